Source: an optimization exercise on an open RTL-to-GDS flow (aim: small area, a short achievable clock period and few clock cycles). Production flows keep margins and buffers that such runs may drop. RTL that was checked went through simulation tests only; none was proved equivalent to the original. Order is by start time. A run may have started before the one above it ended, and the first run may already hold edits. Some runs may be left out. An edit can pass the tests and still lose a function that they never use. Function not checked in runs 5 to 10, 22, 31 and 32: the RTL went through the layout flow alone.

### design/flow/design.v
`timescale 1ns / 1ps
module pcounter(
    input clk,           
    input cp,            
    input clr,           
    output [3:0] pc      
    );
    reg [3:0] count;
    always @(posedge clk)
        if (clr)
            count <= 0;
        else if (cp)
            count <= pc + 1;
    assign pc = count;
endmodule
`timescale 1ns / 1ps
module ram(
    input            clk,
    input            we,
    input      [3:0] wa,
    input      [7:0] wd,
    input      [3:0] a,
    output     [7:0] d
    );
    reg [7:0] mem [0:15];
    always @(posedge clk)
        if (we)
            mem[wa] <= wd;
    assign d = mem[a];
endmodule
`timescale 1ns / 1ps
module controller(
    input            clk,      
    input            clr,      
    input [3:0]      inst,     
    output reg [6:1] t,        
    output           mar_sel,  
    output           lm,       
    output           cp,       
    output           li,       
    output           a_sel,    
    output           la,       
    output           lb,       
    output           su,       
    output           lo,       
    output reg       hlt       
    );
    wire         lda, add, sub, out, halt;
    always @(posedge clk)
        if (clr)
            t <= 6'b000000;
        else if (!hlt) begin
            if (t == 0)
                t <= 6'b000001;
            else begin
                t[6:2] <= t[5:1];
                t[1] <= t[6];
            end
        end
    assign lm = t[1] ||
                (t[4] && (lda || add || sub));
    assign la = (t[5] && lda) ||
                (t[6] && (add || sub));
    assign a_sel = t[6] && (add || sub);
    assign lb = t[5] && (add || sub);
    assign lo = t[4] && out;
    assign lda = (inst == 4'b0000);
    assign add = (inst == 4'b0001);
    assign sub = (inst == 4'b0010);
    assign out = (inst == 4'b1110);
    assign halt = (inst == 4'b1111);
    always @(posedge clk)
        if (clr)
            hlt <= 1'b0;
        else if (t[4] && halt)
            hlt <= 1'b1;
    assign cp = t[2];
    assign li = t[3];
    assign mar_sel = t[4];
    assign su = sub;
endmodule
`timescale 1ns / 1ps
module sap1(
    input        clk,       
    input        clr,       
    input        prog_we,   
    input  [3:0] prog_addr, 
    input  [7:0] prog_data, 
    output [7:0] OUT,       
    output       out_valid, 
    output       halted,    
    output [7:0] ACC        
    );
    reg [3:0]    mar;       
    reg [7:0]    ir;        
    reg [7:0]    a_reg;     
    reg [7:0]    b_reg;     
    reg [7:0]    out_reg;   
    wire         lm;        
    wire         cp;        
    wire         li;        
    wire         su;        
    wire         lo;        
    wire         la;        
    wire         lb;        
    reg          out_strobe;  
    wire [7:0]   alu_out;   
    wire [6:1]   t;         
    wire [3:0]   pc;        
    wire [7:0]   ram_data;  
    wire [3:0]   mar_mux;   
    wire         mar_sel;   
    wire [7:0]   a_mux;     
    wire         a_sel;     
    pcounter program_counter (
        .clk(clk),
        .clr(clr),
        .cp(cp),
        .pc(pc)
    );
    assign mar_mux = (mar_sel) ? ir[3:0] : pc;
    always @(posedge clk)
        if (clr)
            mar <= 0;
        else if (lm)
            mar <= mar_mux;
    ram ram (
        .clk(clk),
        .we(prog_we),
        .wa(prog_addr),
        .wd(prog_data),
        .a(mar),
        .d(ram_data)
    );
    always @(posedge clk)
        if (clr)
            ir[7:4] <= 4'b0000;
        else if (li)
            ir <= ram_data;
    controller controller (
        .clk(clk),
        .clr(clr),
        .inst(ir[7:4]),
        .t(t),
        .mar_sel(mar_sel),
        .lm(lm),
        .cp(cp),
        .li(li),
        .a_sel(a_sel),
        .la(la),
        .lb(lb),
        .su(su),
        .lo(lo),
        .hlt(halted)
    );
    assign a_mux = (a_sel) ? alu_out : ram_data;
    always @(posedge clk)
        if (clr)
            a_reg <= 0;
        else if (la)
            a_reg <= a_mux;
    assign alu_out = (su) ?
                     a_reg - b_reg    
                   : a_reg + b_reg;   
    always @(posedge clk)
        if (clr)
            b_reg <= 0;
        else if (lb)
            b_reg <= ram_data;
    always @(posedge clk)
        if (clr)
            out_reg <= 0;
        else if (lo)
            out_reg <= a_reg;
    always @(posedge clk)
        if (clr)
            out_strobe <= 1'b0;
        else
            out_strobe <= lo;
    assign OUT = out_reg;
    assign out_valid = out_strobe;
    assign ACC = a_reg;
endmodule
### design/flow/run.sh
#!/bin/bash
# synth_recipe.tcl (not shown) runs the flow's synth.tcl, then flattens the netlist and writes it again
# the make line also repeats each setting of config.mk as NAME=value (left out here)
make -C /OpenROAD-flow-scripts/flow DESIGN_CONFIG=/design/flow/config.mk WORK_HOME=/design/flow/orfs CLKGATE_MAP_FILE= SYNTH_SCRIPT=/design/flow/synth_recipe.tcl finish
### design/flow/config.mk
export PLATFORM = sky130hd
export DESIGN_NAME = sap1
export DESIGN_NICKNAME = sap1
export VERILOG_FILES = /design/flow/design.v
export SDC_FILE = /design/flow/constraint.sdc
export NUM_CORES = 4
export LEC_CHECK = 0
export CAP_MARGIN = 20
export CORE_MARGIN = 2
export CORE_UTILIZATION = 40
export SLEW_MARGIN = 20
### design/flow/constraint.sdc
create_clock -name core_clock -period 4.0 [get_ports {clk}]
set_input_delay 0.8000 -clock core_clock [delete_from_list [all_inputs] [get_ports {clk}]]
set_output_delay 0.8000 -clock core_clock [all_outputs]
set_load 0.01 [all_outputs]
==> impl_metrics.yaml, run 1 <==
clock_network:
  cts_buffers: 17
  clockBufferDepth: 2
  clk_pin_slew_ns: 0.07
  htreeDepth: 4
  clock_sink_count: 180
  cts_tree: "yes"
  cts-resized-gates: 0
  clkLatencyLatePin_ns: 0.44
  hold_buffers: 0
  cts-root-buf: "clkbuf_16"
  cts_setup_buffers: 0
synth:
  synth_edf_count: 132
  ys_seq_elements: 180
  synth_common_cells: "edfxtp_1, nor2_1, dfxtp_1"
  yosysSeqAreaShare_pct: 68.2
  synth.avg_cell_area_um2: 16.7
  synth-main-ff-cell: "edfxtp_1"
  synth_warnings: 4
  netlist.area_leader.share_pct: 54.9
  synth_area_um2: 7220
  async_reset_ff_share_pct: 0
  synthTopCellsByArea: "edfxtp_1, dfxtp_1, mux4_2, mux2i_1, nor2_1"
  yosysMostFrequentCell: "edfxtp_1"
  ys_types: 42
  syn_inst: 432
  synth_area_leader_cell: "edfxtp_1"
timing:
  relSlewSlack_pct: 30.6
  tns_ns: 0
  fmax_mhz: 329
  fin_worst_skew_ns: 0.0132
  period_minus_slack_ns: 3.04
  finalHoldViolCount: 0
  drv_slew: 0
  worst_slew_pin_slew_ns: 1.04
  final-setup-viol-count: 0
  period_share_pct: 76.1
  rsz0062_at_grt: "no"
route:
  remaining_drc_errors: 0
  vias: 3823
  postRouteWirelength_mm: 14.0
  drt_iter0_markers: 377
  wl_per_cell_um: 19.7
  first_pass_iters: 5
  drtAntennaViolNets: 0
  viasPerCell: 5.35
worst_setup_path:
  cp-start-kind: "register"
  arrival_ns: 3.36
  slowest_delay_ns: 0.63
  r2r_end: "a_reg[7]$_SDFFE_PP0P_"
  worstRegToRegCells: 9
  cp_slowest_cell: "nor4b_2"
  path_cells: "nor4b_2, mux2i_1, ha_1, nor2b_1, o21a_1, a311o_1, o31ai_1, xnor2_1, o22ai_1"
  r2r-start: "ir[4]$_SDFFE_PP0P_"
  crit_path_end: "a_reg[7]$_SDFFE_PP0P_"
  crit_path_end_kind: "register"
  startpoint: "ir[4]$_SDFFE_PP0P_"
  cp_max_fo: 8
  cp.buffers_inverters: 0
  rrSetupSlack_ns: 0.96
  crit_cells: 9
  crit_family: "compound AO/OA/AOI/OAI gates"
  critPathRequiredTime_ns: 4.31
  criticalPathCategory: "register to register"
die:
  die_area_um2: 19100
  start_util_pct: 40.5
  core_area_um2: 17800
  pin_count: 33
  die_w_um: 138
  fp.dieH_um: 138
  rows: 49
grt:
  globalRouteOverflowTotal: 0
  antenna_found_initial: 0
  grt_pass1_vias: 3879
  grt_max_degree: 35
  grt_pass1_wl_mm: 22.1
  grt.total_usage_pct: 15.4
cells_and_area:
  register_area_um2: 4930
  max_flop_register: "ram.mem"
  fillers: 1501
  multi_input_area_um2: 2170
  diodes: 0
  syn2layout_area_growth_pct: 15.6
  drive_above_1_share_pct: 16.1
  fin_nets: 497
  largest_reg_flops: 128
placed_design:
  dp_hpwl_mm: 9.25
  place.gp.congestion: 0.785
  io_buffer_count: 32
min_path:
  hp-class: "register to register"
status:
  outcome: "no timing/DRC/antenna violations"
job:
  maxCapViolCount: 0
worst min path at each step:
stage	from	end	slack [ns]	cells after the start
floorplan	mar[0]$_SDFFE_PP0N_	register	0.46	2
global placement	out_reg[7]$_SDFFE_PP0P_	out_reg[7]$_SDFFE_PP0P_	0.47	2
detailed placement	mar[2]$_SDFFE_PP0N_	register	0.49	2
CTS	out_reg[7]$_SDFFE_PP0P_	out_reg[7]$_SDFFE_PP0P_	0.50	2
global route	out_reg[7]$_SDFFE_PP0P_	out_reg[7]$_SDFFE_PP0P_	0.52	2
finish	out_reg[7]$_SDFFE_PP0P_	out_reg[7]$_SDFFE_PP0P_	0.50	2
stage by stage:
step           utilization (%)  setup WS (ns)  std cells  instance area [µm²]  hold slack [ns]
2_1_floorplan                -           1.21        432                 7220            0.459
3_3_place_gp              43.6           1.02        682                 7780            0.471
3_5_place_dp              43.6          0.944        682                 7780            0.486
4_1_cts                   46.8          0.930        714                 8350            0.505
5_1_grt                   46.8          0.736        714                 8350            0.523
6_report                  46.8          0.957        714                 8350            0.500
tightest hold or removal path: cells and delay by family, from the launching register on:
kind | cells | cell delay [ns]
muxes | 1 | 0.06
and+or+nand+nor | 1 | 0.08
DFF | 1 | 0.33
area by class of cell:
cell class / instances / share of cell area, %
inverters: 5 / 0.225
repair buffers: 40 / 4.56
flip-flops and latches: 180 / 59.0
multi-input cells: 228 / 26.0
clock buffers: 17 / 5.10
clock inverters: 15 / 1.65
well taps: 229 / 3.43
layer usage:
| metal | up-vias | global-route usage, % | share of wire, % | wire length, µm |
|---|---|---|---|---|
| li1 | 1767 | - | - | - |
| met5 | - | 0 | 0 | 0 |
| met4 | 0 | 5.59 | 1.4 | 197 |
| met3 | 16 | 3.57 | 4.3 | 600 |
| met1 | 1951 | 20.7 | 44 | 6190 |
| met2 | 89 | 24.9 | 50 | 7040 |
cell families (layout without fill, tap and decap cells):
family                     Yosys count  after routing  synth area share (%)
xor gates and xnor gates            17             17                  2.06
AOI/OAI and AO/OA                   44             44                  4.16
and+or+nand+nor                     93             93                  5.86
buffers and inverters               24             77                  1.72
muxes                               64             64                  16.2
adders and majority gates           10             10                  1.84
DFF                                180            180                  68.2
layout by cell type (no fill, tap or decap), types with 3 or more instances in the layout:
cell / netlist / routed
a22o_1: 7 / 7
ha_1: 9 / 9
xnor2_1: 12 / 12
nor2_1: 55 / 55
mux2i_1: 24 / 24
a31oi_1: 3 / 3
nor3_1: 9 / 9
inv_1: 5 / 5
a22oi_1: 7 / 7
buf_4: 2 / 8
nand2_1: 10 / 10
inv_6: 0 / 3
clkbuf_16: 0 / 17
mux4_2: 33 / 33
nor2b_1: 3 / 3
a21oi_1: 18 / 18
dfxtp_1: 48 / 47
mux4_1: 7 / 7
xor2_1: 5 / 5
clkinv_4: 0 / 3
nand2b_1: 4 / 4
clkdlybuf4s50_1: 0 / 32
edfxtp_1: 132 / 132
inv_8: 0 / 4
Testbench counts, summed over its fixed seeds: cycles 21,192.
Power of run 1 is not shown: the default activity estimate is doubtful for this run.
==> run 2: changes to the inputs <==
==> design/flow/design.v (replaced) <==
module pcounter(
    input            clk,
    input            clr,
    input            cp,
    output reg [3:0] pc
    );
    always @(posedge clk)
        if (clr)
            pc <= 4'd1;
        else if (cp)
            pc <= pc + 4'd1;
endmodule
module ram(
    input            clk,
    input            we,
    input      [3:0] wa,
    input      [7:0] wd,
    input      [3:0] ia,
    output     [7:0] id,
    input      [3:0] oa,
    output     [7:0] od,
    output     [7:0] d0
    );
    reg [7:0] mem [0:15];
    always @(posedge clk)
        if (we)
            mem[wa] <= wd;
    assign id = mem[ia];
    assign od = mem[oa];
    assign d0 = mem[0];
endmodule
module controller(
    input  [3:0] op,        
    input  [3:0] nop,       
    output       lda,
    output       add,
    output       sub,
    output       out,
    output       hlt,       
    output       hlt_next   
    );
    assign lda = (op == 4'h0);
    assign add = (op == 4'h1);
    assign sub = (op == 4'h2);
    assign out = (op == 4'he);
    assign hlt = (op == 4'hf);
    assign hlt_next = hlt || ((nop == 4'hf) && !out);
endmodule
module sap1(
    input        clk,
    input        clr,
    input        prog_we,
    input  [3:0] prog_addr,
    input  [7:0] prog_data,
    output [7:0] OUT,
    output       out_valid,
    output       halted,
    output [7:0] ACC
    );
    reg  [7:0] ir;
    reg  [7:0] a_reg;
    reg        hlt_r;
    reg        ov_r;
    wire [3:0] pc;
    wire [7:0] inst_data;
    wire [7:0] opnd;
    wire       lda, add, sub, out, hlt, hlt_next;
    wire [7:0] mem0;
    ram ram (
        .clk(clk),
        .we(prog_we),
        .wa(prog_addr),
        .wd(prog_data),
        .ia(pc),
        .id(inst_data),
        .oa(ir[3:0]),
        .od(opnd),
        .d0(mem0)
    );
    controller controller (
        .op(ir[7:4]),
        .nop(inst_data[7:4]),
        .lda(lda),
        .add(add),
        .sub(sub),
        .out(out),
        .hlt(hlt),
        .hlt_next(hlt_next)
    );
    wire run = !hlt_r;
    pcounter program_counter (
        .clk(clk),
        .clr(clr),
        .cp(run),
        .pc(pc)
    );
    wire wr0 = prog_we && (prog_addr == 4'd0);
    always @(posedge clk)
        if (clr)
            ir <= wr0 ? prog_data : mem0;
        else if (run)
            ir <= inst_data;
    wire [7:0] a_in  = lda ? 8'd0 : a_reg;
    wire [7:0] b_in  = sub ? ~opnd : opnd;
    wire [7:0] a_sum = a_in + b_in + {7'd0, sub};
    always @(posedge clk)
        if (clr)
            a_reg <= 8'd0;
        else if (run && (lda || add || sub))
            a_reg <= a_sum;
    always @(posedge clk)
        if (clr)
            hlt_r <= 1'b0;
        else if (run && hlt_next)
            hlt_r <= 1'b1;
    always @(posedge clk)
        if (clr)
            ov_r <= 1'b0;
        else
            ov_r <= run && out;
    assign OUT = a_reg;
    assign ACC = a_reg;
    assign out_valid = ov_r;
    assign halted = hlt_r;
endmodule
==> run 2 against run 1 <==
  * Synthesized cell count down 0.23%
  * Critical path depth is 3 higher
  * Die area grew 3.4%
  * Non-clock buffer count increased by 15
  * Still clean on timing, DRC and antenna
  * Area after synthesis grew 3.5%
  * Via count increased by 9.8%
  * Hold slack worse by 0.027 ns
  * Count of clock-buffer cells in the layout did not move
  * Flip-flop and latch count fell by 22
  * Sequential share of layout area decreased by 6.8 points
  * Maximum frequency down 12%
==> impl_metrics.yaml, run 2 <==
worst_setup_path:
  arrival_ns: 3.84
  critPathRequiredTime_ns: 4.36
  path_cells: "buf_4, mux4_2, mux4_2, xnor2_1, ha_1, nor2b_1, o21ai_0, a21boi_0, o21a_1, o21ai_0, nand3b_1, a21oi_1"
  cp-start-kind: "register"
  criticalPathCategory: "register to register"
  slowest_delay_ns: 0.52
  cp_max_fo: 10
  cp_slowest_cell: "dfxtp_2"
  rrSetupSlack_ns: 0.52
  r2r_end: "a_reg[6]$_SDFFE_PP0P_"
  crit_path_end_kind: "register"
  worstRegToRegCells: 12
grt:
  antenna_found_initial: 0
  globalRouteOverflowTotal: 0
  grt.total_usage_pct: 18.1
  grt_pass1_vias: 4387
  grt_max_degree: 33
  grt_pass1_wl_mm: 26.5
clock_network:
  cts_buffers: 17
  clockBufferDepth: 2
  clock_sink_count: 158
  cts_tree: "yes"
  cts-resized-gates: 0
  clk_pin_slew_ns: 0.06
  cts-root-buf: "clkbuf_16"
  hold_buffers: 0
  clkLatencyLatePin_ns: 0.43
  htreeDepth: 4
  cts_setup_buffers: 0
synth:
  syn_inst: 431
  synth_area_leader_cell: "edfxtp_1"
  async_reset_ff_share_pct: 0
  yosysMostFrequentCell: "edfxtp_1"
  netlist.area_leader.share_pct: 54.6
  yosysSeqAreaShare_pct: 60.5
  synth_area_um2: 7470
  synth.avg_cell_area_um2: 17.3
  synthTopCellsByArea: "edfxtp_1, mux4_2, dfxtp_1, nor2_1, nand2_1"
  synth_warnings: 3
  synth_common_cells: "edfxtp_1, mux4_2, nor2_1"
  ys_seq_elements: 158
  synth_edf_count: 136
  ys_types: 43
  synth-main-ff-cell: "edfxtp_1"
route:
  wl_per_cell_um: 23.3
  drt_iter0_markers: 404
  vias: 4199
  first_pass_iters: 4
  postRouteWirelength_mm: 16.7
  viasPerCell: 5.86
  remaining_drc_errors: 0
  drtAntennaViolNets: 0
cells_and_area:
  final_cell_mix: "edfxtp_1, mux4_2, clkdlybuf4s50_1"
  largest_reg_flops: 128
  fin_nets: 497
  syn2layout_area_growth_pct: 16.0
  multi_input_area_um2: 2770
  diodes: 0
  final_common_cell: "edfxtp_1"
  register_area_um2: 4530
  drive_above_1_share_pct: 29.0
  fillers: 1514
die:
  start_util_pct: 41.2
  pin_count: 33
  fp.dieH_um: 141
  die_area_um2: 19800
  core_area_um2: 18100
  rows: 49
  die_w_um: 141
min_path:
  hp-class: "register to register"
  hp-start: "ir[0]$_DFFE_PN_"
  hold_depth: 1
timing:
  worst_slew_pin_slew_ns: 1.09
  drv_slew: 0
  hold_slack_ns: 0.473
  finalHoldViolCount: 0
  relSlewSlack_pct: 27.4
  tns_ns: 0
  fmax_mhz: 288
  period_minus_slack_ns: 3.48
  period_share_pct: 86.9
  rsz0062_at_grt: "no"
  final-setup-viol-count: 0
  fin_worst_skew_ns: 0.0166
placed_design:
  dp_hpwl_mm: 11.5
  io_buffer_count: 32
  place.gp.congestion: 0.838
status:
  outcome: "no timing/DRC/antenna violations"
job:
  maxCapViolCount: 0
## run 2: cell types whose count changed after synthesis, moves of 6 or more
cell / before / now
a21oi_1: 18 / 10
a22o_1: 7 / 0
a22oi_1: 7 / 1
buf_4: 2 / 8
clkbuf_1: 8 / 14
dfxtp_1: 48 / 22
mux2i_1: 24 / 4
mux4_1: 7 / 1
mux4_2: 33 / 78
nand2_1: 10 / 28
nor2_1: 55 / 29
nor2b_1: 3 / 10
## run 2: logic make-up after synthesis
kind of cell / count (synthesis) / synth area share [%]
xor gates and xnor gates: 12 / 1.41
and+or+nand+nor: 96 / 6.09
muxes: 88 / 25.2
DFF: 158 / 60.5
buffers and inverters: 36 / 2.39
adders and majority gates: 8 / 1.44
AOI/OAI and AO/OA: 33 / 2.93
## run 2: routing by layer
layer | track usage [%] | vias to the layer above | wire length, µm
met5 | 0 | - | 0
met3 | 4.82 | 17 | 1090
met2 | 28.4 | 169 | 8080
met1 | 25.0 | 2178 | 7290
met4 | 5.53 | 0 | 205
li1 | - | 1835 | -
## run 2: layout make-up
type                       count  share of cell area, %
sequential                   158                   52.2
clock buffer                  17                   4.91
timing repair buffer          55                   5.83
tap                          229                   3.30
inverter                       5                  0.216
clock inverter                15                   1.59
multi-input combinational    237                   32.0
## run 2: per-stage QoR
step / std cells / setup WS [ns] / utilization (%) / area (µm²)
detailed placement: 684 / 0.510 / 44.7 / 8110
global route: 716 / 0.232 / 47.8 / 8670
CTS: 716 / 0.484 / 47.8 / 8670
finish: 716 / 0.524 / 47.8 / 8670
global placement: 684 / 0.532 / 44.7 / 8110
floorplan: 431 / 0.208 / - / 7470
## run 2: worst max-delay path, delay by kind of cell, from the launching register on
family          cells  cell delay [ns]
compound gates      5             0.85
xor+xnor            1             0.15
fa+ha+maj           1             0.36
buf+inv             1             0.27
flops               1             0.52
mux                 2             1.03
simple gates        2             0.23
## run 2: worst max-delay path by stage
stage | start | endpoint | slack [ns]
floorplan | register | a_reg[6]$_SDFFE_PP0P_ | 0.21
global placement | register | a_reg[6]$_SDFFE_PP0P_ | 0.53
detailed placement | register | a_reg[6]$_SDFFE_PP0P_ | 0.51
CTS | register | a_reg[6]$_SDFFE_PP0P_ | 0.48
global route | register | a_reg[6]$_SDFFE_PP0P_ | 0.23
finish | register | a_reg[6]$_SDFFE_PP0P_ | 0.52
Testbench counts for the RTL of run 2, summed over its fixed seeds: cycles 7,603.
Power of run 2 is not shown: the default activity estimate is doubtful for this run.
==> run 3: changes to the inputs <==
--- a/design/flow/design.v
+++ b/design/flow/design.v
@@ -31,12 +31,10 @@
 endmodule
 module controller(
-    input  [3:0] op,        
-    input  [3:0] nop,       
+    input  [3:0] op,
     output       lda,
     output       add,
     output       sub,
     output       out,
-    output       hlt,       
-    output       hlt_next   
+    output       hlt
     );
     assign lda = (op == 4'h0);
@@ -45,5 +43,4 @@
     assign out = (op == 4'he);
     assign hlt = (op == 4'hf);
-    assign hlt_next = hlt || ((nop == 4'hf) && !out);
 endmodule
 module sap1(
@@ -58,5 +55,8 @@
     output [7:0] ACC
     );
-    reg  [7:0] ir;
+    reg  [7:0] f_ir;      
+    reg        e_valid;   
+    reg        e_lda, e_add, e_sub, e_out, e_hlt;
+    reg  [7:0] opnd;      
     reg  [7:0] a_reg;
     reg        hlt_r;
@@ -64,7 +64,7 @@
     wire [3:0] pc;
     wire [7:0] inst_data;
-    wire [7:0] opnd;
-    wire       lda, add, sub, out, hlt, hlt_next;
+    wire [7:0] opnd_data;
     wire [7:0] mem0;
+    wire       lda, add, sub, out, hlt;
     ram ram (
         .clk(clk),
@@ -74,17 +74,15 @@
         .ia(pc),
         .id(inst_data),
-        .oa(ir[3:0]),
-        .od(opnd),
+        .oa(f_ir[3:0]),
+        .od(opnd_data),
         .d0(mem0)
     );
     controller controller (
-        .op(ir[7:4]),
-        .nop(inst_data[7:4]),
+        .op(f_ir[7:4]),
         .lda(lda),
         .add(add),
         .sub(sub),
         .out(out),
-        .hlt(hlt),
-        .hlt_next(hlt_next)
+        .hlt(hlt)
     );
     wire run = !hlt_r;
@@ -98,15 +96,31 @@
     always @(posedge clk)
         if (clr)
-            ir <= wr0 ? prog_data : mem0;
+            f_ir <= wr0 ? prog_data : mem0;
         else if (run)
-            ir <= inst_data;
-    wire [7:0] a_in  = lda ? 8'd0 : a_reg;
-    wire [7:0] b_in  = sub ? ~opnd : opnd;
-    wire [7:0] a_sum = a_in + b_in + {7'd0, sub};
+            f_ir <= inst_data;
+    always @(posedge clk)
+        if (clr)
+            e_valid <= 1'b0;
+        else if (run)
+            e_valid <= 1'b1;
+    always @(posedge clk)
+        if (run) begin
+            e_lda <= lda;
+            e_add <= add;
+            e_sub <= sub;
+            e_out <= out;
+            e_hlt <= hlt;
+            opnd  <= opnd_data;
+        end
+    wire [7:0] a_in  = e_lda ? 8'd0 : a_reg;
+    wire [7:0] b_in  = e_sub ? ~opnd : opnd;
+    wire [7:0] a_sum = a_in + b_in + {7'd0, e_sub};
     always @(posedge clk)
         if (clr)
             a_reg <= 8'd0;
-        else if (run && (lda || add || sub))
+        else if (run && e_valid && (e_lda || e_add || e_sub))
             a_reg <= a_sum;
+    wire e_outv = e_valid && e_out;
+    wire hlt_next = (e_valid && e_hlt) || (hlt && !e_outv);
     always @(posedge clk)
         if (clr)
@@ -118,5 +132,5 @@
             ov_r <= 1'b0;
         else
-            ov_r <= run && out;
+            ov_r <= run && e_outv;
     assign OUT = a_reg;
     assign ACC = a_reg;
==> run 3 against run 2 <==
  * Still clean
  * First-iteration DRC count down 18%
  * Synthesized cell count grew 14%
  * Setup slack better by 0.70 ns
  * Non-clock buffer count fell by 7
  * Area after synthesis rose by 6.3%
  * Die area rose by 6.1%
  * Utilization shrank 1.2 points
  * Wire length is 7.8% higher
  * Count of clock-buffer cells in the layout rose by 3
  * Critical endpoint is now f_ir[3]$_DFFE_PP_
==> impl_metrics.yaml, run 3 <==
job:
  maxCapViolCount: 0
timing:
  worst_slew_pin_slew_ns: 1.03
  relSlewSlack_pct: 31.4
  drv_slew: 0
  period_minus_slack_ns: 2.78
  period_share_pct: 69.4
  rsz0062_at_grt: "no"
  fmax_mhz: 360
  finalHoldViolCount: 0
  final-setup-viol-count: 0
  tns_ns: 0
  fin_worst_skew_ns: 0.00603
synth:
  synthMuxAreaShare_pct: 22.0
  async_reset_ff_share_pct: 0
  syn_inst: 490
  synth_edf_count: 149
  netlist.area_leader.share_pct: 56.3
  ys_types: 54
  synthAdderAreaFrac_pct: 1.35
  yosysMostFrequentCell: "edfxtp_1"
  synthTopCellsByArea: "edfxtp_1, mux4_2, dfxtp_1, mux2_2, mux2i_1"
  ys_seq_elements: 168
  yosysSeqAreaShare_pct: 61.1
  synth_warnings: 3
  synth-simple-area-share_pct: 6.27
  synth_area_leader_cell: "edfxtp_1"
  synth-main-ff-cell: "edfxtp_1"
  synth_common_cells: "edfxtp_1, mux4_2, nand2_1"
  synth_compound_area_share_pct: 4.98
  synth.avg_cell_area_um2: 16.2
  synth_top_family_by_area: "multiplexers"
  synth_xor_area_share_pct: 1.43
  synth_area_um2: 7950
clock_network:
  cts_buffers: 17
  htreeDepth: 4
  cts-root-buf: "clkbuf_16"
  clk_pin_slew_ns: 0.06
  cts-resized-gates: 0
  cts_tree: "yes"
  cts_setup_buffers: 0
  clock_sink_count: 168
  clkLatencyLatePin_ns: 0.43
  hold_buffers: 0
  clockBufferDepth: 2
die:
  rows: 51
  core_area_um2: 19500
  die_area_um2: 21000
  start_util_pct: 40.8
  die_w_um: 145
  pin_count: 33
  fp.dieH_um: 145
cells_and_area:
  largest_reg_flops: 128
  max_flop_register: "ram.mem"
  diodes: 0
  final_cell_mix: "edfxtp_1, mux4_2, nand2_1"
  fin_nets: 544
  register_area_um2: 4860
  syn2layout_area_growth_pct: 14.0
  fillers: 1663
  final_common_cell: "edfxtp_1"
  multi_input_area_um2: 2870
  drive_above_1_share_pct: 23.3
grt:
  grt_pass1_vias: 4712
  grt_pass1_wl_mm: 28.0
  grt_max_degree: 39
  antenna_found_initial: 0
  globalRouteOverflowTotal: 0
  grt.total_usage_pct: 18.0
route:
  wl_per_cell_um: 22.5
  remaining_drc_errors: 0
  drtAntennaViolNets: 0
  viasPerCell: 5.68
  vias: 4526
  first_pass_iters: 4
  drt_iter0_markers: 332
  postRouteWirelength_mm: 18.0
worst_setup_path:
  cp_max_fo: 14
  rrSetupSlack_ns: 1.44
  critPathRequiredTime_ns: 4.30
  cp-start-kind: "primary input"
  arrival_ns: 3.07
  crit_path_end_kind: "register"
  criticalPathCategory: "primary input to register"
placed_design:
  dp_hpwl_mm: 12.0
  io_buffer_count: 32
  place.gp.congestion: 0.858
status:
  outcome: "no timing/DRC/antenna violations"
min_path:
  hp-class: "register to register"
-- run 3: changes by cell type in the layout (fill, tap and decap cells not counted), sizes merged, moves of 8 or more --
cell | previous run | this run
edfxtp | 136 | 149
mux2 | 5 | 20
mux2i | 4 | 17
mux4 | 79 | 60
o21ai | 5 | 13
-- run 3: logic make-up after synthesis --
logic type | Yosys count
buf+inv | 44
compound gates | 58
flops | 168
xor+xnor | 13
simple gates | 102
fa+ha+maj | 8
mux | 97
-- run 3: worst paths after layout --
path / end / cells after the start / from
worst max-delay path: f_ir[3]$_DFFE_PP_ / 7 / prog_we
worst min register to register: a_reg[4]$_SDFFE_PP0P_ / 2 / a_reg[4]$_SDFFE_PP0P_
worst max register to register: a_reg[6]$_SDFFE_PP0P_ / 8 / e_sub$_DFFE_PN_
worst min-delay path: a_reg[4]$_SDFFE_PP0P_ / 2 / a_reg[4]$_SDFFE_PP0P_
-- run 3: cell type report --
cell class	count	share of cell area, %
Tap cell	265	3.66
Clock buffer	20	4.82
Timing Repair Buffer	48	5.00
Clock inverter	10	0.912
Sequential cell	168	53.6
Multi-Input combinational cell	278	31.7
Inverter	8	0.331
-- run 3: metrics by stage --
step	hold WS, ns	instances	setup WS [ns]	area, µm²	util [%]
3_3_place_gp	0.467	767	0.871	8530	43.8
6_report	0.489	797	1.22	9060	46.5
5_1_grt	0.531	797	1.07	9060	46.5
4_1_cts	0.495	797	1.23	9050	46.5
2_1_floorplan	0.474	490	1.64	7950	-
3_5_place_dp	0.484	767	0.780	8530	43.8
-- run 3: per-layer routing --
layer	vias up	global-route usage, %	wire, µm
li1	2023	-	-
met1	2357	22.7	7390
met2	123	30.2	9220
met3	23	4.81	1060
met4	0	5.79	287
met5	-	0	0
-- run 3: worst max-delay path, cell delays in order --
cell and delay (ns):
clkdlybuf4s50_1 0.51, or3b_1 0.41, or3_1 0.54, inv_1 0.45
nand2_1 0.11, nand2_1 0.09, a221o_1 0.14
Testbench counts for the RTL of run 3, summed over its fixed seeds: cycles 7,923.
Power of run 3 is not shown: the default activity estimate is doubtful for this run.
==> run 4: changes to the inputs <==
--- a/design/flow/config.mk
+++ b/design/flow/config.mk
@@ -6,4 +6,5 @@
 export NUM_CORES = 4
 export LEC_CHECK = 0
+export ABC_CLOCK_PERIOD_IN_PS = 1000
 export CAP_MARGIN = 20
 export CORE_MARGIN = 2
==> run 4 against run 3 <==
  * Still clean on timing, DRC and antenna
  * Setup slack stayed put
  * Critical path depth stayed put
  * Via count stayed put
  * Maximum frequency stayed put
  * Highest routed layer unchanged
==> impl_metrics.yaml, run 4 <==
worst_setup_path:
  cp_slowest_cell: "or3_1"
  crit_path_end_kind: "register"
  slowest_delay_ns: 0.54
  crit_cells: 7
  rrSetupSlack_ns: 1.44
  worstRegToRegCells: 8
  cp.buffers_inverters: 2
  criticalPathCategory: "primary input to register"
  critPathRequiredTime_ns: 4.30
  path_cells: "clkdlybuf4s50_1, or3b_1, or3_1, inv_1, nand2_1, nand2_1, a221o_1"
  arrival_ns: 3.07
  cp_max_fo: 14
  r2r-start: "e_sub$_DFFE_PN_"
  crit_top_cell: "nand2_1"
  crit_path_end: "f_ir[3]$_DFFE_PP_"
  cp-start-kind: "primary input"
  crit_family: "simple AND/OR/NAND/NOR gates"
  startpoint: "prog_we"
  r2r_end: "a_reg[6]$_SDFFE_PP0P_"
min_path:
  hold_depth: 2
  hp-class: "register to register"
job:
  maxCapViolCount: 0
clock_network:
  cts_setup_buffers: 0
  htreeDepth: 4
  cts-resized-gates: 0
  clk_pin_slew_ns: 0.06
  clkLatencyLatePin_ns: 0.43
  clockBufferDepth: 2
  hold_buffers: 0
  cts-root-buf: "clkbuf_16"
  cts_tree: "yes"
  clock_sink_count: 168
  cts_buffers: 17
route:
  remaining_drc_errors: 0
  postRouteWirelength_mm: 18.0
  first_pass_iters: 4
  drt_iter0_markers: 332
  drtAntennaViolNets: 0
  wl_per_cell_um: 22.5
  vias: 4526
  viasPerCell: 5.68
synth:
  async_reset_ff_share_pct: 0
  synth_area_um2: 7950
  yosysMostFrequentCell: "edfxtp_1"
  netlist.area_leader.share_pct: 56.3
  syn_inst: 490
  yosysSeqAreaShare_pct: 61.1
  ys_seq_elements: 168
  synth.avg_cell_area_um2: 16.2
  synth_area_leader_cell: "edfxtp_1"
  synth_common_cells: "edfxtp_1, mux4_2, nand2_1"
  synth_edf_count: 149
  ys_types: 54
  synthTopCellsByArea: "edfxtp_1, mux4_2, dfxtp_1, mux2_2, mux2i_1"
  synth-main-ff-cell: "edfxtp_1"
  synth_warnings: 3
placed_design:
  dp_hpwl_mm: 12.0
  dp_cells: 767
  placed_area_um2: 8530
  place.gp.congestion: 0.858
  io_buffer_count: 32
cells_and_area:
  final_cell_mix: "edfxtp_1, mux4_2, nand2_1"
  final_area_um2: 9060
  largest_reg_flops: 128
  finalNonFillerCells: 797
  fin_nets: 544
  fillers: 1663
  diodes: 0
  max_flop_register: "ram.mem"
  drive_above_1_share_pct: 23.3
  final_common_cell: "edfxtp_1"
  fin_util_pct: 46.5
  syn2layout_area_growth_pct: 14.0
status:
  outcome: "no timing/DRC/antenna violations"
grt:
  globalRouteOverflowTotal: 0
  antenna_found_initial: 0
  grt.total_usage_pct: 18.0
  grt_max_degree: 39
  grt_pass1_vias: 4712
  grt_pass1_wl_mm: 28.0
timing:
  period_minus_slack_ns: 2.78
  fin_worst_skew_ns: 0.00603
  rsz0062_at_grt: "no"
  worst_slew_pin_slew_ns: 1.03
  relSlewSlack_pct: 31.4
  tns_ns: 0
  final-setup-viol-count: 0
  period_share_pct: 69.4
  fmax_mhz: 360
  drv_slew: 0
  finalHoldViolCount: 0
die:
  die_area_um2: 21000
  start_util_pct: 40.8
  die_w_um: 145
  core_area_um2: 19500
  rows: 51
  pin_count: 33
  fp.dieH_um: 145
run 4: cell counts in the layout (fill, tap and decap cells not counted):
No cell type changed its count.
run 4: tightest hold or removal path: stages, from the launching register on:
cell and delay [ns]:
dfxtp_1 0.33, nand2_1 0.06, a21oi_1 0.05
run 4: layout make-up:
| cell class | instances | area (µm²) | share of cell area (%) |
|---|---|---|---|
| tap | 265 | 332 | 3.66 |
| timing repair buffer | 48 | 453 | 5.00 |
| clock inverter | 10 | 82.6 | 0.912 |
| clock buffer | 20 | 437 | 4.82 |
| inverter | 8 | 30.0 | 0.331 |
| sequential | 168 | 4860 | 53.6 |
| multi-input combinational | 278 | 2870 | 31.7 |
run 4: through the flow:
step	hold slack (ns)	worst slack (ns)
finish	0.489	1.22
CTS	0.495	1.23
global route	0.531	1.07
floorplan	0.474	1.64
detailed placement	0.484	0.780
global placement	0.467	0.871
run 4: kinds of logic after synthesis:
family                   Yosys count  synth area share (%)
AND/OR/NAND/NOR                  102                  6.27
AO/OA/AOI/OAI                     58                  4.98
multiplexers                      97                  22.0
flip-flops                       168                  61.1
buffers and inverters             44                  2.90
XOR/XNOR                          13                  1.43
adder cells (fa/ha/maj)            8                  1.35
run 4: worst min path at each step:
stage | startpoint | endpoint | slack, ns
floorplan | e_hlt$_DFFE_PN_ | hlt_r$_SDFFE_PP0P_ | 0.47
global placement | a_reg[4]$_SDFFE_PP0P_ | a_reg[4]$_SDFFE_PP0P_ | 0.47
detailed placement | a_reg[2]$_SDFFE_PP0P_ | a_reg[2]$_SDFFE_PP0P_ | 0.48
CTS | a_reg[4]$_SDFFE_PP0P_ | a_reg[4]$_SDFFE_PP0P_ | 0.49
global route | a_reg[2]$_SDFFE_PP0P_ | a_reg[2]$_SDFFE_PP0P_ | 0.53
finish | a_reg[4]$_SDFFE_PP0P_ | a_reg[4]$_SDFFE_PP0P_ | 0.49
run 4: metal layers:
metal,vias to the layer above,GRT usage (%),wire (µm)
met1,2357,22.7,7390
met4,0,5.79,287
met3,23,4.81,1060
met5,-,0,0
li1,2023,-,-
met2,123,30.2,9220
Power of run 4 is not shown: the default activity estimate is doubtful for this run.
==> run 5: changes to the inputs <==
--- a/design/flow/design.v
+++ b/design/flow/design.v
@@ -8,5 +8,5 @@
         if (clr)
             pc <= 4'd1;
-        else if (cp)
+        else
             pc <= pc + 4'd1;
 endmodule
@@ -97,13 +97,10 @@
         if (clr)
             f_ir <= wr0 ? prog_data : mem0;
-        else if (run)
+        else
             f_ir <= inst_data;
     always @(posedge clk)
-        if (clr)
-            e_valid <= 1'b0;
-        else if (run)
-            e_valid <= 1'b1;
+        e_valid <= !clr;
     always @(posedge clk)
-        if (run) begin
+        begin
             e_lda <= lda;
             e_add <= add;
--- a/design/flow/config.mk
+++ b/design/flow/config.mk
@@ -6,7 +6,7 @@
 export NUM_CORES = 4
 export LEC_CHECK = 0
-export ABC_CLOCK_PERIOD_IN_PS = 1000
 export CAP_MARGIN = 20
 export CORE_MARGIN = 2
 export CORE_UTILIZATION = 40
+export SETUP_SLACK_MARGIN = 2.0
 export SLEW_MARGIN = 20
==> run 5 against run 4 <==
  * Critical path depth is 2 higher
  * Register-to-register slack better by 0.47 ns
  * Utilization is 2.6 points higher
  * Count of clock-buffer cells in the layout is 2 lower
==> impl_metrics.yaml, run 5 <==
synth:
  synth_xor_area_share_pct: 1.38
  synth-main-ff-cell: "edfxtp_1"
  synth_area_leader_cell: "edfxtp_1"
  synth_compound_area_share_pct: 5.21
  synthAdderAreaFrac_pct: 1.41
  yosysMostFrequentCell: "edfxtp_1"
  synth_edf_count: 128
  synth_top_family_by_area: "multiplexers"
  syn_inst: 479
  synth.avg_cell_area_um2: 15.9
  async_reset_ff_share_pct: 0
  synthMuxAreaShare_pct: 22.8
  yosysSeqAreaShare_pct: 59.8
  synth_common_cells: "edfxtp_1, mux4_2, dfxtp_1"
  synth_area_um2: 7630
  synth-simple-area-share_pct: 6.44
  ys_seq_elements: 164
  ys_types: 54
  synth_warnings: 3
  netlist.area_leader.share_pct: 50.4
  synthTopCellsByArea: "edfxtp_1, mux4_2, dfxtp_1, mux2_2, mux2i_1"
timing:
  finalHoldViolCount: 0
  drv_slew: 0
  period_share_pct: 52.2
  tns_ns: 0
  fin_worst_skew_ns: 0.0110
  relSlewSlack_pct: 51.4
  worst_slew_pin_slew_ns: 0.728
  fmax_mhz: 478
  rsz0062_at_grt: "yes"
  period_minus_slack_ns: 2.09
  final-setup-viol-count: 0
clock_network:
  clkLatencyLatePin_ns: 0.43
  cts_buffers: 17
  clk_pin_slew_ns: 0.07
  clockBufferDepth: 2
  cts_tree: "yes"
  cts-root-buf: "clkbuf_16"
  htreeDepth: 4
  hold_buffers: 0
  clock_sink_count: 164
min_path:
  hp-class: "register to register"
  holdPathEnd: "e_lda$_DFF_P_"
  hp-start: "f_ir[4]$_DFF_P_"
  hold_depth: 1
route:
  viasPerCell: 5.83
  drt_iter0_markers: 274
  drtAntennaViolNets: 0
  postRouteWirelength_mm: 18.0
  first_pass_iters: 5
  wl_per_cell_um: 22.9
  remaining_drc_errors: 0
  vias: 4601
grt:
  grt_pass1_wl_mm: 27.6
  grt_pass1_vias: 4751
  grt_max_degree: 41
  globalRouteOverflowTotal: 0
  grt.total_usage_pct: 18.9
  antenna_found_initial: 0
worst_setup_path:
  r2r_end: "a_reg[7]$_SDFFE_PP0P_"
  worstRegToRegCells: 9
  slowest_delay_ns: 0.38
  r2r-start: "e_lda$_DFF_P_"
  cp-start-kind: "register"
  path_cells: "buf_4, nor2b_2, ha_1, and3_1, o21ai_2, o311ai_4, xnor2_1, o31ai_1, a41o_1"
  criticalPathCategory: "register to register"
  rrSetupSlack_ns: 1.91
  cp_max_fo: 6
  crit_path_end_kind: "register"
  critPathRequiredTime_ns: 4.31
  arrival_ns: 2.40
  cp_slowest_cell: "dfxtp_4"
cells_and_area:
  largest_reg_flops: 128
  fin_util_pct: 49.2
  final_common_cell: "edfxtp_1"
  drive_above_1_share_pct: 37.1
  syn2layout_area_growth_pct: 20.5
  final_cell_mix: "edfxtp_1, mux4_2, buf_4"
  diodes: 0
  max_flop_register: "ram.mem"
  fin_nets: 565
job:
  maxCapViolCount: 0
die:
  rows: 50
  pin_count: 33
  core_area_um2: 18700
  start_util_pct: 40.8
  fp.dieH_um: 142
  die_area_um2: 20200
  die_w_um: 142
placed_design:
  dp_hpwl_mm: 11.5
  io_buffer_count: 32
  place.gp.congestion: 0.796
status:
  outcome: "no timing/DRC/antenna violations"
run 5: routing by layer:
layer	share of wire [%]	vias up	track usage, %
li1	-	2041	-
met1	43	2365	24.9
met2	50	171	31.1
met3	5.0	24	3.67
met4	1.8	0	7.05
met5	0	-	0
run 5: timing repair:
action / 4_1_cts / 5_1_grt
setup endpoints to repair: 108 / 34
pin swaps: 13 / 16
setup buffers: 16 / 12
gates cloned: 2 / 0
gates resized for setup: 67 / 29
run 5: critical path: cells and delay by family, from the launching register on:
family                   cells  cell delay, ns
AO/OA/AOI/OAI                4            0.62
buffers and inverters        1            0.17
XOR/XNOR                     1            0.23
AND/OR/NAND/NOR              2            0.23
adder cells (fa/ha/maj)      1            0.34
flip-flops                   1            0.38
run 5: logic make-up (layout without fill, tap and decap cells):
family	after synthesis	count (layout)
AO/OA/AOI/OAI	57	57
XOR/XNOR	12	12
adder cells (fa/ha/maj)	8	8
buffers and inverters	43	118
flip-flops	164	164
multiplexers	96	96
AND/OR/NAND/NOR	99	100
run 5: worst max-delay path by stage:
stage / start / endpoint / slack [ns]
finish: e_lda$_DFF_P_ / a_reg[7]$_SDFFE_PP0P_ / 1.91
global route: a_reg[5]$_SDFFE_PP0P_ / a_reg[7]$_SDFFE_PP0P_ / 1.82
CTS: e_sub$_DFF_P_ / a_reg[7]$_SDFFE_PP0P_ / 1.84
detailed placement: prog_we / f_ir[7]$_DFF_P_ / 0.97
global placement: prog_we / f_ir[6]$_DFF_P_ / 1.03
floorplan: prog_addr[2] / f_ir[6]$_DFF_P_ / 1.80
run 5: cell type report:
type / instances / area (µm²)
fill: 1582 / 9510
sequential: 164 / 4590
multi-input combinational: 273 / 3050
timing repair buffer: 77 / 654
clock buffer: 18 / 429
tap: 234 / 293
clock inverter: 14 / 143
inverter: 8 / 33.8
timing repair inverter: 1 / 7.51
run 5: metrics by stage:
step	cells	hold slack (ns)	area, µm²	setup slack [ns]
floorplan	479	0.431	7650	1.80
global placement	727	0.463	8180	1.03
detailed placement	727	0.461	8180	0.973
CTS	777	0.473	8980	1.84
global route	789	0.499	9200	1.82
finish	789	0.474	9200	1.91
Power of run 5 is not shown: the default activity estimate is doubtful for this run.
==> run 6: changes to the inputs <==
--- a/design/flow/config.mk
+++ b/design/flow/config.mk
@@ -9,4 +9,4 @@
 export CORE_MARGIN = 2
 export CORE_UTILIZATION = 40
-export SETUP_SLACK_MARGIN = 2.0
+export SETUP_SLACK_MARGIN = 1.2
 export SLEW_MARGIN = 20
==> run 6 against run 5 <==
  * Still clean
  * Hold slack lost 0.011 ns
  * Utilization shrank 2.3 points
  * Count of clock-buffer cells in the layout is the same
  * Non-clock buffer count shrank 28
  * First-iteration DRC count grew 29%
==> impl_metrics.yaml, run 6 <==
route:
  viasPerCell: 5.68
  first_pass_iters: 5
  postRouteWirelength_mm: 16.5
  remaining_drc_errors: 0
  vias: 4294
  maxUsedRoutingLayer: "met4"
  wl_per_cell_um: 21.9
  wl_met1_mm: 6.90
  drtAntennaViolNets: 0
  routed-wl-met3_um: 918
  wl_met2_mm: 8.57
  drt_iter0_markers: 354
clock_network:
  clkLatencyLatePin_ns: 0.42
  cts_buffers: 17
  clockBufferDepth: 2
  cts_tree: "yes"
  clock_sink_count: 164
  cts-root-buf: "clkbuf_16"
  clk_pin_slew_ns: 0.06
  hold_buffers: 0
  htreeDepth: 4
worst_setup_path:
  slowest_delay_ns: 0.58
  startpoint: "prog_we"
  cp_slowest_cell: "or3_1"
  crit_path_end_kind: "register"
  r2r-start: "e_lda$_DFF_P_"
  path_cells: "clkdlybuf4s50_1, or3b_1, or3_1, clkinvlp_4, buf_4"
  cp-start-kind: "primary input"
  critPathRequiredTime_ns: 4.13
  cp.buffers_inverters: 3
  worstRegToRegCells: 9
  crit_cells: 5
  crit_family: "simple AND/OR/NAND/NOR gates"
  criticalPathCategory: "primary input to register"
  cp_max_fo: 12
  arrival_ns: 2.77
status:
  outcome: "no timing/DRC/antenna violations"
timing:
  drv_slew: 0
  finalHoldViolCount: 0
  relSlewSlack_pct: 31.2
  worst_slew_pin_slew_ns: 1.03
  rsz0062_at_grt: "no"
  final-setup-viol-count: 0
  fin_worst_skew_ns: 0.00687
  period_minus_slack_ns: 2.64
  tns_ns: 0
  fmax_mhz: 379
  period_share_pct: 65.9
cells_and_area:
  largest_reg_flops: 128
  drive_above_1_share_pct: 25.1
  fillers: 1570
  max_flop_register: "ram.mem"
  final_common_cell: "edfxtp_1"
  fin_util_pct: 46.9
  fin_nets: 535
  final_cell_mix: "edfxtp_1, mux4_2, dfxtp_1"
  syn2layout_area_growth_pct: 14.9
  diodes: 0
synth:
  async_reset_ff_share_pct: 0
  ys_seq_elements: 164
  synth_warnings: 3
  synth_common_cells: "edfxtp_1, mux4_2, dfxtp_1"
  syn_inst: 479
  yosysSeqAreaShare_pct: 59.8
  synth-main-ff-cell: "edfxtp_1"
  yosysMostFrequentCell: "edfxtp_1"
  synth_area_um2: 7630
  synth.avg_cell_area_um2: 15.9
  synth_edf_count: 128
  synthTopCellsByArea: "edfxtp_1, mux4_2, dfxtp_1, mux2_2, mux2i_1"
  ys_types: 54
  synth_area_leader_cell: "edfxtp_1"
  netlist.area_leader.share_pct: 50.4
grt:
  grt_pass1_vias: 4340
  grt.total_usage_pct: 17.3
  globalRouteOverflowTotal: 0
  grt_max_degree: 41
  antenna_found_initial: 0
  grt_pass1_wl_mm: 25.4
placed_design:
  io_buffer_count: 32
  dp_hpwl_mm: 11.1
  place.gp.congestion: 0.842
die:
  fp.dieH_um: 142
  die_w_um: 142
  rows: 50
  start_util_pct: 40.8
  pin_count: 33
  die_area_um2: 20200
  core_area_um2: 18700
min_path:
  hold_depth: 2
  hp-start: "e_out$_DFF_P_"
  hp-class: "register to register"
job:
  maxCapViolCount: 0
==> run 6: metrics by stage <==
| stage | hold WS, ns | worst slack (ns) | instances | cell area, µm² |
|---|---|---|---|---|
| detailed placement | 0.458 | 0.849 | 722 | 8140 |
| finish | 0.463 | 1.36 | 756 | 8770 |
| floorplan | 0.431 | 1.71 | 479 | 7630 |
| CTS | 0.466 | 1.27 | 751 | 8730 |
| global route | 0.497 | 1.26 | 756 | 8770 |
| global placement | 0.446 | 0.936 | 722 | 8140 |
==> run 6: worst register-to-register path: stages (launching register included) <==
cell and delay [ns]:
dfxtp_1 0.60, and3b_1 0.26, nor2_1 0.15, fa_1 0.23
nor2b_1 0.06, o21ai_0 0.24, a21boi_0 0.16, o21a_1 0.20
or4_1 0.46, nand3_1 0.09
==> run 6: what timing repair did <==
| item | 4_1_cts | 5_1_grt |
|---|---|---|
| buffers inserted | 0 | 5 |
| resized for setup | 0 | 1 |
| setup endpoints to repair | 0 | 6 |
==> run 6: kinds of logic (layout without fill, tap and decap cells) <==
logic type	after synthesis	after routing	synth area share (%)
flops	164	164	59.8
simple gates	99	99	6.44
mux	96	96	22.8
compound gates	57	57	5.21
buf+inv	43	86	3.02
xor+xnor	12	12	1.38
fa+ha+maj	8	8	1.41
==> run 6: final timing paths <==
path                            slack (ns)                      end
worst max-delay path                  1.36  ram.mem[0][6]$_DFFE_PN_
worst min-delay path                  0.46          ov_r$_SDFF_PP0_
worst max register to register        1.50    a_reg[6]$_SDFFE_PP0P_
worst min register to register        0.46          ov_r$_SDFF_PP0_
==> run 6: final cells by class <==
type | instances | area [µm²] | share of cell area, %
Tap cell | 234 | 293 | 3.34
Sequential cell | 164 | 4570 | 52.1
Timing Repair Buffer | 49 | 448 | 5.11
Multi-Input combinational cell | 272 | 2840 | 32.4
Clock inverter | 11 | 163 | 1.85
Inverter | 8 | 33.8 | 0.385
Clock buffer | 18 | 429 | 4.89
==> run 6: per-layer routing <==
metal	global-route usage (%)	vias to the layer above
met3	4.14	7
met4	4.63	0
met2	29.5	98
met1	22.2	2225
li1	-	1964
met5	0	-
Power of run 6 is not shown: the default activity estimate is doubtful for this run.
==> run 7: changes to the inputs <==
--- a/design/flow/config.mk
+++ b/design/flow/config.mk
@@ -9,4 +9,4 @@
 export CORE_MARGIN = 2
 export CORE_UTILIZATION = 40
-export SETUP_SLACK_MARGIN = 1.2
+export SETUP_SLACK_MARGIN = 2.6
 export SLEW_MARGIN = 20
==> run 7 against run 6 <==
  * Sequential share of layout area shrank 5.2 points
  * Critical endpoint is now a_reg[7]$_SDFFE_PP0P_
  * Utilization is 5.6 points higher
  * Clock skew fell by 0.0010 ns
  * Highest routed layer is now met5
  * Flip-flop and latch count unchanged
  * Count of clock-buffer cells in the layout is 1 higher
  * Die area unchanged
==> impl_metrics.yaml, run 7 <==
clock_network:
  clockBufferDepth: 2
  cts_buffers: 17
  clkLatencyLatePin_ns: 0.43
  cts_tree: "yes"
  htreeDepth: 4
  hold_buffers: 0
  clock_sink_count: 164
  cts-root-buf: "clkbuf_16"
  clk_pin_slew_ns: 0.06
die:
  core_area_um2: 18700
  rows: 50
  die_area_um2: 20200
  fp.dieH_um: 142
  pin_count: 33
  start_util_pct: 40.8
  die_w_um: 142
synth:
  synth_area_leader_cell: "edfxtp_1"
  async_reset_ff_share_pct: 0
  yosysMostFrequentCell: "edfxtp_1"
  syn_inst: 479
  synth_common_cells: "edfxtp_1, mux4_2, dfxtp_1"
  synth_area_um2: 7630
  synth_edf_count: 128
  synthTopCellsByArea: "edfxtp_1, mux4_2, dfxtp_1, mux2_2, mux2i_1"
  synth_warnings: 3
  ys_types: 54
  ys_seq_elements: 164
  netlist.area_leader.share_pct: 50.4
  synth.avg_cell_area_um2: 15.9
  synth-main-ff-cell: "edfxtp_1"
  yosysSeqAreaShare_pct: 59.8
status:
  outcome: "no timing/DRC/antenna violations"
route:
  vias: 4680
  drtAntennaViolNets: 0
  wl_met1_mm: 7.73
  first_pass_iters: 5
  remaining_drc_errors: 0
  wl_met2_mm: 9.38
  maxUsedRoutingLayer: "met5"
  viasPerCell: 5.74
  postRouteWirelength_mm: 18.6
  wl_per_cell_um: 22.8
  drt_iter0_markers: 395
  routed-wl-met3_um: 967
placed_design:
  io_buffer_count: 32
  pre_cts_ws_ns: 0.722
  place.gp.congestion: 0.798
  dp_hpwl_mm: 11.4
timing:
  finalHoldViolCount: 0
  final-setup-viol-count: 0
  period_minus_slack_ns: 2.05
  tns_ns: 0
  drv_slew: 0
  period_share_pct: 51.1
  rsz0062_at_grt: "yes"
  relSlewSlack_pct: 56.3
  worst_slack_ns: 1.95
  fmax_mhz: 489
  worst_slew_pin_slew_ns: 0.656
  fin_worst_skew_ns: 0.00586
grt:
  grt.total_usage_pct: 19.3
  grt_pass1_wl_mm: 28.2
  grt_max_degree: 41
  globalRouteOverflowTotal: 0
  grt_pass1_vias: 4874
  antenna_found_initial: 1
cells_and_area:
  syn2layout_area_growth_pct: 28.7
  final_cell_mix: "edfxtp_1, mux4_2, buf_4"
  diodes: 0
  fin_util_pct: 52.5
  drive_above_1_share_pct: 45.6
  final_common_cell: "edfxtp_1"
  fin_nets: 591
  max_flop_register: "ram.mem"
  largest_reg_flops: 128
worst_setup_path:
  slowest_delay_ns: 0.39
  path_cells: "buf_4, nor2b_1, ha_1, nand4_1, o311ai_2, xnor2_1, buf_4, a41o_1"
  cp_max_fo: 6
  crit_family: "compound AO/OA/AOI/OAI gates"
  arrival_ns: 2.36
  critPathRequiredTime_ns: 4.32
  crit_top_cell: "buf_4"
  criticalPathCategory: "register to register"
  cp.buffers_inverters: 2
  crit_path_end_kind: "register"
  r2r-start: "e_lda$_DFF_P_"
  cp_slowest_cell: "dfxtp_4"
  startpoint: "e_lda$_DFF_P_"
  cp-start-kind: "register"
min_path:
  hp-class: "register to register"
  hp-start: "e_out$_DFF_P_"
job:
  maxCapViolCount: 0
==> run 7: final timing paths <==
check | slack [ns] | cells past startpoint | endpoint
setup / recovery | 1.95 | 8 | a_reg[7]$_SDFFE_PP0P_
hold / removal | 0.45 | 2 | ov_r$_SDFF_PP0_
setup reg to reg | 1.95 | 8 | a_reg[7]$_SDFFE_PP0P_
hold reg to reg | 0.45 | 2 | ov_r$_SDFF_PP0_
==> run 7: what timing repair did <==
| item | in CTS | in global routing |
|---|---|---|
| pin swaps | 29 | 20 |
| gates resized for setup | 178 | 13 |
| cloned | 3 | 1 |
| setup endpoints to repair | 303 | 100 |
| buffers inserted | 50 | 11 |
==> run 7: through the flow <==
stage	hold WS [ns]	std cells	cell area, µm²
3_3_place_gp	0.444	718	8300
5_1_grt	0.488	815	9820
3_5_place_dp	0.447	718	8300
6_report	0.453	815	9820
2_1_floorplan	0.431	479	7900
4_1_cts	0.456	803	9640
==> run 7: area by class of cell <==
class                   instances  area [µm²]
clock buffers                  19         433
clock inverters                13         160
fillers                      1514        8880
inverters                       8        33.8
multi-input cells             273        3120
flip-flops and latches        164        4600
well taps                     234         293
repair buffers                103        1170
repair inverters                1        7.51
==> run 7: layer usage <==
layer	track usage, %	vias up
met2	32.6	133
li1	-	2095
met5	0	-
met3	4.51	30
met1	24.2	2420
met4	7.21	2
==> run 7: kinds of logic after synthesis <==
family | count (synthesis) | share of synthesized area (%)
and+or+nand+nor | 99 | 6.44
xor gates and xnor gates | 12 | 1.38
AOI/OAI and AO/OA | 57 | 5.21
muxes | 96 | 22.8
buffers and inverters | 43 | 3.02
DFF | 164 | 59.8
adders and majority gates | 8 | 1.41
==> run 7: worst reg2reg max path: cells and delay by family (launching register included) <==
kind                     cells  cell delay (ns)
AO/OA/AOI/OAI                2             0.55
XOR/XNOR                     1             0.14
adder cells (fa/ha/maj)      1             0.36
buffers and inverters        2             0.29
flip-flops                   1             0.39
AND/OR/NAND/NOR              2             0.20
Power of run 7 is not shown: the default activity estimate is doubtful for this run.
==> run 8: changes to the inputs <==
--- a/design/flow/design.v
+++ b/design/flow/design.v
@@ -2,10 +2,10 @@
     input            clk,
     input            clr,
-    input            cp,
+    input            ok,      
     output reg [3:0] pc
     );
     always @(posedge clk)
         if (clr)
-            pc <= 4'd1;
+            pc <= ok ? 4'd2 : 4'd1;
         else
             pc <= pc + 4'd1;
@@ -56,5 +56,4 @@
     );
     reg  [7:0] f_ir;      
-    reg        e_valid;   
     reg        e_lda, e_add, e_sub, e_out, e_hlt;
     reg  [7:0] opnd;      
@@ -62,4 +61,7 @@
     reg        hlt_r;
     reg        ov_r;
+    reg        clr_q;     
+    reg        pf_ok;     
+    reg        pf_sel;    
     wire [3:0] pc;
     wire [7:0] inst_data;
@@ -67,4 +69,5 @@
     wire [7:0] mem0;
     wire       lda, add, sub, out, hlt;
+    wire [7:0] e_src = pf_sel ? mem0 : f_ir;
     ram ram (
         .clk(clk),
@@ -74,10 +77,10 @@
         .ia(pc),
         .id(inst_data),
-        .oa(f_ir[3:0]),
+        .oa(e_src[3:0]),
         .od(opnd_data),
         .d0(mem0)
     );
     controller controller (
-        .op(f_ir[7:4]),
+        .op(e_src[7:4]),
         .lda(lda),
         .add(add),
@@ -87,20 +90,15 @@
     );
     wire run = !hlt_r;
+    wire conflict = prog_we && ((prog_addr[3:1] == 3'd0) || (prog_addr == mem0[3:0]));
+    wire ok_clr = clr_q && (pf_sel || pf_ok) && !conflict;
     pcounter program_counter (
         .clk(clk),
         .clr(clr),
-        .cp(run),
+        .ok(ok_clr),
         .pc(pc)
     );
-    wire wr0 = prog_we && (prog_addr == 4'd0);
     always @(posedge clk)
-        if (clr)
-            f_ir <= wr0 ? prog_data : mem0;
-        else
-            f_ir <= inst_data;
-    always @(posedge clk)
-        e_valid <= !clr;
-    always @(posedge clk)
-        begin
+        if (!clr || pf_sel) begin
+            f_ir  <= inst_data;
             e_lda <= lda;
             e_add <= add;
@@ -110,18 +108,29 @@
             opnd  <= opnd_data;
         end
+    always @(posedge clk) begin
+        clr_q <= clr;
+        if (clr) begin
+            pf_ok  <= ok_clr;
+            pf_sel <= !ok_clr;
+        end else begin
+            pf_ok  <= 1'b1;
+            pf_sel <= 1'b0;
+        end
+    end
     wire [7:0] a_in  = e_lda ? 8'd0 : a_reg;
     wire [7:0] b_in  = e_sub ? ~opnd : opnd;
     wire [7:0] a_sum = a_in + b_in + {7'd0, e_sub};
+    wire exec = run && pf_ok;
     always @(posedge clk)
         if (clr)
             a_reg <= 8'd0;
-        else if (run && e_valid && (e_lda || e_add || e_sub))
+        else if (exec && (e_lda || e_add || e_sub))
             a_reg <= a_sum;
-    wire e_outv = e_valid && e_out;
-    wire hlt_next = (e_valid && e_hlt) || (hlt && !e_outv);
+    wire f_hlt = (f_ir[7:4] == 4'hf);
+    wire hlt_next = e_hlt || (f_hlt && !e_out);
     always @(posedge clk)
         if (clr)
             hlt_r <= 1'b0;
-        else if (run && hlt_next)
+        else if (exec && hlt_next)
             hlt_r <= 1'b1;
     always @(posedge clk)
@@ -129,5 +138,5 @@
             ov_r <= 1'b0;
         else
-            ov_r <= run && e_outv;
+            ov_r <= exec && e_out;
     assign OUT = a_reg;
     assign ACC = a_reg;
--- a/design/flow/config.mk
+++ b/design/flow/config.mk
@@ -9,4 +9,4 @@
 export CORE_MARGIN = 2
 export CORE_UTILIZATION = 40
-export SETUP_SLACK_MARGIN = 2.6
+export SETUP_SLACK_MARGIN = 2.0
 export SLEW_MARGIN = 20
==> run 8 against run 7 <==
  * Final cell count increased by 4.3%
  * Count of clock-buffer cells in the layout fell by 2
  * Highest routed layer is now met4
  * Synthesized cell count rose by 1.0%
  * Largest cell class unchanged
  * Hold slack improved by 0.024 ns
  * Critical endpoint is now a_reg[6]$_SDFFE_PP0P_
  * Still clean
  * Non-clock buffer count fell by 1
==> impl_metrics.yaml, run 8 <==
timing:
  tns_ns: 0
  period_share_pct: 55.5
  final-setup-viol-count: 0
  rsz0062_at_grt: "yes"
  worst_slack_ns: 1.78
  fmax_mhz: 450
  finalHoldViolCount: 0
  period_minus_slack_ns: 2.22
  relSlewSlack_pct: 41.4
  fin_worst_skew_ns: 0.0147
  worst_slew_pin_slew_ns: 0.878
  drv_slew: 0
worst_setup_path:
  arrival_ns: 2.60
  crit_cells: 8
  criticalPathCategory: "register to register"
  crit_family: "simple AND/OR/NAND/NOR gates"
  r2r-start: "e_sub$_DFFE_PP_"
  rrSetupSlack_ns: 1.78
  cp-start-kind: "register"
  cp_slowest_cell: "edfxtp_1"
  cp.buffers_inverters: 0
  crit_path_end_kind: "register"
  cp_max_fo: 7
  worstRegToRegCells: 8
  path_cells: "xor2_1, ha_1, nor2b_4, o21ai_2, a21boi_2, o21a_1, or4_4, nand3_2"
  critPathRequiredTime_ns: 4.38
  startpoint: "e_sub$_DFFE_PP_"
  r2r_end: "a_reg[6]$_SDFFE_PP0P_"
  slowest_delay_ns: 0.55
min_path:
  hp-class: "register to register"
  holdPathEnd: "a_reg[5]$_SDFFE_PP0P_"
  hold_depth: 2
  hp-start: "a_reg[5]$_SDFFE_PP0P_"
clock_network:
  clk_pin_slew_ns: 0.07
  cts_tree: "yes"
  htreeDepth: 4
  cts_buffers: 17
  clkLatencyLatePin_ns: 0.43
  cts-root-buf: "clkbuf_16"
  clock_sink_count: 166
  clockBufferDepth: 2
grt:
  globalRouteOverflowTotal: 0
  grt_max_degree: 22
  use_met2_pct: 31.7
  top_usage_layer: "met2"
  grt_util_met1_pct: 26.5
  grt.total_usage_pct: 19.7
  antenna_found_initial: 0
  grt_pass1_vias: 4999
  grtUsageMet3_pct: 3.59
  grt_pass1_wl_mm: 29.7
cells_and_area:
  final_cell_mix: "edfxtp_1, mux4_2, buf_4"
  syn2layout_area_growth_pct: 24.8
  max_flop_register: "ram.mem"
  drive_above_1_share_pct: 39.8
  diodes: 0
  fin_nets: 595
  largest_reg_flops: 128
  final_common_cell: "edfxtp_1"
die:
  pin_count: 33
  rows: 51
  die_area_um2: 21000
  die_w_um: 145
  core_area_um2: 19500
  fp.dieH_um: 145
  start_util_pct: 40.8
placed_design:
  io_buffer_count: 32
  dp_hpwl_mm: 12.7
  pre_cts_ws_ns: 0.922
  place.gp.congestion: 0.817
synth:
  yosysSeqAreaShare_pct: 60.7
  ys_seq_elements: 166
  synth_area_um2: 7930
  synth-main-ff-cell: "edfxtp_1"
  synth_warnings: 3
  async_reset_ff_share_pct: 0
  ys_types: 55
  synthTopCellsByArea: "edfxtp_1, mux4_2, dfxtp_1, nor2_1, nand2_1"
  synth_area_leader_cell: "edfxtp_1"
  synth_edf_count: 149
  synth_common_cells: "edfxtp_1, mux4_2, nor2_1"
  yosysMostFrequentCell: "edfxtp_1"
  netlist.area_leader.share_pct: 56.4
  synth.avg_cell_area_um2: 16.4
  syn_inst: 484
route:
  drt_iter0_markers: 445
  viasPerCell: 5.82
  first_pass_iters: 5
  remaining_drc_errors: 0
  vias: 4950
  drtAntennaViolNets: 0
  wl_per_cell_um: 22.8
  postRouteWirelength_mm: 19.4
job:
  maxCapViolCount: 0
status:
  outcome: "no timing/DRC/antenna violations"
==> run 8: changes by cell type after synthesis, sizes merged, moves of 9 or more <==
cell / previous run / this run
a31oi: 0 / 11
and2: 0 / 9
dfxtp: 36 / 17
edfxtp: 128 / 149
mux2: 20 / 1
mux2i: 16 / 7
mux4: 60 / 70
nor2: 22 / 31
==> run 8: cells by family (layout without fill, tap and decap cells) <==
group                      count (synthesis)  count (layout)  synth area share [%]
muxes                                     78              78                  21.2
adders and majority gates                  8               8                  1.36
buffers and inverters                     46             147                  3.06
DFF                                      166             166                  60.7
and+or+nand+nor                          109             109                  6.77
AOI/OAI and AO/OA                         61              61                  5.21
xor gates and xnor gates                  16              16                  1.77
==> run 8: per-stage QoR <==
stage	hold WS [ns]	std cells	area, µm²	utilization [%]
finish	0.477	850	9900	50.9
global placement	0.465	769	8580	44.1
floorplan	0.486	484	7970	-
CTS	0.479	847	9820	50.4
detailed placement	0.470	769	8580	44.1
global route	0.508	850	9900	50.9
==> run 8: repair_timing <==
action	CTS	global route
hold buffers	0	0
setup endpoints to repair	142	13
cloned	1	0
setup buffers	45	3
resized for setup	91	13
pin swaps	26	10
==> run 8: worst min-delay path, cell delays in order (launching register included) <==
cell and delay, ns:
dfxtp_1 0.33, nand2_1 0.06, a21oi_1 0.05
==> run 8: metal layers <==
metal / vias to the layer above / wire length (µm)
li1: 2116 / -
met1: 2584 / 8160
met2: 215 / 9430
met3: 35 / 1130
met4: 0 / 641
met5: - / 0
==> run 8: layout make-up <==
class | count | area [µm²]
fill | 1564 | 9560
sequential | 166 | 4830
multi-input combinational | 272 | 3140
timing repair buffer | 102 | 932
clock buffer | 17 | 425
tap | 265 | 332
clock inverter | 15 | 190
inverter | 13 | 48.8
==> run 8: worst max-delay path by stage <==
stage	to	slack (ns)
2_1_floorplan	ram.mem[2][0]$_DFFE_PP_	1.95
3_3_place_gp	ram.mem[6][4]$_DFFE_PP_	0.86
3_5_place_dp	ram.mem[6][5]$_DFFE_PP_	0.92
4_1_cts	a_reg[6]$_SDFFE_PP0P_	1.80
5_1_grt	a_reg[7]$_SDFFE_PP0P_	1.66
6_report	a_reg[6]$_SDFFE_PP0P_	1.78
Power of run 8 is not shown: the default activity estimate is doubtful for this run.
==> run 9: changes to the inputs <==
==> design/flow/design.v (replaced) <==
module pcounter(
    input            clk,
    input            clr,
    input            cp,
    output reg [3:0] pc
    );
    always @(posedge clk)
        if (clr)
            pc <= 4'd1;
        else
            pc <= pc + 4'd1;
endmodule
module ram(
    input            clk,
    input            we,
    input      [3:0] wa,
    input      [7:0] wd,
    input      [3:0] ia,
    output     [7:0] id,
    input      [3:0] oa,
    output     [7:0] od,
    output     [7:0] d0
    );
    reg [7:0] mem [0:15];
    always @(posedge clk)
        if (we)
            mem[wa] <= wd;
    assign id = mem[ia];
    assign od = mem[oa];
    assign d0 = mem[0];
endmodule
module controller(
    input  [3:0] op,
    output       lda,
    output       add,
    output       sub,
    output       out,
    output       hlt
    );
    assign lda = (op == 4'h0);
    assign add = (op == 4'h1);
    assign sub = (op == 4'h2);
    assign out = (op == 4'he);
    assign hlt = (op == 4'hf);
endmodule
module sap1(
    input        clk,
    input        clr,
    input        prog_we,
    input  [3:0] prog_addr,
    input  [7:0] prog_data,
    output [7:0] OUT,
    output       out_valid,
    output       halted,
    output [7:0] ACC
    );
    reg  [7:0] f_ir;      
    reg        e_valid;   
    reg        e_lda, e_add, e_sub, e_out, e_hlt;
    reg  [7:0] opnd;      
    reg  [7:0] a_reg;
    reg        hlt_r;
    reg        ov_r;
    wire [3:0] pc;
    wire [7:0] inst_data;
    wire [7:0] opnd_data;
    wire [7:0] mem0;
    wire       lda, add, sub, out, hlt;
    ram ram (
        .clk(clk),
        .we(prog_we),
        .wa(prog_addr),
        .wd(prog_data),
        .ia(pc),
        .id(inst_data),
        .oa(f_ir[3:0]),
        .od(opnd_data),
        .d0(mem0)
    );
    controller controller (
        .op(f_ir[7:4]),
        .lda(lda),
        .add(add),
        .sub(sub),
        .out(out),
        .hlt(hlt)
    );
    wire run = !hlt_r;
    pcounter program_counter (
        .clk(clk),
        .clr(clr),
        .cp(run),
        .pc(pc)
    );
    wire wr0 = prog_we && (prog_addr == 4'd0);
    always @(posedge clk)
        if (clr)
            f_ir <= wr0 ? prog_data : mem0;
        else
            f_ir <= inst_data;
    always @(posedge clk)
        e_valid <= !clr;
    always @(posedge clk)
        begin
            e_lda <= lda;
            e_add <= add;
            e_sub <= sub;
            e_out <= out;
            e_hlt <= hlt;
            opnd  <= opnd_data;
        end
    wire [7:0] b_in  = e_sub ? ~opnd : opnd;
    wire [7:0] a_sum = e_lda ? opnd : a_reg + b_in + {7'd0, e_sub};
    always @(posedge clk)
        if (clr)
            a_reg <= 8'd0;
        else if (run && e_valid && (e_lda || e_add || e_sub))
            a_reg <= a_sum;
    wire e_outv = e_valid && e_out;
    wire hlt_next = (e_valid && e_hlt) || (hlt && !e_outv);
    always @(posedge clk)
        if (clr)
            hlt_r <= 1'b0;
        else if (run && hlt_next)
            hlt_r <= 1'b1;
    always @(posedge clk)
        if (clr)
            ov_r <= 1'b0;
        else
            ov_r <= run && e_outv;
    assign OUT = a_reg;
    assign ACC = a_reg;
    assign out_valid = ov_r;
    assign halted = hlt_r;
endmodule
--- a/design/flow/config.mk
+++ b/design/flow/config.mk
@@ -8,5 +8,7 @@
 export CAP_MARGIN = 20
 export CORE_MARGIN = 2
-export CORE_UTILIZATION = 40
+export CORE_UTILIZATION = 60
+export CTS_BUF_LIST = sky130_fd_sc_hd__clkbuf_8
+export CTS_CLUSTER_SIZE = 40
 export SETUP_SLACK_MARGIN = 2.0
 export SLEW_MARGIN = 20
==> run 9 against run 8 <==
  * Synthesized cell count down 13%
  * Highest routed layer unchanged
  * Global-route usage is 6.9 points higher
  * Wire length down 15%
  * Still clean on timing, DRC and antenna
  * Flip-flop and latch count fell by 2
  * Largest cell class unchanged
  * Critical path depth fell by 1
  * Area after synthesis decreased by 5.4%
  * Maximum frequency shrank 0.46%
  * Sequential share of layout area increased by 4.6 points
==> impl_metrics.yaml, run 9 <==
route:
  postRouteWirelength_mm: 16.5
  first_pass_iters: 5
  viasPerCell: 6.58
  remaining_drc_errors: 0
  drt_iter0_markers: 458
  vias: 4287
  drtAntennaViolNets: 0
  wl_per_cell_um: 25.4
die:
  fp.dieH_um: 116
  core_area_um2: 12100
  start_util_pct: 61.9
  rows: 40
  pin_count: 33
  die_w_um: 116
  die_area_um2: 13400
synth:
  synth_common_cells: "edfxtp_1, mux4_2, dfxtp_1"
  yosysMostFrequentCell: "edfxtp_1"
  synth_xor_area_share_pct: 1.98
  synth_area_um2: 7500
  ys_seq_elements: 164
  async_reset_ff_share_pct: 0
  synth-main-ff-cell: "edfxtp_1"
  synthMuxAreaShare_pct: 24.8
  synthTopCellsByArea: "edfxtp_1, mux4_2, dfxtp_1, mux2_4, mux2i_1"
  synth_top_family_by_area: "multiplexers"
  synth-simple-area-share_pct: 4.29
  synthAdderAreaFrac_pct: 1.60
  netlist.area_leader.share_pct: 51.2
  synth_warnings: 3
  synth_area_leader_cell: "edfxtp_1"
  synth.avg_cell_area_um2: 17.8
  ys_types: 44
  synth_compound_area_share_pct: 3.74
  syn_inst: 422
  yosysSeqAreaShare_pct: 60.8
  synth_edf_count: 128
timing:
  period_share_pct: 55.8
  period_minus_slack_ns: 2.23
  rsz0062_at_grt: "yes"
  worst_slew_pin_slew_ns: 0.944
  fin_worst_skew_ns: 0.00915
  relSlewSlack_pct: 37.0
  drv_slew: 0
  worst_slack_ns: 1.77
  final-setup-viol-count: 0
  finalHoldViolCount: 0
  fmax_mhz: 448
  tns_ns: 0
worst_setup_path:
  cp.buffers_inverters: 2
  critPathRequiredTime_ns: 4.33
  cp-start-kind: "primary input"
  path_cells: "buf_8, or3b_4, buf_4, or3_4, mux2_4, a222oi_1, o21ai_1"
  cp_slowest_cell: "or3b_4"
  crit_family: "simple AND/OR/NAND/NOR gates"
  crit_path_end_kind: "register"
  criticalPathCategory: "primary input to register"
  cp_max_fo: 5
  slowest_delay_ns: 0.42
  arrival_ns: 2.56
cells_and_area:
  syn2layout_area_growth_pct: 14.3
  final_cell_mix: "edfxtp_1, mux4_2, dfxtp_1"
  largest_reg_flops: 128
  drive_above_1_share_pct: 36.4
  max_flop_register: "ram.mem"
  diodes: 0
  final_common_cell: "edfxtp_1"
  fin_nets: 495
placed_design:
  dp_hpwl_mm: 11.1
  pre_cts_ws_ns: 0.713
  place.gp.congestion: 0.834
  io_buffer_count: 32
clock_network:
  hold_buffers: 0
  clock_sink_count: 164
  clockBufferDepth: 2
  cts_buffers: 17
  clk_pin_slew_ns: 0.08
  htreeDepth: 4
  clkLatencyLatePin_ns: 0.45
  cts-root-buf: "clkbuf_8"
  cts_tree: "yes"
status:
  outcome: "no timing/DRC/antenna violations"
min_path:
  hp-class: "register to register"
job:
  maxCapViolCount: 0
grt:
  grt_pass1_wl_mm: 24.5
  globalRouteOverflowTotal: 0
  grt_pass1_vias: 4171
  grt_max_degree: 36
  antenna_found_initial: 0
  grt.total_usage_pct: 26.5
==> run 9: changes by cell type in the layout (fill, tap and decap cells not counted), moves of 12 or more <==
cell and change:
dfxtp_1 +17, clkbuf_8 +18, edfxtp_1 -21, buf_4 -29, clkbuf_16 -17, nor2_1 -12
==> run 9: final timing paths <==
path | startpoint | endpoint | slack (ns) | depth (start not counted)
worst max register to register | e_sub$_DFF_P_ | a_reg[7]$_SDFFE_PP0P_ | 1.88 | 7
worst min register to register | f_ir[5]$_DFF_P_ | e_add$_DFF_P_ | 0.49 | 1
worst max-delay path | prog_addr[3] | f_ir[1]$_DFF_P_ | 1.77 | 7
worst min-delay path | f_ir[5]$_DFF_P_ | e_add$_DFF_P_ | 0.49 | 1
==> run 9: per-stage QoR <==
stage / instance area [µm²] / hold slack (ns) / cells / util (%)
4_1_cts: 8430 / 0.490 / 647 / 69.6
6_report: 8580 / 0.491 / 652 / 70.8
5_1_grt: 8580 / 0.528 / 652 / 70.8
2_1_floorplan: 7520 / 0.445 / 422 / -
3_3_place_gp: 8030 / 0.471 / 612 / 66.3
3_5_place_dp: 8030 / 0.477 / 612 / 66.3
==> run 9: final cells by class <==
| class | instances | area, µm² |
|---|---|---|
| clock buffers | 18 | 248 |
| clock inverters | 14 | 113 |
| fillers | 812 | 3530 |
| inverters | 5 | 18.8 |
| multi-input cells | 222 | 2880 |
| flip-flops and latches | 164 | 4580 |
| well taps | 168 | 210 |
| repair buffers | 61 | 532 |
==> run 9: what timing repair did <==
item | 4_1_cts | 5_1_grt
resized for setup | 50 | 27
buffers inserted | 2 | 5
setup endpoints to repair | 115 | 51
pin swaps | 5 | 12
gates cloned | 1 | 0
==> run 9: metal layers <==
layer,share of wire (%),track usage (%)
met1,39,36.4
met2,51,42.3
met3,7.2,5.81
met4,2.5,10.5
met5,0,0
==> run 9: worst reg2reg max path, delay by kind of cell (launching register included) <==
kind,cells,cell delay (ns)
simple gates,2,0.45
xor+xnor,2,0.36
compound gates,2,0.44
flops,1,0.39
fa+ha+maj,1,0.38
==> run 9: cell families (layout without fill, tap and decap cells) <==
logic type | Yosys count | count (layout)
buffers and inverters | 37 | 98
AO/OA/AOI/OAI | 42 | 42
multiplexers | 91 | 91
AND/OR/NAND/NOR | 62 | 63
flip-flops | 164 | 164
XOR/XNOR | 17 | 17
adder cells (fa/ha/maj) | 9 | 9
Power of run 9 is not shown: the default activity estimate is doubtful for this run.
==> run 10: changes to the inputs <==
--- a/design/flow/config.mk
+++ b/design/flow/config.mk
@@ -8,7 +8,5 @@
 export CAP_MARGIN = 20
 export CORE_MARGIN = 2
-export CORE_UTILIZATION = 60
-export CTS_BUF_LIST = sky130_fd_sc_hd__clkbuf_8
-export CTS_CLUSTER_SIZE = 40
+export CORE_UTILIZATION = 40
 export SETUP_SLACK_MARGIN = 2.0
 export SLEW_MARGIN = 20
==> run 10 against run 9 <==
  * Area after synthesis unchanged
  * Flip-flop and latch count unchanged
  * Non-clock buffer count up 5
  * Critical path depth down 1
  * Sequential share of layout area down 2.2 points
  * Still clean
==> impl_metrics.yaml, run 10 <==
status:
  outcome: "no timing/DRC/antenna violations"
placed_design:
  io_buffer_count: 32
  place.gp.congestion: 0.810
  placed_area_um2: 8110
  pre_cts_ws_ns: 0.736
  dp_hpwl_mm: 11.3
worst_setup_path:
  r2r_end: "a_reg[7]$_SDFFE_PP0P_"
  crit_path_end_kind: "register"
  cp-start-kind: "primary input"
  cp_max_fo: 5
  cp_slowest_cell: "or3_4"
  slowest_delay_ns: 0.43
  critPathRequiredTime_ns: 4.30
  r2r-start: "e_sub$_DFF_P_"
  crit_family: "simple AND/OR/NAND/NOR gates"
  criticalPathCategory: "primary input to register"
  cp.buffers_inverters: 1
  arrival_ns: 2.47
  worstRegToRegCells: 7
  path_cells: "buf_6, or3b_4, or3_4, mux2_4, a222oi_1, o21ai_1"
  crit_cells: 6
  rrSetupSlack_ns: 1.83
grt:
  globalRouteOverflowTotal: 0
  grt_pass1_wl_mm: 26.2
  antenna_found_initial: 1
  grt.total_usage_pct: 18.4
  grt_max_degree: 35
  grt_pass1_vias: 4289
route:
  first_pass_iters: 5
  drtAntennaViolNets: 0
  wl_met1_mm: 7.57
  wl_met2_mm: 8.63
  maxUsedRoutingLayer: "met5"
  remaining_drc_errors: 0
  vias: 4169
  routed-wl-met3_um: 872
  postRouteWirelength_mm: 17.3
  drt_iter0_markers: 361
  wl_per_cell_um: 24.0
  viasPerCell: 5.77
min_path:
  holdPathEnd: "e_sub$_DFF_P_"
  hp-class: "register to register"
  hp-start: "f_ir[4]$_DFF_P_"
  hold_depth: 1
synth:
  async_reset_ff_share_pct: 0
  yosysMostFrequentCell: "edfxtp_1"
  synth.avg_cell_area_um2: 17.8
  synthTopCellsByArea: "edfxtp_1, mux4_2, dfxtp_1, mux2_4, mux2i_1"
  ys_types: 44
  synth_warnings: 3
  synth_area_leader_cell: "edfxtp_1"
  synth_area_um2: 7500
  yosysSeqAreaShare_pct: 60.8
  synth-main-ff-cell: "edfxtp_1"
  synth_edf_count: 128
  netlist.area_leader.share_pct: 51.2
  synth_common_cells: "edfxtp_1, mux4_2, dfxtp_1"
  syn_inst: 422
  ys_seq_elements: 164
clock_network:
  cts-root-buf: "clkbuf_16"
  cts_tree: "yes"
  clkLatencyLatePin_ns: 0.43
  clockBufferDepth: 2
  clock_sink_count: 164
  clk_pin_slew_ns: 0.06
  hold_buffers: 0
  cts_buffers: 17
  htreeDepth: 4
die:
  rows: 50
  die_w_um: 141
  core_area_um2: 18600
  die_area_um2: 19900
  pin_count: 33
  fp.dieH_um: 141
  start_util_pct: 40.4
timing:
  relSlewSlack_pct: 42.7
  final-setup-viol-count: 0
  rsz0062_at_grt: "yes"
  fmax_mhz: 461
  period_minus_slack_ns: 2.17
  fin_worst_skew_ns: 0.00704
  worst_slew_pin_slew_ns: 0.858
  period_share_pct: 54.3
  finalHoldViolCount: 0
  tns_ns: 0
  worst_slack_ns: 1.83
  drv_slew: 0
cells_and_area:
  final_common_cell: "edfxtp_1"
  final_area_um2: 8950
  drive_above_1_share_pct: 37.2
  diodes: 0
  fin_nets: 500
  largest_reg_flops: 128
  max_flop_register: "ram.mem"
  final_cell_mix: "edfxtp_1, mux4_2, buf_4"
  syn2layout_area_growth_pct: 19.4
job:
  maxCapViolCount: 0
-- run 10: final cells by class --
class	count	area, µm²
sequential	164	4580
inverter	5	18.8
fill	1562	9630
tap	234	293
clock inverter	13	153
timing repair buffer	66	563
clock buffer	19	433
multi-input combinational	222	2910
-- run 10: how the worst max path moves through the flow --
stage,start,to,slack [ns]
after floorplan,prog_addr[3],f_ir[0]$_DFF_P_,1.55
after global placement,prog_we,f_ir[0]$_DFF_P_,0.79
after detailed placement,prog_we,f_ir[1]$_DFF_P_,0.74
after CTS,e_sub$_DFF_P_,a_reg[7]$_SDFFE_PP0P_,1.79
after global routing,e_sub$_DFF_P_,a_reg[7]$_SDFFE_PP0P_,1.68
final,prog_addr[2],f_ir[4]$_DFF_P_,1.83
-- run 10: what timing repair did --
| item | 4_1_cts | 5_1_grt |
|---|---|---|
| pin swaps | 5 | 16 |
| resized for setup | 52 | 25 |
| endpoints found under the setup margin | 83 | 23 |
| hold endpoints to repair | 0 | 0 |
| cloned | 1 | 0 |
| buffers inserted | 7 | 5 |
-- run 10: through the flow --
stage	instances	util (%)	hold slack, ns
after floorplan	422	-	0.445
after global placement	678	43.7	0.474
after detailed placement	678	43.7	0.490
after CTS	718	47.3	0.487
after global routing	723	48.2	0.529
final	723	48.2	0.489
-- run 10: layer usage --
layer	up-vias	global-route usage (%)
met4	2	5.00
met5	-	0
met1	2188	25.4
met3	23	5.23
li1	1842	-
met2	114	28.8
-- run 10: kinds of logic after synthesis --
logic type,share of synthesized area [%]
flip-flops,60.8
AND/OR/NAND/NOR,4.29
AO/OA/AOI/OAI,3.74
multiplexers,24.8
buffers and inverters,2.77
adder cells (fa/ha/maj),1.60
XOR/XNOR,1.98
Power of run 10 is not shown: the default activity estimate is doubtful for this run.
==> run 11: changes to the inputs <==
--- a/design/flow/design.v
+++ b/design/flow/design.v
@@ -89,16 +89,19 @@
     pcounter program_counter (
         .clk(clk),
-        .clr(clr),
+        .clr(load0),
         .cp(run),
         .pc(pc)
     );
-    wire wr0 = prog_we && (prog_addr == 4'd0);
+    reg stale0;
     always @(posedge clk)
-        if (clr)
-            f_ir <= wr0 ? prog_data : mem0;
+        stale0 <= clr && prog_we && (prog_addr == 4'd0);
+    wire load0 = clr || stale0;
+    always @(posedge clk)
+        if (load0)
+            f_ir <= mem0;
         else
             f_ir <= inst_data;
     always @(posedge clk)
-        e_valid <= !clr;
+        e_valid <= !load0;
     always @(posedge clk)
         begin
@@ -108,8 +111,7 @@
             e_out <= out;
             e_hlt <= hlt;
-            opnd  <= opnd_data;
+            opnd  <= sub ? ~opnd_data : opnd_data;
         end
-    wire [7:0] b_in  = e_sub ? ~opnd : opnd;
-    wire [7:0] a_sum = e_lda ? opnd : a_reg + b_in + {7'd0, e_sub};
+    wire [7:0] a_sum = e_lda ? opnd : a_reg + opnd + {7'd0, e_sub};
     always @(posedge clk)
         if (clr)
@@ -118,5 +120,5 @@
             a_reg <= a_sum;
     wire e_outv = e_valid && e_out;
-    wire hlt_next = (e_valid && e_hlt) || (hlt && !e_outv);
+    wire hlt_next = (e_valid && e_hlt) || (hlt && !e_outv && !stale0);
     always @(posedge clk)
         if (clr)
--- a/design/flow/config.mk
+++ b/design/flow/config.mk
@@ -8,5 +8,7 @@
 export CAP_MARGIN = 20
 export CORE_MARGIN = 2
-export CORE_UTILIZATION = 40
+export CORE_UTILIZATION = 60
+export CTS_BUF_LIST = sky130_fd_sc_hd__clkbuf_8
+export CTS_CLUSTER_SIZE = 40
 export SETUP_SLACK_MARGIN = 2.0
 export SLEW_MARGIN = 20
==> run 11 against run 10 <==
  * Critical endpoint is now ram.mem[2][3]$_DFFE_PP_
  * Synthesized cell count up 11%
  * Wire length down 3.5%
  * Critical path type unchanged
  * Die area down 31%
  * Non-clock buffer count down 2
  * Largest cell class unchanged
==> impl_metrics.yaml, run 11 <==
status:
  outcome: "no timing/DRC/antenna violations"
route:
  vias: 4437
  drtAntennaViolNets: 0
  wl_per_cell_um: 24.0
  first_pass_iters: 5
  postRouteWirelength_mm: 16.7
  drt_iter0_markers: 459
  viasPerCell: 6.38
  remaining_drc_errors: 0
worst_setup_path:
  critPathRequiredTime_ns: 4.09
  cp-start-kind: "primary input"
  worstRegToRegCells: 8
  arrival_ns: 2.22
  cp_max_fo: 8
  crit_path_end_kind: "register"
  criticalPathCategory: "primary input to register"
grt:
  grt_pass1_wl_mm: 25.3
  grt.total_usage_pct: 25.1
  grtUsageMet3_pct: 5.35
  grt_util_met1_pct: 34.3
  globalRouteOverflowTotal: 0
  antenna_found_initial: 0
  grt_max_degree: 35
  use_met2_pct: 40.3
  top_usage_layer: "met2"
  grt_pass1_vias: 4373
timing:
  fmax_mhz: 470
  tns_ns: 0
  drv_slew: 0
  worst_slew_pin_slew_ns: 0.935
  finalHoldViolCount: 0
  final-setup-viol-count: 0
  period_minus_slack_ns: 2.13
  relSlewSlack_pct: 37.6
  worst_slack_ns: 1.87
  fin_worst_skew_ns: 0.00866
  period_share_pct: 53.2
  hold_slack_ns: 0.501
  rsz0062_at_grt: "yes"
synth:
  synthAdderAreaFrac_pct: 1.66
  synth-simple-area-share_pct: 6.43
  ys_seq_elements: 165
  syn_inst: 468
  ys_types: 48
  yosysSeqAreaShare_pct: 59.5
  yosysMostFrequentCell: "edfxtp_1"
  async_reset_ff_share_pct: 0
  synth_common_cells: "edfxtp_1, mux4_2, dfxtp_1"
  synthTopCellsByArea: "edfxtp_1, mux4_2, dfxtp_1, mux2i_1, mux4_1"
  synth-main-ff-cell: "edfxtp_1"
  synth_top_family_by_area: "multiplexers"
  synth.avg_cell_area_um2: 16.5
  synthMuxAreaShare_pct: 23.0
  synth_edf_count: 128
  synth_compound_area_share_pct: 5.02
  synth_xor_area_share_pct: 1.14
  netlist.area_leader.share_pct: 49.9
  synth_area_um2: 7710
  synth_area_leader_cell: "edfxtp_1"
  synth_warnings: 3
placed_design:
  place.gp.congestion: 0.823
  pre_cts_ws_ns: 1.12
  dp_hpwl_mm: 11.1
  io_buffer_count: 32
cells_and_area:
  fillers: 790
  final_cell_mix: "edfxtp_1, mux4_2, dfxtp_1"
  syn2layout_area_growth_pct: 15.9
  max_flop_register: "ram.mem"
  drive_above_1_share_pct: 32.3
  largest_reg_flops: 128
  diodes: 0
  fin_nets: 535
  final_common_cell: "edfxtp_1"
clock_network:
  clk_pin_slew_ns: 0.08
  clock_sink_count: 165
  cts_buffers: 17
  htreeDepth: 4
  clockBufferDepth: 2
  cts_tree: "yes"
  cts-root-buf: "clkbuf_8"
  clkLatencyLatePin_ns: 0.45
job:
  maxCapViolCount: 0
min_path:
  hold_depth: 1
  hp-class: "register to register"
die:
  fp.dieH_um: 117
  start_util_pct: 61.3
  die_w_um: 117
  pin_count: 33
  core_area_um2: 12600
  rows: 41
  die_area_um2: 13800
run 11: changes by cell type in the layout (fill, tap and decap cells not counted), moves of 9 or more:
cell       previous run  this run
mux4_2               69        56
a211oi_2              0         9
mux2i_1              10        20
a21oi_1               6        16
nor3_1                5        14
clkbuf_16            17         0
clkbuf_8              0        19
buf_4                32        23
run 11: stage by stage:
stage / cells / utilization [%] / cell area, µm²
after floorplan: 468 / - / 7710
after global placement: 644 / 64.5 / 8110
after detailed placement: 644 / 64.5 / 8110
after CTS: 688 / 69.7 / 8760
after global routing: 696 / 71.1 / 8930
final: 696 / 71.1 / 8930
run 11: cell type report:
| type | count | area, µm² | area share, % |
|---|---|---|---|
| clock buffers | 19 | 262 | 2.93 |
| clock inverters | 13 | 168 | 1.88 |
| inverters | 5 | 18.8 | 0.210 |
| multi-input cells | 258 | 3040 | 34.0 |
| flip-flops and latches | 165 | 4610 | 51.6 |
| well taps | 172 | 215 | 2.41 |
| repair buffers | 64 | 623 | 6.98 |
run 11: metal layers:
layer	part of all wire (%)	wire [µm]
met5	0	0
met4	2.8	461
met3	7.0	1170
met2	49	8270
met1	41	6830
run 11: critical path, stage by stage:
cell and delay (ns):
clkdlybuf4s50_1 0.51, or3b_4 0.44, nor2_2 0.47
run 11: timing repair:
| action | CTS | global route |
|---|---|---|
| hold buffers | 0 | 0 |
| endpoints found under the hold margin | 0 | 0 |
| pin swaps | 3 | 14 |
| buffers inserted | 12 | 8 |
| setup endpoints to repair | 139 | 111 |
| gates resized for setup | 61 | 26 |
run 11: worst paths after layout:
check        slack (ns)                   from                 endpoint
min                0.50        f_ir[5]$_DFF_P_            e_add$_DFF_P_
max                1.87                prog_we  ram.mem[2][3]$_DFFE_PP_
min reg2reg        0.50        f_ir[5]$_DFF_P_            e_add$_DFF_P_
max reg2reg        2.00  a_reg[0]$_SDFFE_PP0P_    a_reg[6]$_SDFFE_PP0P_
run 11: logic make-up (layout without fill, tap and decap cells):
group                      after synthesis  count (layout)
adders and majority gates                9               9
AOI/OAI and AO/OA                       54              54
and+or+nand+nor                         92              92
muxes                                   93              93
DFF                                    165             165
xor gates and xnor gates                10              10
buffers and inverters                   45             101
Testbench counts for the RTL of run 11, summed over its fixed seeds: cycles 7,923.
Power of run 11 is not shown: the default activity estimate is doubtful for this run.
==> run 12: changes to the inputs <==
--- a/design/flow/config.mk
+++ b/design/flow/config.mk
@@ -11,4 +11,4 @@
 export CTS_BUF_LIST = sky130_fd_sc_hd__clkbuf_8
 export CTS_CLUSTER_SIZE = 40
-export SETUP_SLACK_MARGIN = 2.0
+export SETUP_SLACK_MARGIN = 2.4
 export SLEW_MARGIN = 20
==> run 12 against run 11 <==
  * Register-to-register slack about the same
  * Hold slack lost 0.013 ns
  * Global-route usage grew 2.2 points
  * Count of clock-buffer cells in the layout decreased by 2
  * Synthesized cell count unchanged
  * Utilization rose by 7.8 points
  * Final cell count rose by 7.3%
  * First-iteration DRC count grew 1.7%
  * Non-clock buffer count grew 51
  * Critical path type is now register to register
  * Largest cell class unchanged
  * Highest routed layer unchanged
==> impl_metrics.yaml, run 12 <==
cells_and_area:
  largest_reg_flops: 128
  final_common_cell: "edfxtp_1"
  syn2layout_area_growth_pct: 28.6
  final_cell_mix: "edfxtp_1, mux4_2, buf_4"
  drive_above_1_share_pct: 49.2
  diodes: 0
  max_flop_register: "ram.mem"
  fin_nets: 586
worst_setup_path:
  path_cells: "buf_12, buf_4, mux4_2, a211oi_2, a21oi_1, xor2_1"
  cp_max_fo: 7
  cp.buffers_inverters: 2
  criticalPathCategory: "register to register"
  arrival_ns: 2.33
  crit_path_end_kind: "register"
  crit_family: "multiplexers"
  worstRegToRegCells: 6
  critPathRequiredTime_ns: 4.32
  cp-start-kind: "register"
  slowest_delay_ns: 0.55
  r2r-start: "f_ir[0]$_DFF_P_"
  cp_slowest_cell: "mux4_2"
  rrSetupSlack_ns: 2.00
  r2r_end: "opnd[4]$_DFF_P_"
timing:
  finalHoldViolCount: 0
  period_share_pct: 50.1
  fin_worst_skew_ns: 0.0115
  tns_ns: 0
  fmax_mhz: 499
  relSlewSlack_pct: 21.4
  worst_slew_pin_slew_ns: 1.18
  period_minus_slack_ns: 2.00
  final-setup-viol-count: 0
  rsz0062_at_grt: "yes"
  drv_slew: 0
route:
  drt_iter0_markers: 467
  first_pass_iters: 5
  wl_per_cell_um: 25.1
  viasPerCell: 6.40
  drtAntennaViolNets: 0
  postRouteWirelength_mm: 18.7
  remaining_drc_errors: 0
  vias: 4782
grt:
  globalRouteOverflowTotal: 0
  grt_pass1_vias: 4736
  grt_max_degree: 35
  grt.total_usage_pct: 27.3
  grt_pass1_wl_mm: 27.4
  antenna_found_initial: 0
synth:
  async_reset_ff_share_pct: 0
  synth.avg_cell_area_um2: 16.5
  synth_warnings: 3
  syn_inst: 468
  ys_types: 48
  synth_area_um2: 7710
  synth_common_cells: "edfxtp_1, mux4_2, dfxtp_1"
  ys_seq_elements: 165
  yosysSeqAreaShare_pct: 59.5
  synth-main-ff-cell: "edfxtp_1"
  yosysMostFrequentCell: "edfxtp_1"
  synthTopCellsByArea: "edfxtp_1, mux4_2, dfxtp_1, mux2i_1, mux4_1"
  synth_area_leader_cell: "edfxtp_1"
  netlist.area_leader.share_pct: 49.9
  synth_edf_count: 128
job:
  maxCapViolCount: 0
die:
  die_area_um2: 13800
  start_util_pct: 61.3
  pin_count: 33
  rows: 41
  fp.dieH_um: 117
  die_w_um: 117
  core_area_um2: 12600
min_path:
  hold_depth: 1
  holdPathEnd: "ov_r$_SDFF_PP0_"
  hp-start: "e_out$_DFF_P_"
  hp-class: "register to register"
clock_network:
  clk_pin_slew_ns: 0.09
  clock_sink_count: 165
  clockBufferDepth: 2
  cts-root-buf: "clkbuf_8"
  hold_buffers: 0
  htreeDepth: 4
  cts_tree: "yes"
  cts_buffers: 17
  clkLatencyLatePin_ns: 0.46
placed_design:
  dp_hpwl_mm: 11.1
  io_buffer_count: 32
  place.gp.congestion: 0.813
status:
  outcome: "no timing/DRC/antenna violations"
[run 12: final cells by class]
class	instances	area [µm²]
clock buffer	17	234
clock inverter	15	211
fill	668	2660
inverter	5	21.3
multi-input combinational	258	3250
sequential	165	4620
tap	172	215
timing repair buffer	115	1360
[run 12: worst max path at each step]
stage / slack [ns] / cells after the start / end / start
floorplan: 2.06 / 2 / ram.mem[0][0]$_DFFE_PP_ / prog_addr[3]
global placement: 1.25 / 3 / ram.mem[3][0]$_DFFE_PP_ / prog_addr[0]
detailed placement: 1.20 / 3 / ram.mem[3][7]$_DFFE_PP_ / prog_addr[0]
CTS: 2.01 / 7 / opnd[3]$_DFF_P_ / f_ir[0]$_DFF_P_
global route: 1.95 / 8 / a_reg[6]$_SDFFE_PP0P_ / opnd[0]$_DFF_P_
finish: 2.00 / 6 / opnd[4]$_DFF_P_ / f_ir[0]$_DFF_P_
[run 12: metal layers]
metal  global-route usage, %  share of wire [%]  routed length [µm]
met1                    34.4                 38                7080
met2                    46.6                 54               10000
met3                    6.27                6.7                1260
met4                    10.5                2.0                 369
met5                       0                  0                   0
[run 12: kinds of logic (layout without fill, tap and decap cells)]
family	count (synthesis)	in the layout	synth area share [%]
AO/OA/AOI/OAI	54	54	5.02
XOR/XNOR	10	10	1.14
adder cells (fa/ha/maj)	9	9	1.66
buffers and inverters	45	152	3.30
flip-flops	165	165	59.5
multiplexers	93	93	23.0
AND/OR/NAND/NOR	92	92	6.43
[run 12: what timing repair did]
item	4_1_cts	5_1_grt
pin swaps	27	21
buffers inserted	48	24
endpoints found under the hold margin	0	0
cloned	2	1
resized for setup	174	51
setup endpoints to repair	176	147
[run 12: metrics by stage]
stage          hold WS, ns  setup WS [ns]  cell area [µm²]  util, %  instances
2_1_floorplan        0.445           2.06             7950        -        468
4_1_cts              0.487           2.01             9500     75.6        722
3_3_place_gp         0.475           1.25             8240     65.6        640
5_1_grt              0.497           1.95             9910     78.9        747
3_5_place_dp         0.474           1.20             8240     65.6        640
6_report             0.487           2.00             9910     78.9        747
Power of run 12 is not shown: the default activity estimate is doubtful for this run.
==> run 13: changes to the inputs <==
==> design/flow/flow/run.sh (new file) <==
#!/bin/bash
# Standard layout, with the port buffers made of plain buffers and cell
# sizing free to change a cell's footprint.
set -euo pipefail
bash standard.sh MATCH_CELL_FOOTPRINT=0 \
    "BUFFER_PORTS_ARGS=-buffer_cell sky130_fd_sc_hd__buf_2" \
    finish > standard.log 2>&1
==> design/flow/standard.sh (new file) <==
#!/bin/bash
# synth_recipe.tcl (not shown) runs the flow's synth.tcl, then flattens the netlist and writes it again
# the make line also repeats each setting of config.mk as NAME=value (left out here)
make -C /OpenROAD-flow-scripts/flow DESIGN_CONFIG=/design/flow/config.mk WORK_HOME=/design/flow/orfs CLKGATE_MAP_FILE= SYNTH_SCRIPT=/design/flow/synth_recipe.tcl "${@:-finish}"
--- a/design/flow/config.mk
+++ b/design/flow/config.mk
@@ -11,4 +11,4 @@
 export CTS_BUF_LIST = sky130_fd_sc_hd__clkbuf_8
 export CTS_CLUSTER_SIZE = 40
-export SETUP_SLACK_MARGIN = 2.4
+export SETUP_SLACK_MARGIN = 2.0
 export SLEW_MARGIN = 20
removed: design/flow/run.sh
==> run 13 against run 12 <==
  * Setup slack gained 0.022 ns
  * Synthesized cell count is the same
  * Flip-flop and latch count unchanged
  * First-iteration DRC count fell by 29%
  * Register-to-register slack gained 0.02 ns
  * Final cell count shrank 8.3%
==> impl_metrics.yaml, run 13 <==
synth:
  synth_common_cells: "edfxtp_1, mux4_2, dfxtp_1"
  netlist.area_leader.share_pct: 49.9
  synth_warnings: 3
  syn_inst: 468
  ys_types: 48
  ys_seq_elements: 165
  synth_area_leader_cell: "edfxtp_1"
  synthTopCellsByArea: "edfxtp_1, mux4_2, dfxtp_1, mux2i_1, mux4_1"
  synth_area_um2: 7710
  yosysMostFrequentCell: "edfxtp_1"
  async_reset_ff_share_pct: 0
  synth_edf_count: 128
  yosysSeqAreaShare_pct: 59.5
  synth-main-ff-cell: "edfxtp_1"
  synth.avg_cell_area_um2: 16.5
worst_setup_path:
  cp_max_fo: 3
  slowest_delay_ns: 0.44
  crit_path_end_kind: "register"
  cp-start-kind: "register"
  critPathRequiredTime_ns: 4.38
  criticalPathCategory: "register to register"
  arrival_ns: 2.36
  path_cells: "fa_2, inv_1, fa_2, nor2b_2, o31a_1, a211oi_1, a21oi_1, a211oi_1"
  cp_slowest_cell: "fa_2"
timing:
  final-setup-viol-count: 0
  worst_slew_pin_slew_ns: 1.03
  fin_worst_skew_ns: 0.00557
  drv_slew: 0
  period_minus_slack_ns: 1.98
  rsz0062_at_grt: "yes"
  finalHoldViolCount: 0
  fmax_mhz: 504
  relSlewSlack_pct: 31.2
  period_share_pct: 49.6
  tns_ns: 0
cells_and_area:
  final_area_um2: 8530
  final_cell_mix: "edfxtp_1, mux4_2, buf_2"
  drive_above_1_share_pct: 32.7
  final_common_cell: "edfxtp_1"
  largest_reg_flops: 128
  fillers: 852
  syn2layout_area_growth_pct: 10.6
  max_flop_register: "ram.mem"
  fin_nets: 524
  diodes: 0
clock_network:
  cts-root-buf: "clkbuf_8"
  clockBufferDepth: 2
  clock_sink_count: 165
  hold_buffers: 0
  clk_pin_slew_ns: 0.08
  clkLatencyLatePin_ns: 0.45
  cts_tree: "yes"
  htreeDepth: 4
  cts_buffers: 17
route:
  drtAntennaViolNets: 0
  first_pass_iters: 4
  remaining_drc_errors: 0
  vias: 4355
  viasPerCell: 6.36
  postRouteWirelength_mm: 16.3
  drt_iter0_markers: 330
  wl_per_cell_um: 23.8
die:
  rows: 41
  core_area_um2: 12600
  start_util_pct: 61.3
  pin_count: 33
  die_area_um2: 13800
  fp.dieH_um: 117
  die_w_um: 117
placed_design:
  io_buffer_count: 32
  dp_hpwl_mm: 10.9
  place.gp.congestion: 0.850
  placed_area_um2: 7970
grt:
  grt_pass1_wl_mm: 25.4
  grt_pass1_vias: 4421
  globalRouteOverflowTotal: 0
  grt.total_usage_pct: 25.2
  antenna_found_initial: 0
  grt_max_degree: 35
min_path:
  hp-class: "register to register"
job:
  maxCapViolCount: 0
status:
  outcome: "no timing/DRC/antenna violations"
run 13: cell counts after synthesis:
Identical to the previous run, type by type.
run 13: kinds of logic (layout without fill, tap and decap cells):
| family | Yosys count | in the layout | synth area share (%) |
|---|---|---|---|
| AO/OA/AOI/OAI | 54 | 54 | 5.02 |
| AND/OR/NAND/NOR | 92 | 92 | 6.43 |
| flip-flops | 165 | 165 | 59.5 |
| buffers and inverters | 45 | 90 | 3.30 |
| multiplexers | 93 | 93 | 23.0 |
| XOR/XNOR | 10 | 10 | 1.14 |
| adder cells (fa/ha/maj) | 9 | 9 | 1.66 |
run 13: path summary, 6_finish.rpt:
kind                         from                    end  slack, ns  depth (start not counted)
setup reg to reg  opnd[0]$_DFF_P_  a_reg[4]$_SDFFE_PP0P_       2.02                          8
setup / recovery  opnd[0]$_DFF_P_  a_reg[4]$_SDFFE_PP0P_       2.02                          8
hold / removal      e_hlt$_DFF_P_     hlt_r$_SDFFE_PP0P_       0.49                          2
hold reg to reg     e_hlt$_DFF_P_     hlt_r$_SDFFE_PP0P_       0.49                          2
run 13: layout make-up:
cell class | count | area (µm²) | share of cell area (%)
clock buffers | 20 | 275 | 3.23
flip-flops and latches | 165 | 4600 | 54.0
well taps | 172 | 215 | 2.52
multi-input cells | 258 | 2920 | 34.3
inverters | 5 | 18.8 | 0.220
clock inverters | 12 | 125 | 1.47
repair buffers | 53 | 367 | 4.30
run 13: routing by layer:
layer	up-vias	GRT usage [%]	wire [µm]
li1	1961	-	-
met1	2241	32.2	6650
met2	133	41.5	8420
met3	20	7.34	956
met4	0	8.96	304
met5	-	0	0
run 13: critical path, delay by kind of cell, from the launching register on:
kind	cells	cell delay, ns
adder cells (fa/ha/maj)	2	0.65
flip-flops	1	0.34
AND/OR/NAND/NOR	1	0.05
AO/OA/AOI/OAI	4	0.78
buffers and inverters	1	0.09
run 13: repair_timing:
item | 4_1_cts | 5_1_grt
pin swaps | 4 | 0
buffers inserted | 8 | 2
resized for setup | 14 | 6
setup endpoints to repair | 32 | 17
run 13: through the flow:
stage / setup slack, ns / hold slack, ns / util, % / std cells
final: 2.02 / 0.493 / 67.8 / 685
after floorplan: 1.92 / 0.445 / - / 468
after detailed placement: 1.46 / 0.480 / 63.4 / 643
after global routing: 1.94 / 0.525 / 67.8 / 685
after CTS: 2.01 / 0.496 / 67.6 / 683
after global placement: 1.47 / 0.476 / 63.4 / 643
Power of run 13 is not shown: the default activity estimate is doubtful for this run.
==> run 14: changes to the inputs <==
--- a/design/flow/config.mk
+++ b/design/flow/config.mk
@@ -11,4 +11,4 @@
 export CTS_BUF_LIST = sky130_fd_sc_hd__clkbuf_8
 export CTS_CLUSTER_SIZE = 40
-export SETUP_SLACK_MARGIN = 2.0
+export SETUP_SLACK_MARGIN = 2.3
 export SLEW_MARGIN = 20
==> run 14 against run 13 <==
  * Area after synthesis unchanged
  * Flip-flop and latch count unchanged
  * Count of clock-buffer cells in the layout decreased by 3
  * Maximum frequency increased by 1.5%
  * First-iteration DRC count increased by 39%
  * Critical endpoint unchanged
  * Largest cell class unchanged
==> impl_metrics.yaml, run 14 <==
clock_network:
  cts_buffers: 17
  clk_pin_slew_ns: 0.09
  clkLatencyLatePin_ns: 0.45
  htreeDepth: 4
  cts-root-buf: "clkbuf_8"
  cts_tree: "yes"
  clockBufferDepth: 2
  clock_sink_count: 165
grt:
  top_usage_layer: "met2"
  grt_max_degree: 35
  grtUsageMet3_pct: 5.79
  antenna_found_initial: 0
  grt_util_met1_pct: 36.4
  grt.total_usage_pct: 27.2
  grt_pass1_vias: 4622
  use_met2_pct: 44.2
  grt_pass1_wl_mm: 27.3
  globalRouteOverflowTotal: 0
placed_design:
  dp_cells: 641
  dp_hpwl_mm: 11.2
  io_buffer_count: 32
  placed_area_um2: 8050
  place.gp.congestion: 0.840
synth:
  ys_types: 48
  synth_edf_count: 128
  async_reset_ff_share_pct: 0
  synth_area_um2: 7710
  netlist.area_leader.share_pct: 49.9
  synth-main-ff-cell: "edfxtp_1"
  synth_common_cells: "edfxtp_1, mux4_2, dfxtp_1"
  synth_warnings: 3
  ys_seq_elements: 165
  yosysMostFrequentCell: "edfxtp_1"
  synthTopCellsByArea: "edfxtp_1, mux4_2, dfxtp_1, mux2i_1, mux4_1"
  yosysSeqAreaShare_pct: 59.5
  synth.avg_cell_area_um2: 16.5
  synth_area_leader_cell: "edfxtp_1"
  syn_inst: 468
worst_setup_path:
  crit_top_cell: "fa_2"
  criticalPathCategory: "register to register"
  worstRegToRegCells: 8
  critPathRequiredTime_ns: 4.36
  r2r-start: "opnd[0]$_DFF_P_"
  rrSetupSlack_ns: 2.05
  cp_max_fo: 3
  arrival_ns: 2.31
  crit_path_end_kind: "register"
  path_cells: "fa_2, inv_1, fa_2, nor2b_2, o31a_1, a211oi_2, a21oi_1, a211oi_1"
  slowest_delay_ns: 0.44
  r2r_end: "a_reg[4]$_SDFFE_PP0P_"
  cp-start-kind: "register"
  cp_slowest_cell: "fa_2"
timing:
  final-setup-viol-count: 0
  relSlewSlack_pct: 40.5
  fin_worst_skew_ns: 0.00799
  fmax_mhz: 512
  worst_slew_pin_slew_ns: 0.891
  period_share_pct: 48.8
  rsz0062_at_grt: "yes"
  tns_ns: 0
  drv_slew: 0
  finalHoldViolCount: 0
  period_minus_slack_ns: 1.95
min_path:
  holdPathEnd: "hlt_r$_SDFFE_PP0P_"
  hp-class: "register to register"
  hold_depth: 2
  hp-start: "e_hlt$_DFF_P_"
route:
  vias: 4681
  drt_iter0_markers: 459
  viasPerCell: 6.57
  drtAntennaViolNets: 0
  remaining_drc_errors: 0
  first_pass_iters: 5
  postRouteWirelength_mm: 18.0
  wl_per_cell_um: 25.3
die:
  pin_count: 33
  core_area_um2: 12600
  fp.dieH_um: 117
  die_w_um: 117
  rows: 41
  start_util_pct: 61.3
  die_area_um2: 13800
cells_and_area:
  diodes: 0
  drive_above_1_share_pct: 46.3
  fin_nets: 551
  finalNonFillerCells: 712
  final_area_um2: 9320
  largest_reg_flops: 128
  syn2layout_area_growth_pct: 20.9
  final_cell_mix: "edfxtp_1, mux4_2, buf_6"
  max_flop_register: "ram.mem"
  final_common_cell: "edfxtp_1"
job:
  maxCapViolCount: 0
status:
  outcome: "no timing/DRC/antenna violations"
run 14: metrics by stage:
| step | hold WS (ns) | setup slack (ns) | util [%] |
|---|---|---|---|
| 2_1_floorplan | 0.445 | 2.06 | - |
| 3_3_place_gp | 0.465 | 1.55 | 64.0 |
| 3_5_place_dp | 0.480 | 1.50 | 64.0 |
| 4_1_cts | 0.491 | 2.06 | 72.8 |
| 5_1_grt | 0.511 | 1.97 | 74.2 |
| 6_report | 0.488 | 2.05 | 74.2 |
run 14: logic make-up after synthesis:
kind of cell | count (synthesis) | synth area share [%]
adders and majority gates | 9 | 1.66
xor gates and xnor gates | 10 | 1.14
and+or+nand+nor | 92 | 6.43
DFF | 165 | 59.5
AOI/OAI and AO/OA | 54 | 5.02
muxes | 93 | 23.0
buffers and inverters | 45 | 3.30
run 14: layout make-up:
class	instances	area, µm²
clock buffers	17	234
clock inverters	15	180
fillers	745	3250
inverters	5	21.3
multi-input cells	258	3200
flip-flops and latches	165	4630
well taps	172	215
repair buffers	80	841
run 14: timing repair:
| item | CTS | global route |
|---|---|---|
| cloned | 5 | 0 |
| hold endpoints to repair | 0 | 0 |
| setup endpoints to repair | 106 | 73 |
| hold buffers | 0 | 0 |
| gates resized for setup | 80 | 25 |
| buffers inserted | 26 | 8 |
| pin swaps | 14 | 13 |
run 14: how the worst max path moves through the flow:
| stage | end | startpoint | cells after the start |
|---|---|---|---|
| 6_report | a_reg[4]$_SDFFE_PP0P_ | opnd[0]$_DFF_P_ | 8 |
| 5_1_grt | a_reg[4]$_SDFFE_PP0P_ | opnd[0]$_DFF_P_ | 8 |
| 4_1_cts | a_reg[7]$_SDFFE_PP0P_ | opnd[0]$_DFF_P_ | 7 |
| 3_5_place_dp | f_ir[1]$_DFF_P_ | program_counter.pc[0]$_SDFF_PN1_ | 4 |
| 3_3_place_gp | f_ir[1]$_DFF_P_ | program_counter.pc[0]$_SDFF_PN1_ | 4 |
| 2_1_floorplan | ram.mem[0][0]$_DFFE_PP_ | prog_addr[3] | 2 |
run 14: metal layers:
metal  part of all wire [%]  vias to the layer above  wire length, µm
li1                       -                     2003                -
met1                     38                     2422             6900
met2                     52                      219             9350
met3                    7.2                       37             1300
met4                    2.6                        0              470
met5                      0                        -                0
run 14: worst max-delay path: cells and delay by family (launching register included):
kind,cells,cell delay (ns)
compound gates,4,0.74
fa+ha+maj,2,0.64
buf+inv,1,0.09
flops,1,0.34
simple gates,1,0.06
Power of run 14 is not shown: the default activity estimate is doubtful for this run.
==> run 15: changes to the inputs <==
--- a/design/flow/config.mk
+++ b/design/flow/config.mk
@@ -11,4 +11,4 @@
 export CTS_BUF_LIST = sky130_fd_sc_hd__clkbuf_8
 export CTS_CLUSTER_SIZE = 40
-export SETUP_SLACK_MARGIN = 2.3
+export SETUP_SLACK_MARGIN = 1.7
 export SLEW_MARGIN = 20
==> run 15 against run 14 <==
  * Wire length is 9.8% lower
  * Global-route usage fell by 2.4 points
  * Still clean on timing, DRC and antenna
  * Critical endpoint is now f_ir[7]$_DFF_P_
  * Non-clock buffer count is 30 lower
==> impl_metrics.yaml, run 15 <==
cells_and_area:
  fin_nets: 521
  diodes: 0
  final_common_cell: "edfxtp_1"
  max_flop_register: "ram.mem"
  drive_above_1_share_pct: 30.8
  largest_reg_flops: 128
  syn2layout_area_growth_pct: 9.64
  final_cell_mix: "edfxtp_1, mux4_2, dfxtp_1"
route:
  vias: 4321
  drt_iter0_markers: 361
  postRouteWirelength_mm: 16.2
  first_pass_iters: 5
  drtAntennaViolNets: 0
  remaining_drc_errors: 0
  wl_per_cell_um: 23.8
  viasPerCell: 6.34
worst_setup_path:
  worstRegToRegCells: 4
  slowest_delay_ns: 0.57
  critPathRequiredTime_ns: 4.35
  path_cells: "buf_4, mux4_1, mux2_2, a221o_1"
  cp-start-kind: "register"
  arrival_ns: 2.52
  cp_max_fo: 17
  cp_slowest_cell: "dfxtp_4"
  crit_path_end_kind: "register"
  criticalPathCategory: "register to register"
grt:
  top_usage_layer: "met2"
  grt_pass1_wl_mm: 25.1
  use_met2_pct: 40.6
  grt.total_usage_pct: 24.9
  grtUsageMet3_pct: 7.20
  grt_pass1_vias: 4352
  grt_util_met1_pct: 32.2
  grt_max_degree: 35
  globalRouteOverflowTotal: 0
  antenna_found_initial: 0
synth:
  netlist.area_leader.share_pct: 49.9
  synth_edf_count: 128
  ys_seq_elements: 165
  yosysMostFrequentCell: "edfxtp_1"
  ys_types: 48
  synth_area_leader_cell: "edfxtp_1"
  synth_xor_area_share_pct: 1.14
  synthMuxAreaShare_pct: 23.0
  synthTopCellsByArea: "edfxtp_1, mux4_2, dfxtp_1, mux2i_1, mux4_1"
  synth-main-ff-cell: "edfxtp_1"
  async_reset_ff_share_pct: 0
  synth_common_cells: "edfxtp_1, mux4_2, dfxtp_1"
  synthAdderAreaFrac_pct: 1.66
  synth_area_um2: 7710
  yosysSeqAreaShare_pct: 59.5
  synth_compound_area_share_pct: 5.02
  synth_top_family_by_area: "multiplexers"
  syn_inst: 468
  synth_warnings: 3
  synth-simple-area-share_pct: 6.43
  synth.avg_cell_area_um2: 16.5
status:
  outcome: "no timing/DRC/antenna violations"
placed_design:
  place.gp.congestion: 0.850
  io_buffer_count: 32
  dp_hpwl_mm: 10.9
job:
  maxCapViolCount: 0
clock_network:
  htreeDepth: 4
  clk_pin_slew_ns: 0.08
  clockBufferDepth: 2
  clkLatencyLatePin_ns: 0.46
  cts-root-buf: "clkbuf_8"
  cts_tree: "yes"
  hold_buffers: 0
  clock_sink_count: 165
  cts_buffers: 17
min_path:
  hp-class: "register to register"
  hold_depth: 1
die:
  core_area_um2: 12600
  fp.dieH_um: 117
  pin_count: 33
  die_w_um: 117
  die_area_um2: 13800
  start_util_pct: 61.3
  rows: 41
timing:
  period_minus_slack_ns: 2.16
  worst_slew_pin_slew_ns: 1.12
  fin_worst_skew_ns: 0.00595
  fmax_mhz: 462
  finalHoldViolCount: 0
  drv_slew: 0
  rsz0062_at_grt: "no"
  tns_ns: 0
  relSlewSlack_pct: 25.1
  period_share_pct: 54.1
  final-setup-viol-count: 0
## run 15: what timing repair did
item / 4_1_cts / 5_1_grt
resized for setup: 3 / 2
setup buffers: 0 / 7
endpoints found under the setup margin: 9 / 6
## run 15: kinds of logic after synthesis
family	count (synthesis)
multiplexers	93
AND/OR/NAND/NOR	92
XOR/XNOR	10
adder cells (fa/ha/maj)	9
buffers and inverters	45
AO/OA/AOI/OAI	54
flip-flops	165
## run 15: cell type report
type                            instances  area [µm²]
Clock buffer                           20         275
Clock inverter                         12         125
Fill cell                             851        4120
Inverter                                5        18.8
Multi-Input combinational cell        258        2900
Sequential cell                       165        4590
Tap cell                              172         215
Timing Repair Buffer                   50         320
## run 15: critical path, delay by kind of cell, from the launching register on
family,cells,cell delay [ns]
buffers and inverters,1,0.25
flip-flops,1,0.57
AO/OA/AOI/OAI,1,0.32
multiplexers,2,0.90
## run 15: worst paths after layout
kind	from	end	slack (ns)
setup / recovery	program_counter.pc[0]$_SDFF_PN1_	f_ir[7]$_DFF_P_	1.84
hold / removal	e_out$_DFF_P_	ov_r$_SDFF_PP0_	0.49
setup reg to reg	program_counter.pc[0]$_SDFF_PN1_	f_ir[7]$_DFF_P_	1.84
hold reg to reg	e_out$_DFF_P_	ov_r$_SDFF_PP0_	0.49
## run 15: metrics by stage
stage          utilization [%]  worst slack [ns]  hold slack (ns)  cell area (µm²)  instances
3_5_place_dp              63.4              1.46            0.480             7970        643
3_3_place_gp              63.4              1.47            0.476             7970        643
6_report                  67.2              1.84            0.493             8450        682
5_1_grt                   67.2              1.71            0.518             8450        682
4_1_cts                   66.7              1.74            0.496             8380        675
2_1_floorplan                -              1.92            0.445             7710        468
## run 15: per-layer routing
| metal | share of wire, % | vias up |
|---|---|---|
| li1 | - | 1948 |
| met1 | 41 | 2205 |
| met2 | 50 | 145 |
| met3 | 6.4 | 23 |
| met4 | 2.0 | 0 |
| met5 | 0 | - |
Power of run 15 is not shown: the default activity estimate is doubtful for this run.
==> run 16: changes to the inputs <==
--- a/design/flow/config.mk
+++ b/design/flow/config.mk
@@ -11,4 +11,4 @@
 export CTS_BUF_LIST = sky130_fd_sc_hd__clkbuf_8
 export CTS_CLUSTER_SIZE = 40
-export SETUP_SLACK_MARGIN = 1.7
+export SETUP_SLACK_MARGIN = 1.9
 export SLEW_MARGIN = 20
==> run 16 against run 15 <==
  * Still clean on timing, DRC and antenna
  * Via count up 1.5%
  * Non-clock buffer count up 1
  * Synthesized cell count unchanged
  * Hold slack better by 0.0012 ns
  * Area after synthesis unchanged
  * Register-to-register slack better by 0.14 ns
  * Clock skew up 0.0013 ns
  * Global-route usage up 0.11 points
  * Wire length up 0.58%
  * Setup slack better by 0.14 ns
  * First-iteration DRC count down 4.4%
==> impl_metrics.yaml, run 16 <==
status:
  outcome: "no timing/DRC/antenna violations"
cells_and_area:
  syn2layout_area_growth_pct: 10.1
  diodes: 0
  max_flop_register: "ram.mem"
  final_cell_mix: "edfxtp_1, mux4_2, buf_2"
  largest_reg_flops: 128
  drive_above_1_share_pct: 32.1
  final_common_cell: "edfxtp_1"
  fin_nets: 522
clock_network:
  clk_pin_slew_ns: 0.08
  cts-root-buf: "clkbuf_8"
  clkLatencyLatePin_ns: 0.45
  cts_tree: "yes"
  clock_sink_count: 165
  cts_buffers: 17
  hold_buffers: 0
  htreeDepth: 4
  clockBufferDepth: 2
synth:
  synth.avg_cell_area_um2: 16.5
  yosysSeqAreaShare_pct: 59.5
  synth_area_leader_cell: "edfxtp_1"
  synth_warnings: 3
  syn_inst: 468
  synth_edf_count: 128
  ys_types: 48
  yosysMostFrequentCell: "edfxtp_1"
  synth-main-ff-cell: "edfxtp_1"
  synth_common_cells: "edfxtp_1, mux4_2, dfxtp_1"
  synthTopCellsByArea: "edfxtp_1, mux4_2, dfxtp_1, mux2i_1, mux4_1"
  ys_seq_elements: 165
  async_reset_ff_share_pct: 0
  netlist.area_leader.share_pct: 49.9
  synth_area_um2: 7710
worst_setup_path:
  cp_slowest_cell: "fa_2"
  critPathRequiredTime_ns: 4.38
  criticalPathCategory: "register to register"
  cp_max_fo: 3
  worstRegToRegCells: 8
  crit_path_end_kind: "register"
  arrival_ns: 2.40
  cp-start-kind: "register"
  crit_top_cell: "a211oi_1"
  slowest_delay_ns: 0.45
  path_cells: "fa_2, inv_1, fa_1, nor2b_2, o31a_1, a211oi_1, a21oi_1, a211oi_1"
timing:
  drv_slew: 0
  finalHoldViolCount: 0
  fmax_mhz: 495
  relSlewSlack_pct: 33.6
  period_minus_slack_ns: 2.02
  worst_slew_pin_slew_ns: 0.992
  final-setup-viol-count: 0
  period_share_pct: 50.5
  rsz0062_at_grt: "no"
  fin_worst_skew_ns: 0.00727
  tns_ns: 0
route:
  first_pass_iters: 5
  wl_per_cell_um: 23.9
  drtAntennaViolNets: 0
  viasPerCell: 6.42
  remaining_drc_errors: 0
  vias: 4384
  postRouteWirelength_mm: 16.3
  drt_iter0_markers: 345
die:
  die_area_um2: 13800
  die_w_um: 117
  start_util_pct: 61.3
  fp.dieH_um: 117
  pin_count: 33
  rows: 41
  core_area_um2: 12600
placed_design:
  dp_hpwl_mm: 10.9
  io_buffer_count: 32
  place.gp.congestion: 0.850
grt:
  grt_pass1_vias: 4343
  globalRouteOverflowTotal: 0
  antenna_found_initial: 0
  grt.total_usage_pct: 25.0
  grt_max_degree: 35
  grt_pass1_wl_mm: 25.2
job:
  maxCapViolCount: 0
min_path:
  hp-class: "register to register"
  hold_depth: 2
run 16: routing by layer:
| layer | wire length [µm] | vias to the layer above | part of all wire (%) | global-route usage (%) |
|---|---|---|---|---|
| li1 | - | 1954 | - | - |
| met1 | 6640 | 2258 | 41 | 32.3 |
| met2 | 8330 | 151 | 51 | 40.8 |
| met3 | 1090 | 21 | 6.7 | 7.34 |
| met4 | 286 | 0 | 1.8 | 8.73 |
| met5 | 0 | - | 0 | 0 |
run 16: cell families after synthesis:
family | share of synthesized area, %
flops | 59.5
fa+ha+maj | 1.66
compound gates | 5.02
buf+inv | 3.30
simple gates | 6.43
xor+xnor | 1.14
mux | 23.0
run 16: final timing paths:
| path | slack (ns) | from | endpoint |
|---|---|---|---|
| worst max register to register | 1.98 | opnd[0]$_DFF_P_ | a_reg[4]$_SDFFE_PP0P_ |
| worst min register to register | 0.49 | e_hlt$_DFF_P_ | hlt_r$_SDFFE_PP0P_ |
| worst min-delay path | 0.49 | e_hlt$_DFF_P_ | hlt_r$_SDFFE_PP0P_ |
| worst max-delay path | 1.98 | opnd[0]$_DFF_P_ | a_reg[4]$_SDFFE_PP0P_ |
run 16: stage by stage:
step                      cell area, µm²  setup slack (ns)  utilization, %  cells  hold slack [ns]
final                               8480              1.98            67.5    683            0.495
after floorplan                     7710              1.92               -    468            0.445
after CTS                           8440              1.92            67.1    679            0.496
after global routing                8480              1.90            67.5    683            0.518
after detailed placement            7970              1.46            63.4    643            0.480
after global placement              7970              1.47            63.4    643            0.476
run 16: final cells by class:
class	count	area, µm²
well taps	172	215
repair buffers	51	332
multi-input cells	258	2920
flip-flops and latches	165	4600
inverters	5	18.8
clock inverters	12	125
fillers	854	4080
clock buffers	20	275
run 16: worst max-delay path, delay by kind of cell, from the launching register on:
kind	cells	cell delay, ns
flops	1	0.34
simple gates	1	0.06
compound gates	4	0.79
buf+inv	1	0.09
fa+ha+maj	2	0.66
run 16: timing repair:
action / 4_1_cts / 5_1_grt
cloned: 0 / 0
setup endpoints to repair: 23 / 17
setup buffers: 4 / 4
gates resized for setup: 9 / 5
pin swaps: 0 / 2
Power of run 16 is not shown: the default activity estimate is doubtful for this run.
==> run 17: changes to the inputs <==
--- a/design/flow/config.mk
+++ b/design/flow/config.mk
@@ -8,7 +8,7 @@
 export CAP_MARGIN = 20
 export CORE_MARGIN = 2
-export CORE_UTILIZATION = 60
+export CORE_UTILIZATION = 75
 export CTS_BUF_LIST = sky130_fd_sc_hd__clkbuf_8
 export CTS_CLUSTER_SIZE = 40
-export SETUP_SLACK_MARGIN = 1.9
+export SETUP_SLACK_MARGIN = 2.0
 export SLEW_MARGIN = 20
==> run 17 against run 16 <==
  * Still clean
  * First-iteration DRC count increased by 53%
  * Sequential share of layout area decreased by 0.13 points
  * Via count increased by 4.5%
  * Global-route usage rose by 6.9 points
  * Utilization rose by 16 points
  * Count of clock-buffer cells in the layout decreased by 2
  * Clock skew grew 0.0075 ns
  * Largest cell class unchanged
==> impl_metrics.yaml, run 17 <==
clock_network:
  cts_tree: "yes"
  cts-root-buf: "clkbuf_8"
  htreeDepth: 4
  cts_buffers: 17
  clockBufferDepth: 2
  clock_sink_count: 165
  hold_buffers: 0
  clkLatencyLatePin_ns: 0.45
  clk_pin_slew_ns: 0.08
cells_and_area:
  largest_reg_flops: 128
  fin_nets: 523
  drive_above_1_share_pct: 32.4
  diodes: 0
  final_cell_mix: "edfxtp_1, mux4_2, buf_2"
  syn2layout_area_growth_pct: 10.3
  final_common_cell: "edfxtp_1"
  max_flop_register: "ram.mem"
worst_setup_path:
  rrSetupSlack_ns: 2.00
  cp-start-kind: "primary input"
  worstRegToRegCells: 8
  crit_path_end_kind: "register"
  r2r_end: "a_reg[6]$_SDFFE_PP0P_"
  arrival_ns: 2.15
  r2r-start: "opnd[0]$_DFF_P_"
  startpoint: "prog_addr[3]"
  criticalPathCategory: "primary input to register"
  critPathRequiredTime_ns: 4.07
  cp_max_fo: 8
die:
  start_util_pct: 76.0
  pin_count: 33
  die_w_um: 105
  core_area_um2: 10100
  die_area_um2: 11100
  fp.dieH_um: 105
  rows: 37
timing:
  tns_ns: 0
  period_minus_slack_ns: 2.09
  worst_slew_pin_slew_ns: 0.987
  finalHoldViolCount: 0
  fin_worst_skew_ns: 0.0147
  relSlewSlack_pct: 33.9
  rsz0062_at_grt: "yes"
  drv_slew: 0
  worst_slack_ns: 1.91
  period_share_pct: 52.2
  fmax_mhz: 479
  final-setup-viol-count: 0
route:
  drt_iter0_markers: 527
  viasPerCell: 7.07
  first_pass_iters: 6
  remaining_drc_errors: 0
  drtAntennaViolNets: 0
  vias: 4580
  postRouteWirelength_mm: 16.2
  wl_per_cell_um: 25.0
synth:
  synth_common_cells: "edfxtp_1, mux4_2, dfxtp_1"
  synth_edf_count: 128
  ys_seq_elements: 165
  yosysMostFrequentCell: "edfxtp_1"
  netlist.area_leader.share_pct: 49.9
  synth_compound_area_share_pct: 5.02
  synth-main-ff-cell: "edfxtp_1"
  synthMuxAreaShare_pct: 23.0
  synthAdderAreaFrac_pct: 1.66
  synth_warnings: 3
  synth_area_leader_cell: "edfxtp_1"
  synth_top_family_by_area: "multiplexers"
  synth.avg_cell_area_um2: 16.5
  yosysSeqAreaShare_pct: 59.5
  synth-simple-area-share_pct: 6.43
  syn_inst: 468
  synthTopCellsByArea: "edfxtp_1, mux4_2, dfxtp_1, mux2i_1, mux4_1"
  async_reset_ff_share_pct: 0
  ys_types: 48
  synth_xor_area_share_pct: 1.14
  synth_area_um2: 7710
placed_design:
  place.gp.congestion: 0.825
  pre_cts_ws_ns: 1.46
  io_buffer_count: 32
  dp_hpwl_mm: 10.5
min_path:
  hp-start: "e_hlt$_DFF_P_"
  holdPathEnd: "hlt_r$_SDFFE_PP0P_"
  hp-class: "register to register"
  hold_depth: 2
grt:
  grt_max_degree: 35
  antenna_found_initial: 0
  grt_pass1_wl_mm: 25.4
  grt_pass1_vias: 4595
  globalRouteOverflowTotal: 0
  grt.total_usage_pct: 31.9
job:
  maxCapViolCount: 0
status:
  outcome: "no timing/DRC/antenna violations"
## run 17: logic make-up (layout without fill, tap and decap cells)
logic type               Yosys count  count (layout)
buffers and inverters             45              89
multiplexers                      93              93
AND/OR/NAND/NOR                   92              92
AO/OA/AOI/OAI                     54              54
XOR/XNOR                          10              10
adder cells (fa/ha/maj)            9               9
flip-flops                       165             165
## run 17: worst max path at each step
stage	to	slack [ns]
after floorplan	ram.mem[1][0]$_DFFE_PP_	1.92
after detailed placement	opnd[2]$_DFF_P_	1.46
final	ram.mem[3][5]$_DFFE_PP_	1.91
after global routing	a_reg[4]$_SDFFE_PP0P_	1.91
after CTS	ram.mem[0][6]$_DFFE_PP_	1.95
after global placement	opnd[2]$_DFF_P_	1.54
## run 17: cell type report
type,instances,area [µm²]
tap,136,170
sequential,165,4600
fill,478,1640
clock inverter,14,160
timing repair buffer,52,384
multi-input combinational,258,2920
inverter,5,18.8
clock buffer,18,248
## run 17: metrics by stage
stage	utilization (%)	hold WS (ns)	std cells	cell area, µm²
finish	83.9	0.493	648	8500
global route	83.9	0.527	648	8500
CTS	83.6	0.499	648	8470
detailed placement	77.9	0.478	605	7890
global placement	77.9	0.469	605	7890
floorplan	-	0.445	468	7710
## run 17: timing repair
item	in CTS	in global routing
pin swaps	2	1
resized for setup	11	10
endpoints found under the setup margin	56	49
setup buffers	11	0
## run 17: critical path, stage by stage
cell and delay (ns):
buf_2 0.12, or3b_2 0.54, nor2_1 0.68
## run 17: metal layers
| metal | wire, µm | track usage (%) | share of wire, % |
|---|---|---|---|
| met3 | 1290 | 7.17 | 7.9 |
| met4 | 520 | 12.9 | 3.2 |
| met2 | 8330 | 52.5 | 51 |
| met5 | 0 | 0 | 0 |
| met1 | 6080 | 42.0 | 37 |
Power of run 17 is not shown: the default activity estimate is doubtful for this run.
==> run 18: changes to the inputs <==
--- a/design/flow/config.mk
+++ b/design/flow/config.mk
@@ -8,7 +8,7 @@
 export CAP_MARGIN = 20
 export CORE_MARGIN = 2
-export CORE_UTILIZATION = 75
+export CORE_UTILIZATION = 60
 export CTS_BUF_LIST = sky130_fd_sc_hd__clkbuf_8
 export CTS_CLUSTER_SIZE = 40
-export SETUP_SLACK_MARGIN = 2.0
+export SETUP_SLACK_MARGIN = 2.1
 export SLEW_MARGIN = 20
==> run 18 against run 17 <==
  * Area after synthesis stayed put
  * Final cell count is 5.2% higher
  * Wire length is 4.3% higher
  * Critical endpoint is now a_reg[7]$_SDFFE_PP0P_
  * Highest routed layer unchanged
==> impl_metrics.yaml, run 18 <==
placed_design:
  io_buffer_count: 32
  place.gp.congestion: 0.837
  pre_cts_ws_ns: 1.53
  dp_hpwl_mm: 10.5
  dp_cells: 639
worst_setup_path:
  crit_path_end_kind: "register"
  path_cells: "fa_2, buf_4, a211oi_4, nor3_2, o31a_1, a211oi_2, o32ai_1"
  cp_slowest_cell: "fa_2"
  cp-start-kind: "register"
  cp_max_fo: 3
  slowest_delay_ns: 0.44
  critPathRequiredTime_ns: 4.34
  arrival_ns: 2.29
  criticalPathCategory: "register to register"
synth:
  synth_top_family_by_area: "multiplexers"
  synth-main-ff-cell: "edfxtp_1"
  netlist.area_leader.share_pct: 49.9
  synth_area_um2: 7710
  yosysSeqAreaShare_pct: 59.5
  synthMuxAreaShare_pct: 23.0
  synthTopCellsByArea: "edfxtp_1, mux4_2, dfxtp_1, mux2i_1, mux4_1"
  synth_area_leader_cell: "edfxtp_1"
  async_reset_ff_share_pct: 0
  synth.avg_cell_area_um2: 16.5
  synth_warnings: 3
  synthAdderAreaFrac_pct: 1.66
  synth_compound_area_share_pct: 5.02
  synth-simple-area-share_pct: 6.43
  yosysMostFrequentCell: "edfxtp_1"
  synth_common_cells: "edfxtp_1, mux4_2, dfxtp_1"
  syn_inst: 468
  ys_seq_elements: 165
  ys_types: 48
  synth_edf_count: 128
  synth_xor_area_share_pct: 1.14
cells_and_area:
  max_flop_register: "ram.mem"
  diodes: 0
  largest_reg_flops: 128
  register_area_um2: 4610
  drive_above_1_share_pct: 39.4
  syn2layout_area_growth_pct: 12.9
  finalNonFillerCells: 682
  multi_input_area_um2: 3020
  final_common_cell: "edfxtp_1"
  fin_util_pct: 69.2
  fillers: 841
  final_cell_mix: "edfxtp_1, mux4_2, buf_2"
  fin_nets: 521
clock_network:
  clk_pin_slew_ns: 0.08
  cts_buffers: 17
  clockBufferDepth: 2
  cts-root-buf: "clkbuf_8"
  clock_sink_count: 165
  cts_tree: "yes"
  htreeDepth: 4
  clkLatencyLatePin_ns: 0.46
timing:
  period_share_pct: 48.8
  worst_slack_ns: 2.05
  worst_slew_pin_slew_ns: 0.972
  final-setup-viol-count: 0
  drv_slew: 0
  fmax_mhz: 512
  rsz0062_at_grt: "yes"
  relSlewSlack_pct: 34.9
  finalHoldViolCount: 0
  fin_worst_skew_ns: 0.0103
  tns_ns: 0
  period_minus_slack_ns: 1.95
route:
  drtAntennaViolNets: 0
  drt_iter0_markers: 410
  postRouteWirelength_mm: 16.9
  wl_per_cell_um: 24.8
  remaining_drc_errors: 0
  viasPerCell: 6.40
  first_pass_iters: 5
  vias: 4367
die:
  pin_count: 33
  start_util_pct: 61.3
  rows: 41
  die_area_um2: 13800
  fp.dieH_um: 117
  core_area_um2: 12600
  die_w_um: 117
grt:
  grt.total_usage_pct: 25.7
  grt_pass1_wl_mm: 25.4
  globalRouteOverflowTotal: 0
  antenna_found_initial: 0
  grt_max_degree: 35
  grt_pass1_vias: 4272
job:
  maxCapViolCount: 0
min_path:
  hp-class: "register to register"
status:
  outcome: "no timing/DRC/antenna violations"
-- run 18: cell counts after synthesis --
No cell type changed its count.
-- run 18: cells by family (layout without fill, tap and decap cells) --
group / Yosys count / count (layout)
DFF: 165 / 165
muxes: 93 / 93
and+or+nand+nor: 92 / 92
AOI/OAI and AO/OA: 54 / 54
buffers and inverters: 45 / 87
xor gates and xnor gates: 10 / 10
adders and majority gates: 9 / 9
-- run 18: through the flow --
stage | hold WS (ns) | instance area, µm²
floorplan | 0.445 | 7740
global placement | 0.488 | 7950
detailed placement | 0.479 | 7950
CTS | 0.494 | 8510
global route | 0.508 | 8700
finish | 0.487 | 8700
-- run 18: final cells by class --
class,instances,share of cell area [%]
Tap cell,172,2.47
Multi-Input combinational cell,258,34.8
Clock inverter,12,1.44
Sequential cell,165,53.0
Inverter,5,0.216
Timing Repair Buffer,50,4.98
Clock buffer,20,3.16
-- run 18: what timing repair did --
action | 4_1_cts | 5_1_grt
setup endpoints to repair | 28 | 52
buffers inserted | 3 | 3
cloned | 2 | 3
pin swaps | 2 | 18
hold buffers | 0 | 0
resized for setup | 24 | 42
-- run 18: path summary, 6_finish.rpt --
kind	from	endpoint	slack, ns	depth (start not counted)
setup reg to reg	e_sub$_DFF_P_	a_reg[7]$_SDFFE_PP0P_	2.05	7
hold / removal	e_out$_DFF_P_	ov_r$_SDFF_PP0_	0.49	1
setup / recovery	e_sub$_DFF_P_	a_reg[7]$_SDFFE_PP0P_	2.05	7
hold reg to reg	e_out$_DFF_P_	ov_r$_SDFF_PP0_	0.49	1
-- run 18: routing by layer --
| layer | part of all wire [%] | track usage (%) | wire length (µm) | vias up |
|---|---|---|---|---|
| met5 | 0 | 0 | 0 | - |
| met4 | 1.6 | 8.28 | 274 | 0 |
| met3 | 6.4 | 5.01 | 1090 | 19 |
| met2 | 51 | 42.7 | 8620 | 165 |
| met1 | 41 | 34.6 | 6920 | 2240 |
| li1 | - | - | - | 1943 |
-- run 18: critical path, delay by kind of cell, from the launching register on --
kind            cells  cell delay (ns)
simple gates        1             0.09
buf+inv             1             0.17
fa+ha+maj           1             0.44
compound gates      4             0.79
flops               1             0.34
Power of run 18 is not shown: the default activity estimate is doubtful for this run.
==> run 19: changes to the inputs <==
--- a/design/flow/design.v
+++ b/design/flow/design.v
@@ -56,6 +56,5 @@
     );
     reg  [7:0] f_ir;      
-    reg        e_valid;   
-    reg        e_lda, e_add, e_sub, e_out, e_hlt;
+    reg        e_alu, e_lda, e_sub, e_out, e_hlt;   
     reg  [7:0] opnd;      
     reg  [7:0] a_reg;
@@ -103,12 +102,10 @@
             f_ir <= inst_data;
     always @(posedge clk)
-        e_valid <= !load0;
-    always @(posedge clk)
         begin
+            e_alu <= !load0 && (lda || add || sub);
             e_lda <= lda;
-            e_add <= add;
             e_sub <= sub;
-            e_out <= out;
-            e_hlt <= hlt;
+            e_out <= !load0 && out;
+            e_hlt <= !load0 && hlt;
             opnd  <= sub ? ~opnd_data : opnd_data;
         end
@@ -117,8 +114,7 @@
         if (clr)
             a_reg <= 8'd0;
-        else if (run && e_valid && (e_lda || e_add || e_sub))
+        else if (run && e_alu)
             a_reg <= a_sum;
-    wire e_outv = e_valid && e_out;
-    wire hlt_next = (e_valid && e_hlt) || (hlt && !e_outv && !stale0);
+    wire hlt_next = e_hlt || (hlt && !e_out && !stale0);
     always @(posedge clk)
         if (clr)
@@ -130,5 +126,5 @@
             ov_r <= 1'b0;
         else
-            ov_r <= run && e_outv;
+            ov_r <= run && e_out;
     assign OUT = a_reg;
     assign ACC = a_reg;
==> run 19 against run 18 <==
  * Still clean
  * Synthesized cell count shrank 2.1%
  * Area after synthesis shrank 1.1%
  * Utilization grew 0.57 points
  * Setup slack lost 0.052 ns
  * First-iteration DRC count shrank 12%
  * Via count shrank 0.32%
  * Critical endpoint unchanged
  * Hold slack lost 0.034 ns
==> impl_metrics.yaml, run 19 <==
clock_network:
  clkLatencyLatePin_ns: 0.45
  clock_sink_count: 164
  htreeDepth: 4
  cts-root-buf: "clkbuf_8"
  clockBufferDepth: 2
  cts_buffers: 17
  cts_tree: "yes"
  hold_buffers: 0
  clk_pin_slew_ns: 0.09
synth:
  synthMuxAreaShare_pct: 23.3
  synth_compound_area_share_pct: 4.71
  synth_area_um2: 7630
  ys_types: 44
  yosysSeqAreaShare_pct: 59.9
  synth_top_family_by_area: "multiplexers"
  synth_edf_count: 128
  yosysMostFrequentCell: "edfxtp_1"
  syn_inst: 458
  synth_xor_area_share_pct: 1.38
  ys_seq_elements: 164
  synth.avg_cell_area_um2: 16.7
  synth-main-ff-cell: "edfxtp_1"
  synth-simple-area-share_pct: 5.84
  synth_common_cells: "edfxtp_1, mux4_2, dfxtp_1"
  synthAdderAreaFrac_pct: 1.67
  synth_area_leader_cell: "edfxtp_1"
  synthTopCellsByArea: "edfxtp_1, mux4_2, dfxtp_1, mux4_1, mux2i_1"
  synth_warnings: 3
  async_reset_ff_share_pct: 0
  netlist.area_leader.share_pct: 50.4
timing:
  rsz0062_at_grt: "yes"
  period_minus_slack_ns: 2.01
  period_share_pct: 50.1
  final-setup-viol-count: 0
  drv_slew: 0
  fmax_mhz: 499
  worst_slew_pin_slew_ns: 0.944
  relSlewSlack_pct: 37.0
  tns_ns: 0
  fin_worst_skew_ns: 0.00703
  finalHoldViolCount: 0
cells_and_area:
  register_area_um2: 4590
  final_cell_mix: "edfxtp_1, mux4_2, buf_2"
  drive_above_1_share_pct: 39.3
  fillers: 870
  multi_input_area_um2: 2940
  max_flop_register: "ram.mem"
  fin_util_pct: 69.8
  fin_nets: 523
  final_common_cell: "edfxtp_1"
  diodes: 0
  syn2layout_area_growth_pct: 14.6
  largest_reg_flops: 128
worst_setup_path:
  r2r-start: "a_reg[0]$_SDFFE_PP0P_"
  cp-start-kind: "register"
  worstRegToRegCells: 7
  r2r_end: "a_reg[7]$_SDFFE_PP0P_"
  rrSetupSlack_ns: 1.99
  critPathRequiredTime_ns: 4.33
  criticalPathCategory: "register to register"
  crit_path_end_kind: "register"
  cp_max_fo: 3
  arrival_ns: 2.34
die:
  die_w_um: 117
  rows: 41
  fp.dieH_um: 117
  core_area_um2: 12500
  die_area_um2: 13600
  start_util_pct: 60.9
  pin_count: 33
min_path:
  hold_depth: 1
  hp-start: "e_out$_DFF_P_"
  hp-class: "register to register"
  holdPathEnd: "hlt_r$_SDFFE_PP0P_"
grt:
  grt_pass1_vias: 4140
  globalRouteOverflowTotal: 0
  grt.total_usage_pct: 27.0
  grt_pass1_wl_mm: 25.4
  grt_max_degree: 35
  antenna_found_initial: 0
route:
  vias: 4353
  drt_iter0_markers: 360
  drtAntennaViolNets: 0
  postRouteWirelength_mm: 17.5
  first_pass_iters: 4
  wl_per_cell_um: 25.6
  viasPerCell: 6.36
  remaining_drc_errors: 0
job:
  maxCapViolCount: 0
status:
  outcome: "no timing/DRC/antenna violations"
placed_design:
  dp_hpwl_mm: 11.1
  io_buffer_count: 32
  place.gp.congestion: 0.873
run 19: changes by cell type after synthesis, sizes merged, moves of 3 or more:
cell	before	now
a21oi	16	12
nand2	6	11
nand2b	7	3
nor2	30	24
o21a	1	4
run 19: kinds of logic after synthesis:
logic type,Yosys count
flops,164
mux,93
simple gates,87
compound gates,49
buf+inv,44
xor+xnor,12
fa+ha+maj,9
run 19: layout make-up:
class,count,share of cell area (%)
well taps,172,2.46
flip-flops and latches,164,52.5
clock buffers,17,2.68
inverters,5,0.215
clock inverters,15,2.35
multi-input cells,250,33.6
repair buffers,61,6.14
run 19: repair_timing:
| item | 4_1_cts | 5_1_grt |
|---|---|---|
| setup endpoints to repair | 19 | 30 |
| pin swaps | 8 | 14 |
| setup buffers | 5 | 11 |
| endpoints found under the hold margin | 0 | 0 |
| cloned | 3 | 2 |
| resized for setup | 35 | 25 |
run 19: stage by stage:
step	setup WS [ns]	cell area [µm²]	std cells	hold slack, ns
6_report	1.99	8740	684	0.453
5_1_grt	1.93	8740	684	0.467
4_1_cts	2.02	8500	671	0.453
3_5_place_dp	1.64	7880	631	0.443
3_3_place_gp	1.66	7880	631	0.434
2_1_floorplan	2.08	7670	458	0.427
run 19: metal layers:
metal  track usage, %  part of all wire [%]
met1             37.6                    40
met2             44.0                    52
met3             4.67                   7.0
met4             9.02                   1.2
met5                0                     0
run 19: critical path, cell delays in order (launching register included):
cell and delay [ns]:
dfxtp_4 0.36, fa_2 0.43, a211oi_4 0.26, o211ai_1 0.14, a21oi_2 0.21, buf_4 0.14, mux2i_2 0.22, a41oi_2 0.12
run 19: worst max path at each step:
stage          depth (start not counted)  slack, ns                   from                      end
2_1_floorplan                          2       2.08           prog_addr[3]  ram.mem[0][0]$_DFFE_PP_
3_3_place_gp                           5       1.66        f_ir[0]$_DFF_P_          opnd[3]$_DFF_P_
3_5_place_dp                           3       1.64           prog_addr[2]  ram.mem[8][1]$_DFFE_PP_
4_1_cts                                8       2.02          e_sub$_DFF_P_    a_reg[4]$_SDFFE_PP0P_
5_1_grt                                8       1.93  a_reg[0]$_SDFFE_PP0P_    a_reg[4]$_SDFFE_PP0P_
6_report                               7       1.99  a_reg[0]$_SDFFE_PP0P_    a_reg[7]$_SDFFE_PP0P_
Testbench counts for the RTL of run 19, summed over its fixed seeds: cycles 7,923.
Power of run 19 is not shown: the default activity estimate is doubtful for this run.
==> run 20: changes to the inputs <==
--- a/design/flow/config.mk
+++ b/design/flow/config.mk
@@ -11,4 +11,4 @@
 export CTS_BUF_LIST = sky130_fd_sc_hd__clkbuf_8
 export CTS_CLUSTER_SIZE = 40
-export SETUP_SLACK_MARGIN = 2.1
+export SETUP_SLACK_MARGIN = 2.0
 export SLEW_MARGIN = 20
==> run 20 against run 19 <==
  * Still clean
  * First-iteration DRC count up 21%
  * Global-route usage down 0.98 points
  * Register-to-register slack about the same
  * Setup slack better by 0.013 ns
  * Utilization down 1.8 points
  * Critical endpoint is now a_reg[4]$_SDFFE_PP0P_
  * Wire length down 5.1%
  * Sequential share of layout area up 1.3 points
==> impl_metrics.yaml, run 20 <==
status:
  outcome: "no timing/DRC/antenna violations"
cells_and_area:
  syn2layout_area_growth_pct: 11.6
  max_flop_register: "ram.mem"
  largest_reg_flops: 128
  drive_above_1_share_pct: 33.3
  fin_nets: 516
  final_cell_mix: "edfxtp_1, mux4_2, buf_2"
  final_common_cell: "edfxtp_1"
  diodes: 0
synth:
  synth_warnings: 3
  synth_common_cells: "edfxtp_1, mux4_2, dfxtp_1"
  synth-main-ff-cell: "edfxtp_1"
  yosysMostFrequentCell: "edfxtp_1"
  synth_area_leader_cell: "edfxtp_1"
  synth.avg_cell_area_um2: 16.7
  async_reset_ff_share_pct: 0
  yosysSeqAreaShare_pct: 59.9
  synth_area_um2: 7630
  synth_edf_count: 128
  ys_types: 44
  netlist.area_leader.share_pct: 50.4
  synthTopCellsByArea: "edfxtp_1, mux4_2, dfxtp_1, mux4_1, mux2i_1"
  ys_seq_elements: 164
  syn_inst: 458
worst_setup_path:
  critPathRequiredTime_ns: 4.37
  criticalPathCategory: "register to register"
  crit_path_end_kind: "register"
  arrival_ns: 2.37
  cp-start-kind: "register"
  cp_max_fo: 4
grt:
  antenna_found_initial: 0
  globalRouteOverflowTotal: 0
  grt_max_degree: 20
  grt.total_usage_pct: 26.0
  grt_pass1_wl_mm: 24.7
  grt_pass1_vias: 4219
route:
  first_pass_iters: 5
  wl_per_cell_um: 24.6
  postRouteWirelength_mm: 16.6
  vias: 4380
  drt_iter0_markers: 437
  drtAntennaViolNets: 0
  remaining_drc_errors: 0
  viasPerCell: 6.47
timing:
  tns_ns: 0
  fin_worst_skew_ns: 0.00794
  drv_slew: 0
  final-setup-viol-count: 0
  relSlewSlack_pct: 30.4
  period_share_pct: 49.8
  worst_slew_pin_slew_ns: 1.04
  rsz0062_at_grt: "yes"
  fmax_mhz: 502
  period_minus_slack_ns: 1.99
  finalHoldViolCount: 0
die:
  pin_count: 33
  start_util_pct: 60.9
  rows: 41
  die_area_um2: 13600
  die_w_um: 117
  fp.dieH_um: 117
  core_area_um2: 12500
placed_design:
  io_buffer_count: 32
  dp_hpwl_mm: 10.7
  place.gp.congestion: 0.820
clock_network:
  clock_sink_count: 164
  clockBufferDepth: 2
  cts_tree: "yes"
  hold_buffers: 0
  clk_pin_slew_ns: 0.08
  cts_buffers: 17
  cts-root-buf: "clkbuf_8"
  htreeDepth: 4
  clkLatencyLatePin_ns: 0.45
job:
  maxCapViolCount: 0
min_path:
  hp-class: "register to register"
[run 20: final cells by class]
| cell class | count | area [µm²] |
|---|---|---|
| clock inverter | 12 | 139 |
| timing repair buffer | 54 | 409 |
| inverter | 5 | 18.8 |
| multi-input combinational | 250 | 2870 |
| fill | 891 | 4010 |
| tap | 172 | 215 |
| clock buffer | 20 | 275 |
| sequential | 164 | 4580 |
[run 20: path summary, 6_finish.rpt]
kind | start | cells past startpoint | to | slack (ns)
min | e_out$_DFF_P_ | 1 | hlt_r$_SDFFE_PP0P_ | 0.48
max | a_reg[0]$_SDFFE_PP0P_ | 8 | a_reg[4]$_SDFFE_PP0P_ | 2.01
max reg2reg | a_reg[0]$_SDFFE_PP0P_ | 8 | a_reg[4]$_SDFFE_PP0P_ | 2.01
min reg2reg | e_out$_DFF_P_ | 1 | hlt_r$_SDFFE_PP0P_ | 0.48
[run 20: cell families after synthesis]
logic type	Yosys count	share of synthesized area [%]
flops	164	59.9
mux	93	23.3
simple gates	87	5.84
compound gates	49	4.71
buf+inv	44	3.25
xor+xnor	12	1.38
fa+ha+maj	9	1.67
[run 20: layer usage]
| metal | GRT usage [%] | vias to the layer above | part of all wire, % | wire length [µm] |
|---|---|---|---|---|
| met5 | 0 | - | 0 | 0 |
| met4 | 9.10 | 0 | 2.3 | 391 |
| met3 | 4.57 | 28 | 5.0 | 824 |
| met2 | 43.5 | 159 | 51 | 8500 |
| met1 | 35.0 | 2275 | 42 | 6930 |
| li1 | - | 1918 | - | - |
[run 20: worst max-delay path, stage by stage (launching register included)]
cell	delay, ns
dfxtp_2	0.35
fa_2	0.43
inv_2	0.07
fa_2	0.19
nor2b_1	0.05
o21a_1	0.21
o21a_1	0.18
o311a_1	0.33
nor3_2	0.10
[run 20: metrics by stage]
step	util, %	hold WS (ns)	worst slack, ns	cells	area, µm²
final	68.0	0.475	2.01	677	8510
after global routing	68.0	0.500	1.91	677	8510
after CTS	67.5	0.482	2.01	674	8450
after detailed placement	63.1	0.472	1.46	636	7890
after global placement	63.1	0.439	1.47	636	7890
after floorplan	-	0.427	1.92	458	7630
[run 20: what timing repair did]
action                                  4_1_cts  5_1_grt
buffers inserted                              5        2
endpoints found under the setup margin       34        9
cloned                                        1        1
resized for setup                            17        6
pin swaps                                     2        2
Power of run 20 is not shown: the default activity estimate is doubtful for this run.
==> run 21: changes to the inputs <==
--- a/design/flow/config.mk
+++ b/design/flow/config.mk
@@ -13,2 +13,3 @@
 export SETUP_SLACK_MARGIN = 2.0
 export SLEW_MARGIN = 20
+export SYNTH_HIERARCHICAL = 1
==> run 21 against run 20 <==
  * Global-route usage is 0.51 points lower
  * Flip-flop and latch count stayed put
  * Count of clock-buffer cells in the layout down 3
  * Largest cell class unchanged
  * Hold slack about the same
  * Setup slack got worse by 0.059 ns
  * Register-to-register slack better by 0.02 ns
  * Non-clock buffer count is 10 lower
  * Synthesized cell count increased by 1.5%
  * Clock skew up 0.0090 ns
  * Still clean on timing, DRC and antenna
==> impl_metrics.yaml, run 21 <==
timing:
  tns_ns: 0
  relSlewSlack_pct: 30.4
  period_minus_slack_ns: 2.05
  final-setup-viol-count: 0
  fin_worst_skew_ns: 0.0170
  period_share_pct: 51.3
  hold_slack_ns: 0.475
  fmax_mhz: 488
  worst_slack_ns: 1.95
  drv_slew: 0
  worst_slew_pin_slew_ns: 1.04
  finalHoldViolCount: 0
  rsz0062_at_grt: "yes"
cells_and_area:
  final_cell_mix: "edfxtp_1, mux4_2, dfxtp_1, buf_2"
  drive_above_1_share_pct: 28.5
  largest_reg_flops: 128
  final_area_um2: 8440
  fillers: 876
  multi_input_area_um2: 2930
  final_common_cell: "edfxtp_1"
  syn2layout_area_growth_pct: 9.20
  max_flop_register: "ram.mem"
  diodes: 0
  register_area_um2: 4580
  fin_nets: 517
synth:
  ys_seq_elements: 164
  synthTopCellsByArea: "edfxtp_1, mux4_2, mux4_1, dfxtp_1, a22oi_1"
  yosysSeqAreaShare_pct: 59.1
  synth-main-ff-cell: "edfxtp_1"
  ys_types: 52
  netlist.area_leader.share_pct: 49.7
  synth_area_leader_cell: "edfxtp_1"
  synth_edf_count: 128
  synth_common_cells: "edfxtp_1, dfxtp_1, mux4_2"
  syn_inst: 465
  synth.avg_cell_area_um2: 16.6
  synth_warnings: 9
  yosysMostFrequentCell: "edfxtp_1"
  synth_area_um2: 7730
  async_reset_ff_share_pct: 0
grt:
  grt.total_usage_pct: 25.5
  grt_util_met1_pct: 34.8
  grtUsageMet3_pct: 6.98
  globalRouteOverflowTotal: 0
  grt_pass1_wl_mm: 25.4
  top_usage_layer: "met2"
  use_met2_pct: 40.2
  grt_max_degree: 35
  antenna_found_initial: 1
  grt_pass1_vias: 4340
die:
  pin_count: 33
  die_area_um2: 13800
  core_area_um2: 12600
  rows: 41
  die_w_um: 117
  start_util_pct: 61.2
  fp.dieH_um: 117
placed_design:
  dp_hpwl_mm: 11.2
  placed_area_um2: 7920
  io_buffer_count: 32
  place.gp.congestion: 0.869
  pre_cts_ws_ns: 1.44
worst_setup_path:
  criticalPathCategory: "primary input to register"
  critPathRequiredTime_ns: 4.08
  crit_path_end_kind: "register"
  cp_max_fo: 8
  r2r-start: "f_ir[1]$_DFF_P_"
  r2r_end: "opnd[1]$_DFF_P_"
  cp-start-kind: "primary input"
  worstRegToRegCells: 5
  rrSetupSlack_ns: 2.03
  cp_slowest_cell: "nor3_2"
  slowest_delay_ns: 0.62
  arrival_ns: 2.13
  path_cells: "buf_2, or3b_2, nor3_2"
job:
  maxCapViolCount: 0
clock_network:
  htreeDepth: 4
  cts_tree: "yes"
  clk_pin_slew_ns: 0.08
  clock_sink_count: 164
  cts-root-buf: "clkbuf_8"
  cts_buffers: 17
  clockBufferDepth: 2
  clkLatencyLatePin_ns: 0.46
min_path:
  holdPathEnd: "hlt_r$_SDFFE_PP0P_"
  hold_depth: 2
  hp-start: "e_hlt$_DFF_P_"
  hp-class: "register to register"
route:
  remaining_drc_errors: 0
  vias: 4421
  drt_iter0_markers: 494
  postRouteWirelength_mm: 16.9
  wl_per_cell_um: 24.9
  viasPerCell: 6.52
  first_pass_iters: 5
  drtAntennaViolNets: 0
status:
  outcome: "no timing/DRC/antenna violations"
run 21: per-layer routing:
metal	share of wire, %	routed length [µm]	up-vias
met5	0.065	11	-
met4	2.6	440	2
met3	6.2	1050	32
met2	49	8330	185
met1	42	7060	2254
li1	-	-	1948
run 21: final cells by class:
class	instances	area share (%)
timing repair buffer	44	3.77
tap	172	2.55
clock buffer	17	2.77
clock inverter	15	1.75
inverter	5	0.222
multi-input combinational	261	34.7
sequential	164	54.2
run 21: kinds of logic (layout without fill, tap and decap cells):
logic type	count (synthesis)	in the layout	share of synthesized area, %
AOI/OAI and AO/OA	61	61	5.65
xor gates and xnor gates	10	10	1.13
adders and majority gates	9	9	1.65
buffers and inverters	40	81	3.64
DFF	164	164	59.1
muxes	77	77	22.0
and+or+nand+nor	104	104	6.88
run 21: Yosys stat by module (local to each module, per instance):
module	copies in the design	flip-flops and latches	cell area, µm²	cells
pcounter	1	4	148	13
sap1	1	32	1510	156
ram	1	128	6020	291
controller	1	0	45.0	5
run 21: timing repair:
action / CTS / global route
buffers inserted: 1 / 1
endpoints found under the setup margin: 49 / 22
gates resized for setup: 13 / 6
gates cloned: 1 / 1
hold buffers: 0 / 0
pin swaps: 1 / 0
run 21: worst max path at each step:
stage	start	endpoint	slack [ns]	cells after the start
after floorplan	prog_addr[3]	ram.mem[1][0]$_DFFE_PP_	1.92	2
after global placement	prog_we	ram.mem[1][7]$_DFFE_PP_	1.47	3
after detailed placement	prog_we	ram.mem[2][7]$_DFFE_PP_	1.44	3
after CTS	prog_we	ram.mem[0][7]$_DFFE_PP_	1.95	3
after global routing	prog_we	ram.mem[0][7]$_DFFE_PP_	1.95	3
final	prog_we	ram.mem[0][7]$_DFFE_PP_	1.95	3
run 21: per-stage QoR:
| step | instances | utilization (%) |
|---|---|---|
| detailed placement | 642 | 62.8 |
| global route | 678 | 66.9 |
| global placement | 642 | 62.7 |
| floorplan | 465 | - |
| finish | 678 | 66.9 |
| CTS | 676 | 66.4 |
run 21: worst max-delay path: cells and delay by family:
family | cells | cell delay, ns
buf+inv | 1 | 0.17
simple gates | 2 | 1.15
Power of run 21 is not shown: the default activity estimate is doubtful for this run.
==> run 22: changes to the inputs <==
--- a/design/flow/design.v
+++ b/design/flow/design.v
@@ -26,7 +26,35 @@
         if (we)
             mem[wa] <= wd;
-    assign id = mem[ia];
-    assign od = mem[oa];
+    wire [127:0] rows;
+    genvar g;
+    generate
+        for (g = 0; g < 16; g = g + 1) begin : row
+            assign rows[8*g +: 8] = mem[g];
+        end
+    endgenerate
+    wire [15:0] isel, osel;
+    dec16 idec (.a(ia), .y(isel));
+    dec16 odec (.a(oa), .y(osel));
+    sel16 iport (.s(isel), .d(rows), .y(id));
+    sel16 oport (.s(osel), .d(rows), .y(od));
     assign d0 = mem[0];
+endmodule
+module dec16(
+    input      [3:0]  a,
+    output     [15:0] y
+    );
+    assign y = 16'd1 << a;
+endmodule
+module sel16(
+    input      [15:0]  s,
+    input      [127:0] d,
+    output reg [7:0]   y
+    );
+    integer i;
+    always @* begin
+        y = 8'd0;
+        for (i = 0; i < 16; i = i + 1)
+            y = y | (d[8*i +: 8] & {8{s[i]}});
+    end
 endmodule
 module controller(
==> run 22 against run 21 <==
  * Die area shrank 1.0%
  * First-iteration DRC count rose by 12%
  * Critical endpoint is now opnd[3]$_DFF_P_
  * Synthesized cell count grew 16%
  * Hold slack worse by 0.020 ns
  * Via count rose by 15%
  * Flip-flop and latch count unchanged
  * Wire length rose by 20%
  * Utilization grew 0.95 points
  * Area after synthesis shrank 1.1%
  * Setup slack better by 0.0099 ns
  * Critical path type is now register to register
  * Critical path depth grew 2
==> impl_metrics.yaml, run 22 <==
clock_network:
  htreeDepth: 4
  cts_buffers: 17
  clockBufferDepth: 2
  clock_sink_count: 164
  clk_pin_slew_ns: 0.09
  clkLatencyLatePin_ns: 0.46
  cts-root-buf: "clkbuf_8"
  cts_tree: "yes"
cells_and_area:
  final_area_um2: 8490
  final_cell_mix: "edfxtp_1, a22o_1, a221oi_2"
  drive_above_1_share_pct: 31.9
  fin_nets: 573
  max_flop_register: "ram.mem"
  diodes: 0
  largest_reg_flops: 128
  final_common_cell: "edfxtp_1"
  syn2layout_area_growth_pct: 11.0
worst_setup_path:
  criticalPathCategory: "register to register"
  critPathRequiredTime_ns: 4.35
  slowest_delay_ns: 0.53
  cp-start-kind: "register"
  r2r_end: "opnd[3]$_DFF_P_"
  worstRegToRegCells: 5
  arrival_ns: 2.40
  cp_slowest_cell: "a221oi_1"
  cp_max_fo: 16
  crit_family: "compound AO/OA/AOI/OAI gates"
  crit_path_end_kind: "register"
  rrSetupSlack_ns: 1.96
  cp.buffers_inverters: 0
  r2r-start: "f_ir[1]$_DFF_P_"
  path_cells: "and4b_1, a22o_1, a221oi_1, nand4_1, xor2_1"
die:
  core_area_um2: 12500
  start_util_pct: 61.1
  fp.dieH_um: 117
  rows: 41
  die_w_um: 117
  pin_count: 33
  die_area_um2: 13700
route:
  postRouteWirelength_mm: 20.2
  drtAntennaViolNets: 0
  first_pass_iters: 7
  drt_iter0_markers: 553
  remaining_drc_errors: 0
  viasPerCell: 6.96
  wl_per_cell_um: 27.5
  vias: 5105
timing:
  finalHoldViolCount: 0
  tns_ns: 0
  fmax_mhz: 490
  fin_worst_skew_ns: 0.00739
  period_minus_slack_ns: 2.04
  period_share_pct: 51.0
  worst_slew_pin_slew_ns: 1.03
  drv_slew: 0
  relSlewSlack_pct: 30.5
  final-setup-viol-count: 0
  hold_slack_ns: 0.454
  rsz0062_at_grt: "yes"
grt:
  grt.total_usage_pct: 31.0
  antenna_found_initial: 0
  grt_pass1_vias: 4777
  grt_pass1_wl_mm: 29.6
  grt_max_degree: 20
  globalRouteOverflowTotal: 0
placed_design:
  place.gp.congestion: 1.02
  dp_hpwl_mm: 14.2
  io_buffer_count: 32
  placed_area_um2: 7660
min_path:
  hp-start: "e_hlt$_DFF_P_"
  holdPathEnd: "hlt_r$_SDFFE_PP0P_"
  hp-class: "register to register"
  hold_depth: 2
job:
  maxCapViolCount: 0
synth:
  syn_inst: 539
  synth_area_um2: 7640
  synth_warnings: 10
  synth.avg_cell_area_um2: 14.2
status:
  outcome: "no timing/DRC/antenna violations"
==> run 22: worst max path at each step <==
stage	startpoint	end	slack, ns	depth (start not counted)
final	f_ir[1]$_DFF_P_	opnd[3]$_DFF_P_	1.96	5
after global routing	f_ir[2]$_DFF_P_	opnd[3]$_DFF_P_	1.98	5
after CTS	f_ir[0]$_DFF_P_	opnd[2]$_DFF_P_	1.97	5
after detailed placement	prog_addr[2]	ram.mem[2][5]$_DFFE_PP_	1.48	3
after global placement	prog_addr[0]	ram.mem[5][4]$_DFFE_PP_	1.24	3
after floorplan	prog_addr[0]	ram.mem[4][0]$_DFFE_PP_	2.01	2
==> run 22: layer usage <==
layer  GRT usage, %  routed length [µm]  part of all wire, %
met5              0                   0                    0
met4           16.5                 883                  4.4
met3           5.72                1490                  7.4
met2           47.6                9510                   47
met1           42.3                8300                   41
==> run 22: what timing repair did <==
action	in CTS	in global routing
endpoints found under the setup margin	34	30
setup buffers	1	10
gates cloned	0	0
pin swaps	4	4
gates resized for setup	34	33
hold buffers	0	0
==> run 22: tightest hold or removal path, stage by stage (launching register included) <==
cell and delay (ns):
dfxtp_1 0.31, a211oi_1 0.04, nor2_1 0.07
==> run 22: cell type report <==
class / instances / area [µm²]
sequential: 164 / 4600
inverter: 5 / 18.8
timing repair buffer: 46 / 265
tap: 172 / 215
multi-input combinational: 315 / 2980
clock inverter: 14 / 178
clock buffer: 17 / 234
fill: 900 / 4030
==> run 22: through the flow <==
stage	setup slack [ns]	cells	util, %
after floorplan	2.01	539	-
after global placement	1.24	690	61.1
after detailed placement	1.48	691	61.2
after CTS	1.97	723	65.7
after global routing	1.98	733	67.8
final	1.96	733	67.8
Power of run 22 is not shown: the default activity estimate is doubtful for this run.
==> run 23: changes to the inputs <==
--- a/design/flow/design.v
+++ b/design/flow/design.v
@@ -26,35 +26,7 @@
         if (we)
             mem[wa] <= wd;
-    wire [127:0] rows;
-    genvar g;
-    generate
-        for (g = 0; g < 16; g = g + 1) begin : row
-            assign rows[8*g +: 8] = mem[g];
-        end
-    endgenerate
-    wire [15:0] isel, osel;
-    dec16 idec (.a(ia), .y(isel));
-    dec16 odec (.a(oa), .y(osel));
-    sel16 iport (.s(isel), .d(rows), .y(id));
-    sel16 oport (.s(osel), .d(rows), .y(od));
+    assign id = mem[ia];
+    assign od = mem[oa];
     assign d0 = mem[0];
-endmodule
-module dec16(
-    input      [3:0]  a,
-    output     [15:0] y
-    );
-    assign y = 16'd1 << a;
-endmodule
-module sel16(
-    input      [15:0]  s,
-    input      [127:0] d,
-    output reg [7:0]   y
-    );
-    integer i;
-    always @* begin
-        y = 8'd0;
-        for (i = 0; i < 16; i = i + 1)
-            y = y | (d[8*i +: 8] & {8{s[i]}});
-    end
 endmodule
 module controller(
==> design/flow/flow/run.sh (replaced) <==
#!/bin/bash
# Standard layout, with the port buffers made of plain buffers, cell sizing
# free to change a cell's footprint, and clock tree synthesis without dummy
# loads.
set -euo pipefail
bash standard.sh MATCH_CELL_FOOTPRINT=0 \
    "BUFFER_PORTS_ARGS=-buffer_cell sky130_fd_sc_hd__buf_2" \
    "CTS_ARGS=-sink_clustering_enable -repair_clock_nets -sink_clustering_size 40 -buf_list sky130_fd_sc_hd__clkbuf_8 -dont_use_dummy_load" \
    finish > standard.log 2>&1
--- a/design/flow/config.mk
+++ b/design/flow/config.mk
@@ -11,5 +11,4 @@
 export CTS_BUF_LIST = sky130_fd_sc_hd__clkbuf_8
 export CTS_CLUSTER_SIZE = 40
-export SETUP_SLACK_MARGIN = 2.0
+export SETUP_SLACK_MARGIN = 2.1
 export SLEW_MARGIN = 20
-export SYNTH_HIERARCHICAL = 1
==> run 23 against run 22 <==
  * Maximum frequency up 2.1%
  * Final cell count down 9.0%
  * Setup slack better by 0.041 ns
  * Non-clock buffer count up 13
  * Critical endpoint is now a_reg[7]$_SDFFE_PP0P_
==> impl_metrics.yaml, run 23 <==
status:
  outcome: "no timing/DRC/antenna violations"
route:
  postRouteWirelength_mm: 17.5
  wl_per_cell_um: 26.2
  viasPerCell: 6.49
  remaining_drc_errors: 0
  vias: 4327
  drtAntennaViolNets: 0
  drt_iter0_markers: 364
  first_pass_iters: 4
synth:
  syn_inst: 458
  synth_common_cells: "edfxtp_1, mux4_2, dfxtp_1"
  netlist.area_leader.share_pct: 50.4
  synth.avg_cell_area_um2: 16.7
  synth_area_leader_cell: "edfxtp_1"
  ys_types: 44
  yosysMostFrequentCell: "edfxtp_1"
  yosysSeqAreaShare_pct: 59.9
  synth-main-ff-cell: "edfxtp_1"
  async_reset_ff_share_pct: 0
  synth_warnings: 3
  ys_seq_elements: 164
  synth_area_um2: 7630
  synthTopCellsByArea: "edfxtp_1, mux4_2, dfxtp_1, mux4_1, mux2i_1"
  synth_edf_count: 128
die:
  start_util_pct: 60.9
  pin_count: 33
  die_w_um: 117
  die_area_um2: 13600
  rows: 41
  core_area_um2: 12500
  fp.dieH_um: 117
timing:
  worst_slew_pin_slew_ns: 0.941
  period_share_pct: 50.0
  fin_worst_skew_ns: 0.0162
  fmax_mhz: 500
  tns_ns: 0
  final-setup-viol-count: 0
  finalHoldViolCount: 0
  rsz0062_at_grt: "yes"
  drv_slew: 0
  relSlewSlack_pct: 37.1
  period_minus_slack_ns: 2.00
clock_network:
  htreeDepth: 4
  clk_pin_slew_ns: 0.08
  cts-root-buf: "clkbuf_8"
  clock_sink_count: 164
  cts_buffers: 17
  clockBufferDepth: 2
  clkLatencyLatePin_ns: 0.46
  cts_tree: "yes"
cells_and_area:
  fin_util_pct: 67.7
  final_cell_mix: "edfxtp_1, mux4_2, buf_2"
  syn2layout_area_growth_pct: 11.1
  drive_above_1_share_pct: 36.8
  fin_nets: 521
  final_common_cell: "edfxtp_1"
  diodes: 0
  largest_reg_flops: 128
  max_flop_register: "ram.mem"
grt:
  grt_pass1_wl_mm: 25.6
  grt_pass1_vias: 4121
  antenna_found_initial: 0
  globalRouteOverflowTotal: 0
  grt.total_usage_pct: 27.2
  grt_max_degree: 35
placed_design:
  io_buffer_count: 32
  place.gp.congestion: 0.873
  dp_hpwl_mm: 11.1
worst_setup_path:
  cp_max_fo: 4
  worstRegToRegCells: 7
  arrival_ns: 2.31
  r2r_end: "a_reg[7]$_SDFFE_PP0P_"
  critPathRequiredTime_ns: 4.31
  cp-start-kind: "register"
  rrSetupSlack_ns: 2.00
  crit_path_end_kind: "register"
  r2r-start: "a_reg[0]$_SDFFE_PP0P_"
  criticalPathCategory: "register to register"
min_path:
  hp-class: "register to register"
  holdPathEnd: "hlt_r$_SDFFE_PP0P_"
  hold_depth: 1
  hp-start: "e_out$_DFF_P_"
job:
  maxCapViolCount: 0
==> run 23: critical path: stages, from the launching register on <==
cell	delay, ns
dfxtp_2	0.34
fa_2	0.44
a211oi_4	0.25
o211ai_1	0.14
a21oi_2	0.21
buf_4	0.14
mux2i_2	0.22
a41oi_2	0.12
==> run 23: metal layers <==
metal	vias to the layer above	global-route usage (%)	part of all wire, %
met4	0	8.55	2.0
met3	30	4.57	5.7
met1	2216	38.2	41
met5	-	0	0
li1	1899	-	-
met2	182	44.4	51
==> run 23: cells by family after synthesis <==
kind of cell / count (synthesis) / synth area share, %
DFF: 164 / 59.9
muxes: 93 / 23.3
and+or+nand+nor: 87 / 5.84
AOI/OAI and AO/OA: 49 / 4.71
buffers and inverters: 44 / 3.25
xor gates and xnor gates: 12 / 1.38
adders and majority gates: 9 / 1.67
==> run 23: final cells by class <==
| class | instances | area, µm² |
|---|---|---|
| tap | 172 | 215 |
| inverter | 5 | 18.8 |
| clock buffer | 17 | 234 |
| timing repair buffer | 59 | 493 |
| sequential | 164 | 4580 |
| multi-input combinational | 250 | 2930 |
| fill | 894 | 4040 |
==> run 23: stage by stage <==
step,std cells,area (µm²),setup WS (ns),hold WS (ns)
after floorplan,458,7670,2.08,0.427
after global placement,631,7880,1.66,0.434
after detailed placement,631,7880,1.64,0.443
after CTS,658,8310,2.02,0.452
after global routing,667,8480,1.93,0.466
final,667,8480,2.00,0.452
==> run 23: worst max path at each step <==
| stage | to | cells after the start | startpoint | slack [ns] |
|---|---|---|---|---|
| floorplan | ram.mem[0][0]$_DFFE_PP_ | 2 | prog_addr[3] | 2.08 |
| global placement | opnd[3]$_DFF_P_ | 5 | f_ir[0]$_DFF_P_ | 1.66 |
| detailed placement | ram.mem[8][1]$_DFFE_PP_ | 3 | prog_addr[2] | 1.64 |
| CTS | a_reg[4]$_SDFFE_PP0P_ | 8 | e_sub$_DFF_P_ | 2.02 |
| global route | a_reg[7]$_SDFFE_PP0P_ | 7 | a_reg[0]$_SDFFE_PP0P_ | 1.93 |
| finish | a_reg[7]$_SDFFE_PP0P_ | 7 | a_reg[0]$_SDFFE_PP0P_ | 2.00 |
==> run 23: repair_timing <==
action	CTS	global route
buffers inserted	6	7
pin swaps	8	13
hold buffers	0	0
gates resized for setup	31	25
gates cloned	4	2
setup endpoints to repair	19	33
Testbench counts for the RTL of run 23, summed over its fixed seeds: cycles 7,923.
Power of run 23 is not shown: the default activity estimate is doubtful for this run.
==> run 24: changes to the inputs <==
--- a/design/flow/config.mk
+++ b/design/flow/config.mk
@@ -11,4 +11,4 @@
 export CTS_BUF_LIST = sky130_fd_sc_hd__clkbuf_8
 export CTS_CLUSTER_SIZE = 40
-export SETUP_SLACK_MARGIN = 2.1
+export SETUP_SLACK_MARGIN = 2.0
 export SLEW_MARGIN = 20
==> run 24 against run 23 <==
  * Still clean
  * Die area unchanged
  * Count of clock-buffer cells in the layout unchanged
  * First-iteration DRC count shrank 1.4%
  * Via count down 2.3%
  * Critical endpoint is now a_reg[4]$_SDFFE_PP0P_
  * Largest cell class unchanged
==> impl_metrics.yaml, run 24 <==
cells_and_area:
  drive_above_1_share_pct: 31.8
  syn2layout_area_growth_pct: 9.22
  final_common_cell: "edfxtp_1"
  fin_nets: 516
  largest_reg_flops: 128
  fin_util_pct: 66.5
  final_cell_mix: "edfxtp_1, mux4_2, buf_2"
  finalNonFillerCells: 662
  max_flop_register: "ram.mem"
  diodes: 0
die:
  fp.dieH_um: 117
  die_w_um: 117
  core_area_um2: 12500
  pin_count: 33
  rows: 41
  die_area_um2: 13600
  start_util_pct: 60.9
clock_network:
  hold_buffers: 0
  htreeDepth: 4
  clkLatencyLatePin_ns: 0.44
  clock_sink_count: 164
  cts_buffers: 17
  clockBufferDepth: 2
  cts-root-buf: "clkbuf_8"
  cts_tree: "yes"
  clk_pin_slew_ns: 0.08
route:
  postRouteWirelength_mm: 16.3
  drt_iter0_markers: 359
  drtAntennaViolNets: 0
  remaining_drc_errors: 0
  viasPerCell: 6.39
  wl_per_cell_um: 24.6
  vias: 4227
  first_pass_iters: 4
synth:
  synth_area_um2: 7630
  synth_area_leader_cell: "edfxtp_1"
  synth-main-ff-cell: "edfxtp_1"
  yosysSeqAreaShare_pct: 59.9
  synth_common_cells: "edfxtp_1, mux4_2, dfxtp_1"
  ys_types: 44
  synthTopCellsByArea: "edfxtp_1, mux4_2, dfxtp_1, mux4_1, mux2i_1"
  async_reset_ff_share_pct: 0
  syn_inst: 458
  synth.avg_cell_area_um2: 16.7
  ys_seq_elements: 164
  netlist.area_leader.share_pct: 50.4
  yosysMostFrequentCell: "edfxtp_1"
  synth_edf_count: 128
  synth_warnings: 3
timing:
  rsz0062_at_grt: "yes"
  period_minus_slack_ns: 1.99
  relSlewSlack_pct: 31.6
  fmax_mhz: 503
  fin_worst_skew_ns: 0.0163
  period_share_pct: 49.7
  drv_slew: 0
  worst_slew_pin_slew_ns: 1.02
  tns_ns: 0
  final-setup-viol-count: 0
  finalHoldViolCount: 0
grt:
  grt_pass1_wl_mm: 24.4
  globalRouteOverflowTotal: 0
  grt.total_usage_pct: 25.7
  grt_pass1_vias: 4168
  antenna_found_initial: 0
  grt_max_degree: 20
worst_setup_path:
  cp-start-kind: "register"
  crit_path_end_kind: "register"
  r2r_end: "a_reg[4]$_SDFFE_PP0P_"
  criticalPathCategory: "register to register"
  r2r-start: "a_reg[0]$_SDFFE_PP0P_"
  crit_path_end: "a_reg[4]$_SDFFE_PP0P_"
  arrival_ns: 2.35
  critPathRequiredTime_ns: 4.36
  startpoint: "a_reg[0]$_SDFFE_PP0P_"
  worstRegToRegCells: 8
  rrSetupSlack_ns: 2.01
  cp_max_fo: 4
placed_design:
  dp_hpwl_mm: 10.7
  dp_cells: 636
  place.gp.congestion: 0.820
  io_buffer_count: 32
min_path:
  hp-class: "register to register"
status:
  outcome: "no timing/DRC/antenna violations"
job:
  maxCapViolCount: 0
[run 24: cell counts after synthesis]
Identical to the previous run, type by type.
[run 24: layout make-up]
| cell class | instances | area, µm² |
|---|---|---|
| Timing Repair Buffer | 54 | 409 |
| Sequential cell | 164 | 4580 |
| Clock buffer | 17 | 234 |
| Tap cell | 172 | 215 |
| Fill cell | 907 | 4190 |
| Inverter | 5 | 18.8 |
| Multi-Input combinational cell | 250 | 2870 |
[run 24: metal layers]
| metal | share of wire, % | wire length [µm] | up-vias | GRT usage, % |
|---|---|---|---|---|
| met3 | 4.3 | 703 | 21 | 4.72 |
| met2 | 52 | 8390 | 125 | 43.0 |
| met1 | 42 | 6850 | 2179 | 34.5 |
| met4 | 2.0 | 329 | 0 | 8.63 |
| li1 | - | - | 1902 | - |
| met5 | 0 | 0 | - | 0 |
[run 24: per-stage QoR]
stage / setup WS [ns] / cell area, µm² / hold slack [ns]
after floorplan: 1.92 / 7630 / 0.427
after global placement: 1.47 / 7890 / 0.439
after detailed placement: 1.46 / 7890 / 0.472
after CTS: 2.00 / 8270 / 0.474
after global routing: 1.91 / 8330 / 0.498
final: 2.01 / 8330 / 0.468
[run 24: how the worst min path moves through the flow]
| stage | startpoint | to | slack (ns) | cells past startpoint |
|---|---|---|---|---|
| floorplan | e_out$_DFF_P_ | hlt_r$_SDFFE_PP0P_ | 0.43 | 1 |
| global placement | e_out$_DFF_P_ | hlt_r$_SDFFE_PP0P_ | 0.44 | 1 |
| detailed placement | e_out$_DFF_P_ | hlt_r$_SDFFE_PP0P_ | 0.47 | 1 |
| CTS | e_out$_DFF_P_ | hlt_r$_SDFFE_PP0P_ | 0.47 | 1 |
| global route | e_out$_DFF_P_ | ov_r$_SDFF_PP0_ | 0.50 | 1 |
| finish | e_out$_DFF_P_ | hlt_r$_SDFFE_PP0P_ | 0.47 | 1 |
[run 24: critical path: stages, from the launching register on]
cell     delay (ns)
dfxtp_2        0.34
fa_2           0.43
inv_2          0.07
fa_2           0.19
nor2b_1        0.05
o21a_1         0.21
o21a_1         0.18
o311a_1        0.33
nor3_2         0.10
[run 24: logic make-up after synthesis]
group / after synthesis / share of synthesized area [%]
AOI/OAI and AO/OA: 49 / 4.71
xor gates and xnor gates: 12 / 1.38
adders and majority gates: 9 / 1.67
buffers and inverters: 44 / 3.25
DFF: 164 / 59.9
muxes: 93 / 23.3
and+or+nand+nor: 87 / 5.84
[run 24: timing repair]
| action | CTS | global route |
|---|---|---|
| gates resized for setup | 18 | 5 |
| setup endpoints to repair | 35 | 14 |
| setup buffers | 5 | 2 |
| pin swaps | 2 | 2 |
| gates cloned | 1 | 1 |
Power of run 24 is not shown: the default activity estimate is doubtful for this run.
==> run 25: changes to the inputs <==
--- a/design/flow/flow/run.sh
+++ b/design/flow/flow/run.sh
@@ -7,3 +7,4 @@
     "BUFFER_PORTS_ARGS=-buffer_cell sky130_fd_sc_hd__buf_2" \
     "CTS_ARGS=-sink_clustering_enable -repair_clock_nets -sink_clustering_size 40 -buf_list sky130_fd_sc_hd__clkbuf_8 -dont_use_dummy_load" \
+    SKIP_GATE_CLONING=1 \
     finish > standard.log 2>&1
==> run 25 against run 24 <==
  * Synthesized cell count stayed put
  * Wire length rose by 3.3%
  * Design area up 2.0%
  * Critical path type unchanged
  * Hold slack about the same
  * Via count increased by 2.3%
  * Highest routed layer unchanged
  * Area after synthesis unchanged
  * Still clean
  * Setup slack got worse by 0.032 ns
==> impl_metrics.yaml, run 25 <==
min_path:
  hp-start: "e_out$_DFF_P_"
  hold_depth: 1
  holdPathEnd: "hlt_r$_SDFFE_PP0P_"
  hp-class: "register to register"
synth:
  synth-simple-area-share_pct: 5.84
  synth_warnings: 3
  synth_area_um2: 7630
  syn_inst: 458
  yosysSeqAreaShare_pct: 59.9
  synth-main-ff-cell: "edfxtp_1"
  synthMuxAreaShare_pct: 23.3
  synth_top_family_by_area: "multiplexers"
  ys_types: 44
  synth_xor_area_share_pct: 1.38
  netlist.area_leader.share_pct: 50.4
  ys_seq_elements: 164
  synthTopCellsByArea: "edfxtp_1, mux4_2, dfxtp_1, mux4_1, mux2i_1"
  yosysMostFrequentCell: "edfxtp_1"
  synth_compound_area_share_pct: 4.71
  synth_area_leader_cell: "edfxtp_1"
  synth_common_cells: "edfxtp_1, mux4_2, dfxtp_1"
  async_reset_ff_share_pct: 0
  synthAdderAreaFrac_pct: 1.67
  synth_edf_count: 128
  synth.avg_cell_area_um2: 16.7
cells_and_area:
  fin_nets: 524
  final_cell_mix: "edfxtp_1, mux4_2, buf_2"
  syn2layout_area_growth_pct: 11.4
  max_flop_register: "ram.mem"
  drive_above_1_share_pct: 35.7
  diodes: 0
  largest_reg_flops: 128
  fin_util_pct: 67.8
  final_common_cell: "edfxtp_1"
worst_setup_path:
  path_cells: "fa_2, inv_2, fa_2, nor2b_2, o21a_1, o21a_1, o311a_1, nor3_2"
  arrival_ns: 2.38
  cp.buffers_inverters: 1
  slowest_delay_ns: 0.43
  rrSetupSlack_ns: 1.98
  crit_family: "compound AO/OA/AOI/OAI gates"
  r2r_end: "a_reg[4]$_SDFFE_PP0P_"
  worstRegToRegCells: 8
  cp-start-kind: "register"
  critPathRequiredTime_ns: 4.36
  cp_slowest_cell: "fa_2"
  crit_path_end_kind: "register"
  cp_max_fo: 4
  criticalPathCategory: "register to register"
  r2r-start: "a_reg[0]$_SDFFE_PP0P_"
timing:
  worst_slew_pin_slew_ns: 1.05
  drv_slew: 0
  relSlewSlack_pct: 29.8
  tns_ns: 0
  finalHoldViolCount: 0
  fmax_mhz: 494
  fin_worst_skew_ns: 0.0168
  period_share_pct: 50.6
  period_minus_slack_ns: 2.02
  rsz0062_at_grt: "yes"
  final-setup-viol-count: 0
clock_network:
  clkLatencyLatePin_ns: 0.45
  clockBufferDepth: 2
  clk_pin_slew_ns: 0.08
  htreeDepth: 4
  cts-root-buf: "clkbuf_8"
  clock_sink_count: 164
  cts_tree: "yes"
  hold_buffers: 0
  cts_buffers: 17
die:
  core_area_um2: 12500
  die_w_um: 117
  rows: 41
  die_area_um2: 13600
  pin_count: 33
  start_util_pct: 60.9
  fp.dieH_um: 117
route:
  first_pass_iters: 5
  vias: 4326
  postRouteWirelength_mm: 16.8
  remaining_drc_errors: 0
  drtAntennaViolNets: 0
  viasPerCell: 6.46
  drt_iter0_markers: 403
  wl_per_cell_um: 25.1
grt:
  grt_pass1_vias: 4186
  grt_pass1_wl_mm: 24.6
  antenna_found_initial: 0
  globalRouteOverflowTotal: 0
  grt_max_degree: 20
  grt.total_usage_pct: 26.0
placed_design:
  dp_hpwl_mm: 10.7
  place.gp.congestion: 0.820
  io_buffer_count: 32
job:
  maxCapViolCount: 0
status:
  outcome: "no timing/DRC/antenna violations"
==> run 25: cell types whose count changed in the layout (fill, tap and decap cells not counted), moves of 4 or more <==
cell | before | now
a211oi_1 | 11 | 5
a211oi_2 | 2 | 7
a21oi_1 | 11 | 7
a21oi_2 | 1 | 5
buf_4 | 16 | 22
==> run 25: how the worst max path moves through the flow <==
stage                                from                 endpoint  slack [ns]  depth (start not counted)
CTS                       opnd[0]$_DFF_P_    a_reg[4]$_SDFFE_PP0P_        2.00                          8
detailed placement           prog_addr[3]  ram.mem[0][0]$_DFFE_PP_        1.46                          3
global route        a_reg[0]$_SDFFE_PP0P_    a_reg[4]$_SDFFE_PP0P_        1.90                          8
global placement             prog_addr[3]  ram.mem[0][0]$_DFFE_PP_        1.47                          3
finish              a_reg[0]$_SDFFE_PP0P_    a_reg[4]$_SDFFE_PP0P_        1.98                          8
floorplan                    prog_addr[3]  ram.mem[1][0]$_DFFE_PP_        1.92                          2
==> run 25: per-layer routing <==
layer  vias up  share of wire, %  track usage [%]
met5         -                 0                0
met4         0               1.7             7.92
met3        26               4.2             4.72
met2       109                52             43.4
met1      2270                42             35.5
li1       1921                 -                -
==> run 25: layout make-up <==
type                       instances  area (µm²)
multi-input combinational        250        2940
sequential                       164        4580
timing repair buffer              62         508
inverter                           5        18.8
clock buffer                      17         234
tap                              172         215
fill                             886        4030
==> run 25: what timing repair did <==
item	CTS	global route
buffers inserted	9	8
setup endpoints to repair	35	18
pin swaps	2	7
resized for setup	18	23
hold endpoints to repair	0	0
==> run 25: through the flow <==
stage	instances	instance area [µm²]	setup slack [ns]	hold WS [ns]
2_1_floorplan	458	7630	1.92	0.427
3_3_place_gp	636	7890	1.47	0.439
3_5_place_dp	636	7890	1.46	0.472
4_1_cts	662	8310	2.00	0.474
5_1_grt	670	8490	1.90	0.498
6_report	670	8490	1.98	0.468
==> run 25: cells by family (layout without fill, tap and decap cells) <==
group	Yosys count	after routing
buffers and inverters	44	84
adders and majority gates	9	9
xor gates and xnor gates	12	12
DFF	164	164
and+or+nand+nor	87	87
AOI/OAI and AO/OA	49	49
muxes	93	93
Power of run 25 is not shown: the default activity estimate is doubtful for this run.
==> run 26: changes to the inputs <==
--- a/design/flow/flow/run.sh
+++ b/design/flow/flow/run.sh
@@ -7,4 +7,4 @@
     "BUFFER_PORTS_ARGS=-buffer_cell sky130_fd_sc_hd__buf_2" \
     "CTS_ARGS=-sink_clustering_enable -repair_clock_nets -sink_clustering_size 40 -buf_list sky130_fd_sc_hd__clkbuf_8 -dont_use_dummy_load" \
-    SKIP_GATE_CLONING=1 \
+    REMOVE_ABC_BUFFERS=1 \
     finish > standard.log 2>&1
==> run 26 against run 25 <==
  * Register-to-register slack improved by 0.03 ns
  * Die area did not move
  * Clock skew barely moved
  * Largest cell class unchanged
==> impl_metrics.yaml, run 26 <==
placed_design:
  place.gp.congestion: 0.915
  dp_hpwl_mm: 10.7
  io_buffer_count: 32
timing:
  hold_slack_ns: 0.469
  fin_worst_skew_ns: 0.0166
  worst_slew_pin_slew_ns: 1.02
  fmax_mhz: 502
  finalHoldViolCount: 0
  relSlewSlack_pct: 31.9
  drv_slew: 0
  period_minus_slack_ns: 1.99
  final-setup-viol-count: 0
  period_share_pct: 49.8
  tns_ns: 0
  rsz0062_at_grt: "yes"
min_path:
  hp-class: "register to register"
  hold_depth: 1
  hp-start: "e_out$_DFF_P_"
  holdPathEnd: "hlt_r$_SDFFE_PP0P_"
worst_setup_path:
  criticalPathCategory: "register to register"
  r2r-start: "a_reg[0]$_SDFFE_PP0P_"
  arrival_ns: 2.37
  worstRegToRegCells: 8
  critPathRequiredTime_ns: 4.38
  r2r_end: "a_reg[4]$_SDFFE_PP0P_"
  cp-start-kind: "register"
  crit_path_end_kind: "register"
  cp_max_fo: 4
  rrSetupSlack_ns: 2.01
clock_network:
  clockBufferDepth: 2
  hold_buffers: 0
  clock_sink_count: 164
  htreeDepth: 4
  cts-root-buf: "clkbuf_8"
  cts_buffers: 17
  clkLatencyLatePin_ns: 0.46
  cts_tree: "yes"
  clk_pin_slew_ns: 0.07
cells_and_area:
  fin_nets: 514
  multi_input_area_um2: 2860
  max_flop_register: "ram.mem"
  final_common_cell: "edfxtp_1"
  final_cell_mix: "edfxtp_1, mux4_2, buf_2"
  diodes: 0
  register_area_um2: 4580
  fillers: 898
  largest_reg_flops: 128
  syn2layout_area_growth_pct: 8.58
  drive_above_1_share_pct: 31.8
synth:
  syn_inst: 458
  yosysSeqAreaShare_pct: 59.9
  ys_seq_elements: 164
  synth_area_leader_cell: "edfxtp_1"
  netlist.area_leader.share_pct: 50.4
  synth-main-ff-cell: "edfxtp_1"
  ys_types: 44
  synthTopCellsByArea: "edfxtp_1, mux4_2, dfxtp_1, mux4_1, mux2i_1"
  synth_warnings: 3
  synth.avg_cell_area_um2: 16.7
  yosysMostFrequentCell: "edfxtp_1"
  async_reset_ff_share_pct: 0
  synth_area_um2: 7630
  synth_common_cells: "edfxtp_1, mux4_2, dfxtp_1"
  synth_edf_count: 128
die:
  die_w_um: 117
  core_area_um2: 12500
  rows: 41
  fp.dieH_um: 117
  die_area_um2: 13600
  start_util_pct: 60.9
  pin_count: 33
grt:
  globalRouteOverflowTotal: 0
  grt.total_usage_pct: 25.4
  antenna_found_initial: 0
  grt_pass1_vias: 4261
  grt_pass1_wl_mm: 24.3
  grt_max_degree: 35
status:
  outcome: "no timing/DRC/antenna violations"
route:
  drtAntennaViolNets: 0
  wl_per_cell_um: 23.9
  remaining_drc_errors: 0
  postRouteWirelength_mm: 15.8
  vias: 4268
  viasPerCell: 6.47
  drt_iter0_markers: 294
  first_pass_iters: 4
job:
  maxCapViolCount: 0
==> run 26: worst max-delay path by stage <==
stage                           from               endpoint  slack [ns]  cells after the start
3_5_place_dp         f_ir[0]$_DFF_P_        opnd[0]$_DFF_P_        1.50                      6
2_1_floorplan        f_ir[0]$_DFF_P_        opnd[0]$_DFF_P_        1.16                      5
6_report       a_reg[0]$_SDFFE_PP0P_  a_reg[4]$_SDFFE_PP0P_        2.01                      8
5_1_grt        a_reg[0]$_SDFFE_PP0P_  a_reg[4]$_SDFFE_PP0P_        1.92                      8
3_3_place_gp         f_ir[0]$_DFF_P_        opnd[2]$_DFF_P_        1.56                      5
4_1_cts              f_ir[1]$_DFF_P_        opnd[4]$_DFF_P_        2.01                      6
==> run 26: metal layers <==
layer  vias up  track usage (%)  share of wire [%]
met3        39             5.24                5.2
li1       1895                -                  -
met1      2178             34.8                 42
met4         0             11.8                3.2
met2       156             39.8                 49
met5         -                0                  0
==> run 26: per-stage QoR <==
| stage | util [%] | worst slack (ns) | cell area (µm²) | instances |
|---|---|---|---|---|
| floorplan | - | 1.16 | 7400 | 419 |
| CTS | 65.8 | 2.01 | 8240 | 659 |
| detailed placement | 62.8 | 1.50 | 7860 | 634 |
| global route | 66.2 | 1.92 | 8280 | 660 |
| finish | 66.2 | 2.01 | 8280 | 660 |
| global placement | 62.8 | 1.56 | 7860 | 634 |
==> run 26: critical path: stages (launching register included) <==
cell and delay (ns):
dfxtp_4 0.36, fa_2 0.44, inv_2 0.08, fa_2 0.20
nor2b_2 0.05, o21a_1 0.21, o21a_1 0.18, o311a_1 0.30
nor3_2 0.09
==> run 26: layout make-up <==
type | count | area share, %
Clock buffer | 17 | 2.83
Inverter | 5 | 0.227
Multi-Input combinational cell | 250 | 34.5
Sequential cell | 164 | 55.4
Tap cell | 172 | 2.60
Timing Repair Buffer | 52 | 4.44
==> run 26: cell families after synthesis <==
logic type / Yosys count / share of synthesized area [%]
AO/OA/AOI/OAI: 49 / 4.71
XOR/XNOR: 12 / 1.38
buffers and inverters: 44 / 3.25
flip-flops: 164 / 59.9
adder cells (fa/ha/maj): 9 / 1.67
multiplexers: 93 / 23.3
AND/OR/NAND/NOR: 87 / 5.84
==> run 26: repair_timing <==
item | 4_1_cts | 5_1_grt
setup endpoints to repair | 19 | 33
cloned | 1 | 0
resized for setup | 19 | 12
endpoints found under the hold margin | 0 | 0
pin swaps | 6 | 6
buffers inserted | 7 | 1
Power of run 26 is not shown: the default activity estimate is doubtful for this run.
==> run 27: changes to the inputs <==
--- a/design/flow/config.mk
+++ b/design/flow/config.mk
@@ -11,4 +11,4 @@
 export CTS_BUF_LIST = sky130_fd_sc_hd__clkbuf_8
 export CTS_CLUSTER_SIZE = 40
-export SETUP_SLACK_MARGIN = 2.0
+export SETUP_SLACK_MARGIN = 2.1
 export SLEW_MARGIN = 20
==> run 27 against run 26 <==
  * Still clean on timing, DRC and antenna
  * Setup slack got worse by 0.0049 ns
  * Wire length rose by 1.2%
  * Register-to-register slack barely moved
  * Global-route usage rose by 0.48 points
  * Utilization rose by 0.61 points
  * Maximum frequency fell by 0.25%
==> impl_metrics.yaml, run 27 <==
status:
  outcome: "no timing/DRC/antenna violations"
timing:
  rsz0062_at_grt: "yes"
  tns_ns: 0
  drv_slew: 0
  relSlewSlack_pct: 39.7
  final-setup-viol-count: 0
  hold_slack_ns: 0.469
  fmax_mhz: 501
  period_minus_slack_ns: 2.00
  worst_slew_pin_slew_ns: 0.902
  finalHoldViolCount: 0
  period_share_pct: 49.9
  fin_worst_skew_ns: 0.0144
die:
  pin_count: 33
  start_util_pct: 60.9
  die_w_um: 117
  core_area_um2: 12500
  fp.dieH_um: 117
  die_area_um2: 13600
  rows: 41
worst_setup_path:
  arrival_ns: 2.37
  startpoint: "a_reg[0]$_SDFFE_PP0P_"
  r2r-start: "a_reg[0]$_SDFFE_PP0P_"
  critPathRequiredTime_ns: 4.37
  cp-start-kind: "register"
  cp_max_fo: 4
  rrSetupSlack_ns: 2.00
  criticalPathCategory: "register to register"
  crit_path_end_kind: "register"
cells_and_area:
  drive_above_1_share_pct: 34.8
  multi_input_area_um2: 2880
  final_cell_mix: "edfxtp_1, mux4_2, buf_2"
  syn2layout_area_growth_pct: 9.58
  diodes: 0
  largest_reg_flops: 128
  fin_nets: 514
  fin_util_pct: 66.8
  fillers: 898
  max_flop_register: "ram.mem"
  register_area_um2: 4590
  final_common_cell: "edfxtp_1"
grt:
  grt_max_degree: 35
  globalRouteOverflowTotal: 0
  grt.total_usage_pct: 25.9
  grt_pass1_wl_mm: 24.6
  grt_pass1_vias: 4281
  antenna_found_initial: 0
synth:
  netlist.area_leader.share_pct: 50.4
  synth_area_leader_cell: "edfxtp_1"
  synth_area_um2: 7630
  ys_types: 44
  synth.avg_cell_area_um2: 16.7
  yosysSeqAreaShare_pct: 59.9
  yosysMostFrequentCell: "edfxtp_1"
  synthTopCellsByArea: "edfxtp_1, mux4_2, dfxtp_1, mux4_1, mux2i_1"
  synth_common_cells: "edfxtp_1, mux4_2, dfxtp_1"
  async_reset_ff_share_pct: 0
  syn_inst: 458
  ys_seq_elements: 164
  synth-main-ff-cell: "edfxtp_1"
  synth_warnings: 3
  synth_edf_count: 128
placed_design:
  dp_hpwl_mm: 10.7
  io_buffer_count: 32
  place.gp.congestion: 0.915
route:
  drtAntennaViolNets: 0
  remaining_drc_errors: 0
  wl_per_cell_um: 24.2
  drt_iter0_markers: 320
  vias: 4243
  first_pass_iters: 5
  postRouteWirelength_mm: 15.9
  viasPerCell: 6.43
job:
  maxCapViolCount: 0
clock_network:
  clockBufferDepth: 2
  clkLatencyLatePin_ns: 0.45
  clk_pin_slew_ns: 0.07
  clock_sink_count: 164
  hold_buffers: 0
  htreeDepth: 4
  cts_buffers: 17
  cts-root-buf: "clkbuf_8"
  cts_tree: "yes"
min_path:
  hp-class: "register to register"
  hp-start: "e_out$_DFF_P_"
[run 27: area by class of cell]
| cell class | count | area share [%] |
|---|---|---|
| Inverter | 5 | 0.225 |
| Timing Repair Buffer | 52 | 5.05 |
| Multi-Input combinational cell | 250 | 34.5 |
| Sequential cell | 164 | 54.9 |
| Tap cell | 172 | 2.58 |
| Clock buffer | 17 | 2.80 |
[run 27: metrics by stage]
stage	worst slack (ns)	std cells	area (µm²)
after floorplan	1.16	419	7400
after global placement	1.56	634	7860
after detailed placement	1.50	634	7860
after CTS	2.02	660	8320
after global routing	1.93	660	8360
final	2.00	660	8360
[run 27: worst paths after layout]
kind | cells after the start | to
max reg2reg | 6 | a_reg[7]$_SDFFE_PP0P_
min reg2reg | 1 | hlt_r$_SDFFE_PP0P_
max | 6 | a_reg[7]$_SDFFE_PP0P_
min | 1 | hlt_r$_SDFFE_PP0P_
[run 27: cells by family (layout without fill, tap and decap cells)]
kind of cell    Yosys count  count (layout)  synth area share (%)
xor+xnor                 12              12                  1.38
simple gates             87              87                  5.84
compound gates           49              49                  4.71
mux                      93              93                  23.3
buf+inv                  44              74                  3.25
flops                   164             164                  59.9
fa+ha+maj                 9               9                  1.67
[run 27: routing by layer]
layer	track usage, %	part of all wire (%)	vias to the layer above	wire [µm]
li1	-	-	1892	-
met1	35.7	42	2167	6630
met2	41.0	50	151	7940
met3	5.03	5.9	33	943
met4	10.9	2.7	0	437
met5	0	0	-	0
[run 27: worst max-delay path, stage by stage, from the launching register on]
cell,delay (ns)
dfxtp_4,0.36
fa_2,0.44
a211oi_2,0.28
o211ai_1,0.13
a21oi_2,0.25
mux2_4,0.33
a41oi_2,0.12
[run 27: repair_timing]
action	CTS	global route
buffers inserted	7	0
gates cloned	2	0
endpoints found under the hold margin	0	0
pin swaps	14	8
setup endpoints to repair	66	44
gates resized for setup	44	18
Power of run 27 is not shown: the default activity estimate is doubtful for this run.
==> run 28: changes to the inputs <==
--- a/design/flow/config.mk
+++ b/design/flow/config.mk
@@ -11,4 +11,5 @@
 export CTS_BUF_LIST = sky130_fd_sc_hd__clkbuf_8
 export CTS_CLUSTER_SIZE = 40
-export SETUP_SLACK_MARGIN = 2.1
+export PLACE_DENSITY = 0.7
+export SETUP_SLACK_MARGIN = 2.0
 export SLEW_MARGIN = 20
==> run 28 against run 27 <==
  * Count of clock-buffer cells in the layout is the same
  * Utilization shrank 0.91 points
  * Wire length grew 0.62%
  * Critical path type is now primary input to register
==> impl_metrics.yaml, run 28 <==
grt:
  grt_pass1_wl_mm: 24.4
  grt_pass1_vias: 4233
  grt.total_usage_pct: 25.6
  antenna_found_initial: 0
  grt_max_degree: 35
  globalRouteOverflowTotal: 0
synth:
  synth_area_leader_cell: "edfxtp_1"
  synth-main-ff-cell: "edfxtp_1"
  ys_seq_elements: 164
  yosysMostFrequentCell: "edfxtp_1"
  synth_area_um2: 7630
  syn_inst: 458
  synth_warnings: 3
  synth.avg_cell_area_um2: 16.7
  netlist.area_leader.share_pct: 50.4
  synth_common_cells: "edfxtp_1, mux4_2, dfxtp_1"
  synthTopCellsByArea: "edfxtp_1, mux4_2, dfxtp_1, mux4_1, mux2i_1"
  ys_types: 44
  synth_edf_count: 128
  yosysSeqAreaShare_pct: 59.9
  async_reset_ff_share_pct: 0
worst_setup_path:
  criticalPathCategory: "primary input to register"
  crit_path_end_kind: "register"
  cp-start-kind: "primary input"
  cp_max_fo: 8
  critPathRequiredTime_ns: 4.09
  arrival_ns: 2.05
clock_network:
  clock_sink_count: 164
  htreeDepth: 4
  cts-root-buf: "clkbuf_8"
  cts_tree: "yes"
  clkLatencyLatePin_ns: 0.47
  clk_pin_slew_ns: 0.07
  clockBufferDepth: 2
  cts_buffers: 17
timing:
  tns_ns: 0
  fmax_mhz: 510
  relSlewSlack_pct: 31.1
  period_minus_slack_ns: 1.96
  drv_slew: 0
  finalHoldViolCount: 0
  worst_slew_pin_slew_ns: 1.03
  hold_slack_ns: 0.454
  rsz0062_at_grt: "yes"
  fin_worst_skew_ns: 0.0207
  period_share_pct: 49.0
  final-setup-viol-count: 0
die:
  start_util_pct: 60.9
  pin_count: 33
  die_w_um: 117
  rows: 41
  die_area_um2: 13600
  fp.dieH_um: 117
  core_area_um2: 12500
route:
  drt_iter0_markers: 262
  wl_per_cell_um: 24.4
  drtAntennaViolNets: 0
  postRouteWirelength_mm: 16.0
  vias: 4211
  first_pass_iters: 4
  viasPerCell: 6.40
  remaining_drc_errors: 0
cells_and_area:
  final_cell_mix: "edfxtp_1, mux4_2, buf_2"
  finalNonFillerCells: 658
  drive_above_1_share_pct: 31.1
  fin_util_pct: 65.9
  largest_reg_flops: 128
  final_common_cell: "edfxtp_1"
  max_flop_register: "ram.mem"
  fillers: 905
  multi_input_area_um2: 2850
  diodes: 0
  register_area_um2: 4590
  fin_nets: 512
  syn2layout_area_growth_pct: 8.09
placed_design:
  place.gp.congestion: 0.815
  io_buffer_count: 32
  dp_hpwl_mm: 10.5
  dp_cells: 633
min_path:
  hp-class: "register to register"
job:
  maxCapViolCount: 0
status:
  outcome: "no timing/DRC/antenna violations"
==> run 28: final cells by class <==
cell class / instances / area share (%)
Clock buffer: 17 / 2.84
Inverter: 5 / 0.228
Multi-Input combinational cell: 250 / 34.6
Sequential cell: 164 / 55.7
Tap cell: 172 / 2.61
Timing Repair Buffer: 50 / 4.08
==> run 28: final timing paths <==
kind                        start                 endpoint  slack [ns]  depth (start not counted)
hold / removal      e_out$_DFF_P_       hlt_r$_SDFFE_PP0P_        0.45                          1
hold reg to reg     e_out$_DFF_P_       hlt_r$_SDFFE_PP0P_        0.45                          1
setup / recovery     prog_addr[3]  ram.mem[2][2]$_DFFE_PP_        2.04                          3
setup reg to reg  opnd[0]$_DFF_P_    a_reg[4]$_SDFFE_PP0P_        2.05                          8
==> run 28: metrics by stage <==
step / worst slack [ns] / cell area (µm²)
2_1_floorplan: 1.16 / 7400
3_3_place_gp: 1.62 / 7860
3_5_place_dp: 1.56 / 7860
4_1_cts: 2.01 / 8190
5_1_grt: 1.97 / 8240
6_report: 2.04 / 8240
==> run 28: critical path, cell delays in order <==
cell and delay (ns):
buf_2 0.11, or3b_2 0.54, nor2_1 0.60
==> run 28: cells by family after synthesis <==
group,after synthesis,share of synthesized area [%]
AO/OA/AOI/OAI,49,4.71
buffers and inverters,44,3.25
adder cells (fa/ha/maj),9,1.67
multiplexers,93,23.3
flip-flops,164,59.9
AND/OR/NAND/NOR,87,5.84
XOR/XNOR,12,1.38
==> run 28: repair_timing <==
item | 4_1_cts | 5_1_grt
cloned | 1 | 0
pin swaps | 3 | 6
hold buffers | 0 | 0
gates resized for setup | 15 | 12
endpoints found under the setup margin | 19 | 20
buffers inserted | 3 | 4
hold endpoints to repair | 0 | 0
==> run 28: layer usage <==
layer | track usage, % | vias up | wire length [µm]
li1 | - | 1894 | -
met1 | 34.1 | 2164 | 6610
met2 | 42.0 | 129 | 8230
met3 | 5.50 | 24 | 911
met4 | 9.65 | 0 | 293
met5 | 0 | - | 0
Power of run 28 is not shown: the default activity estimate is doubtful for this run.
==> run 29: changes to the inputs <==
--- a/design/flow/config.mk
+++ b/design/flow/config.mk
@@ -8,8 +8,7 @@
 export CAP_MARGIN = 20
 export CORE_MARGIN = 2
-export CORE_UTILIZATION = 60
+export CORE_UTILIZATION = 50
 export CTS_BUF_LIST = sky130_fd_sc_hd__clkbuf_8
 export CTS_CLUSTER_SIZE = 40
-export PLACE_DENSITY = 0.7
 export SETUP_SLACK_MARGIN = 2.0
 export SLEW_MARGIN = 20
==> run 29 against run 28 <==
  * Highest routed layer unchanged
  * Flip-flop and latch count unchanged
  * Still clean on timing, DRC and antenna
  * Hold slack improved by 0.0064 ns
  * Final cell count increased by 2.6%
==> impl_metrics.yaml, run 29 <==
synth:
  synth_common_cells: "edfxtp_1, mux4_2, dfxtp_1"
  yosysMostFrequentCell: "edfxtp_1"
  async_reset_ff_share_pct: 0
  synth_area_leader_cell: "edfxtp_1"
  synth.avg_cell_area_um2: 16.7
  synth_warnings: 3
  synth_edf_count: 128
  netlist.area_leader.share_pct: 50.4
  syn_inst: 458
  synthTopCellsByArea: "edfxtp_1, mux4_2, dfxtp_1, mux4_1, mux2i_1"
  ys_types: 44
  synth_area_um2: 7630
  synth-main-ff-cell: "edfxtp_1"
  yosysSeqAreaShare_pct: 59.9
  ys_seq_elements: 164
die:
  die_area_um2: 16300
  start_util_pct: 50.7
  die_w_um: 128
  pin_count: 33
  rows: 45
  fp.dieH_um: 128
  core_area_um2: 15000
clock_network:
  clk_pin_slew_ns: 0.07
  clkLatencyLatePin_ns: 0.45
  cts_tree: "yes"
  clockBufferDepth: 2
  htreeDepth: 4
  clock_sink_count: 164
  cts-root-buf: "clkbuf_8"
  cts_buffers: 17
  hold_buffers: 0
cells_and_area:
  fin_nets: 513
  drive_above_1_share_pct: 33.3
  final_common_cell: "edfxtp_1"
  max_flop_register: "ram.mem"
  fillers: 1191
  largest_reg_flops: 128
  syn2layout_area_growth_pct: 8.74
  diodes: 0
  final_cell_mix: "edfxtp_1, mux4_2, buf_2"
status:
  outcome: "no timing/DRC/antenna violations"
timing:
  fin_worst_skew_ns: 0.0234
  relSlewSlack_pct: 31.4
  final-setup-viol-count: 0
  finalHoldViolCount: 0
  rsz0062_at_grt: "yes"
  period_share_pct: 49.8
  tns_ns: 0
  worst_slew_pin_slew_ns: 1.02
  fmax_mhz: 502
  period_minus_slack_ns: 1.99
  drv_slew: 0
worst_setup_path:
  slowest_delay_ns: 0.43
  crit_path_end_kind: "register"
  criticalPathCategory: "register to register"
  cp_max_fo: 4
  critPathRequiredTime_ns: 4.36
  cp_slowest_cell: "fa_2"
  rrSetupSlack_ns: 2.01
  cp-start-kind: "register"
  path_cells: "fa_2, inv_2, fa_2, nor2b_2, o21a_1, o21a_1, o311a_1, nor3_2"
  arrival_ns: 2.36
job:
  maxCapViolCount: 0
route:
  remaining_drc_errors: 0
  viasPerCell: 6.29
  vias: 4247
  drt_iter0_markers: 271
  first_pass_iters: 5
  postRouteWirelength_mm: 16.6
  wl_per_cell_um: 24.7
  drtAntennaViolNets: 0
grt:
  grt_max_degree: 23
  globalRouteOverflowTotal: 0
  grt_pass1_wl_mm: 25.6
  antenna_found_initial: 0
  grt_pass1_vias: 4304
  grt.total_usage_pct: 21.8
placed_design:
  place.gp.congestion: 0.810
  io_buffer_count: 32
  dp_hpwl_mm: 11.2
min_path:
  hp-class: "register to register"
-- run 29: metrics by stage --
stage          setup WS (ns)  instances  hold slack, ns  area (µm²)  utilization (%)
4_1_cts                 1.98        674           0.468        8220             54.7
2_1_floorplan           1.16        419           0.427        7400                -
3_5_place_dp            1.48        652           0.456        7910             52.6
5_1_grt                 1.91        675           0.489        8290             55.2
6_report                2.01        675           0.460        8290             55.2
3_3_place_gp            1.56        652           0.435        7910             52.6
-- run 29: critical path, delay by kind of cell, from the launching register on --
kind / cells / cell delay (ns)
compound gates: 3 / 0.73
fa+ha+maj: 2 / 0.64
buf+inv: 1 / 0.08
flops: 1 / 0.33
simple gates: 2 / 0.15
-- run 29: cell type report --
class / count / area, µm² / area share [%]
Tap cell: 188 / 235 / 2.84
Inverter: 5 / 18.8 / 0.226
Timing Repair Buffer: 51 / 322 / 3.88
Sequential cell: 164 / 4580 / 55.3
Multi-Input combinational cell: 250 / 2900 / 35.0
Clock buffer: 17 / 234 / 2.82
-- run 29: layer usage --
layer	GRT usage, %	up-vias	routed length [µm]
met1	28.5	2175	6920
met4	7.37	0	258
li1	-	1897	-
met2	36.8	157	8500
met3	4.52	18	969
met5	0	-	0
-- run 29: final timing paths --
path	cells after the start	to	start
worst min register to register	1	hlt_r$_SDFFE_PP0P_	e_out$_DFF_P_
worst max-delay path	8	a_reg[4]$_SDFFE_PP0P_	e_sub$_DFF_P_
worst max register to register	8	a_reg[4]$_SDFFE_PP0P_	e_sub$_DFF_P_
worst min-delay path	1	hlt_r$_SDFFE_PP0P_	e_out$_DFF_P_
-- run 29: repair_timing --
item | CTS | global route
buffers inserted | 5 | 1
gates cloned | 0 | 0
pin swaps | 2 | 1
endpoints found under the setup margin | 34 | 38
gates resized for setup | 16 | 19
-- run 29: kinds of logic (layout without fill, tap and decap cells) --
group,count (synthesis),in the layout,synth area share (%)
AO/OA/AOI/OAI,49,49,4.71
XOR/XNOR,12,12,1.38
adder cells (fa/ha/maj),9,9,1.67
buffers and inverters,44,73,3.25
flip-flops,164,164,59.9
multiplexers,93,93,23.3
AND/OR/NAND/NOR,87,87,5.84
Power of run 29 is not shown: the default activity estimate is doubtful for this run.
==> run 30: changes to the inputs <==
--- a/design/flow/flow/run.sh
+++ b/design/flow/flow/run.sh
@@ -5,5 +5,5 @@
 set -euo pipefail
 bash standard.sh MATCH_CELL_FOOTPRINT=0 \
-    "BUFFER_PORTS_ARGS=-buffer_cell sky130_fd_sc_hd__buf_2" \
+    "BUFFER_PORTS_ARGS=-buffer_cell sky130_fd_sc_hd__buf_1" \
     "CTS_ARGS=-sink_clustering_enable -repair_clock_nets -sink_clustering_size 40 -buf_list sky130_fd_sc_hd__clkbuf_8 -dont_use_dummy_load" \
     REMOVE_ABC_BUFFERS=1 \
--- a/design/flow/config.mk
+++ b/design/flow/config.mk
@@ -8,5 +8,5 @@
 export CAP_MARGIN = 20
 export CORE_MARGIN = 2
-export CORE_UTILIZATION = 50
+export CORE_UTILIZATION = 60
 export CTS_BUF_LIST = sky130_fd_sc_hd__clkbuf_8
 export CTS_CLUSTER_SIZE = 40
==> run 30 against run 29 <==
  * Design area shrank 1.3%
  * Utilization is 10 points higher
  * Area after synthesis is the same
  * Still clean on timing, DRC and antenna
  * Largest cell class unchanged
  * Clock skew decreased by 0.0015 ns
  * Highest routed layer unchanged
  * Final cell count fell by 2.8%
==> impl_metrics.yaml, run 30 <==
status:
  outcome: "no timing/DRC/antenna violations"
cells_and_area:
  fin_nets: 510
  max_flop_register: "ram.mem"
  final_area_um2: 8190
  drive_above_1_share_pct: 24.6
  largest_reg_flops: 128
  finalNonFillerCells: 656
  syn2layout_area_growth_pct: 7.38
  fillers: 923
  diodes: 0
  final_common_cell: "edfxtp_1"
  final_cell_mix: "edfxtp_1, mux4_2, buf_1"
synth:
  async_reset_ff_share_pct: 0
  ys_types: 44
  yosysMostFrequentCell: "edfxtp_1"
  synth_area_leader_cell: "edfxtp_1"
  synth_warnings: 3
  synth.avg_cell_area_um2: 16.7
  synthTopCellsByArea: "edfxtp_1, mux4_2, dfxtp_1, mux4_1, mux2i_1"
  ys_seq_elements: 164
  synth_top_family_by_area: "multiplexers"
  synth_area_um2: 7630
  synth-simple-area-share_pct: 5.84
  synth_common_cells: "edfxtp_1, mux4_2, dfxtp_1"
  yosysSeqAreaShare_pct: 59.9
  synth_edf_count: 128
  netlist.area_leader.share_pct: 50.4
  synth_compound_area_share_pct: 4.71
  syn_inst: 458
  synthAdderAreaFrac_pct: 1.67
  synthMuxAreaShare_pct: 23.3
  synth_xor_area_share_pct: 1.38
  synth-main-ff-cell: "edfxtp_1"
worst_setup_path:
  cp_max_fo: 4
  arrival_ns: 2.33
  rrSetupSlack_ns: 2.04
  r2r_end: "a_reg[4]$_SDFFE_PP0P_"
  crit_path_end_kind: "register"
  cp-start-kind: "register"
  worstRegToRegCells: 8
  critPathRequiredTime_ns: 4.37
  r2r-start: "e_sub$_DFF_P_"
  criticalPathCategory: "register to register"
grt:
  grt_pass1_wl_mm: 24.2
  grt_pass1_vias: 4111
  antenna_found_initial: 0
  globalRouteOverflowTotal: 0
  grt_max_degree: 35
  grt.total_usage_pct: 25.5
min_path:
  hp-start: "f_ir[5]$_DFF_P_"
  hold_depth: 1
  hp-class: "register to register"
  holdPathEnd: "e_lda$_DFF_P_"
clock_network:
  clock_sink_count: 164
  cts_buffers: 17
  hold_buffers: 0
  clockBufferDepth: 2
  cts_tree: "yes"
  htreeDepth: 4
  clk_pin_slew_ns: 0.08
  clkLatencyLatePin_ns: 0.44
  cts-root-buf: "clkbuf_8"
timing:
  rsz0062_at_grt: "yes"
  period_minus_slack_ns: 1.96
  worst_slew_pin_slew_ns: 0.941
  relSlewSlack_pct: 36.9
  finalHoldViolCount: 0
  final-setup-viol-count: 0
  fin_worst_skew_ns: 0.0219
  fmax_mhz: 511
  period_share_pct: 48.9
  tns_ns: 0
  worst_slack_ns: 2.04
  drv_slew: 0
die:
  pin_count: 33
  die_area_um2: 13600
  die_w_um: 117
  start_util_pct: 60.9
  fp.dieH_um: 117
  core_area_um2: 12500
  rows: 41
placed_design:
  io_buffer_count: 32
  placed_area_um2: 7830
  place.gp.congestion: 0.802
  dp_hpwl_mm: 10.9
  pre_cts_ws_ns: 1.47
  dp_cells: 634
route:
  wl_per_cell_um: 24.3
  remaining_drc_errors: 0
  drt_iter0_markers: 329
  first_pass_iters: 5
  viasPerCell: 6.43
  drtAntennaViolNets: 0
  vias: 4220
  postRouteWirelength_mm: 15.9
job:
  maxCapViolCount: 0
==> run 30: cell count changes in the layout (fill, tap and decap cells not counted), moves of 2 or more <==
| cell | change |
|---|---|
| buf_1 | +32 |
| buf_12 | +2 |
| buf_2 | -32 |
| buf_4 | -3 |
| buf_6 | -3 |
| mux2i_1 | +5 |
| mux2i_2 | -5 |
| nor3_1 | +2 |
| nor3_2 | -2 |
==> run 30: worst max path at each step <==
stage,from,endpoint,slack (ns),cells after the start
after detailed placement,prog_we,ram.mem[1][1]$_DFFE_PP_,1.47,3
after floorplan,f_ir[0]$_DFF_P_,opnd[0]$_DFF_P_,1.16,5
after CTS,f_ir[2]$_DFF_P_,opnd[3]$_DFF_P_,2.02,6
final,e_sub$_DFF_P_,a_reg[4]$_SDFFE_PP0P_,2.04,8
after global placement,prog_we,ram.mem[1][6]$_DFFE_PP_,1.58,3
after global routing,a_reg[0]$_SDFFE_PP0P_,a_reg[7]$_SDFFE_PP0P_,1.95,6
==> run 30: worst max-delay path, stage by stage, from the launching register on <==
cell     delay, ns
dfxtp_2       0.33
fa_2          0.42
inv_2         0.07
fa_2          0.18
nor2b_1       0.06
o21a_1        0.22
o21a_1        0.19
o311a_1       0.32
nor3_1        0.11
==> run 30: logic make-up after synthesis <==
logic type,after synthesis
fa+ha+maj,9
compound gates,49
mux,93
buf+inv,44
xor+xnor,12
flops,164
simple gates,87
==> run 30: per-stage QoR <==
step	hold slack [ns]	util, %
after floorplan	0.427	-
after global placement	0.443	62.6
after detailed placement	0.458	62.6
after CTS	0.459	65.1
after global routing	0.494	65.4
final	0.454	65.4
==> run 30: final cells by class <==
| cell class | instances | area [µm²] | share of cell area [%] |
|---|---|---|---|
| tap | 172 | 215 | 2.63 |
| inverter | 5 | 18.8 | 0.229 |
| clock buffer | 17 | 234 | 2.86 |
| sequential | 164 | 4580 | 56.0 |
| multi-input combinational | 250 | 2850 | 34.8 |
| timing repair buffer | 48 | 290 | 3.54 |
==> run 30: what timing repair did <==
item	4_1_cts	5_1_grt
buffers inserted	1	3
pin swaps	3	0
cloned	1	0
setup endpoints to repair	27	40
gates resized for setup	17	7
==> run 30: routing by layer <==
metal / share of wire (%) / up-vias / GRT usage (%)
li1: - / 1892 / -
met1: 42 / 2161 / 34.6
met2: 51 / 147 / 41.0
met3: 6.1 / 20 / 6.38
met4: 1.4 / 0 / 8.39
met5: 0 / - / 0
Power of run 30 is not shown: the default activity estimate is doubtful for this run.
==> run 31: changes to the inputs <==
--- a/design/flow/design.v
+++ b/design/flow/design.v
@@ -110,5 +110,6 @@
             opnd  <= sub ? ~opnd_data : opnd_data;
         end
-    wire [7:0] a_sum = e_lda ? opnd : a_reg + opnd + {7'd0, e_sub};
+    wire [7:0] a_in  = e_lda ? 8'd0 : a_reg;
+    wire [7:0] a_sum = a_in + opnd + {7'd0, e_sub};
     always @(posedge clk)
         if (clr)
==> run 31 against run 30 <==
  * Synthesized cell count up 1.1%
  * Final cell count up 2.7%
  * First-iteration DRC count up 28%
==> impl_metrics.yaml, run 31 <==
synth:
  synth_compound_area_share_pct: 4.49
  yosysMostFrequentCell: "edfxtp_1"
  synth_warnings: 3
  synth-simple-area-share_pct: 6.74
  synthTopCellsByArea: "edfxtp_1, mux4_2, dfxtp_1, mux4_1, mux2i_1"
  netlist.area_leader.share_pct: 50.1
  synth_top_family_by_area: "multiplexers"
  synthAdderAreaFrac_pct: 1.67
  ys_types: 47
  synth_edf_count: 128
  async_reset_ff_share_pct: 0
  synth_xor_area_share_pct: 1.14
  yosysSeqAreaShare_pct: 59.5
  synth-main-ff-cell: "edfxtp_1"
  synthMuxAreaShare_pct: 23.0
  synth_area_um2: 7660
  syn_inst: 463
  synth_common_cells: "edfxtp_1, mux4_2, dfxtp_1"
  synth_area_leader_cell: "edfxtp_1"
  ys_seq_elements: 164
  synth.avg_cell_area_um2: 16.6
cells_and_area:
  max_flop_register: "ram.mem"
  syn2layout_area_growth_pct: 9.45
  fin_nets: 528
  multi_input_area_um2: 2920
  register_area_um2: 4580
  final_common_cell: "edfxtp_1"
  fillers: 897
  final_cell_mix: "edfxtp_1, mux4_2, buf_1"
  diodes: 0
  drive_above_1_share_pct: 25.9
  largest_reg_flops: 128
route:
  vias: 4528
  remaining_drc_errors: 0
  drt_iter0_markers: 421
  postRouteWirelength_mm: 17.8
  first_pass_iters: 5
  drtAntennaViolNets: 0
  viasPerCell: 6.72
  wl_per_cell_um: 26.4
die:
  fp.dieH_um: 117
  pin_count: 33
  core_area_um2: 12600
  die_area_um2: 13700
  die_w_um: 117
  start_util_pct: 61.0
  rows: 41
timing:
  rsz0062_at_grt: "yes"
  worst_slew_pin_slew_ns: 0.700
  relSlewSlack_pct: 53.3
  drv_slew: 0
  fin_worst_skew_ns: 0.0146
  final-setup-viol-count: 0
  fmax_mhz: 478
  tns_ns: 0
  period_share_pct: 52.3
  finalHoldViolCount: 0
  period_minus_slack_ns: 2.09
worst_setup_path:
  crit_top_cell: "fa_2"
  slowest_delay_ns: 0.39
  cp_max_fo: 2
  arrival_ns: 2.47
  criticalPathCategory: "register to register"
  path_cells: "nand2b_4, fa_2, fa_2, nor2b_4, o21ai_2, nor3b_1, or3_1, a21oi_2"
  crit_path_end_kind: "register"
  cp-start-kind: "register"
  rrSetupSlack_ns: 1.91
  cp_slowest_cell: "fa_2"
  cp.buffers_inverters: 0
  r2r_end: "a_reg[4]$_SDFFE_PP0P_"
  worstRegToRegCells: 8
  critPathRequiredTime_ns: 4.38
  crit_family: "adder cells"
  r2r-start: "e_lda$_DFF_P_"
placed_design:
  io_buffer_count: 32
  place.gp.congestion: 0.848
  dp_hpwl_mm: 11.1
grt:
  globalRouteOverflowTotal: 0
  grt_pass1_wl_mm: 26.1
  grt_pass1_vias: 4350
  antenna_found_initial: 0
  grt_max_degree: 35
  grt.total_usage_pct: 27.9
clock_network:
  htreeDepth: 4
  cts-root-buf: "clkbuf_8"
  cts_buffers: 17
  clock_sink_count: 164
  hold_buffers: 0
  clockBufferDepth: 2
  clkLatencyLatePin_ns: 0.46
  clk_pin_slew_ns: 0.07
  cts_tree: "yes"
min_path:
  hp-start: "e_hlt$_DFF_P_"
  hold_depth: 2
  hp-class: "register to register"
  holdPathEnd: "hlt_r$_SDFFE_PP0P_"
status:
  outcome: "no timing/DRC/antenna violations"
job:
  maxCapViolCount: 0
-- run 31: cell types whose count changed after synthesis, moves of 2 or more --
| cell | previous run | this run |
|---|---|---|
| mux4_2 | 55 | 47 |
| mux4_1 | 9 | 17 |
| nor2b_1 | 11 | 16 |
| a21oi_1 | 12 | 14 |
| mux2i_1 | 20 | 17 |
| nand2b_1 | 3 | 8 |
| nand3_1 | 4 | 6 |
| nor3_1 | 18 | 20 |
| a211oi_1 | 13 | 10 |
| inv_1 | 5 | 7 |
| nand2_1 | 11 | 7 |
-- run 31: worst min-delay path: stages (launching register included) --
cell and delay (ns):
dfxtp_1 0.32, nor3_1 0.04, nor2_1 0.07
-- run 31: cells by family after synthesis --
kind of cell / after synthesis
and+or+nand+nor: 97
buffers and inverters: 46
DFF: 164
muxes: 89
xor gates and xnor gates: 10
adders and majority gates: 9
AOI/OAI and AO/OA: 48
-- run 31: worst max-delay path by stage --
stage	from	end	slack, ns	cells past startpoint
final	e_lda$_DFF_P_	a_reg[4]$_SDFFE_PP0P_	1.91	8
after global routing	e_lda$_DFF_P_	a_reg[4]$_SDFFE_PP0P_	1.84	8
after CTS	e_lda$_DFF_P_	a_reg[4]$_SDFFE_PP0P_	1.93	8
after detailed placement	prog_we	ram.mem[1][0]$_DFFE_PP_	1.27	3
after global placement	prog_we	ram.mem[2][0]$_DFFE_PP_	1.32	3
after floorplan	f_ir[0]$_DFF_P_	opnd[0]$_DFF_P_	1.18	5
-- run 31: what timing repair did --
item | CTS | global route
cloned | 1 | 1
setup endpoints to repair | 53 | 31
gates resized for setup | 27 | 9
pin swaps | 6 | 3
setup buffers | 6 | 2
-- run 31: per-stage QoR --
stage                     utilization (%)  setup WS, ns  instance area, µm²  instances  hold WS (ns)
after floorplan                         -          1.18                7430        424         0.415
after global placement               63.0          1.32                7910        647         0.435
after detailed placement             63.0          1.27                7920        647         0.451
after CTS                            66.3          1.93                8330        671         0.458
after global routing                 66.7          1.84                8390        674         0.482
final                                66.7          1.91                8390        674         0.451
-- run 31: cell type report --
class	instances	share of cell area [%]
repair buffers	61	4.95
multi-input cells	253	34.8
inverters	7	0.313
flip-flops and latches	164	54.6
clock buffers	17	2.79
well taps	172	2.57
-- run 31: layer usage --
| layer | track usage (%) | up-vias | part of all wire [%] |
|---|---|---|---|
| met4 | 12.5 | 0 | 4.3 |
| met2 | 45.5 | 233 | 49 |
| met3 | 5.30 | 50 | 6.9 |
| met1 | 36.9 | 2312 | 40 |
| li1 | - | 1933 | - |
| met5 | 0 | - | 0 |
Power of run 31 is not shown: the default activity estimate is doubtful for this run.
==> run 32: changes to the inputs <==
--- a/design/flow/design.v
+++ b/design/flow/design.v
@@ -108,8 +108,8 @@
             e_out <= !load0 && out;
             e_hlt <= !load0 && hlt;
-            opnd  <= sub ? ~opnd_data : opnd_data;
+            opnd  <= opnd_data;
         end
-    wire [7:0] a_in  = e_lda ? 8'd0 : a_reg;
-    wire [7:0] a_sum = a_in + opnd + {7'd0, e_sub};
+    wire [7:0] b_in  = e_sub ? ~opnd : opnd;
+    wire [7:0] a_sum = e_lda ? opnd : a_reg + b_in + {7'd0, e_sub};
     always @(posedge clk)
         if (clr)
==> run 32 against run 31 <==
  * Clock skew is 0.0036 ns higher
  * Critical endpoint is now a_reg[7]$_SDFFE_PP0P_
  * Critical path depth is 1 lower
  * Hold slack gained 0.0039 ns
==> impl_metrics.yaml, run 32 <==
cells_and_area:
  drive_above_1_share_pct: 17.8
  largest_reg_flops: 128
  syn2layout_area_growth_pct: 8.25
  final_common_cell: "edfxtp_1"
  diodes: 0
  fin_nets: 549
  max_flop_register: "ram.mem"
  final_cell_mix: "edfxtp_1, mux2i_1, buf_1"
route:
  wl_per_cell_um: 25.5
  vias: 4592
  drtAntennaViolNets: 0
  remaining_drc_errors: 0
  first_pass_iters: 7
  viasPerCell: 6.61
  drt_iter0_markers: 421
  postRouteWirelength_mm: 17.7
synth:
  synth_area_um2: 7680
  synth_area_leader_cell: "edfxtp_1"
  ys_seq_elements: 164
  synth-main-ff-cell: "edfxtp_1"
  synth.avg_cell_area_um2: 15.6
  netlist.area_leader.share_pct: 50.0
  ys_types: 48
  yosysMostFrequentCell: "edfxtp_1"
  synth_edf_count: 128
  synthTopCellsByArea: "edfxtp_1, dfxtp_1, mux4_1, mux4_2, mux2i_1"
  synth_common_cells: "edfxtp_1, mux2i_1, dfxtp_1"
  syn_inst: 492
  synth_warnings: 3
  async_reset_ff_share_pct: 0
  yosysSeqAreaShare_pct: 59.4
timing:
  tns_ns: 0
  relSlewSlack_pct: 41.1
  fin_worst_skew_ns: 0.0182
  drv_slew: 0
  period_minus_slack_ns: 2.04
  rsz0062_at_grt: "yes"
  period_share_pct: 51.1
  worst_slew_pin_slew_ns: 0.881
  finalHoldViolCount: 0
  final-setup-viol-count: 0
  fmax_mhz: 489
placed_design:
  dp_hpwl_mm: 11.8
  io_buffer_count: 32
  place.gp.congestion: 0.906
worst_setup_path:
  crit_path_end_kind: "register"
  cp_max_fo: 6
  arrival_ns: 2.38
  critPathRequiredTime_ns: 4.33
  cp-start-kind: "register"
  criticalPathCategory: "register to register"
die:
  fp.dieH_um: 117
  pin_count: 33
  die_w_um: 117
  rows: 41
  start_util_pct: 61.1
  core_area_um2: 12600
  die_area_um2: 13700
grt:
  grt_pass1_wl_mm: 26.7
  antenna_found_initial: 0
  grt_pass1_vias: 4408
  grt_max_degree: 33
  grt.total_usage_pct: 28.2
  globalRouteOverflowTotal: 0
clock_network:
  cts-root-buf: "clkbuf_8"
  hold_buffers: 0
  clkLatencyLatePin_ns: 0.46
  htreeDepth: 4
  clock_sink_count: 164
  clockBufferDepth: 2
  cts_tree: "yes"
  cts_buffers: 17
  clk_pin_slew_ns: 0.08
status:
  outcome: "no timing/DRC/antenna violations"
job:
  maxCapViolCount: 0
min_path:
  hp-class: "register to register"
run 32: cell types whose count changed in the layout (fill, tap and decap cells not counted), sizes merged, moves of 11 or more:
cell	previous run	this run
nor3	20	5
mux4	64	50
nand2	7	25
nor2b	16	5
mux2i	17	49
a31oi	1	15
a22oi	0	12
o21ai	2	13
run 32: logic make-up (layout without fill, tap and decap cells):
group	Yosys count	in the layout	share of synthesized area [%]
buffers and inverters	40	71	3.32
adder cells (fa/ha/maj)	9	9	1.56
multiplexers	101	101	22.5
flip-flops	164	164	59.4
AO/OA/AOI/OAI	64	64	5.39
AND/OR/NAND/NOR	101	101	6.35
XOR/XNOR	13	13	1.48
run 32: worst max-delay path: stages, from the launching register on:
cell	delay, ns
dfxtp_4	0.43
xor2_1	0.28
ha_1	0.30
nand4_1	0.11
o22ai_2	0.11
o211ai_1	0.22
mux2i_1	0.10
or3_1	0.36
run 32: metrics by stage:
stage | cells | setup WS (ns) | hold WS [ns] | utilization (%) | cell area [µm²]
2_1_floorplan | 454 | 0.587 | 0.427 | - | 7440
3_3_place_gp | 667 | 1.36 | 0.438 | 62.4 | 7850
3_5_place_dp | 667 | 1.41 | 0.448 | 62.5 | 7850
4_1_cts | 695 | 1.90 | 0.457 | 65.9 | 8280
5_1_grt | 695 | 1.85 | 0.479 | 66.2 | 8320
6_report | 695 | 1.96 | 0.455 | 66.2 | 8320
run 32: worst paths after layout:
| check | endpoint | cells past startpoint | startpoint | slack, ns |
|---|---|---|---|---|
| setup reg to reg | a_reg[7]$_SDFFE_PP0P_ | 7 | e_sub$_DFF_P_ | 1.96 |
| hold reg to reg | hlt_r$_SDFFE_PP0P_ | 1 | e_out$_DFF_P_ | 0.45 |
| setup / recovery | a_reg[7]$_SDFFE_PP0P_ | 7 | e_sub$_DFF_P_ | 1.96 |
| hold / removal | hlt_r$_SDFFE_PP0P_ | 1 | e_out$_DFF_P_ | 0.45 |
run 32: per-layer routing:
metal	part of all wire [%]	global-route usage, %
met1	42	37.8
met3	6.3	6.75
met4	2.5	11.2
met2	49	45.3
met5	0	0
run 32: what timing repair did:
| item | in CTS | in global routing |
|---|---|---|
| resized for setup | 17 | 12 |
| pin swaps | 1 | 2 |
| gates cloned | 0 | 0 |
| setup buffers | 11 | 0 |
| setup endpoints to repair | 44 | 59 |
run 32: area by class of cell:
| cell class | instances | area [µm²] |
|---|---|---|
| fill | 886 | 4250 |
| multi-input combinational | 288 | 2930 |
| sequential | 164 | 4580 |
| tap | 172 | 215 |
| timing repair buffer | 52 | 345 |
| clock buffer | 17 | 234 |
| inverter | 2 | 7.51 |
Power of run 32 is not shown: the default activity estimate is doubtful for this run.

==> re-timing with driven ports <==
In the flow no input, the clock included, has a driving cell. The finished layouts below were timed again as built, in two steps. Step 1 sets driving cells, clkbuf_16 on the clock port and buf_2 on the other inputs (assumed; they add their load-dependent delay and slew). Step 2 adds t to the input delays and takes it off the output delays; t is the mean of the earliest and latest rising clock arrival at the registers after step 1. Input paths then give back, and output paths get back, about the clock's delay inside the block. a / b / c = ideal / step 1 / step 2; a / b = the first two.
| run | shift t [ns] | setup slack, ns | worst setup path at the end | clock arrival spread, ns |
|---|---|---|---|---|
| run 1 | 0.475 | 0.957 / 0.957 / 0.957 | register to register | 0.014 / 0.013 |
| run 2 | 0.470 | 0.524 / 0.524 / 0.524 | register to register | 0.019 / 0.018 |
| run 3 | 0.472 | 1.224 / 1.244 / 0.772 | input to register | 0.008 / 0.007 |
| run 4 | 0.472 | 1.224 / 1.244 / 0.772 | input to register | 0.008 / 0.007 |
| run 5 | 0.469 | 1.910 / 1.910 / 1.577 | input to register | 0.014 / 0.014 |
| run 6 | 0.457 | 1.364 / 1.382 / 0.925 | input to register | 0.010 / 0.010 |
| run 7 | 0.465 | 1.954 / 1.954 / 1.580 | input to register | 0.007 / 0.007 |
| run 8 | 0.464 | 1.779 / 1.779 / 1.644 | input to register | 0.015 / 0.016 |
| run 9 | 0.487 | 1.769 / 1.768 / 1.281 | input to register | 0.010 / 0.010 |
| run 10 | 0.461 | 1.829 / 1.833 / 1.376 | input to register | 0.010 / 0.010 |
| run 11 | 0.485 | 1.871 / 1.883 / 1.397 | input to register | 0.009 / 0.009 |
| run 12 | 0.492 | 1.995 / 1.990 / 1.775 | input to register | 0.013 / 0.013 |
| run 13 | 0.488 | 2.017 / 2.017 / 1.547 | input to register | 0.008 / 0.007 |
| run 14 | 0.486 | 2.047 / 2.047 / 1.766 | input to register | 0.009 / 0.008 |
| run 15 | 0.491 | 1.835 / 1.835 / 1.453 | input to register | 0.009 / 0.009 |
| run 16 | 0.487 | 1.978 / 1.978 / 1.540 | input to register | 0.008 / 0.008 |
| run 17 | 0.476 | 1.913 / 1.928 / 1.452 | input to register | 0.016 / 0.016 |
| run 18 | 0.489 | 2.047 / 2.047 / 1.646 | input to register | 0.012 / 0.012 |
| run 19 | 0.485 | 1.995 / 1.995 / 1.707 | input to register | 0.009 / 0.009 |
| run 20 | 0.483 | 2.008 / 2.008 / 1.611 | input to register | 0.009 / 0.010 |
| run 21 | 0.486 | 1.949 / 1.964 / 1.477 | input to register | 0.018 / 0.017 |
| run 22 | 0.491 | 1.959 / 1.959 / 1.598 | input to register | 0.008 / 0.007 |
| run 23 | 0.479 | 2.000 / 2.000 / 1.655 | input to register | 0.021 / 0.021 |
| run 24 | 0.472 | 2.010 / 2.010 / 1.615 | input to register | 0.017 / 0.017 |
| run 25 | 0.477 | 1.978 / 1.978 / 1.594 | input to register | 0.017 / 0.017 |
| run 26 | 0.480 | 2.009 / 2.009 / 1.573 | input to register | 0.018 / 0.018 |
| run 27 | 0.478 | 2.004 / 2.004 / 1.652 | input to register | 0.018 / 0.018 |
| run 28 | 0.495 | 2.038 / 2.054 / 1.561 | input to register | 0.021 / 0.021 |
| run 29 | 0.480 | 2.007 / 2.007 / 1.554 | input to register | 0.024 / 0.024 |
| run 30 | 0.466 | 2.044 / 2.044 / 1.605 | input to register | 0.022 / 0.022 |
| run 31 | 0.484 | 1.910 / 1.910 / 1.530 | input to register | 0.019 / 0.020 |
| run 32 | 0.487 | 1.956 / 1.956 / 1.627 | input to register | 0.019 / 0.019 |
After both steps every run listed still meets setup and hold. The setup slack of run 9, which loses most, moves by -0.001 ns with the drivers and by -0.488 ns with both steps.
